Context: an optimization exercise on an open-source flow, tuned for small area. The choices shown serve that exercise and are no tape-out recipe.
At most, simulation tests tie the RTL to the original design; equivalence was not proved.
Runs are listed by start time; runs that overlapped did not see each other's results, and the first one shown may already differ from the original design.
Some runs may be left out. An edit can pass the tests and still lose a function that they never use.
Function not checked in runs 3 to 5: the RTL went through the layout flow alone.
In runs 8 to 17 the design's own scripts or RTL, not TritonCTS, make the clock network.
No driver is modelled on the clock port, so clock power and skew are understated where the tree is cut down; a real chip needs a root buffer or a tree.
Power figures rest on the tool's default switching activity, not on a simulated workload.

## design/flow/run.sh

```bash
#!/bin/bash
# synth_recipe.tcl (not shown) runs the flow's synth.tcl, then flattens the netlist and writes it again
# the make line also repeats each setting of config.mk as NAME=value (left out here)
make -C /OpenROAD-flow-scripts/flow DESIGN_CONFIG=/design/flow/config.mk WORK_HOME=/design/flow/orfs CLKGATE_MAP_FILE= SYNTH_SCRIPT=/design/flow/synth_recipe.tcl finish
```

## design/flow/config.mk

```make
export PLATFORM = sky130hd
export DESIGN_NAME = stop_watch
export DESIGN_NICKNAME = stop_watch
export VERILOG_FILES = /design/flow/design.v
export SDC_FILE = /design/flow/constraint.sdc
export NUM_CORES = 4
export LEC_CHECK = 0
export CAP_MARGIN = 20
export CORE_MARGIN = 2
export CORE_UTILIZATION = 40
export SLEW_MARGIN = 20
```

## design/flow/constraint.sdc

```tcl
create_clock -name core_clock -period 6.0 [get_ports {clk}]
set_input_delay 1.2000 -clock core_clock [delete_from_list [all_inputs] [get_ports {clk}]]
set_output_delay 1.2000 -clock core_clock [all_outputs]
set_load 0.01 [all_outputs]
```

## design/flow/design.v

```verilog
`timescale 1ns / 1ps
module clock_divider( clk, rst, one_hz_tick, two_hz_tick, blink_clock, hundred_hz_tick
    );
	input clk, rst;
	output one_hz_tick, two_hz_tick, blink_clock, hundred_hz_tick;
	reg one_hz_temp;
	reg two_hz_temp;
	reg blink_temp;
	reg hundred_hz_temp;
	reg [14:0] oneHz_counter;
	reg [13:0] twoHz_counter;
	reg [12:0] blinkHz_counter;
	reg [5:0] hundredHz_counter;
	wire one_hz_wrap     = (oneHz_counter == 15'd20000 - 15'd1);
	wire two_hz_wrap     = (twoHz_counter == 14'd10000 - 14'd1);
	wire blink_wrap      = (blinkHz_counter == 13'd5000 - 13'd1);
	wire hundred_hz_wrap = (hundredHz_counter == 6'd50 - 6'd1);
	 always @ (posedge clk) begin
        if (rst == 1'b1) begin
            oneHz_counter <= 15'b0;
            one_hz_temp <= 1'b0;
        end
        else if (one_hz_wrap) begin
            oneHz_counter <= 15'b0;
            one_hz_temp <= ~one_hz_temp;
        end
        else begin
            oneHz_counter <= oneHz_counter + 15'b1;
        end
    end
    always @ (posedge clk) begin
        if (rst == 1'b1) begin
            twoHz_counter <= 14'b0;
            two_hz_temp <= 1'b0;
        end
        else if (two_hz_wrap) begin
            twoHz_counter <= 14'b0;
            two_hz_temp <= ~two_hz_temp;
        end
        else begin
            twoHz_counter <= twoHz_counter + 14'b1;
        end
    end
    always @ (posedge clk) begin
        if (rst == 1'b1) begin
            hundredHz_counter <= 6'b0;
            hundred_hz_temp <= 1'b0;
        end
        else if (hundred_hz_wrap) begin
            hundredHz_counter <= 6'b0;
            hundred_hz_temp <= ~hundred_hz_temp;
        end
        else begin
            hundredHz_counter <= hundredHz_counter + 6'b1;
        end
    end
    always @ (posedge clk) begin
        if (rst == 1'b1) begin
            blinkHz_counter <= 13'b0;
            blink_temp <= 1'b0;
        end
        else if (blink_wrap) begin
            blinkHz_counter <= 13'b0;
            blink_temp <= ~blink_temp;
        end
        else begin
            blinkHz_counter <= blinkHz_counter + 13'b1;
        end
    end
	assign one_hz_tick = one_hz_wrap & ~one_hz_temp;
	assign two_hz_tick = two_hz_wrap & ~two_hz_temp;
	assign hundred_hz_tick = hundred_hz_wrap & ~hundred_hz_temp;
	assign blink_clock = blink_temp;
endmodule
`timescale 1ns / 1ps
module debouncing( clk, rst, pause_btn, pause_pulse, hundred_hz_tick
    );
    input clk, rst, hundred_hz_tick, pause_btn;
    output pause_pulse;
    reg [2:0] step_d_pause;
    always @ (posedge clk) begin
        if (rst)
            step_d_pause <= 3'b000;
        else if (hundred_hz_tick)
            step_d_pause[2:0] <= {pause_btn, step_d_pause[2:1]};
    end
    assign pause_pulse = hundred_hz_tick & ~step_d_pause[1] & step_d_pause[2];
endmodule
`timescale 1ns / 1ps
module counter(clk, rst, pause_pulse, one_hz_tick, two_hz_tick,
   select, adj, seconds, minutes);
   input clk, rst;
   input one_hz_tick, two_hz_tick;
   input pause_pulse, select, adj;
   output [5:0] seconds, minutes;
   reg [5:0] minutes_temp;
   reg [5:0] seconds_temp;
   reg is_pause;
   wire count_tick;
   always @ (posedge clk)
   begin
    if (rst)
      is_pause <= 1'b0;
    else if (pause_pulse)
      is_pause <= ~is_pause;
   end
   assign count_tick = adj ? two_hz_tick : one_hz_tick;
   always @ (posedge clk)
   begin
      if (rst)
        begin
        seconds_temp <= 6'b000000;
        minutes_temp <= 6'b000000;
        end
      else if (count_tick)
        begin
        if (~is_pause)
            begin
            if (adj)
                begin
                if (select)
                    begin
                    if (seconds_temp >= 59)
                        seconds_temp <= 6'b000000;
                    else
                        seconds_temp <= seconds_temp + 2;
                    end
                 else
                    begin
                    if (minutes_temp >= 59)
                        minutes_temp <= 6'b000000;
                    else
                        minutes_temp <= minutes_temp + 2;
                    end
                 end
             else
                begin
                if(seconds_temp >= 59)
                begin
                    if(minutes_temp >= 59)
                    begin
                        seconds_temp <= 59;
                        minutes_temp <= 59;
                    end
                    else
                    begin
                        seconds_temp <= 0;
                        minutes_temp <= minutes_temp + 1;
                    end
                end
                else
                    seconds_temp <= seconds_temp + 1;
                end
           end
       end
   end
assign seconds = seconds_temp;
assign minutes = minutes_temp;
endmodule
`timescale 1ns / 1ps
module seven_segment_display(minutes, seconds, v0, v1, v2, v3
    );
    input [5:0] minutes;
    input [5:0] seconds;
    output [6:0] v0;
    output [6:0] v1;
    output [6:0] v2;
    output [6:0] v3;
    wire [3:0] min0_temp;
    wire [3:0] min1_temp;
    wire [3:0] sec0_temp;
    wire [3:0] sec1_temp;
    reg [6:0] vec0;
    reg [6:0] vec1;
    reg [6:0] vec2;
    reg [6:0] vec3;
    assign min1_temp = minutes / 10;
    assign min0_temp = minutes -  (10*min1_temp);
    assign sec1_temp = seconds / 10;
    assign sec0_temp = seconds - (10*sec1_temp);
    always @ (*)
    begin
        case (min0_temp)
            4'b0000: vec2 = 7'b1000000;
            4'b0001: vec2 = 7'b1111001;
            4'b0010: vec2 = 7'b0100100;
            4'b0011: vec2 = 7'b0110000;
            4'b0100: vec2 = 7'b0011001;
            4'b0101: vec2 = 7'b0010010;
            4'b0110: vec2 = 7'b0000010;
            4'b0111: vec2 = 7'b1111000;
            4'b1000: vec2 = 7'b0000000;
            4'b1001: vec2 = 7'b0010000;
            default: vec2 = 7'b1111111;
        endcase
        case (min1_temp)
            4'b0000: vec3 = 7'b1000000;
            4'b0001: vec3 = 7'b1111001;
            4'b0010: vec3 = 7'b0100100;
            4'b0011: vec3 = 7'b0110000;
            4'b0100: vec3 = 7'b0011001;
            4'b0101: vec3 = 7'b0010010;
            4'b0110: vec3 = 7'b0000010;
            4'b0111: vec3 = 7'b1111000;
            4'b1000: vec3 = 7'b0000000;
            4'b1001: vec3 = 7'b0010000;
            default: vec3 = 7'b1111111;
        endcase
        case (sec0_temp)
            4'b0000: vec0 = 7'b1000000;
            4'b0001: vec0 = 7'b1111001;
            4'b0010: vec0 = 7'b0100100;
            4'b0011: vec0 = 7'b0110000;
            4'b0100: vec0 = 7'b0011001;
            4'b0101: vec0 = 7'b0010010;
            4'b0110: vec0 = 7'b0000010;
            4'b0111: vec0 = 7'b1111000;
            4'b1000: vec0 = 7'b0000000;
            4'b1001: vec0 = 7'b0010000;
            default: vec0 = 7'b1111111;
        endcase
        case (sec1_temp)
            4'b0000: vec1 = 7'b1000000;
            4'b0001: vec1 = 7'b1111001;
            4'b0010: vec1 = 7'b0100100;
            4'b0011: vec1 = 7'b0110000;
            4'b0100: vec1 = 7'b0011001;
            4'b0101: vec1 = 7'b0010010;
            4'b0110: vec1 = 7'b0000010;
            4'b0111: vec1 = 7'b1111000;
            4'b1000: vec1 = 7'b0000000;
            4'b1001: vec1 = 7'b0010000;
            default: vec1 = 7'b1111111;
        endcase
    end
    assign v0 = vec0;
    assign v1 = vec1;
    assign v2 = vec2;
    assign v3 = vec3;
endmodule
`timescale 1ns / 1ps
module final_display(clk, rst, blink_hz, hundred_hz_tick, select, adj, vec0, vec1, vec2, vec3,
               cathode, anode);
    input clk, rst;
    input blink_hz, hundred_hz_tick, select, adj;
    input [6:0]vec0;
    input [6:0]vec1;
    input [6:0]vec2;
    input [6:0]vec3;
    output [6:0] cathode;
    output [3:0] anode;
    reg [1:0] seg_case;
    reg [6:0] cathode_temp;
    reg [3:0] anode_temp;
    always @ (posedge clk)
    begin
        if (rst)
        begin
            seg_case <= 2'b00;
            anode_temp <= 4'b1111;
            cathode_temp <= 7'b1111111;
        end
        else if (hundred_hz_tick)
        begin
        if(seg_case == 0)
        begin
            seg_case <= seg_case + 2'b01;
            anode_temp <= 4'b0111;
            if(adj)
            begin
                if(!select)
                begin
                    if(blink_hz)
                        cathode_temp <= vec3;
                    else
                        cathode_temp <= 7'b1111111;
                end
                else
                    cathode_temp <= vec3;
            end  
            else
                cathode_temp <= vec3;
        end  
        else if (seg_case == 1)
        begin
            seg_case <= seg_case + 2'b01;
            anode_temp <= 4'b1011;
            if(adj)
            begin
                if(!select)
                begin
                    if(blink_hz)
                        cathode_temp <= vec2;
                    else
                        cathode_temp <= 7'b1111111;
                end
                else
                    cathode_temp <= vec2;
            end  
            else
                cathode_temp <= vec2;
        end  
       else if(seg_case == 2)
        begin
            seg_case <= seg_case + 2'b01;
            anode_temp <= 4'b1101;
            if(adj)
            begin
                if(select)
                begin
                    if(blink_hz)
                        cathode_temp <= vec1;
                    else
                        cathode_temp <= 7'b1111111;
                end
                else
                    cathode_temp <= vec1;
            end  
            else
                cathode_temp <= vec1;
        end  
        else if (seg_case == 3)
        begin
            seg_case <= seg_case + 2'b01;
            anode_temp <= 4'b1110;
            if(adj)
            begin
                if(select)
                begin
                    if(blink_hz)
                        cathode_temp <= vec0;
                    else
                        cathode_temp <= 7'b1111111;
                end
                else
                    cathode_temp <= vec0;
            end  
            else
                cathode_temp <= vec0;
        end  
        end
    end  
assign cathode = cathode_temp;
assign anode = anode_temp;
endmodule
`timescale 1ns / 1ps
module stop_watch(clk, pause, rst, adj, select, anode, cathode
    );
    input clk, pause, rst, adj, select;
    output [3:0] anode;
    output [6:0] cathode;
    wire one_hz_tick;
    wire two_hz_tick;
    wire blink_clock;
    wire hundred_hz_tick;
    wire pause_pulse;  
    wire [5:0] minutes_top;
    wire [5:0] seconds_top;
    wire [6:0] vec0;
    wire [6:0] vec1;
    wire [6:0] vec2;
    wire [6:0] vec3;
    clock_divider clk_div(.clk(clk), .rst(rst),
        .one_hz_tick(one_hz_tick), .two_hz_tick(two_hz_tick),
        .blink_clock(blink_clock), .hundred_hz_tick(hundred_hz_tick));
    debouncing debouncer(.clk(clk), .rst(rst), .pause_btn(pause),
        .pause_pulse(pause_pulse), .hundred_hz_tick(hundred_hz_tick));
    counter counting(.clk(clk), .rst(rst), .pause_pulse(pause_pulse),
        .one_hz_tick(one_hz_tick), .two_hz_tick(two_hz_tick),
        .select(select), .adj(adj), .seconds(seconds_top), .minutes(minutes_top));
    seven_segment_display seg_display(.minutes(minutes_top), .seconds(seconds_top),
        .v0(vec0), .v1(vec1), .v2(vec2), .v3(vec3));
    final_display f_dis (.clk(clk), .rst(rst), .blink_hz(blink_clock), .hundred_hz_tick(hundred_hz_tick),
        .select(select), .adj(adj), .vec0(vec0), .vec1(vec1), .vec2(vec2), .vec3(vec3),
        .cathode(cathode), .anode(anode));
endmodule
```

==> results.py, run 1 <==
metrics = {
    "cells_and_area": {
        "nets": 757,
        "nFillCells": 1328,
        "final_common_cell": "nor2_1",
        "final_cell_mix": "nor2_1 (94), dfxtp_1 (79), ha_1 (54)",
        "multi_input_area_sq_um": 3747,
        "area_delta_synth_final_pct": 13.26,
        "n_antenna_cell": 0,
        "layoutNonFillerInstCount": 876,
        "finalInstanceArea_sq_um": 6261,
        "drive_gt1_frac": 0.09143,
        "seq_area_sq_um": 1603,
    },
    "grt": {
        "grt_usage": 0.1779,
        "grt_max_degree": 31,
        "grt_first_pass_wirelength_microns": 21480,
        "grt_pass1_vias": 4597,
        "grt_overflow_total": 0,
        "antenna_found_initial": 0,
    },
    "timing": {
        "relSlewSlack": 0.4212,
        "tightest_slew_ns": 0.8616,
        "fin_crit_ns": 5.598,
        "report.final.slew_viol_count": 0,
        "period_share": 0.9331,
        "hold_violations": 0,
        "setup_violations": 0,
        "clock.fmax_mhz": 178.6,
        "skew_ns": 0.007392,
    },
    "logic_synthesis": {
        "syn_inst": 679,
        "ys_ff_latch": 80,
        "syn-mean-instance-area_sq_um": 8.141,
        "async_flop_share": 0,
        "synthesis.area_sq_um": 5528,
        "synth_top_area_share": 0.2897,
        "syn_nets": 740,
        "yosys.area.top_type": "dfxtp_1",
        "ys.flop_type": "dfxtp_1",
        "ys_seq_area_frac": 0.2897,
        "yosys_warnings": 5,
        "synth_edf_count": 0,
        "synth_cell_types": 79,
        "synth_area_leaders": "dfxtp_1 (29%), ha_1 (12%), nor2_1 (6.4%)",
    },
    "placement": {
        "hpwl_microns": 9082,
        "portBuffers": 15,
        "place.gp.congestion": 0.9289,
        "placed_area_sq_um": 5877,
        "dp_cells": 857,
    },
    "detailed_routing": {
        "wl_microns": 12520,
        "first_pass_iters": 4,
        "drt_iter0_drc": 288,
        "drcViolationCount": 0,
        "vias": 4787,
        "wl_per_cell_microns": 14.29,
        "antenna_left": 0,
        "vias_per_cell": 5.465,
    },
    "worst_setup_path": {
        "worstPathRequired_ns": 6.23,
        "end_kind": "flip-flop",
        "worst-r2r-setup-slack_ns": 0.40,
        "start_kind": "flip-flop",
        "arrival_ns": 5.83,
        "critPathKind": "flip-flop to flip-flop",
        "path_max_fanout": 7,
    },
    "outcome": {
        "status": "timing/DRC/antenna clean",
    },
    "clock_tree": {
        "ctsHoldBuffers": 0,
        "cts_buffers": 9,
        "clk_pin_slew_ns": 0.06,
        "cts_max_level": 3,
        "cts_sinks": 80,
        "clock_latency_ns": 0.34,
        "clockRootBuffer": "clkbuf_16",
        "clk_path_buf_depth": 2,
        "cts_tree": "built",
    },
    "floorplan": {
        "core-area_sq_um": 13350,
        "die_area_sq_um": 14780,
        "fp.dieH_microns": 121.6,
        "io_pins": 16,
        "initial_core_util": 0.4141,
        "core.rowCount": 42,
        "dieWidth_microns": 121.6,
    },
    "power_and_ir_drop": {
        "peakVddDrop_mv": 0.1733,
        "cellLeakagePower_uw": 0.002424,
        "cellPowerDensity_nw_per_um2": 181.1,
    },
    "flow_run": {
        "drv_cap": 0,
    },
    "hold_path": {
        "hold_path.class": "flip-flop to flip-flop",
    },
}
worst max-delay path, stage by stage (launching register included):
cell and delay [ns]:
dfxtp_1 0.32, inv_1 0.10, ha_1 0.24, nand2b_1 0.18, a21o_1 0.19, ha_1 0.32
o21bai_1 0.17, a222oi_1 0.37, nand4_2 0.16, inv_1 0.09, ha_1 0.12, nor3b_2 0.22
nor2_1 0.06, and3_1 0.21, mux2i_4 0.17, nand3_2 0.11, ha_1 0.21, fa_1 0.40
xnor2_2 0.17, xnor2_2 0.18, a31oi_1 0.35, nor2b_4 0.13, or4_1 0.48, a31o_1 0.23
a221o_1 0.30
area by class of cell:
class	count	share of cell area
Clock buffer	11	0.03877
Clock inverter	4	0.008593
Inverter	29	0.01739
Multi-Input combinational cell	543	0.5985
Sequential cell	80	0.2560
Tap cell	176	0.03517
Timing Repair Buffer	33	0.04556
final timing paths:
path / start / to / cells past startpoint
max: counting.seconds_temp[1]$_SDFFE_PP0P_ / f_dis.cathode_temp[0]$_SDFFE_PP1P_ / 24
min: clk_div.blinkHz_counter[0]$_SDFF_PP0_ / clk_div.blinkHz_counter[0]$_SDFF_PP0_ / 1
max reg2reg: counting.seconds_temp[1]$_SDFFE_PP0P_ / f_dis.cathode_temp[0]$_SDFFE_PP1P_ / 24
min reg2reg: clk_div.blinkHz_counter[0]$_SDFF_PP0_ / clk_div.blinkHz_counter[0]$_SDFF_PP0_ / 1
power by group:
part | internal (uW) | switching (uW)
logic | 15.1 | 24.6
registers | 538 | 5.92
clock network | 333 | 217
metal layers:
metal  vias up  GRT usage  wire length [microns]
met5         -          0                      0
met4         0    0.06466                    213
met3        18    0.02996                    401
met2        72     0.2992                   5928
met1      2277     0.2301                   5971
li1       2420          -                      -
Yosys cell counts (4+ instances only):
cell type	instances
nor4b_1	4
a211o_1	10
nor3b_1	6
xnor2_1	27
inv_1	29
and2_1	4
mux2i_1	10
a211oi_1	4
nand2b_1	9
nor2b_1	8
o21ai_0	25
a21oi_1	42
o21ai_1	9
buf_6	4
a21o_1	6
or3_1	8
and3_1	7
nor2_1	94
o31ai_1	5
nand2_1	53
dfxtp_1	80
xor2_1	22
nand4_1	14
ha_1	54
nor3_1	12
a31oi_1	4
o21a_1	7
clkbuf_1	17
nand3_1	29
or2_2	6
cell families (layout without fill, tap and decap cells):
kind of cell | Yosys count | in the layout | share of synthesized area
adders and majority gates | 56 | 56 | 0.1295
and+or+nand+nor | 273 | 273 | 0.2424
AOI/OAI and AO/OA | 150 | 150 | 0.1863
buffers and inverters | 56 | 77 | 0.04482
xor gates and xnor gates | 50 | 50 | 0.08058
DFF | 80 | 80 | 0.2897
muxes | 14 | 14 | 0.02671
registers in the layout, indices dropped and copies added (netlist names):
register	cells
counting.is_pause	1
clk_div.blinkHz_counter	13
clk_div.blink_temp	1
debouncer.step_d_pause	2
f_dis.seg_case	2
clk_div.one_hz_temp	1
f_dis.cathode_temp	7
clk_div.twoHz_counter	14
counting.seconds_temp	6
clk_div.hundredHz_counter	6
counting.minutes_temp	6
clk_div.two_hz_temp	1
clk_div.oneHz_counter	15
f_dis.anode_temp	4
clk_div.hundred_hz_temp	1
metrics by stage:
| step | TNS [ns] | hold slack [ns] | utilization | setup slack, ns | power, uW |
|---|---|---|---|---|---|
| after floorplan | 0 | 0.4175 | - | 0.04111 | 583.4 |
| after global placement | 0 | 0.4280 | 0.4403 | 0.4193 | 594.0 |
| after detailed placement | 0 | 0.4381 | 0.4403 | 0.2083 | 595.7 |
| after CTS | 0 | 0.4503 | 0.4625 | 0.1915 | 1150 |
| after global routing | -0.02521 | 0.4789 | 0.4691 | -0.02521 | 1178 |
| final | 0 | 0.4458 | 0.4691 | 0.4016 | 1134 |
repair_timing:
item | CTS | global route
buffers inserted | 0 | 4
setup endpoints to repair | 0 | 7
resized for setup | 0 | 10
==> inputs of run 2 (changes only) <==
==> design/flow/design.v (replaced) <==
`timescale 1ns / 1ps
module stop_watch(clk, pause, rst, adj, select, anode, cathode);
    input clk, pause, rst, adj, select;
    output [3:0] anode;
    output [6:0] cathode;
    reg [5:0] p;
    reg h;
    reg [4:0] q;
    reg [2:0] c2;
    reg [3:0] ring;
    reg s2, s1, paused;
    reg [1:0] pend;
    reg mask;
    reg [2:0] st, mt;
    reg [3:0] su, mu;
    wire pw   = (p == 6'd49);
    wire t400 = pw & ~h;
    wire t100 = pw & h;
    wire even = ring[3] & ring[1] & ~(ring[2] & ring[0]);   
    wire q0   = (q == 5'd0);
    wire bt   = t100 & q0 & even;        
    wire post = t400 & q0 & even;        
    wire s_top = (st == 3'd6) | (st == 3'd5 && su == 4'd9);
    wire m_top = (mt == 3'd6) | (mt == 3'd5 && mu == 4'd9);
    always @(posedge clk) begin
        if (rst) begin
            p <= 6'd0; h <= 1'b0; q <= 5'd0; c2 <= 3'd0; ring <= 4'b1111;
            s2 <= 1'b0; paused <= 1'b0; mask <= 1'b1;
            st <= 3'd0; su <= 4'd0; mt <= 3'd0; mu <= 4'd0;
        end else begin
            p <= pw ? 6'd0 : p + 6'd1;
            if (pw) h <= ~h;
            if (bt) c2 <= c2 + 3'd1;
            if (t400) begin
                q <= (q == 5'd24) ? 5'd0 : q + 5'd1;
                ring <= (ring[3] & ring[2] & ring[1]) ? 4'b0111 : {1'b1, ring[3:1]};
                s2 <= pause;
                if (s2 & ~s1) paused <= ~paused;
                mask <= adj & ~c2[0] & (select == (ring[3] & ring[0] & ~(ring[2] & ring[1])));
            end
            if (post & ~paused) begin
                case (pend)
                2'd1: begin  
                    if (s_top) begin
                        if (m_top) begin st <= 3'd5; su <= 4'd9; mt <= 3'd5; mu <= 4'd9; end
                        else begin
                            st <= 3'd0; su <= 4'd0;
                            if (mu == 4'd9) begin mu <= 4'd0; mt <= mt + 3'd1; end
                            else mu <= mu + 4'd1;
                        end
                    end else if (su == 4'd9) begin su <= 4'd0; st <= st + 3'd1; end
                    else su <= su + 4'd1;
                end
                2'd3: begin  
                    if (s_top) begin st <= 3'd0; su <= 4'd0; end
                    else if (su[3]) begin su <= {3'b000, su[0]}; st <= st + 3'd1; end
                    else su <= su + 4'd2;
                end
                2'd2: begin  
                    if (m_top) begin mt <= 3'd0; mu <= 4'd0; end
                    else if (mu[3]) begin mu <= {3'b000, mu[0]}; mt <= mt + 3'd1; end
                    else mu <= mu + 4'd2;
                end
                default: ;
                endcase
            end
        end
        if (t400) s1 <= s2;
        if (pw) pend <= (adj & c2[1:0] == 2'b01) ? {1'b1, select} :
                        (~adj & c2 == 3'b011) ? 2'd1 : 2'd0;
    end
    reg [3:0] dig;
    always @(*) begin
        case (ring)
        4'b0111: dig = {1'b0, mt};
        4'b1011: dig = mu;
        4'b1101: dig = {1'b0, st};
        default: dig = su;
        endcase
    end
    reg [6:0] seg;
    always @(*) begin
        case (dig)
        4'd0: seg = 7'b1000000;
        4'd1: seg = 7'b1111001;
        4'd2: seg = 7'b0100100;
        4'd3: seg = 7'b0110000;
        4'd4: seg = 7'b0011001;
        4'd5: seg = 7'b0010010;
        4'd6: seg = 7'b0000010;
        4'd7: seg = 7'b1111000;
        4'd8: seg = 7'b0000000;
        4'd9: seg = 7'b0010000;
        default: seg = 7'bxxxxxxx;
        endcase
    end
    assign anode = ring;
    assign cathode = mask ? 7'b1111111 : seg;
endmodule
==> run 2 against run 1 <==
  * Synthesized cell count decreased by 55%
  * Power fell by 57%
  * Largest cell class unchanged
  * Hold slack better by 0.024 ns
  * Sequential power fell by 51%
  * Critical endpoint is now cathode[5]
  * Via count decreased by 55%
  * Critical path depth fell by 16
==> results.py, run 2 <==
metrics = {
    "logic_synthesis": {
        "ys_seq_area_frac": 0.3140,
        "syn-mean-instance-area_sq_um": 8.467,
        "synthesis.area_sq_um": 2582,
        "synth_edf_count": 3,
        "synth_area_leaders": "dfxtp_1 (28%), ha_1 (12%), nor2_1 (4.5%)",
        "ys.flop_type": "dfxtp_1",
        "yosysMostFrequentCell": "dfxtp_1",
        "yosys-top-cells-count": "dfxtp_1 (36), nor2_1 (31), ha_1 (25)",
        "ys_ff_latch": 39,
        "yosys.area.top_type": "dfxtp_1",
        "async_flop_share": 0,
        "syn_nets": 335,
        "synth_cell_types": 55,
        "syn_inst": 305,
        "yosys_warnings": 1,
        "synth_top_area_share": 0.2791,
    },
    "timing": {
        "rsz0062_at_grt": "no",
        "setup_violations": 0,
        "relSlewSlack": 0.3508,
        "skew_ns": 0.01154,
        "tightest_slew_ns": 0.9696,
        "report.final.slew_viol_count": 0,
        "hold_violations": 0,
        "fin_crit_ns": 4.588,
        "setup_tns_ns": 0,
        "period_share": 0.7646,
        "clock.fmax_mhz": 218.0,
    },
    "outcome": {
        "status": "timing/DRC/antenna clean",
    },
    "detailed_routing": {
        "antenna_left": 0,
        "vias_per_cell": 5.436,
        "vias": 2131,
        "drt-met1-wl_microns": 2606,
        "drcViolationCount": 0,
        "dr_wl_met3_microns": 176,
        "drt_iter0_drc": 76,
        "wl_microns": 5328,
        "wl_per_cell_microns": 13.59,
        "top_layer": "met4",
        "first_pass_iters": 4,
        "met2_wirelength_microns": 2499,
    },
    "cells_and_area": {
        "drive_gt1_frac": 0.05714,
        "largest_reg_flops": 6,
        "nets": 344,
        "finalInstanceArea_sq_um": 2900,
        "n_antenna_cell": 0,
        "area_delta_synth_final_pct": 12.31,
        "largest-register": "p",
        "final_common_cell": "dfxtp_1",
        "top_regs": "p (6), q (5)",
        "nFillCells": 654,
        "final_cell_mix": "dfxtp_1 (36), nor2_1 (31), ha_1 (25)",
    },
    "clock_tree": {
        "cts_buffers": 5,
        "ctsResizeCount": 0,
        "clock_latency_ns": 0.30,
        "cts_setup_buffers": 0,
        "cts_tree": "built",
        "ctsHoldBuffers": 0,
        "cts_sinks": 39,
        "cts_max_level": 2,
        "clk_pin_slew_ns": 0.08,
        "clockRootBuffer": "clkbuf_8",
        "clk_path_buf_depth": 2,
    },
    "placement": {
        "place.gp.congestion": 0.8235,
        "portBuffers": 15,
        "placed_area_sq_um": 2790,
        "hpwl_microns": 3890,
    },
    "grt": {
        "grt_usage": 0.1635,
        "grt_pass1_vias": 2055,
        "grt_max_degree": 29,
        "grt_first_pass_wirelength_microns": 9584,
        "grt_overflow_total": 0,
        "antenna_found_initial": 0,
    },
    "power_and_ir_drop": {
        "cellPowerDensity_nw_per_um2": 168.6,
        "power_uw": 489.0,
        "peakVddDrop_mv": 0.1196,
        "cellLeakagePower_uw": 0.001101,
    },
    "flow_run": {
        "drv_cap": 0,
    },
    "worst_setup_path": {
        "worstPathRequired_ns": 4.80,
        "startpoint": "ring[2]$_SDFFE_PP1P_",
        "end_kind": "output pin",
        "r2r-start": "ring[1]$_SDFFE_PP1P_",
        "critPathKind": "flip-flop to output pin",
        "start_kind": "flip-flop",
        "path_max_fanout": 19,
        "arrival_ns": 3.39,
    },
    "floorplan": {
        "initial_core_util": 0.4090,
        "io_pins": 16,
        "fp.dieH_microns": 84.35,
        "die_area_sq_um": 7115,
        "core-area_sq_um": 6314,
        "core.rowCount": 29,
        "dieWidth_microns": 84.35,
    },
    "hold_path": {
        "hold_path.class": "flip-flop to flip-flop",
        "min-delay-start": "p[0]$_SDFF_PP0_",
    },
}
## run 2: kinds of logic (layout without fill, tap and decap cells)
logic type / count (synthesis) / in the layout / synth area share
buf+inv: 31 / 41 / 0.04603
simple gates: 116 / 116 / 0.2529
xor+xnor: 15 / 15 / 0.05087
fa+ha+maj: 25 / 25 / 0.1211
mux: 5 / 5 / 0.01938
compound gates: 74 / 74 / 0.1957
flops: 39 / 39 / 0.3140
## run 2: worst max-delay path, stage by stage (launching register included)
cell             delay (ns)
dfxtp_1                0.67
a21oi_1                0.16
a211o_1                0.33
a221oi_1               0.61
inv_1                  0.19
ha_1                   0.25
nor3b_1                0.13
a211o_1                0.28
clkdlybuf4s50_1        0.47
## run 2: power breakdown
part | switching [uW] | total [uW] | internal, uW
logic | 6.29 | 11.6 | 5.33
clock network | 104 | 212 | 109
registers | 2.07 | 265 | 263
total | 112 | 489 | 377
## run 2: cell type report
type                    count  area, sq um  area share
clock buffers               6        93.84     0.03236
multi-input cells         235         1662      0.5729
inverters                  17        63.81     0.02200
repair buffers             16        157.7     0.05436
well taps                  77        96.34     0.03322
clock inverters             2        16.27    0.005608
flip-flops and latches     39        810.8      0.2796
## run 2: final timing paths
path / slack, ns / end / cells past startpoint
setup / recovery: 1.41 / cathode[5] / 8
hold / removal: 0.47 / p[0]$_SDFF_PP0_ / 1
setup reg to reg: 3.58 / mt[2]$_SDFFE_PP0P_ / 5
hold reg to reg: 0.47 / p[0]$_SDFF_PP0_ / 1
## run 2: per-layer routing
metal	GRT usage	vias to the layer above
met1	0.2181	999
met5	0	-
met4	0.05051	0
met2	0.2655	20
met3	0.03540	6
li1	-	1106
## run 2: per-stage QoR
step	worst slack, ns	util	cells	hold WS [ns]
final	1.412	0.4594	392	0.4697
after global routing	1.092	0.4594	392	0.4994
after CTS	1.382	0.4594	392	0.4792
after detailed placement	1.724	0.4419	384	0.4572
after global placement	1.791	0.4419	384	0.4483
after floorplan	2.414	-	305	0.4299
==> inputs of run 3 (changes only) <==
--- a/design/flow/design.v
+++ b/design/flow/design.v
@@ -13,11 +13,11 @@
     reg mask;
     reg [2:0] st, mt;
     reg [3:0] su, mu;
-    wire pw   = (p == 6'd49);
+    wire pw   = (p == 6'b001001);    
     wire t400 = pw & ~h;
     wire t100 = pw & h;
     wire even = ring[3] & ring[1] & ~(ring[2] & ring[0]);   
-    wire q0   = (q == 5'd0);
+    wire q0   = (q == 5'b00000);
     wire bt   = t100 & q0 & even;        
     wire post = t400 & q0 & even;        
     wire s_top = (st == 3'd6) | (st == 3'd5 && su == 4'd9);
@@ -28,11 +28,11 @@
             s2 <= 1'b0; paused <= 1'b0; mask <= 1'b1;
             st <= 3'd0; su <= 4'd0; mt <= 3'd0; mu <= 4'd0;
         end else begin
-            p <= pw ? 6'd0 : p + 6'd1;
+            p <= pw ? 6'd0 : {p[4:0], ~(p[5] ^ p[4])};
             if (pw) h <= ~h;
             if (bt) c2 <= c2 + 3'd1;
             if (t400) begin
-                q <= (q == 5'd24) ? 5'd0 : q + 5'd1;
+                q <= (q == 5'b10100) ? 5'd0 : {q[3:0], ~(q[4] ^ q[2])};
                 ring <= (ring[3] & ring[2] & ring[1]) ? 4'b0111 : {1'b1, ring[3:1]};
                 s2 <= pause;
                 if (s2 & ~s1) paused <= ~paused;
==> design/flow/flow/run.sh (new file) <==
#!/bin/bash
# Own layout flow: the standard synthesis, then the combinational logic between the
# (unchanged) flip-flops is re-optimised for area with ABC, proven equivalent to the standard
# netlist with a SAT miter, and the standard ORFS flow continues from that netlist.
set -euo pipefail
W=$PWD
F=$W/flow
PLAT=${FLOW_PLATFORM:-sky130hd}
TOP=${FLOW_TOP:-stop_watch}
R=$W/orfs/results/$PLAT/stop_watch/base
LIB=$FLOW_HOME/platforms/$PLAT/lib/sky130_fd_sc_hd__tt_025C_1v80.lib

bash standard.sh synth > $W/log_1_standard_synth.log 2>&1

cp $R/1_2_yosys.v $W/std_netlist.v
python3 $F/unmap.py $LIB $W/std_netlist.v $W/std_unmapped.v > $W/log_2_unmap.log 2>&1

DU=$(sed -n '/DONT_USE_CELLS/,/^$/p' $FLOW_HOME/platforms/$PLAT/config.mk | tr -d '\\' \
     | grep -o 'sky130_fd_sc_hd__[a-z0-9_]*' | sed 's/^/-dont_use /' | tr '\n' ' ')
SCRIPT=${REOPT_SCRIPT:-'+strash;&get,-n;&deepsyn,-T,60;&dch,-f;&nf,-R,1000;&put'}
cat > $W/reopt.ys <<EOT
read_liberty -lib $LIB
read_verilog $W/std_unmapped.v
hierarchy -top $TOP
opt -purge
techmap
opt -fast -purge
abc -liberty $LIB $DU -script $SCRIPT
opt_clean -purge
hilomap -singleton -hicell sky130_fd_sc_hd__conb_1 HI -locell sky130_fd_sc_hd__conb_1 LO
insbuf -buf sky130_fd_sc_hd__buf_4 A X
splitnets
opt_clean -purge
stat -liberty $LIB
write_verilog -noattr -nohex -nodec $W/reopt_netlist.v
EOT
ok=0
if yosys -s $W/reopt.ys > $W/log_3_reopt.log 2>&1; then
  # prove the new logic equal to the standard netlist's, flip-flops cut
  python3 $F/unmap.py $LIB $W/reopt_netlist.v $W/reopt_unmapped.v >> $W/log_2_unmap.log 2>&1
  python3 $F/cut.py $W/std_unmapped.v $W/cut_gold.v $TOP
  python3 $F/cut.py $W/reopt_unmapped.v $W/cut_gate.v $TOP
  cat > $W/equiv.ys <<EOT
read_verilog $W/cut_gold.v
rename $TOP gold
read_verilog $W/cut_gate.v
rename $TOP gate
proc
opt_clean
miter -equiv -flatten -make_assert -ignore_gold_x gold gate miter
hierarchy -top miter
sat -verify -prove-asserts -set-init-undef miter
EOT
  if yosys -s $W/equiv.ys > $W/log_4_equiv.log 2>&1 && grep -q "SUCCESS" $W/log_4_equiv.log; then
    ok=1
  fi
fi
if [[ $ok == 1 ]]; then
  echo "using re-optimised netlist" | tee $W/log_5_choice.log
  cp $W/reopt_netlist.v $R/1_2_yosys.v
  rm -f $R/1_synth.odb $R/1_synth.sdc
else
  echo "re-optimisation failed or not proven; using the standard netlist" | tee $W/log_5_choice.log
fi

bash standard.sh finish ${FLOW_MAKE_ARGS:-} > $W/log_6_standard_finish.log 2>&1
==> design/flow/flow/cut.py (new file) <==
#!/usr/bin/env python3
"""Turn a flat netlist of unmapped logic (unmap.py output) into a purely combinational module:
each flip-flop instance becomes a primary input (its Q) and a primary output (its D pins),
so two versions of the logic can be compared by a SAT miter."""
import re, sys, hashlib
src, dst, top = sys.argv[1:4]
text = open(src).read()
inst_re = re.compile(r'^\s*(sky130_fd_sc_hd__\w+)\s+(\S+)\s*\((.*?)\);', re.S | re.M)
ins, outs, assigns = [], [], []
k = 0
def rep(m):
    global k
    cell, name, body = m.groups()
    conns = re.findall(r'\.(\w+)\(([^()]*)\)', body)
    lines = []
    for pin, net in conns:
        net = net.strip()
        if net == '': continue
        port = 'cut_' + hashlib.md5((name + '.' + pin).encode()).hexdigest()[:16]
        if pin in ('Q', 'Q_N'):
            ins.append(port); lines.append('  assign %s = %s;' % (net + ' ', port))
        elif pin == 'CLK':
            continue
        else:
            outs.append(port); lines.append('  assign %s = %s;' % (port, net + ' '))
    return '\n'.join(lines)
text = inst_re.sub(rep, text)
# add the cut ports to the module header
m = re.search(r'module\s+%s\s*\(' % re.escape(top), text)
extra = ''.join(' %s,' % x for x in ins + outs)
text = text[:m.end()] + extra + text[m.end():]
decl = ''.join('  input %s;\n' % x for x in ins) + ''.join('  output %s;\n' % x for x in outs)
semi = text.index(';', m.end())
text = text[:semi + 1] + '\n' + decl + text[semi + 1:]
open(dst, 'w').write(text)
==> design/flow/flow/unmap.py (new file) <==
#!/usr/bin/env python3
"""Replace each combinational standard-cell instance in a flat Yosys netlist by
assign statements of its liberty function; sequential cells are kept."""
import re, sys
lib, src, dst = sys.argv[1:4]
funcs = {}   # cell -> {outpin: expr}
cur = None; pin = None; seq = set()
for line in open(lib):
    m = re.match(r'\s*cell\s*\(\s*"?(\w+)"?\s*\)', line)
    if m: cur = m.group(1); funcs[cur] = {}; continue
    if cur is None: continue
    if re.match(r'\s*(ff|latch|statetable)\s*\(', line): seq.add(cur)
    m = re.match(r'\s*pin\s*\(\s*"?(\w+)"?\s*\)', line)
    if m: pin = m.group(1); continue
    m = re.match(r'\s*function\s*:\s*"([^"]*)"', line)
    if m and pin: funcs[cur][pin] = m.group(1)
text = open(src).read()
out = []
inst_re = re.compile(r'^\s*(sky130_fd_sc_hd__\w+)\s+(\S+)\s*\((.*?)\);', re.S | re.M)
pos = 0; n = 0
for m in inst_re.finditer(text):
    cell, name, body = m.groups()
    if cell in seq or cell not in funcs or not funcs[cell]:
        continue
    conns = dict(re.findall(r'\.(\w+)\(([^()]*)\)', body))
    assigns = []
    for op, f in funcs[cell].items():
        if op not in conns or conns[op].strip() == '': continue
        e = f.replace('!', '~')
        e = re.sub(r'\b([A-Za-z_]\w*)\b', lambda k: '(' + conns[k.group(1)].strip() + ' )', e)
        assigns.append('  assign %s = %s;' % (conns[op].strip() + ' ', e))
    out.append((m.start(), m.end(), '\n'.join(assigns)))
    n += 1
res = []; last = 0
for s, e, rep in out:
    res.append(text[last:s]); res.append(rep); last = e
res.append(text[last:])
open(dst, 'w').write(''.join(res))
print('unmapped', n, 'cells', file=sys.stderr)
==> design/flow/standard.sh (new file) <==
#!/bin/bash
# synth_recipe.tcl (not shown) runs the flow's synth.tcl, then flattens the netlist and writes it again
# the make line also repeats each setting of config.mk as NAME=value (left out here)
make -C /OpenROAD-flow-scripts/flow DESIGN_CONFIG=/design/flow/config.mk WORK_HOME=/design/flow/orfs CLKGATE_MAP_FILE= SYNTH_SCRIPT=/design/flow/synth_recipe.tcl "${@:-finish}"
removed: design/flow/run.sh
==> run 3 against run 2 <==
  * Hold slack lost 0.014 ns
  * Wire length grew 2.3%
  * Final cell count increased by 0.51%
  * Via count grew 1.8%
  * Critical path type unchanged
  * Largest cell class unchanged
==> results.py, run 3 <==
metrics = {
    "timing": {
        "setup_violations": 0,
        "setup_tns_ns": 0,
        "rsz0062_at_grt": "no",
        "hold_violations": 0,
        "clock.fmax_mhz": 218.5,
        "fin_crit_ns": 4.576,
        "skew_ns": 0.008624,
        "relSlewSlack": 0.5180,
        "tightest_slew_ns": 0.7231,
        "period_share": 0.7627,
        "report.final.slew_viol_count": 0,
    },
    "logic_synthesis": {
        "synth_cell_types": 55,
        "yosys-top-cells-count": "dfxtp_1 (36), nand2_1 (36), a21oi_1 (22), ha_1 (22), nor2_1 (22)",
        "synth_area_leaders": "dfxtp_1 (28%), ha_1 (11%), nand2_1 (5.3%)",
        "synth_edf_count": 3,
        "yosys.area.top_type": "dfxtp_1",
        "synthesis.area_sq_um": 2537,
        "syn_inst": 309,
        "ys.flop_type": "dfxtp_1",
        "synth_top_area_share": 0.2840,
        "async_flop_share": 0,
        "syn_nets": 336,
        "syn-mean-instance-area_sq_um": 8.212,
        "ys_ff_latch": 39,
        "yosys_warnings": 1,
        "ys_seq_area_frac": 0.3195,
    },
    "detailed_routing": {
        "drcViolationCount": 0,
        "wl_per_cell_microns": 13.83,
        "drt_iter0_drc": 136,
        "vias_per_cell": 5.508,
        "vias": 2170,
        "antenna_left": 0,
        "wl_microns": 5450,
        "first_pass_iters": 4,
    },
    "cells_and_area": {
        "nFillCells": 635,
        "final_cell_mix": "nand2_1 (36), dfxtp_1 (36), a21oi_1 (22), nor2_1 (22), ha_1 (22)",
        "layoutNonFillerInstCount": 394,
        "post-route-util": 0.4555,
        "drive_gt1_frac": 0.05363,
        "finalInstanceArea_sq_um": 2843,
        "area_delta_synth_final_pct": 12.03,
        "nets": 343,
        "largest-register": "p",
        "top_regs": "p (6), q (5)",
        "largest_reg_flops": 6,
        "n_antenna_cell": 0,
    },
    "clock_tree": {
        "ctsResizeCount": 0,
        "clk_pin_slew_ns": 0.09,
        "cts_setup_buffers": 0,
        "clock_latency_ns": 0.30,
        "clk_path_buf_depth": 2,
        "clockRootBuffer": "clkbuf_8",
        "cts_max_level": 2,
        "cts_sinks": 39,
        "cts_tree": "built",
        "cts_buffers": 5,
        "ctsHoldBuffers": 0,
    },
    "power_and_ir_drop": {
        "p_clk_frac": 0.444,
        "peakVddDrop_mv": 0.1091,
        "pwr-share-comb": 0.042,
        "power_uw": 519.7,
        "cellPowerDensity_nw_per_um2": 182.8,
        "switching_share": 0.2302,
        "p_int_uw": 400.1,
        "cellLeakagePower_uw": 0.001120,
        "switchingPower_uw": 119.6,
        "pwr-share-seq": 0.514,
    },
    "hold_path": {
        "holdPathStages": 0,
        "hold_path.class": "flip-flop to flip-flop",
        "min_to": "s1$_DFFE_PP_",
        "min-delay-start": "s2$_SDFFE_PP0P_",
    },
    "grt": {
        "grt_pass1_vias": 2055,
        "grt_max_degree": 29,
        "grt_usage": 0.1696,
        "antenna_found_initial": 0,
        "grt_first_pass_wirelength_microns": 9763,
        "grt_overflow_total": 0,
    },
    "outcome": {
        "status": "timing/DRC/antenna clean",
    },
    "floorplan": {
        "core-area_sq_um": 6241,
        "fp.dieH_microns": 83.65,
        "die_area_sq_um": 6996,
        "core.rowCount": 29,
        "initial_core_util": 0.4066,
        "dieWidth_microns": 83.65,
        "io_pins": 16,
    },
    "placement": {
        "placed_area_sq_um": 2726,
        "hpwl_microns": 4065,
        "place.gp.congestion": 0.8458,
        "portBuffers": 15,
        "dp_cells": 386,
    },
    "worst_setup_path": {
        "r2r_cells": 8,
        "path_max_fanout": 18,
        "worst-r2r-setup-slack_ns": 3.47,
        "start_kind": "flip-flop",
        "r2r-start": "mu[1]$_SDFFE_PP0P_",
        "worstPathRequired_ns": 4.80,
        "critPathKind": "flip-flop to output pin",
        "arrival_ns": 3.38,
        "r2r_end": "mt[2]$_SDFFE_PP0P_",
        "end_kind": "output pin",
    },
    "flow_run": {
        "drv_cap": 0,
    },
}
## run 3: changes by cell type after synthesis, sizes merged, moves of 4 or more
cell	change
a221o	+4
a21oi	+5
a211oi	-5
nor3	+6
nand2	+12
xnor2	-6
nor2	-8
nand4b	-5
inv	+4
xor2	-4
## run 3: worst max path at each step
stage                               startpoint    endpoint  slack, ns
after floorplan           ring[2]$_SDFFE_PP1P_  cathode[6]       2.60
after global placement    ring[2]$_SDFFE_PP1P_  cathode[6]       1.87
after detailed placement  ring[2]$_SDFFE_PP1P_  cathode[6]       1.76
after CTS                 ring[2]$_SDFFE_PP1P_  cathode[6]       1.42
after global routing      ring[2]$_SDFFE_PP1P_  cathode[6]       1.21
final                     ring[2]$_SDFFE_PP1P_  cathode[6]       1.42
## run 3: per-stage QoR
stage / hold slack, ns / setup WS, ns
final: 0.4554 / 1.424
after global routing: 0.4729 / 1.214
after CTS: 0.4578 / 1.416
after detailed placement: 0.4328 / 1.762
after global placement: 0.4384 / 1.870
after floorplan: 0.4220 / 2.596
## run 3: power groups by stage
stage / clock network [uW] / registers [uW] / logic (uW)
global route: 251 / 268 / 24.8
floorplan: 0 / 272 / 14.7
finish: 231 / 267 / 22.0
detailed placement: 0 / 273 / 22.4
CTS: 237 / 267 / 22.4
global placement: 0 / 273 / 22.4
## run 3: final cells by class
| type | count | area [sq um] | area share |
|---|---|---|---|
| inverters | 21 | 78.83 | 0.02773 |
| flip-flops and latches | 39 | 810.8 | 0.2852 |
| multi-input cells | 232 | 1575 | 0.5541 |
| clock buffers | 5 | 68.82 | 0.02421 |
| clock inverters | 3 | 47.55 | 0.01673 |
| well taps | 77 | 96.34 | 0.03389 |
| repair buffers | 17 | 165.2 | 0.05810 |
## run 3: logic make-up after synthesis
group / after synthesis / share of synthesized area
flops: 39 / 0.3195
compound gates: 74 / 0.2002
xor+xnor: 5 / 0.01726
buf+inv: 38 / 0.05966
fa+ha+maj: 22 / 0.1085
simple gates: 121 / 0.2530
mux: 10 / 0.04191
## run 3: metal layers
metal | track usage | vias to the layer above | wire (microns)
met5 | 0 | - | 0
met4 | 0.05132 | 0 | 117
met3 | 0.04352 | 10 | 201
met2 | 0.2778 | 43 | 2527
met1 | 0.2195 | 1010 | 2603
li1 | - | 1107 | -
## run 3: worst max-delay path: stages (launching register included)
cell	delay [ns]
dfxtp_1	0.66
a21oi_1	0.16
a211o_1	0.34
a221oi_1	0.68
inv_1	0.19
ha_1	0.26
a221o_1	0.31
clkdlybuf4s50_1	0.47
==> inputs of run 4 (changes only) <==
--- a/design/flow/flow/run.sh
+++ b/design/flow/flow/run.sh
@@ -49,7 +49,7 @@
 opt_clean
 miter -equiv -flatten -make_assert -ignore_gold_x gold gate miter
 hierarchy -top miter
-sat -verify -prove-asserts -set-init-undef miter
+sat -verify -prove-asserts miter
 EOT
   if yosys -s $W/equiv.ys > $W/log_4_equiv.log 2>&1 && grep -q "SUCCESS" $W/log_4_equiv.log; then
     ok=1
==> run 4 against run 3 <==
  * Still clean on timing, DRC and antenna
  * Hold slack improved by 0.0018 ns
  * Clock skew shrank 0.0033 ns
  * Die area shrank 29%
  * Global-route usage fell by 0.41 points
  * Flip-flop and latch count stayed put
  * First-iteration DRC count fell by 37%
  * Clock power shrank 26%
  * Count of clock-buffer cells in the layout increased by 1
  * Fmax is 8.7% higher
  * Register-to-register slack worse by 0.74 ns
  * Combinational power shrank 21%
  * Sequential share of layout area rose by 11 points
  * Critical endpoint is now cathode[5]
  * Largest cell class unchanged
==> results.py, run 4 <==
metrics = {
    "power_and_ir_drop": {
        "peakVddDrop_mv": 0.1352,
        "cellLeakagePower_uw": 0.0007448,
        "cellPowerDensity_nw_per_um2": 221.1,
    },
    "timing": {
        "relSlewSlack": 0.5498,
        "setup_tns_ns": 0,
        "setup_violations": 0,
        "fin_hold_ws_ns": 0.4572,
        "period_share": 0.7015,
        "tightest_slew_ns": 0.6683,
        "clock.fmax_mhz": 237.6,
        "fin_crit_ns": 4.209,
        "hold_violations": 0,
        "report.final.slew_viol_count": 0,
        "skew_ns": 0.005356,
        "fin_ws_ns": 1.791,
        "rsz0062_at_grt": "no",
    },
    "floorplan": {
        "initial_core_util": 0.4105,
        "die_area_sq_um": 4954,
        "core-area_sq_um": 4294,
        "io_pins": 16,
        "core.rowCount": 24,
        "dieWidth_microns": 70.39,
        "fp.dieH_microns": 70.39,
    },
    "detailed_routing": {
        "vias_per_cell": 5.314,
        "wl_microns": 3744,
        "vias": 1541,
        "drcViolationCount": 0,
        "antenna_left": 0,
        "first_pass_iters": 4,
        "drt_iter0_drc": 86,
        "wl_per_cell_microns": 12.91,
    },
    "clock_tree": {
        "ctsHoldBuffers": 0,
        "clk_path_buf_depth": 2,
        "clock_latency_ns": 0.28,
        "cts_tree": "built",
        "cts_buffers": 5,
        "cts_setup_buffers": 0,
        "cts_max_level": 2,
        "clk_pin_slew_ns": 0.08,
        "ctsResizeCount": 0,
        "cts_sinks": 39,
        "clockRootBuffer": "clkbuf_8",
    },
    "worst_setup_path": {
        "worstPathRequired_ns": 4.80,
        "r2r-start": "p[1]$_SDFF_PP0_",
        "critPathKind": "flip-flop to output pin",
        "startpoint": "ring[1]$_SDFFE_PP1P_",
        "slowest_stage": "dfxtp_1",
        "cpPeakStageDelay_ns": 0.51,
        "r2r_end": "mu[3]$_SDFFE_PP0P_",
        "cp_cell_sequence": "maj3_1, nand3_1, a311o_1, o21ai_0, xor2_1, a21oi_1, nand2b_1, a22o_1, clkdlybuf4s50_1",
        "r2r_cells": 12,
        "arrival_ns": 3.01,
        "end_kind": "output pin",
        "start_kind": "flip-flop",
        "path_max_fanout": 11,
        "worst-r2r-setup-slack_ns": 2.73,
    },
    "grt": {
        "antenna_found_initial": 0,
        "grtUsageMet1": 0.2337,
        "grt_max_degree": 20,
        "grt_usage": 0.1656,
        "use_met3": 0.03319,
        "gr-max-usage-layer": "met2",
        "grt_first_pass_wirelength_microns": 6492,
        "grt_pass1_vias": 1420,
        "use_met2": 0.2358,
        "grt_overflow_total": 0,
    },
    "cells_and_area": {
        "area_delta_synth_final_pct": 16.18,
        "finalInstanceArea_sq_um": 2048,
        "largest_reg_flops": 6,
        "final_cell_mix": "dfxtp_1 (36), nor2_1 (32), nand2_1 (24)",
        "top_regs": "p (6), q (5)",
        "n_antenna_cell": 0,
        "nets": 242,
        "layoutNonFillerInstCount": 290,
        "final_common_cell": "dfxtp_1",
        "drive_gt1_frac": 0.03361,
        "largest-register": "p",
        "nFillCells": 437,
    },
    "placement": {
        "pre_cts_ws_ns": 2.106,
        "placed_area_sq_um": 1963,
        "hpwl_microns": 2873,
        "place.gp.congestion": 0.8403,
        "portBuffers": 15,
        "dp_cells": 282,
    },
    "hold_path": {
        "min_to": "h$_SDFFE_PP0N_",
        "holdPathStages": 2,
        "hold_path.class": "flip-flop to flip-flop",
        "min-delay-start": "h$_SDFFE_PP0N_",
    },
    "logic_synthesis": {
        "yosys_warnings": 1,
        "syn-mean-instance-area_sq_um": 8.124,
        "syn_inst": 217,
        "synthesis.area_sq_um": 1763,
        "syn_nets": 222,
    },
    "flow_run": {
        "drv_cap": 0,
    },
    "outcome": {
        "status": "timing/DRC/antenna clean",
    },
}
==> run 4: worst max-delay path: cells and delay by family, from the launching register on <==
family | cells | cell delay, ns
and+or+nand+nor | 2 | 0.27
buffers and inverters | 1 | 0.47
AOI/OAI and AO/OA | 4 | 1.11
xor gates and xnor gates | 1 | 0.13
DFF | 1 | 0.51
adders and majority gates | 1 | 0.23
==> run 4: worst max-delay path by stage <==
stage | end | slack, ns
finish | cathode[5] | 1.79
global route | cathode[5] | 1.52
CTS | cathode[5] | 1.78
detailed placement | cathode[5] | 2.11
global placement | cathode[5] | 2.18
floorplan | cathode[5] | 2.70
==> run 4: layout make-up <==
| cell class | instances | area [sq um] | share of cell area |
|---|---|---|---|
| clock buffer | 6 | 72.57 | 0.03543 |
| sequential | 39 | 810.8 | 0.3958 |
| tap | 52 | 65.06 | 0.03177 |
| clock inverter | 2 | 12.51 | 0.006109 |
| multi-input combinational | 165 | 892.1 | 0.4356 |
| timing repair buffer | 16 | 157.7 | 0.07697 |
| inverter | 10 | 37.54 | 0.01833 |
==> run 4: where the power goes <==
| part | switching, uW | internal [uW] | total, uW |
|---|---|---|---|
| clock | 89.2 | 81.2 | 170 |
| sequential | 1.46 | 264 | 265 |
| combinational | 9.66 | 7.63 | 17.3 |
| total | 100 | 353 | 453 |
==> run 4: metal layers <==
metal	wire (microns)	vias up
met3	127	7
met4	92	0
met1	1941	692
li1	-	806
met2	1582	36
met5	0	-
==> run 4: stage by stage <==
step	util	power, uW
after global routing	0.4770	473.5
after global placement	0.4572	288.6
after CTS	0.4770	460.7
after floorplan	-	279.9
final	0.4770	452.9
after detailed placement	0.4572	288.7
==> inputs of run 5 (changes only) <==
--- a/design/flow/flow/run.sh
+++ b/design/flow/flow/run.sh
@@ -63,4 +63,4 @@
   echo "re-optimisation failed or not proven; using the standard netlist" | tee $W/log_5_choice.log
 fi
 
-bash standard.sh finish ${FLOW_MAKE_ARGS:-} > $W/log_6_standard_finish.log 2>&1
+bash standard.sh finish "BUFFER_PORTS_ARGS=-buffer_cell sky130_fd_sc_hd__buf_1" > $W/log_6_standard_finish.log 2>&1
==> run 5 against run 4 <==
  * Clock skew grew 0.00073 ns
  * Sequential power is essentially flat
  * Power rose by 9.6%
  * Wire length shrank 2.1%
  * Critical path type unchanged
  * Largest cell class unchanged
  * Largest power group unchanged
==> results.py, run 5 <==
metrics = {
    "outcome": {
        "status": "timing/DRC/antenna clean",
    },
    "placement": {
        "dp_cells": 286,
        "portBuffers": 15,
        "place.gp.congestion": 0.8282,
        "hpwl_microns": 2648,
    },
    "grt": {
        "grt_max_degree": 25,
        "grt_pass1_vias": 1446,
        "antenna_found_initial": 0,
        "grt_first_pass_wirelength_microns": 6382,
        "grt_overflow_total": 0,
        "grt_usage": 0.1586,
    },
    "cells_and_area": {
        "area_delta_synth_final_pct": 12.44,
        "top_regs": "p (6), q (5)",
        "drive_gt1_frac": 0.03719,
        "multi_input_area_sq_um": 933.4,
        "nets": 246,
        "largest-register": "p",
        "final_cell_mix": "dfxtp_1 (36), nor2_1 (31), a21oi_1 (25)",
        "nFillCells": 445,
        "final_common_cell": "dfxtp_1",
        "n_antenna_cell": 0,
        "post-route-util": 0.4649,
        "largest_reg_flops": 6,
        "layoutNonFillerInstCount": 294,
        "seq_area_sq_um": 810.8,
    },
    "detailed_routing": {
        "wl_per_cell_microns": 12.46,
        "wl_microns": 3664,
        "drt-met1-wl_microns": 1903,
        "first_pass_iters": 4,
        "dr_wl_met3_microns": 107,
        "met2_wirelength_microns": 1587,
        "top_layer": "met4",
        "vias_per_cell": 5.306,
        "drt_iter0_drc": 50,
        "drcViolationCount": 0,
        "vias": 1560,
        "antenna_left": 0,
    },
    "clock_tree": {
        "clockRootBuffer": "clkbuf_8",
        "cts_max_level": 2,
        "clk_pin_slew_ns": 0.08,
        "cts_sinks": 39,
        "ctsResizeCount": 0,
        "cts_tree": "built",
        "ctsHoldBuffers": 0,
        "clock_latency_ns": 0.30,
        "cts_buffers": 5,
        "clk_path_buf_depth": 2,
        "cts_setup_buffers": 0,
    },
    "worst_setup_path": {
        "critPathKind": "flip-flop to output pin",
        "slowest_stage": "dfxtp_1",
        "worst_path_most_repeated_cell": "a21oi_1",
        "r2r_end": "mu[3]$_SDFFE_PP0P_",
        "worst-r2r-setup-slack_ns": 3.35,
        "path_delay_family": "compound AO/OA/AOI/OAI gates",
        "cp_cell_sequence": "nand2_1, nand2_1, nand3_1, a21oi_1, a22oi_1, o21a_1, a21oi_1, a21oi_1, a21oi_1, nand2_1, buf_1",
        "worstPathBufferInverterCount": 1,
        "r2r_cells": 14,
        "path_max_fanout": 11,
        "arrival_ns": 2.50,
        "cpPeakStageDelay_ns": 0.52,
        "end_kind": "output pin",
        "worstPathRequired_ns": 4.80,
        "start_kind": "flip-flop",
        "r2r-start": "p[4]$_SDFF_PP0_",
    },
    "timing": {
        "setup_violations": 0,
        "tightest_slew_ns": 0.5239,
        "report.final.slew_viol_count": 0,
        "hold_violations": 0,
        "relSlewSlack": 0.6470,
        "fin_crit_ns": 3.704,
        "period_share": 0.6173,
        "clock.fmax_mhz": 270.0,
        "skew_ns": 0.006081,
        "rsz0062_at_grt": "no",
        "setup_tns_ns": 0,
    },
    "hold_path": {
        "min-delay-start": "p[5]$_SDFF_PP0_",
        "min_to": "p[0]$_SDFF_PP0_",
        "holdPathStages": 2,
        "hold_path.class": "flip-flop to flip-flop",
    },
    "floorplan": {
        "initial_core_util": 0.4135,
        "fp.dieH_microns": 71.09,
        "core-area_sq_um": 4354,
        "dieWidth_microns": 71.09,
        "die_area_sq_um": 5054,
        "core.rowCount": 24,
        "io_pins": 16,
    },
    "power_and_ir_drop": {
        "cellPowerDensity_nw_per_um2": 245.3,
        "peakVddDrop_mv": 0.1276,
        "cellLeakagePower_uw": 0.0007088,
    },
    "logic_synthesis": {
        "syn_nets": 225,
        "synthesis.area_sq_um": 1800,
        "syn-mean-instance-area_sq_um": 8.184,
        "yosys_warnings": 1,
        "syn_inst": 220,
    },
    "flow_run": {
        "drv_cap": 0,
    },
}
run 5: through the flow:
step	total power, uW	worst slack (ns)	hold WS [ns]	area (sq um)
3_5_place_dp	284.8	2.679	0.4526	1914
3_3_place_gp	284.7	2.804	0.4479	1914
6_report	496.5	2.296	0.4641	2024
5_1_grt	513.1	1.981	0.4847	2024
4_1_cts	502.4	2.337	0.4657	2024
2_1_floorplan	278.3	3.009	0.4304	1800
run 5: how the worst max path moves through the flow:
stage / start / to / slack [ns] / cells past startpoint
floorplan: ring[1]$_SDFFE_PP1P_ / cathode[0] / 3.01 / 10
global placement: ring[1]$_SDFFE_PP1P_ / cathode[1] / 2.80 / 7
detailed placement: ring[1]$_SDFFE_PP1P_ / cathode[0] / 2.68 / 11
CTS: ring[1]$_SDFFE_PP1P_ / cathode[0] / 2.34 / 11
global route: ring[1]$_SDFFE_PP1P_ / cathode[0] / 1.98 / 11
finish: ring[1]$_SDFFE_PP1P_ / cathode[4] / 2.30 / 11
run 5: routing by layer:
layer	vias up	global-route usage
met5	-	0
met4	0	0.06918
met3	8	0.04558
met2	15	0.2347
met1	708	0.2160
li1	829	-
run 5: area by class of cell:
type                            count  share of cell area
Clock buffer                        6             0.03585
Clock inverter                      2             0.01854
Inverter                            9             0.01669
Multi-Input combinational cell    169              0.4611
Sequential cell                    39              0.4005
Tap cell                           52             0.03214
Timing Repair Buffer               17             0.03523
run 5: power by group:
part	switching, uW	leakage (uW)	internal [uW]
clock	94.1	0.0000514	124
combinational	8.40	0.000342	4.84
sequential	1.43	0.000316	264
total	104	0.000709	393
run 5: worst reg2reg max path: stages, from the launching register on:
cell and delay [ns]:
dfxtp_1 0.32, or2_0 0.25, nor4_1 0.24, buf_4 0.19, nand4_1 0.12, nor3_1 0.27, nand2_1 0.21, nor2_1 0.22
nand2_1 0.10, nand2_1 0.09, and2_0 0.18, nand2_1 0.10, nor2_1 0.10, a21oi_1 0.04, a21oi_1 0.16
==> inputs of run 6 (changes only) <==
==> design/flow/design.v (replaced) <==
`timescale 1ns / 1ps
module stop_watch(clk, pause, rst, adj, select, anode, cathode);
    input clk, pause, rst, adj, select;
    output [3:0] anode;
    output [6:0] cathode;
    reg [5:0] p;
    reg h;
    reg [5:0] r;
    reg [2:0] c2;
    reg started;
    reg s2, s1, paused;
    reg [1:0] pend;
    reg mask;
    reg [2:0] st, mt;
    reg [3:0] su, mu;
    wire pw   = (p == 6'b001001);    
    wire t400 = pw & ~h;
    wire r0   = (r == 6'd0);
    wire post = t400 & r0 & started;   
    wire [1:0] idx = {r[1] ^ c2[0], r[0]};    
    wire s_top = (st[2] & st[1]) | (st[2] & st[0] & su[3] & su[0]);
    wire m_top = (mt[2] & mt[1]) | (mt[2] & mt[0] & mu[3] & mu[0]);
    wire [3:0] su1 = {(su[3] & ~su[0]) | (su[2] & su[1] & su[0]), su[2] ^ (su[1] & su[0]), ~su[3] & (su[1] ^ su[0]), ~su[0]};
    wire [3:0] mu1 = {(mu[3] & ~mu[0]) | (mu[2] & mu[1] & mu[0]), mu[2] ^ (mu[1] & mu[0]), ~mu[3] & (mu[1] ^ mu[0]), ~mu[0]};
    wire [3:0] su2 = {su[2] & su[1], su[2] ^ su[1], ~su[3] & ~su[1], su[0]};
    wire [3:0] mu2 = {mu[2] & mu[1], mu[2] ^ mu[1], ~mu[3] & ~mu[1], mu[0]};
    wire [2:0] st1 = {st[2] ^ (st[1] & st[0]), st[1] ^ st[0], ~st[0]};
    wire [2:0] mt1 = {mt[2] ^ (mt[1] & mt[0]), mt[1] ^ mt[0], ~mt[0]};
    always @(posedge clk) begin
        if (rst) begin
            p <= 6'd0; h <= 1'b0; r <= 6'd0; c2 <= 3'd0; started <= 1'b0;
            s2 <= 1'b0; paused <= 1'b0; mask <= 1'b1;
            st <= 3'd0; su <= 4'd0; mt <= 3'd0; mu <= 4'd0;
        end else begin
            p <= pw ? 6'd0 : {p[4:0], ~(p[5] ^ p[4])};
            if (pw) h <= ~h;
            if (t400) begin
                started <= 1'b1;
                if (r == 6'd49) begin r <= 6'd0; c2 <= c2 + 3'd1; end
                else r <= r + 6'd1;
                s2 <= pause;
                if (s2 & ~s1) paused <= ~paused;
                mask <= adj & ~c2[0] & (select == idx[1]);
            end
            if (post & ~paused) begin
                case (pend)
                2'd1: begin  
                    if (s_top) begin
                        if (m_top) begin st <= 3'd5; su <= 4'd9; mt <= 3'd5; mu <= 4'd9; end
                        else begin
                            st <= 3'd0; su <= 4'd0;
                            mu <= mu1;
                            if (mu[3] & mu[0]) mt <= mt1;
                        end
                    end else begin
                        su <= su1;
                        if (su[3] & su[0]) st <= st1;
                    end
                end
                2'd3: begin  
                    if (s_top) begin st <= 3'd0; su <= 4'd0; end
                    else begin su <= su2; if (su[3]) st <= st1; end
                end
                2'd2: begin  
                    if (m_top) begin mt <= 3'd0; mu <= 4'd0; end
                    else begin mu <= mu2; if (mu[3]) mt <= mt1; end
                end
                default: ;
                endcase
            end
        end
        if (t400) s1 <= s2;
        if (pw) pend <= (adj & c2[1:0] == 2'b10) ? {1'b1, select} :
                        (~adj & c2 == 3'b100) ? 2'd1 : 2'd0;
    end
    wire [1:0] shown = idx - 2'd1;
    reg [3:0] dig;
    always @(*) begin
        case (shown)
        2'd0: dig = {1'b0, mt};
        2'd1: dig = mu;
        2'd2: dig = {1'b0, st};
        default: dig = su;
        endcase
    end
    reg [6:0] seg;
    always @(*) begin
        case (dig)
        4'd0: seg = 7'b1000000;
        4'd1: seg = 7'b1111001;
        4'd2: seg = 7'b0100100;
        4'd3: seg = 7'b0110000;
        4'd4: seg = 7'b0011001;
        4'd5: seg = 7'b0010010;
        4'd6: seg = 7'b0000010;
        4'd7: seg = 7'b1111000;
        4'd8: seg = 7'b0000000;
        4'd9: seg = 7'b0010000;
        default: seg = 7'bxxxxxxx;
        endcase
    end
    assign anode = started ? ~(4'b1000 >> shown) : 4'b1111;
    assign cathode = mask ? 7'b1111111 : seg;
endmodule
==> run 6 against run 5 <==
  * Power fell by 1.6%
  * Clock skew about the same
  * Non-clock buffer count unchanged
  * Register-to-register slack got worse by 0.26 ns
  * Via count shrank 4.9%
  * Combinational power grew 23%
  * First-iteration DRC count grew 78%
==> results.py, run 6 <==
metrics = {
    "outcome": {
        "status": "timing/DRC/antenna clean",
    },
    "timing": {
        "setup_violations": 0,
        "skew_ns": 0.005960,
        "period_share": 0.6407,
        "fin_ws_ns": 2.156,
        "fin_hold_ws_ns": 0.4655,
        "hold_violations": 0,
        "rsz0062_at_grt": "no",
        "relSlewSlack": 0.6360,
        "setup_tns_ns": 0,
        "tightest_slew_ns": 0.5418,
        "clock.fmax_mhz": 260.2,
        "report.final.slew_viol_count": 0,
        "fin_crit_ns": 3.844,
    },
    "clock_tree": {
        "clk_pin_slew_ns": 0.08,
        "ctsResizeCount": 0,
        "clockRootBuffer": "clkbuf_8",
        "cts_sinks": 37,
        "cts_buffers": 5,
        "clk_path_buf_depth": 2,
        "cts_max_level": 2,
        "clock_latency_ns": 0.29,
        "cts_tree": "built",
        "ctsHoldBuffers": 0,
        "cts_setup_buffers": 0,
    },
    "cells_and_area": {
        "top_regs": "p (6), r (6), mu (4)",
        "n_antenna_cell": 0,
        "nets": 229,
        "seq_area_sq_um": 770.7,
        "area_delta_synth_final_pct": 15.00,
        "drive_gt1_frac": 0.04444,
        "final_common_cell": "dfxtp_1",
        "multi_input_area_sq_um": 863.3,
        "nFillCells": 412,
        "final_cell_mix": "dfxtp_1 (34), nor2_1 (30), a21oi_1 (21)",
        "finalInstanceArea_sq_um": 1909,
        "post-route-util": 0.4773,
    },
    "hold_path": {
        "hold_path.class": "flip-flop to flip-flop",
        "min-delay-start": "p[3]$_SDFF_PP0_",
    },
    "worst_setup_path": {
        "cpPeakStageDelay_ns": 0.46,
        "arrival_ns": 2.64,
        "critPathKind": "flip-flop to output pin",
        "path_max_fanout": 7,
        "startpoint": "r[1]$_SDFFE_PP0N_",
        "worstPathRequired_ns": 4.80,
        "path_delay_family": "compound AO/OA/AOI/OAI gates",
        "start_kind": "flip-flop",
        "end_kind": "output pin",
        "r2r-start": "p[4]$_SDFF_PP0_",
        "slowest_stage": "dfxtp_1",
        "cp_cell_sequence": "xor2_1, nand2b_1, o22ai_1, nor2_1, a221oi_1, o21ai_0, o31ai_1, a31o_1, clkinv_1, a21o_1, buf_1",
        "worstPathBufferInverterCount": 2,
    },
    "grt": {
        "grt_overflow_total": 0,
        "grt_max_degree": 20,
        "grt_pass1_vias": 1352,
        "grt_first_pass_wirelength_microns": 5899,
        "antenna_found_initial": 0,
        "grt_usage": 0.1717,
    },
    "placement": {
        "portBuffers": 15,
        "placed_area_sq_um": 1794,
        "place.gp.congestion": 0.7444,
        "pre_cts_ws_ns": 2.473,
        "hpwl_microns": 2635,
    },
    "detailed_routing": {
        "drt_iter0_drc": 89,
        "drcViolationCount": 0,
        "vias": 1484,
        "vias_per_cell": 5.396,
        "first_pass_iters": 4,
        "wl_per_cell_microns": 12.95,
        "wl_microns": 3561,
        "antenna_left": 0,
    },
    "power_and_ir_drop": {
        "cellPowerDensity_nw_per_um2": 256.0,
        "peakVddDrop_mv": 0.1654,
        "cellLeakagePower_uw": 0.0006788,
    },
    "floorplan": {
        "dieWidth_microns": 68.43,
        "core-area_sq_um": 4000,
        "io_pins": 16,
        "fp.dieH_microns": 68.43,
        "initial_core_util": 0.4151,
        "core.rowCount": 23,
        "die_area_sq_um": 4682,
    },
    "logic_synthesis": {
        "yosys_warnings": 1,
        "synthesis.area_sq_um": 1660,
        "syn-mean-instance-area_sq_um": 8.302,
        "syn_inst": 200,
        "syn_nets": 205,
    },
    "flow_run": {
        "drv_cap": 0,
    },
}
==> run 6: cell count changes in the layout (fill, tap and decap cells not counted), moves of 3 or more <==
cell	delta
a211oi_1	-3
o22ai_1	+7
nand2_1	-7
a22o_1	-4
nor3b_1	-3
and3_1	+5
or2_0	-3
a21oi_1	-4
nand4_1	-3
==> run 6: final cells by class <==
| cell class | instances | share of cell area |
|---|---|---|
| Sequential cell | 37 | 0.4037 |
| Tap cell | 50 | 0.03277 |
| Timing Repair Buffer | 17 | 0.03735 |
| Multi-Input combinational cell | 156 | 0.4522 |
| Clock inverter | 3 | 0.02425 |
| Inverter | 7 | 0.01376 |
| Clock buffer | 5 | 0.03604 |
==> run 6: power by group <==
part / total, uW / internal (uW) / switching, uW
Combinational: 16.3 / 6.44 / 9.88
Sequential: 254 / 251 / 2.72
Clock: 219 / 124 / 94.4
Total: 489 / 382 / 107
==> run 6: worst paths after layout <==
path	to	slack [ns]	cells after the start
worst max register to register	mu[0]$_SDFFE_PP0P_	3.09	13
worst min-delay path	p[4]$_SDFF_PP0_	0.47	1
worst min register to register	p[4]$_SDFF_PP0_	0.47	1
worst max-delay path	cathode[1]	2.16	11
==> run 6: layer usage <==
metal	GRT usage	vias to the layer above	share of wire	routed length [microns]
li1	-	780	-	-
met1	0.2100	676	0.47	1682
met2	0.2788	23	0.47	1688
met3	0.05099	5	0.038	135
met4	0.07250	0	0.015	55
met5	0	-	0	0
==> run 6: per-stage QoR <==
stage	power [uW]	cells
after global routing	508.1	275
after CTS	496.9	275
after global placement	276.0	267
after floorplan	269.1	200
after detailed placement	275.9	267
final	488.7	275
==> inputs of run 7 (changes only) <==
--- a/design/flow/config.mk
+++ b/design/flow/config.mk
@@ -8,4 +8,7 @@
 export CAP_MARGIN = 20
 export CORE_MARGIN = 2
 export CORE_UTILIZATION = 40
+export CTS_BUF_LIST = sky130_fd_sc_hd__clkbuf_4 sky130_fd_sc_hd__clkbuf_8
+export CTS_CLUSTER_DIAMETER = 200
+export CTS_CLUSTER_SIZE = 40
 export SLEW_MARGIN = 20
==> run 7 against run 6 <==
  * Synthesized area is the same
  * Clock skew is the same
  * Combinational power is essentially flat
  * Global-route usage is the same
  * Power is the same
  * Final cell count is the same
  * Core utilization is the same
  * Count of clock-buffer cells in the layout is the same
  * Worst setup slack is the same
  * Sequential power is essentially flat
  * Non-clock buffer count is the same
  * Critical path type unchanged
==> results.py, run 7 <==
metrics = {
    "detailed_routing": {
        "vias_per_cell": 5.396,
        "antenna_left": 0,
        "drt_iter0_drc": 89,
        "first_pass_iters": 4,
        "vias": 1484,
        "wl_per_cell_microns": 12.95,
        "drcViolationCount": 0,
        "wl_microns": 3561,
    },
    "timing": {
        "relSlewSlack": 0.6360,
        "hold_violations": 0,
        "clock.fmax_mhz": 260.2,
        "fin_ws_ns": 2.156,
        "tightest_slew_ns": 0.5418,
        "report.final.slew_viol_count": 0,
        "skew_ns": 0.005960,
        "fin_crit_ns": 3.844,
        "setup_violations": 0,
        "period_share": 0.6407,
        "rsz0062_at_grt": "no",
        "fin_hold_ws_ns": 0.4655,
        "setup_tns_ns": 0,
    },
    "worst_setup_path": {
        "worstPathBufferInverterCount": 2,
        "worstSetupEndpoint": "cathode[1]",
        "slowest_stage": "dfxtp_1",
        "worst-r2r-setup-slack_ns": 3.09,
        "cp_cell_sequence": "xor2_1, nand2b_1, o22ai_1, nor2_1, a221oi_1, o21ai_0, o31ai_1, a31o_1, clkinv_1, a21o_1, buf_1",
        "path_delay_family": "compound AO/OA/AOI/OAI gates",
        "path_max_fanout": 7,
        "startpoint": "r[1]$_SDFFE_PP0N_",
        "end_kind": "output pin",
        "worstPathRequired_ns": 4.80,
        "r2r-start": "p[4]$_SDFF_PP0_",
        "critPathKind": "flip-flop to output pin",
        "r2r_cells": 13,
        "r2r_end": "mu[0]$_SDFFE_PP0P_",
        "cpPeakStageDelay_ns": 0.46,
        "start_kind": "flip-flop",
        "worstSetupPathDepth": 11,
        "arrival_ns": 2.64,
    },
    "floorplan": {
        "io_pins": 16,
        "initial_core_util": 0.4151,
        "fp.dieH_microns": 68.43,
        "core.rowCount": 23,
        "dieWidth_microns": 68.43,
        "die_area_sq_um": 4682,
        "core-area_sq_um": 4000,
    },
    "cells_and_area": {
        "final_cell_mix": "dfxtp_1 (34), nor2_1 (30), a21oi_1 (21)",
        "area_delta_synth_final_pct": 15.00,
        "drive_gt1_frac": 0.04444,
        "finalInstanceArea_sq_um": 1909,
        "nets": 229,
        "final_common_cell": "dfxtp_1",
        "n_antenna_cell": 0,
        "top_regs": "p (6), r (6), mu (4)",
    },
    "grt": {
        "grt_pass1_vias": 1352,
        "grt_first_pass_wirelength_microns": 5899,
        "antenna_found_initial": 0,
        "grt_max_degree": 20,
        "grt_overflow_total": 0,
        "grt_usage": 0.1717,
    },
    "clock_tree": {
        "ctsHoldBuffers": 0,
        "cts_sinks": 37,
        "ctsResizeCount": 0,
        "clk_path_buf_depth": 2,
        "cts_max_level": 2,
        "clockRootBuffer": "clkbuf_8",
        "clk_pin_slew_ns": 0.08,
        "clock_latency_ns": 0.29,
        "cts_setup_buffers": 0,
        "cts_tree": "built",
        "cts_buffers": 5,
    },
    "placement": {
        "pre_cts_ws_ns": 2.473,
        "portBuffers": 15,
        "place.gp.congestion": 0.7444,
        "placed_area_sq_um": 1794,
        "hpwl_microns": 2635,
    },
    "power_and_ir_drop": {
        "peakVddDrop_mv": 0.1654,
        "cellLeakagePower_uw": 0.0006788,
        "cellPowerDensity_nw_per_um2": 256.0,
        "power_uw": 488.7,
    },
    "logic_synthesis": {
        "syn_nets": 205,
        "syn-mean-instance-area_sq_um": 8.302,
        "yosys_warnings": 1,
        "syn_inst": 200,
        "synthesis.area_sq_um": 1660,
    },
    "hold_path": {
        "hold_path.class": "flip-flop to flip-flop",
    },
    "flow_run": {
        "drv_cap": 0,
    },
    "outcome": {
        "status": "timing/DRC/antenna clean",
    },
}
run 7: cell counts in the layout (fill, tap and decap cells not counted):
No cell type changed its count.
run 7: metrics by stage:
step / util / cells
finish: 0.4773 / 275
global route: 0.4773 / 275
CTS: 0.4773 / 275
detailed placement: 0.4485 / 267
global placement: 0.4485 / 267
floorplan: - / 200
run 7: area by class of cell:
class / instances / area, sq um
fillers: 412 / 2091
multi-input cells: 156 / 863.3
flip-flops and latches: 37 / 770.7
repair buffers: 17 / 71.32
clock buffers: 5 / 68.82
well taps: 50 / 62.56
clock inverters: 3 / 46.29
inverters: 7 / 26.28
run 7: layer usage:
layer,GRT usage,wire length [microns],up-vias,part of all wire
met5,0,0,-,0
met4,0.07250,55,0,0.015
met3,0.05099,135,5,0.038
met2,0.2788,1688,23,0.47
met1,0.2100,1682,676,0.47
li1,-,-,780,-
run 7: worst min path at each step:
stage                    start              end  slack (ns)  cells after the start
2_1_floorplan   h$_SDFFE_PP0N_   h$_SDFFE_PP0N_        0.43                      1
3_3_place_gp   s2$_SDFFE_PP0N_     s1$_DFFE_PN_        0.44                      0
3_5_place_dp   s2$_SDFFE_PP0N_     s1$_DFFE_PN_        0.45                      0
4_1_cts        p[3]$_SDFF_PP0_  p[4]$_SDFF_PP0_        0.47                      1
5_1_grt         h$_SDFFE_PP0N_   h$_SDFFE_PP0N_        0.49                      1
6_report       p[3]$_SDFF_PP0_  p[4]$_SDFF_PP0_        0.47                      1
run 7: report_power, final:
group          total, uW  internal [uW]  leakage, uW  switching [uW]
registers            254            251     0.000300            2.72
clock network        219            124    0.0000543            94.4
logic               16.3           6.44     0.000325            9.88
total                489            382     0.000679             107
==> inputs of run 8 (changes only) <==
--- a/design/flow/flow/run.sh
+++ b/design/flow/flow/run.sh
@@ -63,4 +63,13 @@
   echo "re-optimisation failed or not proven; using the standard netlist" | tee $W/log_5_choice.log
 fi
 
-bash standard.sh finish "BUFFER_PORTS_ARGS=-buffer_cell sky130_fd_sc_hd__buf_1" > $W/log_6_standard_finish.log 2>&1
+PORTBUF="BUFFER_PORTS_ARGS=-buffer_cell sky130_fd_sc_hd__buf_1"
+bash standard.sh place "$PORTBUF" > $W/log_6_standard_place.log 2>&1
+
+# clock tree: the clock port drives three clock buffers, each driving a cluster of flip-flops
+FLOW_HOME=$FLOW_HOME PLAT=$PLAT R=$R CLKPORT=clk CLKBUFS=3 CLKBUF=sky130_fd_sc_hd__clkbuf_8 \
+  openroad -no_init -exit $F/mycts.tcl > $W/log_7_cts.log 2>&1
+cp $R/4_1_cts.odb $R/4_cts.odb
+touch $R/4_cts.sdc
+
+bash standard.sh finish "$PORTBUF" > $W/log_8_standard_finish.log 2>&1
==> design/flow/flow/mycts.tcl (new file) <==
# Clock tree of one buffer: the clock port drives a single clock buffer, placed at the
# centre of the flip-flops, which drives every flip-flop clock pin.
set plat $::env(FLOW_HOME)/platforms/$::env(PLAT)
read_lef $plat/lef/sky130_fd_sc_hd.tlef
read_lef $plat/lef/sky130_fd_sc_hd_merged.lef
read_liberty $plat/lib/sky130_fd_sc_hd__tt_025C_1v80.lib
read_db $::env(R)/3_place.odb
read_sdc $::env(R)/3_place.sdc
source $plat/setRC.tcl
set block [ord::get_db_block]
set clknet [$block findNet $::env(CLKPORT)]
$clknet setSigType CLOCK
set master [[ord::get_db] findMaster $::env(CLKBUF)]
set K $::env(CLKBUFS)
# sinks and their positions
set sinks {}
foreach it [$clknet getITerms] {
  set bb [[$it getInst] getBBox]
  lappend sinks [list $it [expr {([$bb xMin] + [$bb xMax]) / 2.0}] [expr {([$bb yMin] + [$bb yMax]) / 2.0}]]
}
# k-means on the sink positions, started from sinks spread along x
set sorted [lsort -real -index 1 $sinks]
set N [llength $sorted]
set cent {}
for {set k 0} {$k < $K} {incr k} {
  set s [lindex $sorted [expr {int(($k + 0.5) * $N / $K)}]]
  lappend cent [list [lindex $s 1] [lindex $s 2]]
}
for {set iter 0} {$iter < 50} {incr iter} {
  set assign {}
  foreach s $sinks {
    set best 0; set bd 1e30
    for {set k 0} {$k < $K} {incr k} {
      set c [lindex $cent $k]
      set d [expr {abs([lindex $s 1] - [lindex $c 0]) + abs([lindex $s 2] - [lindex $c 1])}]
      if {$d < $bd} { set bd $d; set best $k }
    }
    lappend assign $best
  }
  set newcent {}
  for {set k 0} {$k < $K} {incr k} {
    set sx 0; set sy 0; set n 0
    foreach s $sinks a $assign { if {$a == $k} { set sx [expr {$sx + [lindex $s 1]}]; set sy [expr {$sy + [lindex $s 2]}]; incr n } }
    if {$n > 0} { lappend newcent [list [expr {$sx / $n}] [expr {$sy / $n}]] } else { lappend newcent [lindex $cent $k] }
  }
  set cent $newcent
}
for {set k 0} {$k < $K} {incr k} {
  set buf [odb::dbInst_create $block $master clkbuf_leaf_$k]
  set net [odb::dbNet_create $block clknet_leaf_$k]
  $net setSigType CLOCK
  set n 0
  foreach s $sinks a $assign {
    if {$a == $k} { set it [lindex $s 0]; $it disconnect; $it connect $net; incr n }
  }
  [$buf findITerm A] connect $clknet
  [$buf findITerm X] connect $net
  set c [lindex $cent $k]
  $buf setLocation [expr {int([lindex $c 0])}] [expr {int([lindex $c 1])}]
  $buf setPlacementStatus PLACED
  puts "clock buffer $k drives $n sinks"
}
detailed_placement
set_propagated_clock [all_clocks]
estimate_parasitics -placement
repair_timing -hold -hold_margin 0
detailed_placement
check_placement -verbose
report_checks -path_delay min -format end
report_checks -path_delay max -format end
report_check_types -max_slew -max_capacitance -violators
write_db $::env(R)/4_1_cts.odb
write_sdc -no_timestamp $::env(R)/4_cts.sdc
--- a/design/flow/config.mk
+++ b/design/flow/config.mk
@@ -8,7 +8,4 @@
 export CAP_MARGIN = 20
 export CORE_MARGIN = 2
 export CORE_UTILIZATION = 40
-export CTS_BUF_LIST = sky130_fd_sc_hd__clkbuf_4 sky130_fd_sc_hd__clkbuf_8
-export CTS_CLUSTER_DIAMETER = 200
-export CTS_CLUSTER_SIZE = 40
 export SLEW_MARGIN = 20
==> run 8 against run 7 <==
  * Worst setup slack gained 0.17 ns
  * Via count shrank 1.7%
  * Sequential power is essentially flat
  * Fmax grew 4.6%
  * First-iteration DRC count shrank 18%
  * Die area is the same
  * Critical path depth is the same
  * Wire length shrank 3.2%
  * Sequential share of layout area grew 1.6 points
  * Final cell count shrank 1.8%
  * Flip-flop and latch count is the same
  * Core utilization shrank 1.8 points
==> results.py, run 8 <==
metrics = {
    "outcome": {
        "status": "timing/DRC/antenna clean",
    },
    "timing": {
        "relSlewSlack": 0.6317,
        "hold_violations": 0,
        "period_share": 0.6123,
        "report.final.slew_viol_count": 0,
        "setup_tns_ns": 0,
        "rsz0062_at_grt": "no",
        "skew_ns": 0.01199,
        "fin_crit_ns": 3.674,
        "tightest_slew_ns": 0.5482,
        "setup_violations": 0,
        "clock.fmax_mhz": 272.2,
    },
    "power_and_ir_drop": {
        "cellLeakagePower_uw": 0.0006460,
        "switching_share": 0.1911,
        "pwr-share-comb": 0.043,
        "switchingPower_uw": 71.63,
        "p_int_uw": 303.2,
        "cellPowerDensity_nw_per_um2": 204.2,
        "pwr-share-seq": 0.677,
        "p_clk_frac": 0.280,
        "peakVddDrop_mv": 0.1482,
    },
    "placement": {
        "hpwl_microns": 2635,
        "place.gp.congestion": 0.7444,
        "portBuffers": 15,
        "dp_cells": 267,
    },
    "grt": {
        "grt_usage": 0.1537,
        "antenna_found_initial": 0,
        "use_met2": 0.2752,
        "grt_overflow_total": 0,
        "use_met3": 0.01645,
        "grtUsageMet1": 0.2029,
        "gr-max-usage-layer": "met2",
        "grt_max_degree": 20,
        "grt_first_pass_wirelength_microns": 5713,
        "grt_pass1_vias": 1324,
    },
    "detailed_routing": {
        "vias_per_cell": 5.404,
        "first_pass_iters": 4,
        "wl_microns": 3446,
        "vias": 1459,
        "antenna_left": 0,
        "wl_per_cell_microns": 12.76,
        "drt_iter0_drc": 73,
        "drcViolationCount": 0,
    },
    "logic_synthesis": {
        "syn-mean-instance-area_sq_um": 8.302,
        "yosys_warnings": 1,
        "syn_nets": 205,
        "syn_inst": 200,
        "synthesis.area_sq_um": 1660,
    },
    "floorplan": {
        "dieWidth_microns": 68.43,
        "initial_core_util": 0.4151,
        "fp.dieH_microns": 68.43,
        "io_pins": 16,
        "core-area_sq_um": 4000,
        "core.rowCount": 23,
        "die_area_sq_um": 4682,
    },
    "worst_setup_path": {
        "start_kind": "flip-flop",
        "cpPeakStageDelay_ns": 0.46,
        "path_max_fanout": 7,
        "slowest_stage": "dfxtp_1",
        "critPathKind": "flip-flop to output pin",
        "cp_cell_sequence": "xor2_1, nand2b_1, o22ai_1, nor2_1, a221oi_1, o21ai_0, o31ai_1, a31o_1, clkinv_1, a21o_1, buf_1",
        "worstPathRequired_ns": 4.80,
        "path_delay_family": "compound AO/OA/AOI/OAI gates",
        "worstPathBufferInverterCount": 2,
        "startpoint": "r[1]$_SDFFE_PP0N_",
        "r2r-start": "p[4]$_SDFF_PP0_",
        "worstSetupPathDepth": 11,
        "arrival_ns": 2.47,
        "r2r_cells": 13,
        "end_kind": "output pin",
    },
    "cells_and_area": {
        "top_regs": "p (6), r (6), mu (4)",
        "final_common_cell": "dfxtp_1",
        "area_delta_synth_final_pct": 10.55,
        "nFillCells": 421,
        "n_antenna_cell": 0,
        "nets": 227,
        "final_cell_mix": "dfxtp_1 (34), nor2_1 (30), a21oi_1 (21)",
        "layoutNonFillerInstCount": 270,
        "drive_gt1_frac": 0.02273,
    },
    "hold_path": {
        "hold_path.class": "flip-flop to flip-flop",
        "holdPathStages": 1,
        "min-delay-start": "p[3]$_SDFF_PP0_",
    },
    "clock_tree": {
        "clk_pin_slew_ns": 0.08,
        "clock_latency_ns": 0.14,
    },
    "flow_run": {
        "drv_cap": 0,
    },
}
## run 8: final timing paths
path,to,slack (ns)
max reg2reg,mu[0]$_SDFFE_PP0P_,3.09
min reg2reg,p[4]$_SDFF_PP0_,0.47
max,cathode[1],2.33
min,p[4]$_SDFF_PP0_,0.47
## run 8: per-stage QoR
stage / setup slack (ns) / area [sq um] / utilization / hold WS (ns) / power [uW]
floorplan: 2.499 / 1660 / - / 0.4284 / 269.1
global placement: 2.545 / 1794 / 0.4485 / 0.4443 / 276.0
detailed placement: 2.473 / 1794 / 0.4485 / 0.4479 / 275.9
global route: 2.069 / 1836 / 0.4589 / 0.4909 / 390.2
finish: 2.326 / 1836 / 0.4589 / 0.4658 / 374.8
## run 8: layout make-up
| cell class | instances | area [sq um] | share of cell area |
|---|---|---|---|
| Buffer | 3 | 41.29 | 0.02249 |
| Tap cell | 50 | 62.56 | 0.03408 |
| Sequential cell | 37 | 770.7 | 0.4199 |
| Inverter | 7 | 26.28 | 0.01431 |
| Timing Repair Buffer | 17 | 71.32 | 0.03885 |
| Multi-Input combinational cell | 156 | 863.3 | 0.4703 |
## run 8: power groups by stage
stage,Clock [uW],Sequential (uW),Combinational (uW)
global route,118,254,18.4
finish,105,254,16.3
global placement,0,260,16.5
floorplan,0,259,10.4
detailed placement,0,259,16.5
## run 8: per-layer routing
layer | routed length, microns | vias to the layer above | share of wire
met1 | 1661 | 668 | 0.48
met4 | 38 | 0 | 0.011
li1 | - | 771 | -
met2 | 1637 | 17 | 0.48
met5 | 0 | - | 0
met3 | 108 | 3 | 0.031
==> inputs of run 9 (changes only) <==
--- a/design/flow/design.v
+++ b/design/flow/design.v
@@ -15,9 +15,11 @@
     reg [3:0] su, mu;
     wire pw   = (p == 6'b001001);    
     wire t400 = pw & ~h;
-    wire r0   = (r == 6'd0);
-    wire post = t400 & r0 & started;   
-    wire [1:0] idx = {r[1] ^ c2[0], r[0]};    
+    wire rw   = (r == 6'd49);
+    wire post = t400 & rw & started;   
+    wire [1:0] shown = {r[1] ^ c2[0], r[0]};    
+    wire [1:0] idx = shown + 2'd1;              
+    wire blink = c2[0] ^ rw;                    
     wire s_top = (st[2] & st[1]) | (st[2] & st[0] & su[3] & su[0]);
     wire m_top = (mt[2] & mt[1]) | (mt[2] & mt[0] & mu[3] & mu[0]);
     wire [3:0] su1 = {(su[3] & ~su[0]) | (su[2] & su[1] & su[0]), su[2] ^ (su[1] & su[0]), ~su[3] & (su[1] ^ su[0]), ~su[0]};
@@ -28,19 +30,18 @@
     wire [2:0] mt1 = {mt[2] ^ (mt[1] & mt[0]), mt[1] ^ mt[0], ~mt[0]};
     always @(posedge clk) begin
         if (rst) begin
-            p <= 6'd0; h <= 1'b0; r <= 6'd0; c2 <= 3'd0; started <= 1'b0;
-            s2 <= 1'b0; paused <= 1'b0; mask <= 1'b1;
+            p <= 6'd0; h <= 1'b0; r <= 6'd49; c2 <= 3'd7; started <= 1'b0;
+            s2 <= 1'b0; paused <= 1'b0;
             st <= 3'd0; su <= 4'd0; mt <= 3'd0; mu <= 4'd0;
         end else begin
             p <= pw ? 6'd0 : {p[4:0], ~(p[5] ^ p[4])};
             if (pw) h <= ~h;
             if (t400) begin
                 started <= 1'b1;
-                if (r == 6'd49) begin r <= 6'd0; c2 <= c2 + 3'd1; end
+                if (rw) begin r <= 6'd0; c2 <= c2 + 3'd1; end
                 else r <= r + 6'd1;
                 s2 <= pause;
                 if (s2 & ~s1) paused <= ~paused;
-                mask <= adj & ~c2[0] & (select == idx[1]);
             end
             if (post & ~paused) begin
                 case (pend)
@@ -69,11 +70,10 @@
                 endcase
             end
         end
-        if (t400) s1 <= s2;
-        if (pw) pend <= (adj & c2[1:0] == 2'b10) ? {1'b1, select} :
-                        (~adj & c2 == 3'b100) ? 2'd1 : 2'd0;
+        if (t400) begin s1 <= s2; mask <= adj & ~blink & (select == idx[1]); end
+        if (pw) pend <= (adj & c2[1:0] == 2'b01) ? {1'b1, select} :
+                        (~adj & c2 == 3'b011) ? 2'd1 : 2'd0;
     end
-    wire [1:0] shown = idx - 2'd1;
     reg [3:0] dig;
     always @(*) begin
         case (shown)
@@ -100,5 +100,5 @@
         endcase
     end
     assign anode = started ? ~(4'b1000 >> shown) : 4'b1111;
-    assign cathode = mask ? 7'b1111111 : seg;
+    assign cathode = (mask | ~started) ? 7'b1111111 : seg;
 endmodule
==> run 9 against run 8 <==
  * Combinational power up 13%
  * Flip-flop and latch count unchanged
  * Final cell count fell by 5.9%
  * Register-to-register slack lost 0.55 ns
  * Critical path type unchanged
==> results.py, run 9 <==
metrics = {
    "logic_synthesis": {
        "syn_inst": 186,
        "syn_nets": 191,
        "syn-mean-instance-area_sq_um": 8.893,
        "yosys_warnings": 1,
        "synthesis.area_sq_um": 1654,
    },
    "grt": {
        "grt_first_pass_wirelength_microns": 5250,
        "antenna_found_initial": 0,
        "grt_usage": 0.1413,
        "grt_overflow_total": 0,
        "grt_pass1_vias": 1118,
        "grt_max_degree": 22,
    },
    "cells_and_area": {
        "nets": 211,
        "n_antenna_cell": 0,
        "final_cell_mix": "dfxtp_1 (33), nor2_1 (29), nand2_1 (15), a21oi_1 (15), buf_1 (15)",
        "layoutNonFillerInstCount": 254,
        "area_delta_synth_final_pct": 9.682,
        "top_regs": "p (6), r (6), mu (4)",
        "final_common_cell": "dfxtp_1",
        "drive_gt1_frac": 0.02451,
    },
    "power_and_ir_drop": {
        "p_int_uw": 306.9,
        "cellPowerDensity_nw_per_um2": 208.7,
        "p_clk_frac": 0.271,
        "peakVddDrop_mv": 0.09167,
        "power_uw": 378.6,
        "switchingPower_uw": 71.69,
        "cellLeakagePower_uw": 0.0006253,
        "switching_share": 0.1894,
        "pwr-share-comb": 0.049,
        "pwr-share-seq": 0.680,
    },
    "placement": {
        "dp_cells": 251,
        "hpwl_microns": 2536,
        "place.gp.congestion": 0.7989,
        "portBuffers": 15,
        "pre_cts_ws_ns": 2.515,
    },
    "detailed_routing": {
        "vias_per_cell": 5.374,
        "first_pass_iters": 4,
        "wl_per_cell_microns": 12.87,
        "drcViolationCount": 0,
        "wl_microns": 3270,
        "drt_iter0_drc": 93,
        "vias": 1365,
        "antenna_left": 0,
    },
    "floorplan": {
        "io_pins": 16,
        "die_area_sq_um": 4666,
        "initial_core_util": 0.4135,
        "dieWidth_microns": 68.31,
        "core-area_sq_um": 4000,
        "core.rowCount": 23,
        "fp.dieH_microns": 68.31,
    },
    "clock_tree": {
        "clock_latency_ns": 0.15,
        "clk_pin_slew_ns": 0.09,
    },
    "timing": {
        "rsz0062_at_grt": "no",
        "fin_ws_ns": 2.324,
        "report.final.slew_viol_count": 0,
        "setup_tns_ns": 0,
        "fin_crit_ns": 3.676,
        "clock.fmax_mhz": 272.0,
        "relSlewSlack": 0.4055,
        "skew_ns": 0.03009,
        "setup_violations": 0,
        "hold_violations": 0,
        "tightest_slew_ns": 0.8918,
        "period_share": 0.6127,
    },
    "worst_setup_path": {
        "path_delay_family": "compound AO/OA/AOI/OAI gates",
        "cpPeakStageDelay_ns": 0.54,
        "arrival_ns": 2.48,
        "critPathKind": "flip-flop to output pin",
        "worstPathBufferInverterCount": 1,
        "end_kind": "output pin",
        "worstPathRequired_ns": 4.80,
        "worst_path_most_repeated_cell": "nor2_1",
        "start_kind": "flip-flop",
        "cp_cell_sequence": "xnor2_1, and2_0, a22oi_1, nand2_1, nor2_1, nor2_1, a21boi_0, o32a_1, o21ai_0, buf_1",
        "path_max_fanout": 10,
        "slowest_stage": "dfxtp_1",
    },
    "flow_run": {
        "drv_cap": 0,
    },
    "hold_path": {
        "hold_path.class": "flip-flop to flip-flop",
    },
    "outcome": {
        "status": "timing/DRC/antenna clean",
    },
}
==> run 9: final cells by class <==
type / instances / area (sq um)
fill: 400 / 2186
multi-input combinational: 144 / 854.6
sequential: 37 / 780.7
tap: 50 / 62.56
timing repair buffer: 15 / 56.30
buffer: 3 / 41.29
inverter: 5 / 18.77
==> run 9: per-stage QoR <==
stage            util  instance area (sq um)  hold WS, ns
2_1_floorplan       -                   1654       0.4293
3_3_place_gp   0.4432                   1773       0.4383
3_5_place_dp   0.4432                   1773       0.4492
5_1_grt        0.4536                   1814       0.4829
6_report       0.4536                   1814       0.4681
==> run 9: worst paths after layout <==
path / from / end / slack (ns) / cells past startpoint
max: c2[0]$_SDFFE_PP1N_ / cathode[3] / 2.32 / 10
min: p[2]$_SDFF_PP0_ / p[3]$_SDFF_PP0_ / 0.47 / 1
max reg2reg: r[0]$_SDFFE_PP1N_ / mt[1]$_SDFFE_PP0P_ / 2.54 / 11
min reg2reg: p[2]$_SDFF_PP0_ / p[3]$_SDFF_PP0_ / 0.47 / 1
==> run 9: layer usage <==
layer | track usage | up-vias | wire length (microns) | share of wire
li1 | - | 699 | - | -
met1 | 0.1904 | 628 | 1530 | 0.47
met2 | 0.2488 | 35 | 1504 | 0.46
met3 | 0.01809 | 3 | 196 | 0.060
met4 | 0.01500 | 0 | 38 | 0.012
met5 | 0 | - | 0 | 0
==> run 9: worst register-to-register path, cell delays in order (launching register included) <==
cell	delay [ns]
dfxtp_1	0.52
nor2b_1	0.24
nand4_1	0.17
nor3_1	0.58
and3b_1	0.35
nand2_1	0.12
nor3b_1	0.32
nor2b_1	0.31
a32o_1	0.25
and3_1	0.24
nor2_1	0.06
a211oi_1	0.19
==> run 9: power groups by stage <==
stage / Sequential [uW] / Clock (uW) / Combinational (uW)
floorplan: 262 / 0 / 12.6
global placement: 263 / 0 / 18.1
detailed placement: 263 / 0 / 18.5
global route: 258 / 114 / 20.6
finish: 257 / 103 / 18.5
==> inputs of run 10 (changes only) <==
--- a/design/flow/design.v
+++ b/design/flow/design.v
@@ -7,15 +7,15 @@
     reg h;
     reg [5:0] r;
     reg [2:0] c2;
-    reg started;
     reg s2, s1, paused;
     reg [1:0] pend;
     reg mask;
     reg [2:0] st, mt;
     reg [3:0] su, mu;
-    wire pw   = (p == 6'b001001);    
+    wire pw   = ~p[5] & ~p[3] & ~p[1] & ~p[0];    
     wire t400 = pw & ~h;
-    wire rw   = (r == 6'd49);
+    wire rw   = r[5] & r[4] & r[0];            
+    wire started = ~(r[5] & r[4] & r[1]);     
     wire post = t400 & rw & started;   
     wire [1:0] shown = {r[1] ^ c2[0], r[0]};    
     wire [1:0] idx = shown + 2'd1;              
@@ -30,14 +30,13 @@
     wire [2:0] mt1 = {mt[2] ^ (mt[1] & mt[0]), mt[1] ^ mt[0], ~mt[0]};
     always @(posedge clk) begin
         if (rst) begin
-            p <= 6'd0; h <= 1'b0; r <= 6'd49; c2 <= 3'd7; started <= 1'b0;
+            p <= 6'd1; h <= 1'b0; r <= 6'd63; c2 <= 3'd7;
             s2 <= 1'b0; paused <= 1'b0;
             st <= 3'd0; su <= 4'd0; mt <= 3'd0; mu <= 4'd0;
         end else begin
-            p <= pw ? 6'd0 : {p[4:0], ~(p[5] ^ p[4])};
+            p <= pw ? 6'd1 : {p[4:0], p[5] ^ p[0]};
             if (pw) h <= ~h;
             if (t400) begin
-                started <= 1'b1;
                 if (rw) begin r <= 6'd0; c2 <= c2 + 3'd1; end
                 else r <= r + 6'd1;
                 s2 <= pause;
@@ -70,7 +69,7 @@
                 endcase
             end
         end
-        if (t400) begin s1 <= s2; mask <= adj & ~blink & (select == idx[1]); end
+        if (t400) begin s1 <= s2; mask <= adj & ~blink & (select == (idx[1] & started)); end
         if (pw) pend <= (adj & c2[1:0] == 2'b01) ? {1'b1, select} :
                         (~adj & c2 == 3'b011) ? 2'd1 : 2'd0;
     end
--- a/design/flow/flow/run.sh
+++ b/design/flow/flow/run.sh
@@ -17,33 +17,40 @@
 
 DU=$(sed -n '/DONT_USE_CELLS/,/^$/p' $FLOW_HOME/platforms/$PLAT/config.mk | tr -d '\\' \
      | grep -o 'sky130_fd_sc_hd__[a-z0-9_]*' | sed 's/^/-dont_use /' | tr '\n' ' ')
-SCRIPT=${REOPT_SCRIPT:-'+strash;&get,-n;&deepsyn,-T,60;&dch,-f;&nf,-R,1000;&put'}
-cat > $W/reopt.ys <<EOT
+# several deepsyn runs with different seeds, in parallel; the smallest proven one is used
+run_reopt() {
+  local S=$1
+  cat > $W/reopt_$S.ys <<EOT
 read_liberty -lib $LIB
 read_verilog $W/std_unmapped.v
 hierarchy -top $TOP
 opt -purge
 techmap
 opt -fast -purge
-abc -liberty $LIB $DU -script $SCRIPT
+abc -liberty $LIB $DU -script +strash;&get,-n;&deepsyn,-T,90,-S,$S;&dch,-f;&nf,-R,1000;&put
 opt_clean -purge
 hilomap -singleton -hicell sky130_fd_sc_hd__conb_1 HI -locell sky130_fd_sc_hd__conb_1 LO
 insbuf -buf sky130_fd_sc_hd__buf_4 A X
 splitnets
 opt_clean -purge
 stat -liberty $LIB
-write_verilog -noattr -nohex -nodec $W/reopt_netlist.v
+write_verilog -noattr -nohex -nodec $W/reopt_netlist_$S.v
 EOT
+  yosys -s $W/reopt_$S.ys > $W/log_3_reopt_$S.log 2>&1 || true
+}
+for S in 1 2 3 4; do run_reopt $S & done
+wait
+
+python3 $F/cut.py $W/std_unmapped.v $W/cut_gold.v $TOP
 ok=0
-if yosys -s $W/reopt.ys > $W/log_3_reopt.log 2>&1; then
+for S in $(for S in 1 2 3 4; do a=$(grep 'Chip area' $W/log_3_reopt_$S.log | awk '{print $NF}' || true); [[ -n "$a" ]] && echo "$a $S"; done | sort -n | awk '{print $2}'); do
   # prove the new logic equal to the standard netlist's, flip-flops cut
-  python3 $F/unmap.py $LIB $W/reopt_netlist.v $W/reopt_unmapped.v >> $W/log_2_unmap.log 2>&1
-  python3 $F/cut.py $W/std_unmapped.v $W/cut_gold.v $TOP
-  python3 $F/cut.py $W/reopt_unmapped.v $W/cut_gate.v $TOP
-  cat > $W/equiv.ys <<EOT
+  python3 $F/unmap.py $LIB $W/reopt_netlist_$S.v $W/reopt_unmapped_$S.v >> $W/log_2_unmap.log 2>&1
+  python3 $F/cut.py $W/reopt_unmapped_$S.v $W/cut_gate_$S.v $TOP
+  cat > $W/equiv_$S.ys <<EOT
 read_verilog $W/cut_gold.v
 rename $TOP gold
-read_verilog $W/cut_gate.v
+read_verilog $W/cut_gate_$S.v
 rename $TOP gate
 proc
 opt_clean
@@ -51,10 +58,12 @@
 hierarchy -top miter
 sat -verify -prove-asserts miter
 EOT
-  if yosys -s $W/equiv.ys > $W/log_4_equiv.log 2>&1 && grep -q "SUCCESS" $W/log_4_equiv.log; then
-    ok=1
+  if yosys -s $W/equiv_$S.ys > $W/log_4_equiv_$S.log 2>&1 && grep -q "SUCCESS" $W/log_4_equiv_$S.log; then
+    ok=1; cp $W/reopt_netlist_$S.v $W/reopt_netlist.v
+    echo "seed $S chosen" > $W/log_4_equiv.log
+    break
   fi
-fi
+done
 if [[ $ok == 1 ]]; then
   echo "using re-optimised netlist" | tee $W/log_5_choice.log
   cp $W/reopt_netlist.v $R/1_2_yosys.v
==> run 10 against run 9 <==
  * Final area fell by 2.2%
  * Synthesized cell count up 1.6%
  * Die area down 2.3%
  * Critical path depth increased by 3
  * Fmax fell by 4.2%
  * Wire length down 2.8%
  * Critical path type is now flip-flop to flip-flop
==> results.py, run 10 <==
metrics = {
    "worst_setup_path": {
        "cpPeakStageDelay_ns": 0.73,
        "worstPathRequired_ns": 6.03,
        "r2r_cells": 13,
        "start_kind": "flip-flop",
        "path_max_fanout": 11,
        "cp_cell_sequence": "nor4_1, nor2b_1, nand4_1, nor3_1, nand2_1, nor2_1, and3b_1, nor2b_1, nand2_1, o21ai_0, and2_0, a21oi_1, o21a_1",
        "slowest_stage": "nor4_1",
        "arrival_ns": 3.87,
        "end_kind": "flip-flop",
        "critPathKind": "flip-flop to flip-flop",
    },
    "clock_tree": {
        "clk_pin_slew_ns": 0.10,
        "clock_latency_ns": 0.16,
    },
    "placement": {
        "portBuffers": 15,
        "hpwl_microns": 2450,
        "place.gp.congestion": 0.8813,
        "placed_area_sq_um": 1733,
        "dp_cells": 254,
    },
    "timing": {
        "relSlewSlack": 0.4411,
        "period_share": 0.6395,
        "hold_violations": 0,
        "report.final.slew_viol_count": 0,
        "fin_hold_ws_ns": 0.4429,
        "rsz0062_at_grt": "no",
        "setup_tns_ns": 0,
        "clock.fmax_mhz": 260.6,
        "setup_violations": 0,
        "tightest_slew_ns": 0.8307,
        "fin_crit_ns": 3.837,
        "skew_ns": 0.03530,
    },
    "detailed_routing": {
        "first_pass_iters": 4,
        "dr_wl_met3_microns": 149,
        "vias_per_cell": 5.140,
        "antenna_left": 0,
        "top_layer": "met4",
        "drt-met1-wl_microns": 1651,
        "drcViolationCount": 0,
        "wl_microns": 3179,
        "met2_wirelength_microns": 1317,
        "vias": 1321,
        "wl_per_cell_microns": 12.37,
        "drt_iter0_drc": 138,
    },
    "cells_and_area": {
        "layoutNonFillerInstCount": 257,
        "n_antenna_cell": 0,
        "final_cell_mix": "dfxtp_1 (32), nand2_1 (26), nor2_1 (19)",
        "drive_gt1_frac": 0.01449,
        "final_common_cell": "dfxtp_1",
        "finalInstanceArea_sq_um": 1774,
        "area_delta_synth_final_pct": 9.922,
        "top_regs": "p (6), r (6), mu (4)",
        "nFillCells": 400,
        "nets": 214,
    },
    "floorplan": {
        "io_pins": 16,
        "core.rowCount": 23,
        "initial_core_util": 0.4094,
        "dieWidth_microns": 67.52,
        "fp.dieH_microns": 67.52,
        "core-area_sq_um": 3943,
        "die_area_sq_um": 4559,
    },
    "logic_synthesis": {
        "synthesis.area_sq_um": 1614,
        "syn_nets": 194,
        "syn_inst": 189,
        "syn-mean-instance-area_sq_um": 8.540,
        "yosys_warnings": 1,
    },
    "hold_path": {
        "hold_path.class": "flip-flop to flip-flop",
        "holdPathStages": 1,
    },
    "outcome": {
        "status": "timing/DRC/antenna clean",
    },
    "grt": {
        "grt_first_pass_wirelength_microns": 5230,
        "grt_overflow_total": 0,
        "grt_pass1_vias": 1139,
        "grt_usage": 0.1432,
        "antenna_found_initial": 0,
        "grt_max_degree": 19,
    },
    "power_and_ir_drop": {
        "cellLeakagePower_uw": 0.0006305,
        "peakVddDrop_mv": 0.1543,
        "cellPowerDensity_nw_per_um2": 212.5,
    },
    "flow_run": {
        "drv_cap": 0,
    },
}
==> run 10: metal layers <==
metal  GRT usage  vias up
met1      0.2157      574
li1            -      714
met2      0.2255       29
met3     0.01000        4
met5           0        -
met4     0.02551        0
==> run 10: where the power goes <==
| part | total, uW | internal, uW | switching [uW] |
|---|---|---|---|
| sequential | 251 | 247 | 4.27 |
| clock | 103 | 45.7 | 57.5 |
| combinational | 22.8 | 8.89 | 13.9 |
| total | 377 | 301 | 75.6 |
==> run 10: metrics by stage <==
stage / total power [uW] / util / setup WS [ns]
2_1_floorplan: 271.5 / - / 2.632
3_3_place_gp: 279.2 / 0.4395 / 2.333
3_5_place_dp: 279.1 / 0.4395 / 2.264
5_1_grt: 392.0 / 0.4500 / 1.723
6_report: 377.0 / 0.4500 / 2.163
==> run 10: path summary, 6_finish.rpt <==
| check | slack, ns | startpoint | to |
|---|---|---|---|
| hold / removal | 0.44 | p[4]$_SDFF_PP0_ | p[5]$_SDFF_PP0_ |
| setup reg to reg | 2.16 | p[1]$_SDFF_PP0_ | mu[2]$_SDFFE_PP0P_ |
| setup / recovery | 2.16 | p[1]$_SDFF_PP0_ | mu[2]$_SDFFE_PP0P_ |
| hold reg to reg | 0.44 | p[4]$_SDFF_PP0_ | p[5]$_SDFF_PP0_ |
==> run 10: cell type report <==
| cell class | instances | area, sq um | share of cell area |
|---|---|---|---|
| tap | 50 | 62.56 | 0.03526 |
| sequential | 36 | 760.7 | 0.4288 |
| multi-input combinational | 150 | 842.1 | 0.4746 |
| inverter | 3 | 11.26 | 0.006347 |
| buffer | 3 | 41.29 | 0.02327 |
| timing repair buffer | 15 | 56.30 | 0.03173 |
==> run 10: critical path, delay by kind of cell (launching register included) <==
family / cells / cell delay (ns)
simple gates: 10 / 2.98
flops: 1 / 0.32
compound gates: 3 / 0.42
==> inputs of run 11 (changes only) <==
--- a/design/flow/design.v
+++ b/design/flow/design.v
@@ -15,7 +15,7 @@
     wire pw   = ~p[5] & ~p[3] & ~p[1] & ~p[0];    
     wire t400 = pw & ~h;
     wire rw   = r[5] & r[4] & r[0];            
-    wire started = ~(r[5] & r[4] & r[1]);     
+    wire started = ~(r[5] & r[4] & r[2]);     
     wire post = t400 & rw & started;   
     wire [1:0] shown = {r[1] ^ c2[0], r[0]};    
     wire [1:0] idx = shown + 2'd1;              
@@ -30,7 +30,7 @@
     wire [2:0] mt1 = {mt[2] ^ (mt[1] & mt[0]), mt[1] ^ mt[0], ~mt[0]};
     always @(posedge clk) begin
         if (rst) begin
-            p <= 6'd1; h <= 1'b0; r <= 6'd63; c2 <= 3'd7;
+            p <= 6'd1; h <= 1'b0; r <= 6'd53; c2 <= 3'd7;
             s2 <= 1'b0; paused <= 1'b0;
             st <= 3'd0; su <= 4'd0; mt <= 3'd0; mu <= 4'd0;
         end else begin
@@ -69,7 +69,7 @@
                 endcase
             end
         end
-        if (t400) begin s1 <= s2; mask <= adj & ~blink & (select == (idx[1] & started)); end
+        if (t400) begin s1 <= s2; mask <= adj & ~blink & (select == idx[1]); end
         if (pw) pend <= (adj & c2[1:0] == 2'b01) ? {1'b1, select} :
                         (~adj & c2 == 3'b011) ? 2'd1 : 2'd0;
     end
--- a/design/flow/flow/run.sh
+++ b/design/flow/flow/run.sh
@@ -27,7 +27,7 @@
 opt -purge
 techmap
 opt -fast -purge
-abc -liberty $LIB $DU -script +strash;&get,-n;&deepsyn,-T,90,-S,$S;&dch,-f;&nf,-R,1000;&put
+abc -liberty $LIB $DU -script +strash;&get,-n;&deepsyn,-J,2000,-T,240,-S,$S;&dch,-f;&nf,-R,1000;&put
 opt_clean -purge
 hilomap -singleton -hicell sky130_fd_sc_hd__conb_1 HI -locell sky130_fd_sc_hd__conb_1 LO
 insbuf -buf sky130_fd_sc_hd__buf_4 A X
==> run 11 against run 10 <==
  * Worst setup slack worse by 0.17 ns
  * Still clean
  * Sequential share of layout area is 0.18 points lower
  * Fmax is 4.3% lower
  * Critical path type is now flip-flop to output pin
  * Clock power is 4% higher
  * First-iteration DRC count is 13% lower
  * Core utilization is 0.19 points higher
  * Register-to-register slack better by 0.28 ns
  * Flip-flop and latch count stayed put
  * Critical path depth is 4 lower
  * Wire length is 5.9% higher
==> results.py, run 11 <==
metrics = {
    "worst_setup_path": {
        "path_max_fanout": 7,
        "start_kind": "flip-flop",
        "r2r_end": "mt[1]$_SDFFE_PP0P_",
        "r2r-start": "p[0]$_SDFF_PP1_",
        "startpoint": "c2[0]$_SDFFE_PP1N_",
        "worstPathRequired_ns": 4.80,
        "cpPeakStageDelay_ns": 0.65,
        "path_delay_family": "simple AND/OR/NAND/NOR gates",
        "worstSetupEndpoint": "cathode[0]",
        "slowest_stage": "nor4_1",
        "arrival_ns": 2.81,
        "cp_cell_sequence": "xor2_1, nor3_1, nor4_1, a21oi_1, o21ai_0, nand2_1, a21oi_1, a21boi_0, buf_1",
        "worst_path_most_repeated_cell": "a21oi_1",
        "end_kind": "output pin",
        "worstPathBufferInverterCount": 1,
        "critPathKind": "flip-flop to output pin",
        "r2r_cells": 13,
        "worst-r2r-setup-slack_ns": 2.44,
        "worstSetupPathDepth": 9,
    },
    "detailed_routing": {
        "vias": 1385,
        "drt_iter0_drc": 120,
        "top_layer": "met4",
        "antenna_left": 0,
        "wl_microns": 3368,
        "first_pass_iters": 4,
        "met2_wirelength_microns": 1523,
        "dr_wl_met3_microns": 146,
        "vias_per_cell": 5.410,
        "wl_per_cell_microns": 13.16,
        "drcViolationCount": 0,
        "drt-met1-wl_microns": 1657,
    },
    "placement": {
        "portBuffers": 15,
        "hpwl_microns": 2540,
        "pre_cts_ws_ns": 2.150,
        "place.gp.congestion": 0.8373,
    },
    "clock_tree": {
        "clk_pin_slew_ns": 0.10,
        "clock_latency_ns": 0.15,
    },
    "grt": {
        "antenna_found_initial": 0,
        "grt_first_pass_wirelength_microns": 5471,
        "grt_overflow_total": 0,
        "grt_pass1_vias": 1163,
        "grt_usage": 0.1529,
        "grt_max_degree": 20,
    },
    "timing": {
        "tightest_slew_ns": 0.8429,
        "clock.fmax_mhz": 249.4,
        "report.final.slew_viol_count": 0,
        "fin_ws_ns": 1.990,
        "relSlewSlack": 0.4329,
        "fin_crit_ns": 4.010,
        "setup_violations": 0,
        "hold_violations": 0,
        "skew_ns": 0.02486,
        "rsz0062_at_grt": "no",
        "setup_tns_ns": 0,
        "fin_hold_ws_ns": 0.4343,
        "period_share": 0.6684,
    },
    "logic_synthesis": {
        "synthesis.area_sq_um": 1614,
        "syn_inst": 187,
        "syn-mean-instance-area_sq_um": 8.631,
        "yosys_warnings": 1,
        "syn_nets": 192,
    },
    "flow_run": {
        "drv_cap": 0,
    },
    "cells_and_area": {
        "top_regs": "p (6), r (6), mu (4)",
        "nets": 213,
        "final_cell_mix": "dfxtp_1 (32), nor2_1 (22), nand2_1 (18)",
        "area_delta_synth_final_pct": 10.39,
        "final_common_cell": "dfxtp_1",
        "n_antenna_cell": 0,
        "drive_gt1_frac": 0.01942,
    },
    "floorplan": {
        "die_area_sq_um": 4559,
        "fp.dieH_microns": 67.52,
        "initial_core_util": 0.4094,
        "core-area_sq_um": 3943,
        "dieWidth_microns": 67.52,
        "io_pins": 16,
        "core.rowCount": 23,
    },
    "hold_path": {
        "hold_path.class": "flip-flop to flip-flop",
        "holdPathStages": 1,
    },
    "power_and_ir_drop": {
        "peakVddDrop_mv": 0.1389,
        "cellLeakagePower_uw": 0.0006393,
        "cellPowerDensity_nw_per_um2": 214.0,
    },
    "outcome": {
        "status": "timing/DRC/antenna clean",
    },
}
[run 11: stage by stage]
stage | std cells | util | total power, uW | cell area [sq um]
detailed placement | 253 | 0.4414 | 279.6 | 1740
floorplan | 187 | - | 271.2 | 1614
finish | 256 | 0.4519 | 381.3 | 1782
global route | 256 | 0.4519 | 398.4 | 1782
global placement | 253 | 0.4414 | 279.6 | 1740
[run 11: where the power goes]
part / internal [uW] / leakage [uW] / switching [uW]
Clock: 45.9 / 0.0000216 / 61.4
Combinational: 9.13 / 0.000317 / 13.8
Sequential: 247 / 0.000300 / 4.45
[run 11: final cells by class]
type	count	area [sq um]
Inverter	4	15.01
Timing Repair Buffer	16	63.81
Sequential cell	36	760.7
Multi-Input combinational cell	147	838.3
Tap cell	50	62.56
Buffer	3	41.29
Fill cell	390	2161
[run 11: how the worst min path moves through the flow]
stage                          from         endpoint  slack (ns)
floorplan           p[2]$_SDFF_PP0_  p[3]$_SDFF_PP0_        0.41
global placement    p[2]$_SDFF_PP0_  p[3]$_SDFF_PP0_        0.41
detailed placement  p[2]$_SDFF_PP0_  p[3]$_SDFF_PP0_        0.43
global route        p[4]$_SDFF_PP0_  p[5]$_SDFF_PP0_        0.46
finish              p[4]$_SDFF_PP0_  p[5]$_SDFF_PP0_        0.43
[run 11: metal layers]
layer,vias up,track usage
li1,714,-
met1,637,0.2272
met2,31,0.2463
met3,3,0.01667
met4,0,0.01531
met5,-,0
==> inputs of run 12 (changes only) <==
--- a/design/flow/flow/run.sh
+++ b/design/flow/flow/run.sh
@@ -40,10 +40,12 @@
 }
 for S in 1 2 3 4; do run_reopt $S & done
 wait
+for S in 5 6 7 8; do run_reopt $S & done
+wait
 
 python3 $F/cut.py $W/std_unmapped.v $W/cut_gold.v $TOP
 ok=0
-for S in $(for S in 1 2 3 4; do a=$(grep 'Chip area' $W/log_3_reopt_$S.log | awk '{print $NF}' || true); [[ -n "$a" ]] && echo "$a $S"; done | sort -n | awk '{print $2}'); do
+for S in $(for S in 1 2 3 4 5 6 7 8; do a=$(grep 'Chip area' $W/log_3_reopt_$S.log | awk '{print $NF}' || true); [[ -n "$a" ]] && echo "$a $S"; done | sort -n | awk '{print $2}'); do
   # prove the new logic equal to the standard netlist's, flip-flops cut
   python3 $F/unmap.py $LIB $W/reopt_netlist_$S.v $W/reopt_unmapped_$S.v >> $W/log_2_unmap.log 2>&1
   python3 $F/cut.py $W/reopt_unmapped_$S.v $W/cut_gate_$S.v $TOP
==> run 12 against run 11 <==
  * Still clean
  * Register-to-register slack got worse by 0.38 ns
  * Via count decreased by 3.5%
  * Critical path depth increased by 3
  * Fmax increased by 1.7%
  * Clock skew about the same
  * Sequential share of layout area increased by 0.36 points
  * Worst setup slack improved by 0.065 ns
  * Synthesized area decreased by 0.47%
  * Clock power decreased by 4%
  * Wire length decreased by 6.0%
  * Global-route usage decreased by 0.47 points
  * Largest cell class unchanged
  * Highest routed layer unchanged
==> results.py, run 12 <==
metrics = {
    "placement": {
        "portBuffers": 15,
        "pre_cts_ws_ns": 2.094,
        "place.gp.congestion": 0.8154,
        "hpwl_microns": 2424,
    },
    "outcome": {
        "status": "timing/DRC/antenna clean",
    },
    "cells_and_area": {
        "top_regs": "p (6), r (6), mu (4)",
        "drive_gt1_frac": 0.01456,
        "final_common_cell": "dfxtp_1",
        "nFillCells": 388,
        "n_antenna_cell": 0,
        "final_cell_mix": "dfxtp_1 (32), nor2_1 (26), nand2_1 (21)",
        "area_delta_synth_final_pct": 9.969,
        "nets": 213,
    },
    "worst_setup_path": {
        "startpoint": "p[0]$_SDFF_PP1_",
        "worstSetupEndpoint": "mt[1]$_SDFFE_PP0P_",
        "critPathKind": "flip-flop to flip-flop",
        "worstPathRequired_ns": 6.04,
        "path_max_fanout": 9,
        "r2r_cells": 12,
        "arrival_ns": 3.99,
        "worst-r2r-setup-slack_ns": 2.06,
        "start_kind": "flip-flop",
        "end_kind": "flip-flop",
        "r2r_end": "mt[1]$_SDFFE_PP0P_",
        "r2r-start": "p[0]$_SDFF_PP1_",
    },
    "detailed_routing": {
        "wl_microns": 3167,
        "vias_per_cell": 5.223,
        "drcViolationCount": 0,
        "drt_iter0_drc": 92,
        "first_pass_iters": 4,
        "antenna_left": 0,
        "wl_per_cell_microns": 12.37,
        "vias": 1337,
    },
    "flow_run": {
        "drv_cap": 0,
    },
    "logic_synthesis": {
        "syn_nets": 193,
        "syn_inst": 188,
        "synthesis.area_sq_um": 1607,
        "yosys_warnings": 1,
        "syn-mean-instance-area_sq_um": 8.545,
    },
    "timing": {
        "clock.fmax_mhz": 253.5,
        "hold_violations": 0,
        "setup_tns_ns": 0,
        "relSlewSlack": 0.4589,
        "skew_ns": 0.02467,
        "period_share": 0.6575,
        "setup_violations": 0,
        "fin_crit_ns": 3.945,
        "report.final.slew_viol_count": 0,
        "rsz0062_at_grt": "no",
        "fin_ws_ns": 2.055,
        "tightest_slew_ns": 0.8042,
    },
    "floorplan": {
        "initial_core_util": 0.4075,
        "io_pins": 16,
        "dieWidth_microns": 67.38,
        "fp.dieH_microns": 67.38,
        "core.rowCount": 23,
        "die_area_sq_um": 4539,
        "core-area_sq_um": 3943,
    },
    "hold_path": {
        "hold_path.class": "flip-flop to flip-flop",
    },
    "grt": {
        "use_met3": 0.01500,
        "grt_overflow_total": 0,
        "use_met2": 0.2327,
        "grt_pass1_vias": 1209,
        "grt_max_degree": 16,
        "antenna_found_initial": 0,
        "grt_usage": 0.1482,
        "grtUsageMet1": 0.2262,
        "grt_first_pass_wirelength_microns": 5402,
        "gr-max-usage-layer": "met2",
    },
    "power_and_ir_drop": {
        "cellPowerDensity_nw_per_um2": 211.4,
        "power_uw": 373.5,
        "peakVddDrop_mv": 0.1277,
        "cellLeakagePower_uw": 0.0006302,
    },
    "clock_tree": {
        "clk_pin_slew_ns": 0.07,
        "clock_latency_ns": 0.15,
    },
}
-- run 12: cell type report --
cell class              count  area (sq um)  area share
plain buffers               3         41.29     0.02337
inverters                   1         3.754    0.002125
multi-input cells         151         842.1      0.4766
flip-flops and latches     36         760.7      0.4306
well taps                  50         62.56     0.03541
repair buffers             15         56.30     0.03187
-- run 12: worst min path at each step --
stage	startpoint	endpoint	slack, ns	cells past startpoint
final	p[4]$_SDFF_PP0_	p[5]$_SDFF_PP0_	0.43	1
after global routing	p[4]$_SDFF_PP0_	p[5]$_SDFF_PP0_	0.44	1
after detailed placement	p[4]$_SDFF_PP0_	p[5]$_SDFF_PP0_	0.41	1
after global placement	p[4]$_SDFF_PP0_	p[5]$_SDFF_PP0_	0.41	1
after floorplan	p[2]$_SDFF_PP0_	p[3]$_SDFF_PP0_	0.41	1
-- run 12: critical path, stage by stage (launching register included) --
cell      delay (ns)
dfxtp_1         0.33
nor4_1          0.72
nor2b_1         0.64
nand4_1         0.27
nor3_1          0.30
and2_0          0.28
nand2_1         0.09
nor3_1          0.50
nand2_1         0.15
nand2_1         0.14
and3_1          0.23
nor2_1          0.05
a211oi_1        0.16
-- run 12: report_power, final --
part / total [uW] / internal [uW] / switching (uW)
Clock: 103 / 45.7 / 57.1
Combinational: 20.3 / 7.69 / 12.6
Sequential: 250 / 246 / 4.00
-- run 12: through the flow --
| stage | utilization | instances | hold slack, ns | cell area [sq um] |
|---|---|---|---|---|
| after floorplan | - | 188 | 0.4072 | 1607 |
| after global placement | 0.4376 | 253 | 0.4135 | 1725 |
| after detailed placement | 0.4376 | 253 | 0.4147 | 1725 |
| after global routing | 0.4481 | 256 | 0.4429 | 1767 |
| final | 0.4481 | 256 | 0.4275 | 1767 |
-- run 12: routing by layer --
metal,wire (microns),share of wire
met3,134,0.042
met2,1333,0.42
met1,1669,0.53
met5,0,0
met4,30,0.0095
==> inputs of run 13 (changes only) <==
--- a/design/flow/design.v
+++ b/design/flow/design.v
@@ -31,7 +31,7 @@
     always @(posedge clk) begin
         if (rst) begin
             p <= 6'd1; h <= 1'b0; r <= 6'd53; c2 <= 3'd7;
-            s2 <= 1'b0; paused <= 1'b0;
+            s2 <= 1'b0; paused <= 1'b0; mask <= 1'b1;
             st <= 3'd0; su <= 4'd0; mt <= 3'd0; mu <= 4'd0;
         end else begin
             p <= pw ? 6'd1 : {p[4:0], p[5] ^ p[0]};
@@ -41,6 +41,7 @@
                 else r <= r + 6'd1;
                 s2 <= pause;
                 if (s2 & ~s1) paused <= ~paused;
+                mask <= adj & ~blink & (select == idx[1]);
             end
             if (post & ~paused) begin
                 case (pend)
@@ -69,7 +70,7 @@
                 endcase
             end
         end
-        if (t400) begin s1 <= s2; mask <= adj & ~blink & (select == idx[1]); end
+        if (t400) s1 <= s2;
         if (pw) pend <= (adj & c2[1:0] == 2'b01) ? {1'b1, select} :
                         (~adj & c2 == 3'b011) ? 2'd1 : 2'd0;
     end
@@ -99,5 +100,5 @@
         endcase
     end
     assign anode = started ? ~(4'b1000 >> shown) : 4'b1111;
-    assign cathode = (mask | ~started) ? 7'b1111111 : seg;
+    assign cathode = mask ? 7'b1111111 : seg;
 endmodule
==> run 13 against run 12 <==
  * Flip-flop and latch count stayed put
  * Hold slack better by 0.021 ns
  * Highest routed layer unchanged
  * Final cell count is 1.2% lower
==> results.py, run 13 <==
metrics = {
    "floorplan": {
        "dieWidth_microns": 67.03,
        "io_pins": 16,
        "core.rowCount": 22,
        "die_area_sq_um": 4493,
        "core-area_sq_um": 3744,
        "initial_core_util": 0.4245,
        "fp.dieH_microns": 67.03,
    },
    "grt": {
        "grt_first_pass_wirelength_microns": 5492,
        "antenna_found_initial": 0,
        "grt_max_degree": 23,
        "grt_pass1_vias": 1208,
        "grt_overflow_total": 0,
        "grt_usage": 0.1517,
    },
    "worst_setup_path": {
        "cp_cell_sequence": "xnor2_1, and2_0, clkinv_1, o22ai_1, a211oi_1, clkinv_1, o21ai_0, a21o_1, o31a_1, o21ai_0, clkinv_1, o21ai_0, buf_1",
        "startpoint": "c2[0]$_SDFFE_PP1N_",
        "slowest_stage": "dfxtp_1",
        "end_kind": "output pin",
        "critPathKind": "flip-flop to output pin",
        "worstSetupEndpoint": "cathode[1]",
        "path_max_fanout": 6,
        "worst-r2r-setup-slack_ns": 2.07,
        "r2r_cells": 13,
        "r2r_end": "mt[1]$_SDFFE_PP0P_",
        "cpPeakStageDelay_ns": 0.38,
        "arrival_ns": 2.77,
        "worstPathRequired_ns": 4.80,
        "r2r-start": "p[0]$_SDFF_PP1_",
        "start_kind": "flip-flop",
    },
    "detailed_routing": {
        "vias": 1338,
        "antenna_left": 0,
        "wl_microns": 3179,
        "drcViolationCount": 0,
        "wl_per_cell_microns": 12.57,
        "drt_iter0_drc": 83,
        "first_pass_iters": 4,
        "vias_per_cell": 5.289,
    },
    "placement": {
        "pre_cts_ws_ns": 2.090,
        "portBuffers": 15,
        "place.gp.congestion": 0.9110,
        "hpwl_microns": 2456,
    },
    "logic_synthesis": {
        "syn_inst": 186,
        "yosys_warnings": 1,
        "syn-mean-instance-area_sq_um": 8.543,
        "synthesis.area_sq_um": 1589,
        "syn_nets": 191,
    },
    "cells_and_area": {
        "nFillCells": 397,
        "drive_gt1_frac": 0.01951,
        "final_common_cell": "dfxtp_1",
        "final_cell_mix": "dfxtp_1 (33), a21oi_1 (22), nor2_1 (21)",
        "nets": 212,
        "n_antenna_cell": 0,
        "seq_area_sq_um": 750.7,
        "top_regs": "p (6), r (6), mu (4)",
        "area_delta_synth_final_pct": 10.39,
        "multi_input_area_sq_um": 804.5,
    },
    "clock_tree": {
        "clock_latency_ns": 0.15,
        "clk_pin_slew_ns": 0.09,
    },
    "timing": {
        "setup_violations": 0,
        "fin_ws_ns": 2.031,
        "fin_crit_ns": 3.969,
        "period_share": 0.6615,
        "report.final.slew_viol_count": 0,
        "relSlewSlack": 0.5314,
        "rsz0062_at_grt": "no",
        "fin_hold_ws_ns": 0.4486,
        "setup_tns_ns": 0,
        "hold_violations": 0,
        "clock.fmax_mhz": 251.9,
        "skew_ns": 0.02545,
        "tightest_slew_ns": 0.7015,
    },
    "flow_run": {
        "drv_cap": 0,
    },
    "hold_path": {
        "hold_path.class": "flip-flop to flip-flop",
        "min-delay-start": "p[4]$_SDFF_PP0_",
    },
    "power_and_ir_drop": {
        "cellLeakagePower_uw": 0.0006010,
        "peakVddDrop_mv": 0.1325,
        "cellPowerDensity_nw_per_um2": 210.2,
    },
    "outcome": {
        "status": "timing/DRC/antenna clean",
    },
}
run 13: worst max-delay path: cells and delay by family (launching register included):
kind                   cells  cell delay (ns)
XOR/XNOR                   1             0.36
flip-flops                 1             0.38
buffers and inverters      4             0.50
AND/OR/NAND/NOR            1             0.37
AO/OA/AOI/OAI              7             1.04
run 13: how the worst min path moves through the flow:
stage | slack (ns) | cells past startpoint | endpoint
3_3_place_gp | 0.43 | 1 | p[5]$_SDFF_PP0_
6_report | 0.45 | 1 | p[5]$_SDFF_PP0_
2_1_floorplan | 0.41 | 1 | p[3]$_SDFF_PP0_
3_5_place_dp | 0.42 | 1 | p[5]$_SDFF_PP0_
5_1_grt | 0.46 | 1 | p[5]$_SDFF_PP0_
run 13: per-layer routing:
layer | part of all wire | global-route usage
met2 | 0.47 | 0.2426
met4 | 0.013 | 0.03827
met1 | 0.48 | 0.2163
met3 | 0.039 | 0.01689
met5 | 0 | 0
run 13: through the flow:
stage	utilization	total power [uW]	instance area (sq um)	std cells
final	0.4686	368.7	1754	253
after floorplan	-	263.1	1589	186
after global routing	0.4686	387.6	1754	253
after detailed placement	0.4576	270.3	1713	250
after global placement	0.4576	270.0	1713	250
run 13: power breakdown:
part           internal (uW)  switching [uW]
combinational           6.81            10.5
clock                   45.8            58.3
sequential               245            2.58
run 13: final cells by class:
cell class / instances / share of cell area
Multi-Input combinational cell: 141 / 0.4586
Timing Repair Buffer: 16 / 0.03638
Sequential cell: 36 / 0.4280
Inverter: 9 / 0.01926
Buffer: 3 / 0.02354
Tap cell: 48 / 0.03424
==> inputs of run 14 (changes only) <==
--- a/design/flow/flow/run.sh
+++ b/design/flow/flow/run.sh
@@ -38,14 +38,14 @@
 EOT
   yosys -s $W/reopt_$S.ys > $W/log_3_reopt_$S.log 2>&1 || true
 }
-for S in 1 2 3 4; do run_reopt $S & done
+for S in 1 2 3 4 5 6 7 8; do run_reopt $S & done
 wait
-for S in 5 6 7 8; do run_reopt $S & done
+for S in 9 10 11 12 13 14 15 16; do run_reopt $S & done
 wait
 
 python3 $F/cut.py $W/std_unmapped.v $W/cut_gold.v $TOP
 ok=0
-for S in $(for S in 1 2 3 4 5 6 7 8; do a=$(grep 'Chip area' $W/log_3_reopt_$S.log | awk '{print $NF}' || true); [[ -n "$a" ]] && echo "$a $S"; done | sort -n | awk '{print $2}'); do
+for S in $(for S in $(seq 1 16); do a=$(grep 'Chip area' $W/log_3_reopt_$S.log | awk '{print $NF}' || true); [[ -n "$a" ]] && echo "$a $S"; done | sort -n | awk '{print $2}'); do
   # prove the new logic equal to the standard netlist's, flip-flops cut
   python3 $F/unmap.py $LIB $W/reopt_netlist_$S.v $W/reopt_unmapped_$S.v >> $W/log_2_unmap.log 2>&1
   python3 $F/cut.py $W/reopt_unmapped_$S.v $W/cut_gate_$S.v $TOP
==> run 14 against run 13 <==
  * Still clean on timing, DRC and antenna
  * Global-route usage is the same
  * Critical path depth did not move
  * Fmax stayed put
  * Combinational power about the same
  * Clock power barely moved
  * Synthesized area unchanged
  * Clock skew stayed put
  * Register-to-register slack about the same
  * Power unchanged
  * Hold slack did not move
  * Die area is the same
  * Flip-flop and latch count unchanged
  * Critical path type unchanged
  * Highest routed layer unchanged
==> results.py, run 14 <==
metrics = {
    "floorplan": {
        "io_pins": 16,
        "core.rowCount": 22,
        "dieWidth_microns": 67.03,
        "initial_core_util": 0.4245,
        "core-area_sq_um": 3744,
        "fp.dieH_microns": 67.03,
        "die_area_sq_um": 4493,
    },
    "grt": {
        "grt_max_degree": 23,
        "grt_overflow_total": 0,
        "grt_first_pass_wirelength_microns": 5492,
        "grt_pass1_vias": 1208,
        "grt_usage": 0.1517,
        "antenna_found_initial": 0,
    },
    "timing": {
        "report.final.slew_viol_count": 0,
        "fin_crit_ns": 3.969,
        "clock.fmax_mhz": 251.9,
        "tightest_slew_ns": 0.7015,
        "skew_ns": 0.02545,
        "setup_tns_ns": 0,
        "hold_violations": 0,
        "period_share": 0.6615,
        "rsz0062_at_grt": "no",
        "fin_hold_ws_ns": 0.4486,
        "relSlewSlack": 0.5314,
        "setup_violations": 0,
    },
    "detailed_routing": {
        "drcViolationCount": 0,
        "vias_per_cell": 5.289,
        "antenna_left": 0,
        "first_pass_iters": 4,
        "vias": 1338,
        "wl_per_cell_microns": 12.57,
        "wl_microns": 3179,
        "drt_iter0_drc": 83,
    },
    "worst_setup_path": {
        "worstPathRequired_ns": 4.80,
        "start_kind": "flip-flop",
        "end_kind": "output pin",
        "critPathKind": "flip-flop to output pin",
        "arrival_ns": 2.77,
        "path_max_fanout": 6,
    },
    "power_and_ir_drop": {
        "peakVddDrop_mv": 0.1325,
        "cellLeakagePower_uw": 0.0006010,
        "cellPowerDensity_nw_per_um2": 210.2,
    },
    "cells_and_area": {
        "drive_gt1_frac": 0.01951,
        "final_cell_mix": "dfxtp_1 (33), a21oi_1 (22), nor2_1 (21)",
        "nets": 212,
        "area_delta_synth_final_pct": 10.39,
        "seq_area_sq_um": 750.7,
        "multi_input_area_sq_um": 804.5,
        "top_regs": "p (6), r (6), mu (4)",
        "post-route-util": 0.4686,
        "layoutNonFillerInstCount": 253,
        "n_antenna_cell": 0,
        "final_common_cell": "dfxtp_1",
        "nFillCells": 397,
    },
    "placement": {
        "dp_cells": 250,
        "place.gp.congestion": 0.9110,
        "portBuffers": 15,
        "hpwl_microns": 2456,
    },
    "hold_path": {
        "hold_path.class": "flip-flop to flip-flop",
    },
    "logic_synthesis": {
        "syn_nets": 191,
        "syn-mean-instance-area_sq_um": 8.543,
        "yosys_warnings": 1,
        "synthesis.area_sq_um": 1589,
        "syn_inst": 186,
    },
    "flow_run": {
        "drv_cap": 0,
    },
    "clock_tree": {
        "clk_pin_slew_ns": 0.09,
        "clock_latency_ns": 0.15,
    },
    "outcome": {
        "status": "timing/DRC/antenna clean",
    },
}
==> run 14: area by class of cell <==
| class | instances | area share |
|---|---|---|
| multi-input cells | 141 | 0.4586 |
| flip-flops and latches | 36 | 0.4280 |
| repair buffers | 16 | 0.03638 |
| well taps | 48 | 0.03424 |
| plain buffers | 3 | 0.02354 |
| inverters | 9 | 0.01926 |
==> run 14: worst max-delay path, stage by stage (launching register included) <==
cell and delay (ns):
dfxtp_1 0.38, xnor2_1 0.36, and2_0 0.37, clkinv_1 0.11, o22ai_1 0.17, a211oi_1 0.10, clkinv_1 0.10, o21ai_0 0.08
a21o_1 0.20, o31a_1 0.11, o21ai_0 0.23, clkinv_1 0.12, o21ai_0 0.15, buf_1 0.17
==> run 14: through the flow <==
stage	total power [uW]	cell area, sq um	setup slack [ns]
3_3_place_gp	270.0	1713	2.237
5_1_grt	387.6	1754	1.512
6_report	368.7	1754	2.031
3_5_place_dp	270.3	1713	2.090
2_1_floorplan	263.1	1589	2.442
==> run 14: power breakdown <==
group	internal, uW	switching [uW]
combinational	6.81	10.5
clock	45.8	58.3
sequential	245	2.58
total	297	71.4
==> run 14: per-layer routing <==
metal,global-route usage,up-vias,part of all wire
li1,-,707,-
met1,0.2163,601,0.48
met2,0.2426,27,0.47
met3,0.01689,3,0.039
met4,0.03827,0,0.013
met5,0,-,0
==> run 14: path summary, 6_finish.rpt <==
| path | from | to | slack [ns] | cells past startpoint |
|---|---|---|---|---|
| hold / removal | p[4]$_SDFF_PP0_ | p[5]$_SDFF_PP0_ | 0.45 | 1 |
| hold reg to reg | p[4]$_SDFF_PP0_ | p[5]$_SDFF_PP0_ | 0.45 | 1 |
| setup reg to reg | p[0]$_SDFF_PP1_ | mt[1]$_SDFFE_PP0P_ | 2.07 | 13 |
| setup / recovery | c2[0]$_SDFFE_PP1N_ | cathode[1] | 2.03 | 13 |
==> inputs of run 15 (changes only) <==
--- a/design/flow/config.mk
+++ b/design/flow/config.mk
@@ -5,7 +5,7 @@
 export SDC_FILE = /design/flow/constraint.sdc
 export NUM_CORES = 4
 export LEC_CHECK = 0
-export CAP_MARGIN = 20
+export CAP_MARGIN = 0
 export CORE_MARGIN = 2
 export CORE_UTILIZATION = 40
-export SLEW_MARGIN = 20
+export SLEW_MARGIN = 0
==> run 15 against run 14 <==
  * Fmax unchanged
  * Highest routed layer unchanged
  * Largest cell class unchanged
  * Synthesized cell count unchanged
  * Clock skew unchanged
  * Core utilization unchanged
  * Sequential share of layout area unchanged
  * Final area unchanged
  * Flip-flop and latch count unchanged
  * Clock power about the same
  * Power unchanged
  * Wire length unchanged
  * Final cell count unchanged
==> results.py, run 15 <==
metrics = {
    "floorplan": {
        "core-area_sq_um": 3744,
        "dieWidth_microns": 67.03,
        "fp.dieH_microns": 67.03,
        "initial_core_util": 0.4245,
        "die_area_sq_um": 4493,
        "io_pins": 16,
        "core.rowCount": 22,
    },
    "detailed_routing": {
        "vias_per_cell": 5.289,
        "first_pass_iters": 4,
        "wl_microns": 3179,
        "drcViolationCount": 0,
        "drt_iter0_drc": 83,
        "wl_per_cell_microns": 12.57,
        "antenna_left": 0,
        "vias": 1338,
    },
    "logic_synthesis": {
        "syn-mean-instance-area_sq_um": 8.543,
        "yosys_warnings": 1,
        "syn_nets": 191,
        "synthesis.area_sq_um": 1589,
        "syn_inst": 186,
    },
    "worst_setup_path": {
        "path_max_fanout": 6,
        "path_delay_family": "compound AO/OA/AOI/OAI gates",
        "cp_cell_sequence": "xnor2_1, and2_0, clkinv_1, o22ai_1, a211oi_1, clkinv_1, o21ai_0, a21o_1, o31a_1, o21ai_0, clkinv_1, o21ai_0, buf_1",
        "cpPeakStageDelay_ns": 0.38,
        "start_kind": "flip-flop",
        "worst-r2r-setup-slack_ns": 2.07,
        "critPathKind": "flip-flop to output pin",
        "arrival_ns": 2.77,
        "end_kind": "output pin",
        "worstPathRequired_ns": 4.80,
        "slowest_stage": "dfxtp_1",
        "worstPathBufferInverterCount": 4,
    },
    "cells_and_area": {
        "nets": 212,
        "layoutNonFillerInstCount": 253,
        "top_regs": "p (6), r (6), mu (4)",
        "final_cell_mix": "dfxtp_1 (33), a21oi_1 (22), nor2_1 (21)",
        "drive_gt1_frac": 0.01951,
        "area_delta_synth_final_pct": 10.39,
        "final_common_cell": "dfxtp_1",
        "nFillCells": 397,
        "n_antenna_cell": 0,
    },
    "grt": {
        "grt_usage": 0.1517,
        "antenna_found_initial": 0,
        "grt_pass1_vias": 1208,
        "use_met2": 0.2426,
        "use_met3": 0.01689,
        "grt_first_pass_wirelength_microns": 5492,
        "grt_overflow_total": 0,
        "grtUsageMet1": 0.2163,
        "grt_max_degree": 23,
        "gr-max-usage-layer": "met2",
    },
    "placement": {
        "portBuffers": 15,
        "dp_cells": 250,
        "place.gp.congestion": 0.9110,
        "hpwl_microns": 2456,
    },
    "hold_path": {
        "hold_path.class": "flip-flop to flip-flop",
    },
    "timing": {
        "skew_ns": 0.02545,
        "relSlewSlack": 0.5314,
        "report.final.slew_viol_count": 0,
        "hold_violations": 0,
        "tightest_slew_ns": 0.7015,
        "fin_crit_ns": 3.969,
        "setup_tns_ns": 0,
        "period_share": 0.6615,
        "rsz0062_at_grt": "no",
        "clock.fmax_mhz": 251.9,
        "setup_violations": 0,
    },
    "outcome": {
        "status": "timing/DRC/antenna clean",
    },
    "power_and_ir_drop": {
        "cellPowerDensity_nw_per_um2": 210.2,
        "peakVddDrop_mv": 0.1325,
        "cellLeakagePower_uw": 0.0006010,
    },
    "flow_run": {
        "drv_cap": 0,
    },
    "clock_tree": {
        "clk_pin_slew_ns": 0.09,
        "clock_latency_ns": 0.15,
    },
}
==> run 15: area by class of cell <==
type	instances	area [sq um]	area share
Buffer	3	41.29	0.02354
Inverter	9	33.78	0.01926
Multi-Input combinational cell	141	804.5	0.4586
Sequential cell	36	750.7	0.4280
Tap cell	48	60.06	0.03424
Timing Repair Buffer	16	63.81	0.03638
==> run 15: metal layers <==
layer / vias up / share of wire
met4: 0 / 0.013
li1: 707 / -
met1: 601 / 0.48
met3: 3 / 0.039
met2: 27 / 0.47
met5: - / 0
==> run 15: final timing paths <==
kind | from | to | depth (start not counted)
hold / removal | p[4]$_SDFF_PP0_ | p[5]$_SDFF_PP0_ | 1
setup / recovery | c2[0]$_SDFFE_PP1N_ | cathode[1] | 13
setup reg to reg | p[0]$_SDFF_PP1_ | mt[1]$_SDFFE_PP0P_ | 13
hold reg to reg | p[4]$_SDFF_PP0_ | p[5]$_SDFF_PP0_ | 1
==> run 15: worst register-to-register path: stages, from the launching register on <==
cell and delay [ns]:
dfxtp_1 0.34, nor4_1 0.61, nor2b_1 0.66, nand4_1 0.20, nor3_1 0.35, nand2_1 0.13, nor2_1 0.15, and3b_1 0.18
nor2b_1 0.22, nand2_1 0.10, o21ai_0 0.20, and3_1 0.28, nor2_1 0.05, a2111oi_0 0.34
==> run 15: power breakdown <==
group	leakage (uW)	internal, uW	switching, uW
logic	0.000280	6.81	10.5
registers	0.000299	245	2.58
clock network	0.0000216	45.8	58.3
==> run 15: metrics by stage <==
| step | cell area (sq um) | total power [uW] | util | worst slack [ns] | hold slack, ns |
|---|---|---|---|---|---|
| floorplan | 1589 | 263.1 | - | 2.442 | 0.4072 |
| global placement | 1713 | 270.0 | 0.4576 | 2.237 | 0.4343 |
| detailed placement | 1713 | 270.3 | 0.4576 | 2.090 | 0.4232 |
| global route | 1754 | 387.6 | 0.4686 | 1.512 | 0.4645 |
| finish | 1754 | 368.7 | 0.4686 | 2.031 | 0.4486 |
==> inputs of run 16 (changes only) <==
--- a/design/flow/design.v
+++ b/design/flow/design.v
@@ -32,7 +32,6 @@
         if (rst) begin
             p <= 6'd1; h <= 1'b0; r <= 6'd53; c2 <= 3'd7;
             s2 <= 1'b0; paused <= 1'b0; mask <= 1'b1;
-            st <= 3'd0; su <= 4'd0; mt <= 3'd0; mu <= 4'd0;
         end else begin
             p <= pw ? 6'd1 : {p[4:0], p[5] ^ p[0]};
             if (pw) h <= ~h;
@@ -71,6 +70,7 @@
             end
         end
         if (t400) s1 <= s2;
+        if (~started) begin st <= 3'd0; su <= 4'd0; mt <= 3'd0; mu <= 4'd0; end
         if (pw) pend <= (adj & c2[1:0] == 2'b01) ? {1'b1, select} :
                         (~adj & c2 == 3'b011) ? 2'd1 : 2'd0;
     end
--- a/design/flow/config.mk
+++ b/design/flow/config.mk
@@ -5,7 +5,7 @@
 export SDC_FILE = /design/flow/constraint.sdc
 export NUM_CORES = 4
 export LEC_CHECK = 0
-export CAP_MARGIN = 0
+export CAP_MARGIN = 20
 export CORE_MARGIN = 2
 export CORE_UTILIZATION = 40
-export SLEW_MARGIN = 0
+export SLEW_MARGIN = 20
==> run 16 against run 15 <==
  * Via count rose by 7.6%
  * Global-route usage rose by 1.4 points
  * Synthesized area rose by 0.24%
  * Largest power group unchanged
  * Largest cell class unchanged
  * Sequential share of layout area rose by 0.092 points
  * Power fell by 1.2%
  * Highest routed layer unchanged
  * Critical endpoint unchanged
==> results.py, run 16 <==
metrics = {
    "hold_path": {
        "hold_path.class": "flip-flop to flip-flop",
    },
    "grt": {
        "grt_first_pass_wirelength_microns": 5961,
        "grt_usage": 0.1653,
        "grt_overflow_total": 0,
        "grt_max_degree": 15,
        "grt_pass1_vias": 1357,
        "antenna_found_initial": 0,
    },
    "cells_and_area": {
        "n_antenna_cell": 0,
        "layoutNonFillerInstCount": 259,
        "nFillCells": 385,
        "top_regs": "p (6), r (6), mu (4)",
        "final_cell_mix": "dfxtp_1 (33), nand2_1 (33), nor2_1 (21)",
        "nets": 218,
        "area_delta_synth_final_pct": 9.898,
        "drive_gt1_frac": 0.01422,
    },
    "worst_setup_path": {
        "worstPathRequired_ns": 4.80,
        "start_kind": "flip-flop",
        "worst_path_most_repeated_cell": "nand2_1",
        "path_max_fanout": 10,
        "arrival_ns": 2.66,
        "cp_cell_sequence": "xor2_1, nor2_1, a222oi_1, nand2_1, a21oi_1, a21boi_0, nand2_1, o21ai_0, buf_1",
        "cpPeakStageDelay_ns": 0.53,
        "critPathKind": "flip-flop to output pin",
        "end_kind": "output pin",
        "slowest_stage": "dfxtp_1",
    },
    "placement": {
        "place.gp.congestion": 0.8538,
        "dp_cells": 256,
        "portBuffers": 15,
        "pre_cts_ws_ns": 2.298,
        "hpwl_microns": 2660,
    },
    "timing": {
        "tightest_slew_ns": 0.8474,
        "clock.fmax_mhz": 259.4,
        "fin_ws_ns": 2.145,
        "setup_violations": 0,
        "rsz0062_at_grt": "no",
        "report.final.slew_viol_count": 0,
        "period_share": 0.6425,
        "skew_ns": 0.01518,
        "setup_tns_ns": 0,
        "fin_crit_ns": 3.855,
        "relSlewSlack": 0.4299,
        "hold_violations": 0,
    },
    "power_and_ir_drop": {
        "cellLeakagePower_uw": 0.0006129,
        "switching_share": 0.1907,
        "pwr-share-comb": 0.040,
        "cellPowerDensity_nw_per_um2": 208.2,
        "p_clk_frac": 0.284,
        "switchingPower_uw": 69.48,
        "pwr-share-seq": 0.676,
        "p_int_uw": 294.9,
        "peakVddDrop_mv": 0.1205,
    },
    "flow_run": {
        "drv_cap": 0,
    },
    "logic_synthesis": {
        "yosys_warnings": 1,
        "syn-mean-instance-area_sq_um": 8.253,
        "syn_inst": 193,
        "syn_nets": 198,
        "synthesis.area_sq_um": 1593,
    },
    "floorplan": {
        "fp.dieH_microns": 67.10,
        "die_area_sq_um": 4502,
        "initial_core_util": 0.4255,
        "dieWidth_microns": 67.10,
        "io_pins": 16,
        "core.rowCount": 22,
        "core-area_sq_um": 3744,
    },
    "detailed_routing": {
        "vias_per_cell": 5.560,
        "antenna_left": 0,
        "wl_per_cell_microns": 13.46,
        "vias": 1440,
        "wl_microns": 3487,
        "drcViolationCount": 0,
        "drt_iter0_drc": 111,
        "first_pass_iters": 5,
    },
    "clock_tree": {
        "clk_pin_slew_ns": 0.08,
        "clock_latency_ns": 0.14,
    },
    "outcome": {
        "status": "timing/DRC/antenna clean",
    },
}
-- run 16: cell type report --
type / count / area [sq um] / share of cell area
Multi-Input combinational cell: 150 / 815.8 / 0.4660
Sequential cell: 36 / 750.7 / 0.4289
Tap cell: 48 / 60.06 / 0.03431
Timing Repair Buffer: 15 / 56.30 / 0.03217
Buffer: 3 / 41.29 / 0.02359
Inverter: 7 / 26.28 / 0.01501
-- run 16: through the flow --
| step | util | area (sq um) | power (uW) | hold slack [ns] |
|---|---|---|---|---|
| after floorplan | - | 1593 | 260.8 | 0.4072 |
| after global placement | 0.4566 | 1709 | 266.0 | 0.4131 |
| after detailed placement | 0.4566 | 1709 | 266.5 | 0.4307 |
| after global routing | 0.4676 | 1750 | 380.5 | 0.4649 |
| final | 0.4676 | 1750 | 364.4 | 0.4364 |
-- run 16: final timing paths --
| path | start | endpoint | slack (ns) | cells after the start |
|---|---|---|---|---|
| max reg2reg | p[5]$_SDFF_PP0_ | mt[1]$_SDFFE_PP0P_ | 2.26 | 12 |
| min reg2reg | p[2]$_SDFF_PP0_ | p[3]$_SDFF_PP0_ | 0.44 | 1 |
| max | c2[0]$_SDFFE_PP1N_ | cathode[1] | 2.14 | 9 |
| min | p[2]$_SDFF_PP0_ | p[3]$_SDFF_PP0_ | 0.44 | 1 |
-- run 16: power by group through the flow --
stage	sequential (uW)	clock, uW	combinational, uW
2_1_floorplan	251	0	9.34
3_3_place_gp	252	0	14.1
3_5_place_dp	252	0	14.5
5_1_grt	247	117	16.6
6_report	246	104	14.4
-- run 16: worst max-delay path, delay by kind of cell, from the launching register on --
kind | cells | cell delay [ns]
AOI/OAI and AO/OA | 4 | 1.19
xor gates and xnor gates | 1 | 0.22
buffers and inverters | 1 | 0.17
DFF | 1 | 0.53
and+or+nand+nor | 3 | 0.41
-- run 16: layer usage --
metal / track usage / part of all wire / vias to the layer above
met5: 0 / 0 / -
met3: 0.01520 / 0.045 / 10
li1: - / - / 731
met4: 0.04592 / 0.028 / 0
met2: 0.2896 / 0.48 / 42
met1: 0.2162 / 0.44 / 657
==> inputs of run 17 (changes only) <==
--- a/design/flow/flow/run.sh
+++ b/design/flow/flow/run.sh
@@ -38,14 +38,14 @@
 EOT
   yosys -s $W/reopt_$S.ys > $W/log_3_reopt_$S.log 2>&1 || true
 }
-for S in 1 2 3 4 5 6 7 8; do run_reopt $S & done
-wait
-for S in 9 10 11 12 13 14 15 16; do run_reopt $S & done
-wait
+for W0 in 0 8 16 24; do
+  for S in $(seq $((W0 + 1)) $((W0 + 8))); do run_reopt $S & done
+  wait
+done
 
 python3 $F/cut.py $W/std_unmapped.v $W/cut_gold.v $TOP
 ok=0
-for S in $(for S in $(seq 1 16); do a=$(grep 'Chip area' $W/log_3_reopt_$S.log | awk '{print $NF}' || true); [[ -n "$a" ]] && echo "$a $S"; done | sort -n | awk '{print $2}'); do
+for S in $(for S in $(seq 1 32); do a=$(grep 'Chip area' $W/log_3_reopt_$S.log | awk '{print $NF}' || true); [[ -n "$a" ]] && echo "$a $S"; done | sort -n | awk '{print $2}'); do
   # prove the new logic equal to the standard netlist's, flip-flops cut
   python3 $F/unmap.py $LIB $W/reopt_netlist_$S.v $W/reopt_unmapped_$S.v >> $W/log_2_unmap.log 2>&1
   python3 $F/cut.py $W/reopt_unmapped_$S.v $W/cut_gate_$S.v $TOP
==> run 17 against run 16 <==
  * Still clean on timing, DRC and antenna
  * Sequential share of layout area unchanged
  * Register-to-register slack about the same
  * Via count unchanged
  * Core utilization unchanged
  * Synthesized area unchanged
  * Power unchanged
  * Fmax unchanged
==> results.py, run 17 <==
metrics = {
    "power_and_ir_drop": {
        "peakVddDrop_mv": 0.1205,
        "power_uw": 364.4,
        "cellLeakagePower_uw": 0.0006129,
        "cellPowerDensity_nw_per_um2": 208.2,
    },
    "worst_setup_path": {
        "end_kind": "output pin",
        "start_kind": "flip-flop",
        "critPathKind": "flip-flop to output pin",
        "worst-r2r-setup-slack_ns": 2.26,
        "startpoint": "c2[0]$_SDFFE_PP1N_",
        "worstPathRequired_ns": 4.80,
        "path_max_fanout": 10,
        "arrival_ns": 2.66,
        "r2r_cells": 12,
        "r2r-start": "p[5]$_SDFF_PP0_",
        "r2r_end": "mt[1]$_SDFFE_PP0P_",
    },
    "detailed_routing": {
        "vias": 1440,
        "drcViolationCount": 0,
        "antenna_left": 0,
        "vias_per_cell": 5.560,
        "wl_microns": 3487,
        "drt_iter0_drc": 111,
        "wl_per_cell_microns": 13.46,
        "first_pass_iters": 5,
    },
    "grt": {
        "grt_usage": 0.1653,
        "grt_pass1_vias": 1357,
        "grt_first_pass_wirelength_microns": 5961,
        "grt_overflow_total": 0,
        "grt_max_degree": 15,
        "antenna_found_initial": 0,
    },
    "timing": {
        "report.final.slew_viol_count": 0,
        "setup_violations": 0,
        "tightest_slew_ns": 0.8474,
        "clock.fmax_mhz": 259.4,
        "hold_violations": 0,
        "relSlewSlack": 0.4299,
        "setup_tns_ns": 0,
        "rsz0062_at_grt": "no",
        "fin_crit_ns": 3.855,
        "period_share": 0.6425,
        "skew_ns": 0.01518,
    },
    "floorplan": {
        "fp.dieH_microns": 67.10,
        "dieWidth_microns": 67.10,
        "initial_core_util": 0.4255,
        "core.rowCount": 22,
        "die_area_sq_um": 4502,
        "core-area_sq_um": 3744,
        "io_pins": 16,
    },
    "hold_path": {
        "hold_path.class": "flip-flop to flip-flop",
        "min_to": "p[3]$_SDFF_PP0_",
        "min-delay-start": "p[2]$_SDFF_PP0_",
        "holdPathStages": 1,
    },
    "cells_and_area": {
        "top_regs": "p (6), r (6), mu (4)",
        "seq_area_sq_um": 750.7,
        "nets": 218,
        "drive_gt1_frac": 0.01422,
        "area_delta_synth_final_pct": 9.898,
        "multi_input_area_sq_um": 815.8,
        "nFillCells": 385,
        "n_antenna_cell": 0,
        "final_cell_mix": "dfxtp_1 (33), nand2_1 (33), nor2_1 (21)",
    },
    "logic_synthesis": {
        "syn_inst": 193,
        "syn_nets": 198,
        "synthesis.area_sq_um": 1593,
        "yosys_warnings": 1,
        "syn-mean-instance-area_sq_um": 8.253,
    },
    "placement": {
        "hpwl_microns": 2660,
        "portBuffers": 15,
        "place.gp.congestion": 0.8538,
    },
    "clock_tree": {
        "clk_pin_slew_ns": 0.08,
        "clock_latency_ns": 0.14,
    },
    "outcome": {
        "status": "timing/DRC/antenna clean",
    },
    "flow_run": {
        "drv_cap": 0,
    },
}
## run 17: worst max path at each step
stage	end	slack [ns]	cells past startpoint
final	cathode[1]	2.14	9
after floorplan	cathode[1]	2.61	8
after detailed placement	mt[1]$_SDFFE_PP0P_	2.30	12
after global routing	mt[1]$_SDFFE_PP0P_	1.74	12
after global placement	cathode[1]	2.41	9
## run 17: critical path, stage by stage, from the launching register on
cell and delay, ns:
dfxtp_1 0.53, xor2_1 0.22, nor2_1 0.13, a222oi_1 0.47, nand2_1 0.16, a21oi_1 0.18, a21boi_0 0.38, nand2_1 0.12
o21ai_0 0.16, buf_1 0.17
## run 17: metrics by stage
step | hold WS (ns) | util | setup WS, ns | instance area (sq um) | instances
after floorplan | 0.4072 | - | 2.613 | 1593 | 193
after global placement | 0.4131 | 0.4566 | 2.409 | 1709 | 256
after detailed placement | 0.4307 | 0.4566 | 2.298 | 1709 | 256
after global routing | 0.4649 | 0.4676 | 1.743 | 1750 | 259
final | 0.4364 | 0.4676 | 2.145 | 1750 | 259
## run 17: cell type report
cell class              count  share of cell area
repair buffers             15             0.03217
inverters                   7             0.01501
well taps                  48             0.03431
multi-input cells         150              0.4660
plain buffers               3             0.02359
flip-flops and latches     36              0.4289
## run 17: routing by layer
metal	share of wire	vias up	global-route usage
li1	-	731	-
met2	0.48	42	0.2896
met5	0	-	0
met4	0.028	0	0.04592
met1	0.44	657	0.2162
met3	0.045	10	0.01520
## run 17: power by group
group	leakage (uW)	internal (uW)	switching [uW]
logic	0.000292	4.89	9.52
clock network	0.0000216	45.7	57.8
registers	0.000299	244	2.15

## re-timing with driven ports
How much do the figures lean on ideal ports? The routed layouts below were timed once more, with nothing changed but the port constraints. Step 1 assumes that a clkbuf_16 drives the clock port and a buf_2 every other input. Step 2 moves the port delays by t, midway between the first and last clock arrival at a register: inputs arrive t later, outputs are due t later. That takes back most of the time a late clock gives input paths. Slacks: no drivers / after step 1 / after step 2; pairs: no drivers / after step 1.
run	t, ns	setup WS [ns]	worst setup path after step 2
run 1	0.374	0.402 / 0.402 / 0.402	register to register
run 2	0.325	1.412 / 1.381 / 1.706	register to output
run 3	0.323	1.424 / 1.396 / 1.719	register to output
run 4	0.308	1.791 / 1.765 / 2.073	register to output
run 5	0.318	2.296 / 2.271 / 2.589	register to output
run 6	0.316	2.156 / 2.130 / 2.446	register to output
run 7	0.316	2.156 / 2.130 / 2.446	register to output
run 8	0.186	2.326 / 2.278 / 2.464	register to output
run 9	0.184	2.324 / 2.276 / 2.461	register to output
run 10	0.189	2.163 / 2.163 / 2.163	register to register
run 11	0.189	1.990 / 1.942 / 2.130	register to output
run 12	0.186	2.055 / 2.055 / 2.055	register to register
run 13	0.188	2.031 / 1.982 / 2.070	register to register
run 14	0.188	2.031 / 1.982 / 2.070	register to register
run 15	0.188	2.031 / 1.982 / 2.070	register to register
run 16	0.183	2.145 / 2.098 / 2.258	register to register
run 17	0.183	2.145 / 2.098 / 2.258	register to register
After both steps every run listed still meets setup and hold.
